Source: an optimization exercise on an open RTL-to-GDS flow (aim: small area). Production flows keep margins and buffers that such runs may drop. At most, simulation tests tie the RTL to the original design; equivalence was not proved. Runs are listed by start time; runs that overlapped did not see each other's results, and the first one shown may already differ from the original design. Some runs may be left out. An edit can pass the tests and still lose a function that they never use. No functional check of the RTL was part of runs 4 and 5. No driver is modelled on the clock port, so clocking that relies on it looks cheaper here than on a real chip.

==> flow/design.v <==
`timescale 1ns/100ps
module alu (clk, rst_f, alu_en, rsa, rsb, imm, alu_op, alu_result, stat, stat_en);
  input   clk;
  input   rst_f;
  input   alu_en;
  input   [31:0] rsa;
  input   [31:0] rsb;
  input   [15:0] imm;
  input   [1:0]  alu_op;
  output  [31:0] alu_result;
  output  [3:0]  stat;
  output         stat_en;
  wire [3:0]  stat;
  reg  [32:0] add_out;
  reg  [31:0] log_out;
  reg  [31:0] shf_out;
  reg  [31:0] alu_out;
  reg  [63:0] reg_rot;
  reg  [31:0] imm_ext;
  reg  [31:0] alu_result;
  wire [3:0]  funct;
  wire        stat_en, fsb;
  parameter add = 1, sub = 2, lnot = 4, lor = 5, land = 6, lxor = 7;
  parameter shf_r = 10, shf_l = 11, rot_r = 8, rot_l = 9;
  assign funct = imm[3:0];
  always @ (imm)
  begin
    if (imm[15] == 1'b0)
      imm_ext[31:16] = 16'h0000;
    else
      imm_ext[31:16] = 16'hFFFF;
    imm_ext[15:0] = imm;
  end
  always @ (rsa, rsb, funct, imm_ext, alu_op)
    if (alu_op[0] == 1'b0)
      if (funct == sub)
        add_out = rsa - rsb;
      else
        add_out = rsa + rsb;
    else
      add_out = rsa + imm_ext;  
  always @ (rsa, rsb, funct)
    case (funct[1:0])
      2'b00:    log_out = ~rsa;
      2'b01:    log_out = rsa | rsb;
      2'b10:    log_out = rsa & rsb;
      2'b11:    log_out = rsa ^ rsb;
    endcase
  always @ (rsa, rsb, funct)
  begin
    reg_rot = 64'h0;
    case (funct[1:0])
      2'b10: begin                    
        shf_out = rsa >> rsb;
      end
      2'b11: begin                    
        shf_out = rsa << rsb;
      end
      2'b00: begin                    
        reg_rot = {rsa, rsa} >> rsb[4:0];
        shf_out = reg_rot[31:0];
      end
      default: begin                  
        reg_rot = {rsa, rsa} << rsb[4:0];
        shf_out = reg_rot[63:32];
      end
    endcase
  end
  always @ (add_out, log_out, shf_out, funct, alu_op)
  begin
    if (alu_op[0] == 1'b1)
      alu_out = add_out[31:0];
    else
    begin
      case (funct[3:2])
        2'b00: alu_out = add_out[31:0];
        2'b01: alu_out = log_out;
        2'b10: alu_out = shf_out;
        2'b11: alu_out = 32'H00000000;
      endcase
    end
  end
  always @(posedge clk or negedge rst_f)
    if (!rst_f)
      alu_result <= 32'H00000000;
    else if (alu_en == 1'b1)
      alu_result <= alu_out;
  assign fsb = (funct == sub) ? 1'b1 : 1'b0;
  assign stat[3] = add_out[32];
  assign stat[2] = (~(fsb ^ rsa[31] ^ rsb[31])) & (fsb ^ rsb[31] ^ add_out[31]);
  assign stat[1] = alu_out[31];
  assign stat[0] = ~|alu_out[31:0];
  assign stat_en = ((funct == add) || (funct == sub)) && (alu_op[1] == 1'b0) ? 1'b1 : 1'b0;
endmodule
`timescale 1ns/100ps
module rf (clk, read_rega, read_regb, rd_en, write_reg, write_data, rf_we, rsa, rsb);
  input  clk;
  input  [3:0]  read_rega;
  input  [3:0]  read_regb;
  input  rd_en;
  input  [3:0]  write_reg;
  input  [31:0] write_data;
  input  rf_we;
  output [31:0] rsa;
  output [31:0] rsb;
  reg    [31:0] ram_array [15:0];
  reg    [31:0] rsa;
  reg    [31:0] rsb;
  always @(posedge clk)
  begin
    if (rd_en == 1'b1)
    begin
      if (read_rega == 4'H0)
        rsa <= 32'H00000000;
      else
        rsa <= ram_array[read_rega];
    end
  end
  always @(posedge clk)
  begin
    if (rd_en == 1'b1)
    begin
      if (read_regb == 4'H0)
        rsb <= 32'H00000000;
      else
        rsb <= ram_array[read_regb];
    end
  end
  always @(posedge clk)
  begin
    if (rf_we == 1'b1)
      ram_array[write_reg] <= write_data;
  end
endmodule
`timescale 1ns/100ps
module statreg (clk, rst_f, in, enable, out);
  input        clk;
  input        rst_f;
  input  [3:0] in;
  input        enable;
  output [3:0] out;
  reg   [3:0] outreg;
  always @ (posedge clk or negedge rst_f)
    if (!rst_f)
      outreg <= 4'b0000;
    else if (enable == 1'b1)
      outreg <= in;
  assign out = outreg;
endmodule
`timescale 1ns/100ps
module ir (clk, rst_f, ir_load, read_data, instr);
  input         clk;
  input         rst_f;
  input         ir_load;
  input  [31:0] read_data;
  output [31:0] instr;
  wire          clk;
  wire          ir_load;
  wire   [31:0] read_data;
  reg    [31:0] instr;
  always @(posedge clk or negedge rst_f)
    if (!rst_f)
      instr <= 32'h00000000;
    else if (ir_load == 1'b1)
      instr <= read_data;
endmodule
`timescale 1ns/100ps
module pc (clk, br_addr, pc_sel, pc_write, pc_rst, pc_out, pc_inc);
  input         clk;
  input  [15:0] br_addr;
  input         pc_sel;
  input         pc_write;
  input         pc_rst;
  output [15:0] pc_out;
  output [15:0] pc_inc;
  reg    [15:0] pc_in;
  reg    [15:0] pc_out;
  wire   [15:0] pc_inc;
  always @(posedge clk or posedge pc_rst)
  begin
    if (pc_rst == 1'b1)
      pc_out <= 16'h0000;
    else
      if (pc_write == 1'b1)
        pc_out <= pc_in;
  end
  always @(br_addr, pc_inc, pc_sel)
  begin
    if (pc_sel == 1'b0)
      pc_in = pc_inc;
    else
      pc_in = br_addr;
  end
  assign pc_inc = pc_out + 1;
endmodule
`timescale 1ns/100ps
module br (pc_inc, imm, br_sel, br_addr);
  input  [15:0] pc_inc;
  input  [15:0] imm;
  input         br_sel;
  output [15:0] br_addr;
  reg   [15:0] br_in;
  always @ (pc_inc, br_sel)
  begin
    if (br_sel == 1'b1)
      br_in = 16'h0000;
    else
      br_in = pc_inc;
  end
  assign br_addr = br_in + imm;
endmodule
`timescale 1ns/100ps
module mux4 (in_a, in_b, in_swap, sel, out);
  input  [3:0] in_a;
  input  [3:0] in_b;
  input  [3:0] in_swap;
  input  [1:0] sel;
  output [3:0] out;
  reg   [3:0] out;
  always @ (in_a, in_b, in_swap, sel)
  begin
    if (sel == 0)
      out = in_a;
    else if(sel == 1)
      out = in_b;
    else
      out = in_swap;
  end
endmodule
`timescale 1ns/100ps
module mux16 (in_a, in_b, sel, out);
  input  [15:0] in_a;
  input  [15:0] in_b;
  input         sel;
  output [15:0] out;
  reg   [15:0] out;
  always @ (in_a, in_b, sel)
  begin
    if (sel == 1'b0)
      out = in_a;
    else
      out = in_b;
  end
endmodule 
`timescale 1ns/100ps
module mux32 (in_a, in_b, sel, out);
  input  [31:0] in_a;
  input  [31:0] in_b;
  input         sel;
  output [31:0] out;
  reg   [31:0] outreg;
  always @ (in_a, in_b, sel)
  begin
    if (sel == 1'b0)
      outreg = in_a;
    else
      outreg = in_b;
  end
  assign out = outreg;
endmodule
`timescale 1ns/100ps
module register_swap(in_a, in_b, sel, data_out);
input [3:0] in_a;
input [3:0] in_b;
input sel;
output [3:0] data_out;
reg [3:0] data_out;
always @ (in_a, in_b, sel)
begin
	if(sel == 1'b1)
		data_out = in_a;
	else
		data_out = in_b;
end
endmodule
`timescale 1ns/100ps
module ctrl (clk, rst_f, opcode, mm, stat, rf_we, alu_op, wb_sel, rd_sel, br_sel, pc_rst, pc_write, pc_sel,
             mm_sel, dm_we, ir_load, rd_en, stat_we, reg_swap, data_swap, mux_swap, halted);
  input clk, rst_f;
  input [3:0] stat, opcode, mm;
  output reg rf_we, wb_sel, mm_sel, dm_we, ir_load, rd_en, stat_we;
  output reg br_sel, pc_write, pc_sel;
  output pc_rst;
  output reg [1:0] alu_op;
  output reg [1:0] rd_sel;
  output reg reg_swap, data_swap, mux_swap;
  output halted;
  parameter start0 = 0, start1 = 1, fetch = 2, decode = 3, execute = 4, mem = 5, writeback = 6, halt = 7;
  parameter NOOP = 0, LOD = 1, STR = 2, SWAP = 3, ALU_OP = 8, BRA = 4, BRR = 5, BNE = 6, HLT = 15;
  parameter am_imm = 8;
  reg [2:0]  present_state, next_state;
  reg        taken;
  assign pc_rst = ~rst_f;
  assign halted = (present_state == halt);
  always @(posedge clk or negedge rst_f)
  begin
    if (!rst_f)
      present_state <= start0;
    else
      present_state <= next_state;
  end
  always @(opcode, mm, stat)
  begin
    case (opcode)
      BRA, BRR: taken = ((mm & stat) != 4'b0000);
      BNE:      taken = ((mm & stat) == 4'b0000);
      default:  taken = 1'b0;
    endcase
  end
  always @(present_state, opcode, taken)
  begin
    case (present_state)
      start0:    next_state = start1;
      start1:    next_state = fetch;
      fetch:     next_state = decode;
      decode:    next_state = (opcode == HLT) ? halt : execute;
      execute:   next_state = taken ? fetch : mem;
      mem:       next_state = writeback;
      writeback: next_state = fetch;
      default:   next_state = halt;
    endcase
  end
  always @(present_state, opcode, mm, taken)
  begin
    rf_we     = 1'b0;
    wb_sel    = 1'b0;
    dm_we     = 1'b0;
    ir_load   = 1'b0;
    rd_en     = 1'b0;
    stat_we   = 1'b0;
    pc_write  = 1'b0;
    pc_sel    = 1'b0;
    rd_sel    = 2'b00;
    reg_swap  = 1'b0;
    data_swap = 1'b0;
    mux_swap  = 1'b0;
    if (opcode == ALU_OP)
      alu_op = (mm == am_imm) ? 2'b01 : 2'b00;
    else if ((opcode == LOD) || (opcode == STR))
      alu_op = 2'b11;
    else
      alu_op = 2'b10;
    mm_sel = (mm == am_imm);
    br_sel = (opcode != BRR);
    case (present_state)
      fetch:   ir_load = 1'b1;
      decode:  rd_en = 1'b1;
      execute:
        begin
          stat_we  = 1'b1;
          pc_write = 1'b1;
          pc_sel   = taken;
        end
      mem:
        begin
          if (opcode == STR)
            dm_we = 1'b1;
          if (opcode == SWAP)
            begin
              rf_we     = 1'b1;
              rd_sel    = 2'b10;
              reg_swap  = 1'b0;
              data_swap = 1'b0;
              mux_swap  = 1'b1;
            end
        end
      writeback:
        begin
          if (opcode == ALU_OP)
            begin
              rf_we  = 1'b1;
              rd_sel = (mm == am_imm) ? 2'b01 : 2'b00;
            end
          if (opcode == LOD)
            begin
              rf_we  = 1'b1;
              rd_sel = 2'b01;
              wb_sel = 1'b1;
            end
          if (opcode == SWAP)
            begin
              rf_we     = 1'b1;
              rd_sel    = 2'b10;
              reg_swap  = 1'b1;
              data_swap = 1'b1;
              mux_swap  = 1'b1;
            end
        end
      default: ;
    endcase
  end
endmodule
`timescale 1ns/100ps
module sisc (clk, rst_f, imem_addr, imem_rdata, dmem_addr, dmem_wdata, dmem_we, dmem_rdata, halted);
  input         clk, rst_f;
  output [15:0] imem_addr;
  input  [31:0] imem_rdata;
  output [15:0] dmem_addr;
  output [31:0] dmem_wdata;
  output        dmem_we;
  input  [31:0] dmem_rdata;
  output        halted;
  wire [3:0] mux4_result;
  wire [31:0] wb_data;
  wire [31:0] rsa;
  wire [31:0] rsb;
  wire rf_we;
  wire rd_en;
  wire cc_en;
  wire stat_we;
  wire [3:0] cc;
  wire [31:0] alu_result;
  wire wb_sel;
  wire [1:0] alu_op;
  wire [3:0] stat_out;
  wire [1:0] rd_sel;
  wire [15:0] pc_out;
  wire [15:0] pc_inc;
  wire [15:0] branch_address;
  wire [31:0] IR;
  wire pc_write;
  wire pc_sel;
  wire pc_rst;
  wire br_sel;
  wire ir_load;
  wire [15:0] mux16_result;
  wire mm_sel;
  wire dm_we;
  wire [31:0] data_swapped;
  wire [31:0] swap_mux_data;
  wire [3:0] swap_reg;
  wire swapmux;
  wire swap_data_sel;
  wire swap_reg_sel;
  assign imem_addr  = pc_out;
  assign dmem_addr  = mux16_result;
  assign dmem_wdata = rsb;
  assign dmem_we    = dm_we;
  mux32 swapmuxer (.in_a (wb_data),
                   .in_b (data_swapped),
                   .sel  (swapmux),
                   .out  (swap_mux_data));
  mux32 sd (.in_a (rsa),
            .in_b (rsb),
            .sel  (swap_data_sel),
            .out  (data_swapped));
  register_swap sr (.in_a     (IR[23:20]),
                    .in_b     (IR[19:16]),
                    .sel      (swap_reg_sel),
                    .data_out (swap_reg));
  mux16 amux16 (.in_a (alu_result[15:0]),
                .in_b (IR[15:0]),
                .sel  (mm_sel),
                .out  (mux16_result));
  mux4 amux4 (.in_a    (IR[15:12]),
              .in_b    (IR[19:16]),
              .in_swap (swap_reg),
              .sel     (rd_sel),
              .out     (mux4_result));
  rf my_rf (.clk        (clk),
            .read_rega  (IR[23:20]),
            .read_regb  (IR[19:16]),
            .rd_en      (rd_en),
            .write_reg  (mux4_result[3:0]),
            .write_data (swap_mux_data[31:0]),
            .rf_we      (rf_we),
            .rsa        (rsa),
            .rsb        (rsb));
  alu my_alu (.clk        (clk),
              .rst_f      (rst_f),
              .alu_en     (stat_we),
              .rsa        (rsa[31:0]),
              .rsb        (rsb[31:0]),
              .imm        (IR[15:0]),
              .alu_op     (alu_op[1:0]),
              .alu_result (alu_result),
              .stat       (cc),
              .stat_en    (cc_en));
  mux32 amux32 (.in_a (alu_result[31:0]),
                .in_b (dmem_rdata[31:0]),
                .sel  (wb_sel),
                .out  (wb_data));
  statreg my_s (.clk    (clk),
                .rst_f  (rst_f),
                .in     (cc[3:0]),
                .enable (cc_en & stat_we),
                .out    (stat_out));
  ctrl my_ctrl (.clk       (clk),
                .rst_f     (rst_f),
                .opcode    (IR[31:28]),
                .mm        (IR[27:24]),
                .stat      (stat_out),
                .rf_we     (rf_we),
                .alu_op    (alu_op),
                .wb_sel    (wb_sel),
                .rd_sel    (rd_sel),
                .br_sel    (br_sel),
                .pc_rst    (pc_rst),
                .pc_write  (pc_write),
                .pc_sel    (pc_sel),
                .mm_sel    (mm_sel),
                .dm_we     (dm_we),
                .ir_load   (ir_load),
                .rd_en     (rd_en),
                .stat_we   (stat_we),
                .reg_swap  (swap_reg_sel),
                .data_swap (swap_data_sel),
                .mux_swap  (swapmux),
                .halted    (halted));
  pc progcounter (.clk      (clk),
                  .br_addr  (branch_address[15:0]),
                  .pc_sel   (pc_sel),
                  .pc_write (pc_write),
                  .pc_rst   (pc_rst),
                  .pc_out   (pc_out[15:0]),
                  .pc_inc   (pc_inc[15:0]));
  ir instr_reg (.clk       (clk),
                .rst_f     (rst_f),
                .ir_load   (ir_load),
                .read_data (imem_rdata),
                .instr     (IR));
  br branch (.pc_inc  (pc_inc[15:0]),
             .imm     (IR[15:0]),
             .br_sel  (br_sel),
             .br_addr (branch_address));
endmodule
==> flow/run.sh <==
#!/bin/bash
# synth_recipe.tcl (not shown) runs the flow's synth.tcl, then flattens the netlist and writes it again
# the make line also repeats each setting of config.mk as NAME=value (left out here)
make -C /OpenROAD-flow-scripts/flow DESIGN_CONFIG=/design/flow/config.mk WORK_HOME=/design/flow/orfs CLKGATE_MAP_FILE= SYNTH_SCRIPT=/design/flow/synth_recipe.tcl finish
==> flow/config.mk <==
export PLATFORM = sky130hd
export DESIGN_NAME = sisc
export DESIGN_NICKNAME = sisc
export VERILOG_FILES = /design/flow/design.v
export SDC_FILE = /design/flow/constraint.sdc
export NUM_CORES = 4
export LEC_CHECK = 0
export CAP_MARGIN = 20
export CORE_MARGIN = 2
export CORE_UTILIZATION = 40
export SLEW_MARGIN = 20
==> flow/constraint.sdc <==
create_clock -name core_clock -period 10.0 [get_ports {clk}]
set_input_delay 2.0000 -clock core_clock [delete_from_list [all_inputs] [get_ports {clk}]]
set_output_delay 2.0000 -clock core_clock [all_outputs]
set_load 0.01 [all_outputs]
==> impl_metrics.yaml, run 1 <==
global_route:
  grt_pass1_vias: 31000
  grtUsageTotal_pct: 27.8
  grt_max_degree: 74
  antenna_found_initial: 8
  grt_overflow: 0
  grt_pass1_wl_mm: 224
floorplan:
  dieArea_sq_um: 110000
  pin_count: 132
  die_width_um: 332
  initial_utilization_pct: 40.2
  die_h_um: 332
  num_rows: 120
  core-area_sq_um: 107000
synthesis:
  syn_inst: 3298
  ys.warnings.count: 11
  synth_area_sq_um: 43000
  postSynth.asyncResetShare_pct: 13.1
  synth-seq-cells: 663
  yosysTopAreaCellShare_pct: 40.2
  synth_commonest_cells: "edfxtp_1, mux4_2, nand2_1"
  yosysMostFrequentCell: "edfxtp_1"
  yosys_most_used_dff: "edfxtp_1"
  netlist-cell-type-count: 92
  synth_edf_count: 576
  syn_avg_cell_area_sq_um: 13.0
  synth.largest_area_cell: "edfxtp_1"
  yosys-top-cells-area: "edfxtp_1, mux4_2, dfrtp_1"
  ys_seq_area_share_pct: 45.3
setup_path:
  crit_start: "my_rf.rsb[1]"
  reg2reg_depth: 24
  crit_type: "reg -> reg"
  critPathCaptureType: "flip-flop"
  crit_path_end: "my_s.outreg[1]"
  cp.arrival_ns: 8.08
  reg2reg_slack_ns: 2.42
  reg2reg_from: "my_rf.rsb[1]"
  reg2reg_to: "my_s.outreg[1]"
  crit_path_start_kind: "flip-flop"
  cp_data_required_time_ns: 10.50
  critPathMaxFanout: 12
clocking:
  clockBufferDepth: 3
  htree_num_levels: 3
  path_clk_slew_ns: 0.07
  cts.sinks: 663
  cts_tree: "built"
  clock_latency_ns: 0.65
  cts-root-buf: "clkbuf_16"
  cts_resized: 0
  cts_hold_buf: 0
  numCtsBuffers: 70
  postCtsSetupBuffers: 0
route:
  vias: 31600
  dr.pass1.iters: 6
  routed_via_density: 6.56
  wire_per_inst_um: 32.2
  drc_errors: 0
  routed_wl_mm: 155
  drt_first_iter_violations: 4163
  drtAntennaViolNets: 0
cells_and_area:
  final_cells: 4818
  synthToLayoutAreaGrowth_pct: 12.7
  regArea_sq_um: 19500
  largest_register_ffs: 512
  fillers: 9521
  regMostFlops: "my_rf.ram_array"
  drive_gt1_share_pct: 23.9
  multi_input_comb_area_sq_um: 22200
  post-route-cell-area_sq_um: 48500
  num-nets-final: 3544
timing:
  slew_headroom_pct: 13.4
  worst_pin_slew_ns: 1.27
  finalCriticalPeriod_ns: 7.58
  worst_slack_ns: 2.42
  fmax_mhz: 132
  drv_slew: 0
  fin_crit_sh_pct: 75.8
  final-setup-viol-count: 0
  fin_worst_skew_ns: 0.0340
  hold_violations: 0
  rsz0062_at_grt: "no"
  setup_tns_ns: 0
run_status:
  status: "no timing/DRC/antenna violations"
placement:
  portBuffers: 131
  place.gp.congestion: 1.02
  dp_slack_ns: 2.62
  dp_hpwl_mm: 104
  dpl_cell_area_sq_um: 46100
  dp_cells: 4689
flow_run:
  max-cap-violations: 0
hold_path:
  hold_class: "reg -> reg"
placed cells by master (no fill, tap or decap), types with 84 or more instances in the layout:
master	instances
buf_4	122
nand2_1	266
nor2_1	181
inv_1	114
edfxtp_1	576
mux4_2	426
ha_1	118
o21ai_0	142
clkdlybuf4s50_1	130
xnor2_1	84
a21oi_1	143
nor2b_1	84
through the flow:
step | hold slack (ns) | util, %
after detailed placement | 0.475 | 43.2
final | 0.488 | 45.3
after CTS | 0.489 | 45.3
after global routing | 0.524 | 45.3
after global placement | 0.459 | 43.2
after floorplan | 0.445 | -
worst max-delay path: stages (launching register included):
cell	delay, ns
edfxtp_1	0.75
clkinv_1	0.44
ha_1	0.37
nor2b_1	0.24
nor3_1	0.22
o21ai_0	0.12
o2bb2ai_1	0.21
o2111ai_1	0.34
nor4_2	0.58
nand2_1	0.13
xnor2_1	0.18
a21oi_1	0.12
ha_1	0.44
nand2_1	0.08
nor4_1	0.59
o2111ai_1	0.44
a21oi_1	0.33
nor4_1	0.10
or2_2	0.32
o21ai_0	0.41
a21oi_1	0.14
o21ba_2	0.22
xor2_1	0.20
a21oi_1	0.15
mux2_2	0.32
routing by layer:
metal	up-vias	share of wire [%]	GRT usage, %
met2	1773	46	43.1
met4	8	4.8	12.4
met1	16300	39	38.3
met3	338	9.9	5.30
li1	13200	-	-
met5	-	0.034	0
final cells by class:
cell class | count | share of cell area (%)
multi-input cells | 2252 | 45.9
well taps | 1403 | 3.62
diodes | 1 | 0.00516
repair buffers | 253 | 4.62
clock inverters | 40 | 0.790
inverters | 118 | 0.914
clock buffers | 88 | 3.95
flip-flops and latches | 663 | 40.2
how the worst min path moves through the flow:
stage	end	from	depth (start not counted)	slack, ns
after floorplan	my_alu.alu_result[20]	my_alu.alu_result[20]	2	0.45
after global placement	my_alu.alu_result[18]	my_alu.alu_result[18]	2	0.46
after CTS	my_alu.alu_result[18]	my_alu.alu_result[18]	2	0.49
after global routing	my_alu.alu_result[18]	my_alu.alu_result[18]	2	0.52
after detailed placement	my_alu.alu_result[18]	my_alu.alu_result[18]	2	0.48
final	my_alu.alu_result[29]	my_alu.alu_result[29]	2	0.49
cell families after synthesis:
family / Yosys count / share of synthesized area, %
mux: 602 / 27.1
simple gates: 839 / 9.40
compound gates: 585 / 8.97
fa+ha+maj: 120 / 3.53
buf+inv: 383 / 3.58
xor+xnor: 106 / 2.16
flops: 663 / 45.3
Power of run 1 is not shown: the default activity estimate is doubtful for this run.
==> inputs of run 2 (changes only) <==
==> flow/design.v (replaced) <==
`timescale 1ns/100ps
module sisc (clk, rst_f, imem_addr, imem_rdata, dmem_addr, dmem_wdata, dmem_we, dmem_rdata, halted);
  input         clk, rst_f;
  output [15:0] imem_addr;
  input  [31:0] imem_rdata;
  output [15:0] dmem_addr;
  output [31:0] dmem_wdata;
  output        dmem_we;
  input  [31:0] dmem_rdata;
  output        halted;
  reg  [4:0]  ph;         
  reg         rot;        
  reg         hlt;
  reg  [15:0] pc;
  reg  [3:0]  st;         
  reg         c;          
  reg         acc;        
  reg  [4:0]  k;          
  reg  [15:0] a;          
  reg  [31:0] t;          
  reg  [31:0] r1, r2, r3, r4, r5, r6, r7, r8, r9, r10, r11, r12, r13, r14, r15;
  wire [3:0] op = imem_rdata[31:28];
  wire [3:0] mm = imem_rdata[27:24];
  wire [3:0] rs = imem_rdata[23:20];
  wire [3:0] rt = imem_rdata[19:16];
  wire [3:0] rd = imem_rdata[15:12];
  wire [3:0] fn = imem_rdata[3:0];
  wire act   = ~hlt;
  wire mm8   = (mm == 4'd8);
  wire isalu = (op == 4'd8);
  wire immf  = isalu & mm8;
  wire regf  = isalu & ~mm8;
  wire islod = (op == 4'd1);
  wire isstr = (op == 4'd2);
  wire isls  = islod | isstr;
  wire isswp = (op == 4'd3);
  wire ishlt = (op == 4'd15);
  wire isbr  = (op == 4'd4) | (op == 4'd5) | (op == 4'd6);
  wire issh  = regf & (fn[3:2] == 2'b10);
  wire two   = isalu | isls | isswp;
  wire last  = two ? rot : 1'b1;
  wire pcp   = act & ~ishlt & last & ph[4];      
  wire r0    = ~rot;
  wire anys  = |(mm & st);
  wire tk    = isbr & ((op == 4'd6) ? ~anys : anys);
  wire rel   = ~(tk & ((op == 4'd4) | (op == 4'd6)));
  reg pa, pb;
  always @* begin
    case (rs)
      4'd1: pa = r1[0];   4'd2: pa = r2[0];   4'd3: pa = r3[0];   4'd4: pa = r4[0];
      4'd5: pa = r5[0];   4'd6: pa = r6[0];   4'd7: pa = r7[0];   4'd8: pa = r8[0];
      4'd9: pa = r9[0];   4'd10: pa = r10[0]; 4'd11: pa = r11[0]; 4'd12: pa = r12[0];
      4'd13: pa = r13[0]; 4'd14: pa = r14[0]; 4'd15: pa = r15[0];
      default: pa = 1'b0;
    endcase
    case (rt)
      4'd1: pb = r1[0];   4'd2: pb = r2[0];   4'd3: pb = r3[0];   4'd4: pb = r4[0];
      4'd5: pb = r5[0];   4'd6: pb = r6[0];   4'd7: pb = r7[0];   4'd8: pb = r8[0];
      4'd9: pb = r9[0];   4'd10: pb = r10[0]; 4'd11: pb = r11[0]; 4'd12: pb = r12[0];
      4'd13: pb = r13[0]; 4'd14: pb = r14[0]; 4'd15: pb = r15[0];
      default: pb = 1'b0;
    endcase
  end
  wire [3:0] iidx  = (ph[4] & ~pcp) ? 4'd15 : ph[3:0];
  wire       ibit  = imem_rdata[iidx];
  wire       pcbit = pc[ph[3:0]];
  wire       dbit  = dmem_rdata[ph];
  wire inv   = issh ? fn[0] : (fn == 4'd2);
  wire first = (ph[3:0] == 4'd0) & (ph[4] == pcp);
  wire xb    = pcp ? (rel & pcbit) : ((immf | (regf & ~issh) | (isls & ~mm8)) & pa);
  wire yb    = pcp ? (tk & ibit) : ((immf | isls) ? ibit : (regf & (pb ^ inv)));
  wire cin   = pcp ? rel : (regf & inv);
  wire ci    = first ? cin : c;
  wire sum   = xb ^ yb ^ ci;
  wire co    = (xb & yb) | (xb & ci) | (yb & ci);
  reg lg;
  always @* begin
    case (fn[1:0])
      2'b00: lg = ~pa;
      2'b01: lg = pa | pb;
      2'b10: lg = pa & pb;
      default: lg = pa ^ pb;
    endcase
  end
  wire res = (regf & fn[3]) ? 1'b0 : ((regf & fn[2]) ? lg : sum);
  wire [4:0] kn   = ~k;
  wire       tap  = t[kn];
  wire [5:0] pk   = {1'b0, ph} + {1'b0, k};
  wire       msk  = fn[1] & (acc | (fn[0] ? ((k != 5'd0) & ~pk[5]) : pk[5]));
  reg       we;
  reg [3:0] wa;
  reg       wb;
  always @* begin
    we = 1'b0;
    wa = rt;
    wb = res;
    if (act) begin
      if (r0) begin
        if (isalu & ~issh) begin we = 1'b1; wa = regf ? rd : rt; wb = res; end
        if (isswp)         begin we = 1'b1; wa = rt; wb = pa; end
        if (islod & ph[4]) begin we = 1'b1; wa = rt; wb = dbit; end
      end else begin
        if (issh)           begin we = 1'b1; wa = rd; wb = tap & ~msk; end
        if (isswp)          begin we = 1'b1; wa = rs; wb = tap; end
        if (islod & ~ph[4]) begin we = 1'b1; wa = rt; wb = dbit; end
      end
    end
  end
  wire [15:0] wsel = we ? (16'd1 << wa) : 16'd0;
  always @(posedge clk) begin
    r1  <= {wsel[1]  ? wb : r1[0],  r1[31:1]};
    r2  <= {wsel[2]  ? wb : r2[0],  r2[31:1]};
    r3  <= {wsel[3]  ? wb : r3[0],  r3[31:1]};
    r4  <= {wsel[4]  ? wb : r4[0],  r4[31:1]};
    r5  <= {wsel[5]  ? wb : r5[0],  r5[31:1]};
    r6  <= {wsel[6]  ? wb : r6[0],  r6[31:1]};
    r7  <= {wsel[7]  ? wb : r7[0],  r7[31:1]};
    r8  <= {wsel[8]  ? wb : r8[0],  r8[31:1]};
    r9  <= {wsel[9]  ? wb : r9[0],  r9[31:1]};
    r10 <= {wsel[10] ? wb : r10[0], r10[31:1]};
    r11 <= {wsel[11] ? wb : r11[0], r11[31:1]};
    r12 <= {wsel[12] ? wb : r12[0], r12[31:1]};
    r13 <= {wsel[13] ? wb : r13[0], r13[31:1]};
    r14 <= {wsel[14] ? wb : r14[0], r14[31:1]};
    r15 <= {wsel[15] ? wb : r15[0], r15[31:1]};
  end
  wire aen = pcp | (act & r0 & isls & ~ph[4]);
  always @(posedge clk) begin
    c <= co;
    t <= {t[30:0], issh ? pa : pb};
    if (r0) acc <= ((ph == 5'd0) ? 1'b0 : acc) | (issh ? (pb & (ph >= 5'd5)) : sum);
    if (r0 & (ph < 5'd5)) k <= {sum, k[4:1]};
    if (aen) a <= {sum, a[15:1]};
  end
  wire stwe = act & r0 & (ph == 5'd31) & isalu & ((fn == 4'd1) | (fn == 4'd2));
  wire fsb  = (fn == 4'd2);
  always @(posedge clk or negedge rst_f) begin
    if (!rst_f) begin
      ph  <= 5'd0;
      rot <= 1'b0;
      hlt <= 1'b0;
      pc  <= 16'd0;
      st  <= 4'd0;
    end else begin
      ph  <= ph + 5'd1;
      hlt <= hlt | ishlt;
      if (ph == 5'd31) rot <= two & r0 & act;
      if (pcp & (ph == 5'd31)) pc <= {sum, a[15:1]};
      if (stwe) st <= {co ^ (regf & fsb),
                       ~(fsb ^ pa ^ pb) & (fsb ^ pb ^ sum),
                       sum,
                       ~(acc | sum)};
    end
  end
  assign imem_addr  = pc;
  assign dmem_addr  = a;
  assign dmem_we    = act & isstr & rot & (ph == 5'd0);
  assign dmem_wdata = {t[0], t[1], t[2], t[3], t[4], t[5], t[6], t[7],
                       t[8], t[9], t[10], t[11], t[12], t[13], t[14], t[15],
                       t[16], t[17], t[18], t[19], t[20], t[21], t[22], t[23],
                       t[24], t[25], t[26], t[27], t[28], t[29], t[30], t[31]};
  assign halted = hlt;
endmodule
--- a/flow/config.mk
+++ b/flow/config.mk
@@ -6,4 +6,5 @@
 export NUM_CORES = 4
 export LEC_CHECK = 0
+export ABC_AREA = 1
 export CAP_MARGIN = 20
 export CORE_MARGIN = 2
==> run 2 against run 1 <==
Still clean. Critical path depth down 18. First-iteration DRC count fell by 92%. Die area fell by 65%. Clock skew decreased by 0.023 ns. Sequential share of layout area rose by 23 points. Synthesized cell count down 63%. Design area is 62% lower. Fmax grew 24%. Critical path type is now in -> out. Largest cell class is now registers.
==> impl_metrics.yaml, run 2 <==
clocking:
  cts.sinks: 562
  htree_num_levels: 2
  clock_latency_ns: 0.55
  cts_hold_buf: 0
  cts-root-buf: "clkbuf_16"
  clockBufferDepth: 3
  path_clk_slew_ns: 0.06
  postCtsSetupBuffers: 0
  numCtsBuffers: 50
  cts_resized: 0
  cts_tree: "built"
global_route:
  grt_overflow: 0
  grt_use_met1_pct: 18.9
  grtUsageTotal_pct: 13.5
  grt_pass1_vias: 8097
  antenna_found_initial: 0
  busiest_layer: "met2"
  groute.layer.met3.usage_pct: 3.47
  grt_max_degree: 37
  use_met2_pct: 20.7
  grt_pass1_wl_mm: 42.0
cells_and_area:
  diodes: 0
  synthToLayoutAreaGrowth_pct: 22.8
  drive_gt1_share_pct: 10.1
  final_common_cell: "dfxtp_1"
  fillers: 3240
  num-nets-final: 1458
  final_cell_mix: "dfxtp_1, nand2_1, clkdlybuf4s50_1, nand3_1"
route:
  routed_via_density: 4.46
  drtAntennaViolNets: 0
  dr.pass1.iters: 5
  drc_errors: 0
  wire_per_inst_um: 13.7
  vias: 8413
  drt_first_iter_violations: 317
  routed_wl_mm: 25.9
synthesis:
  yosys_most_used_dff: "dfxtp_1"
  synth-seq-cells: 562
  synth.largest_area_cell: "dfxtp_1"
  yosysTopAreaCellShare_pct: 68.9
  postSynth.asyncResetShare_pct: 4.80
  syn_avg_cell_area_sq_um: 12.3
  synth_edf_count: 22
  netlist-cell-type-count: 48
  syn_inst: 1217
  ys.warnings.count: 1
  yosys-top-cells-area: "dfxtp_1, nand2_1, dfrtp_1"
  synth_commonest_cells: "dfxtp_1, nand2_1, nand3_1"
  yosysMostFrequentCell: "dfxtp_1"
  synth_area_sq_um: 14900
  ys_seq_area_share_pct: 77.8
setup_path:
  reg2reg_from: "ph[0]"
  crit_path_start_kind: "input pin"
  reg2reg_slack_ns: 5.52
  reg2reg_depth: 19
  cp_data_required_time_ns: 8.00
  critPathMaxFanout: 8
  max_stage_delay_ns: 0.67
  reg2reg_to: "r12[31]"
  critPathCaptureType: "output port"
  crit_type: "in -> out"
  path_delay_family: "buffers and inverters"
  crit_chain: "clkdlybuf4s50_1 > inv_1 > nor3_1 > nand2_1 > nor2_1 > clkdlybuf4s50_1"
  critPathSlowestCell: "clkdlybuf4s50_1"
  cp_common_cell: "clkdlybuf4s50_1"
  cp.arrival_ns: 4.11
  path_buf_inv: 3
timing:
  finalCriticalPeriod_ns: 6.11
  worst_pin_slew_ns: 1.04
  fmax_mhz: 164
  drv_slew: 0
  setup_tns_ns: 0
  hold_violations: 0
  fin_crit_sh_pct: 61.1
  fin_worst_skew_ns: 0.0107
  slew_headroom_pct: 30.7
  rsz0062_at_grt: "no"
  final-setup-viol-count: 0
hold_path:
  hold_class: "reg -> reg"
  min_to: "r4[3]"
  holdPathStages: 0
  worstHoldStart: "r4[4]"
placement:
  dp_hpwl_mm: 17.2
  portBuffers: 131
  place.gp.congestion: 0.831
floorplan:
  die_h_um: 197
  pin_count: 132
  core-area_sq_um: 36700
  dieArea_sq_um: 38800
  num_rows: 70
  die_width_um: 197
  initial_utilization_pct: 40.6
run_status:
  status: "no timing/DRC/antenna violations"
flow_run:
  max-cap-violations: 0
[run 2: layer usage]
| metal | up-vias | part of all wire, % | wire (um) |
|---|---|---|---|
| met5 | - | 0 | 0 |
| met1 | 3917 | 49 | 12800 |
| li1 | 4240 | - | - |
| met2 | 212 | 42 | 10900 |
| met3 | 44 | 6.3 | 1620 |
| met4 | 0 | 2.0 | 515 |
[run 2: cell families (layout without fill, tap and decap cells)]
| group | after synthesis | in the layout | synth area share [%] |
|---|---|---|---|
| AO/OA/AOI/OAI | 84 | 84 | 3.28 |
| adder cells (fa/ha/maj) | 11 | 11 | 0.973 |
| multiplexers | 15 | 15 | 1.13 |
| AND/OR/NAND/NOR | 431 | 431 | 13.4 |
| buffers and inverters | 110 | 311 | 3.18 |
| flip-flops | 562 | 562 | 77.8 |
| XOR/XNOR | 4 | 4 | 0.235 |
[run 2: layout make-up]
type	count	area [sq um]	share of cell area, %
sequential	562	11600	63.4
tap	468	586	3.20
clock inverter	15	126	0.690
timing repair buffer	133	1330	7.25
multi-input combinational	545	2840	15.5
inverter	89	342	1.87
clock buffer	74	1480	8.11
[run 2: how the worst max path moves through the flow]
stage	slack (ns)	endpoint	startpoint	cells after the start
global route	3.77	dmem_we	imem_rdata[29]	6
CTS	3.99	dmem_we	imem_rdata[29]	6
global placement	4.03	dmem_we	imem_rdata[29]	6
floorplan	5.26	r8[31]	imem_rdata[29]	28
detailed placement	3.91	r11[31]	imem_rdata[29]	25
finish	3.89	dmem_we	imem_rdata[29]	6
[run 2: per-stage QoR]
step	setup WS (ns)	hold slack [ns]	utilization [%]	instances	cell area [sq um]
6_report	3.89	0.316	49.9	1886	18300
5_1_grt	3.77	0.324	49.9	1886	18300
4_1_cts	3.99	0.317	49.9	1886	18300
3_5_place_dp	3.91	0.312	45.5	1797	16700
3_3_place_gp	4.03	0.310	45.5	1797	16700
2_1_floorplan	5.26	0.310	-	1217	14900
Power of run 2 is not shown: the default activity estimate is doubtful for this run.
==> inputs of run 3 (changes only) <==
==> flow/flow/run.sh (new file) <==
#!/bin/bash
# Standard ORFS layout (standard synthesis unchanged) with smaller port buffers
# and a clock tree with larger sink clusters and no dummy loads.
set -euo pipefail
export BUFFER_PORTS_ARGS="-buffer_cell sky130_fd_sc_hd__buf_1"
export CTS_ARGS="-sink_clustering_enable -repair_clock_nets -dont_use_dummy_load -sink_clustering_size 30 -sink_clustering_max_diameter 100"
bash standard.sh finish > flow_make.log 2>&1
==> flow/standard.sh (new file) <==
#!/bin/bash
# synth_recipe.tcl (not shown) runs the flow's synth.tcl, then flattens the netlist and writes it again
# the make line also repeats each setting of config.mk as NAME=value (left out here)
make -C /OpenROAD-flow-scripts/flow DESIGN_CONFIG=/design/flow/config.mk WORK_HOME=/design/flow/orfs CLKGATE_MAP_FILE= SYNTH_SCRIPT=/design/flow/synth_recipe.tcl "${@:-finish}"
--- a/flow/config.mk
+++ b/flow/config.mk
@@ -9,4 +9,5 @@
 export CAP_MARGIN = 20
 export CORE_MARGIN = 2
-export CORE_UTILIZATION = 40
+export CORE_UTILIZATION = 70
+export PLACE_DENSITY = 0.8
 export SLEW_MARGIN = 20
removed: flow/run.sh
==> run 3 against run 2 <==
Flip-flop and latch count stayed put. Utilization up 27 points. First-iteration DRC count up 82%. Worst hold slack lost 0.011 ns. Critical endpoint is now r12[31]. Highest routed layer is now met5. Design area decreased by 12%. Via count rose by 1.7%. Routed wire length rose by 6.4%. Critical path type is now in -> reg. Still clean. Synthesized cell count unchanged. Sequential share of layout area increased by 8.2 points. Global-route usage increased by 11 points. Final cell count fell by 14%.
==> impl_metrics.yaml, run 3 <==
timing:
  hold_violations: 0
  rsz0062_at_grt: "no"
  finalCriticalPeriod_ns: 5.31
  drv_slew: 0
  fin_crit_sh_pct: 53.1
  worst_pin_slew_ns: 0.680
  slew_headroom_pct: 54.6
  worst_slack_ns: 4.69
  setup_tns_ns: 0
  fmax_mhz: 188
  fin_worst_skew_ns: 0.0496
  final-setup-viol-count: 0
clocking:
  cts-root-buf: "clkbuf_16"
  htree_num_levels: 1
  clock_latency_ns: 0.55
  postCtsSetupBuffers: 0
  cts_hold_buf: 0
  cts.sinks: 562
  numCtsBuffers: 22
  cts_tree: "built"
  path_clk_slew_ns: 0.11
  clockBufferDepth: 3
  cts_resized: 0
route:
  drt-met1-wl_mm: 11.7
  drc_errors: 0
  drt_first_iter_violations: 578
  routed-wl-met3_mm: 2.12
  routed_via_density: 5.25
  routed_wl_mm: 27.5
  met2_length_mm: 13.1
  vias: 8553
  top_layer: "met5"
  wire_per_inst_um: 16.9
  drtAntennaViolNets: 0
  dr.pass1.iters: 5
synthesis:
  yosysTopAreaCellShare_pct: 68.9
  synth_commonest_cells: "dfxtp_1, nand2_1, nand3_1"
  synth-seq-cells: 562
  synthMuxAreaShare_pct: 1.13
  synth_top_family_by_area: "simple AND/OR/NAND/NOR gates"
  synthXorXnorAreaFrac_pct: 0.235
  yosysMostFrequentCell: "dfxtp_1"
  synth_simple_gate_area_share_pct: 13.4
  ys_seq_area_share_pct: 77.8
  netlist-cell-type-count: 48
  syn_avg_cell_area_sq_um: 12.3
  synth_area_sq_um: 14900
  ys.warnings.count: 1
  synth-compound-area-share_pct: 3.28
  yosys.area_share.adder_pct: 0.973
  syn_inst: 1217
  postSynth.asyncResetShare_pct: 4.80
  synth.largest_area_cell: "dfxtp_1"
  synth_edf_count: 22
  yosys_most_used_dff: "dfxtp_1"
  yosys-top-cells-area: "dfxtp_1, nand2_1, dfrtp_1"
setup_path:
  cp_common_cell: "nand2_1"
  cp.arrival_ns: 5.77
  critPathSlowestCell: "fa_1"
  path_buf_inv: 4
  crit_path_start_kind: "input pin"
  critPathCaptureType: "flip-flop"
  path_delay_family: "simple AND/OR/NAND/NOR gates"
  cp_data_required_time_ns: 10.46
  crit_type: "in -> reg"
  critPathMaxFanout: 15
  max_stage_delay_ns: 0.64
global_route:
  grt_overflow: 0
  grt_pass1_vias: 8138
  antenna_found_initial: 2
  grt_max_degree: 37
  grtUsageTotal_pct: 24.4
  grt_pass1_wl_mm: 42.7
placement:
  place.gp.congestion: 0.969
  dp_slack_ns: 4.37
  dpl_cell_area_sq_um: 15600
  dp_hpwl_mm: 17.9
  portBuffers: 131
cells_and_area:
  regArea_sq_um: 11600
  drive_gt1_share_pct: 6.65
  diodes: 0
  final_common_cell: "dfxtp_1"
  multi_input_comb_area_sq_um: 2840
  fillers: 1271
  final_cell_mix: "dfxtp_1, nand2_1, buf_1, nand3_1"
  post-route-cell-area_sq_um: 16200
  num-nets-final: 1432
  synthToLayoutAreaGrowth_pct: 8.64
floorplan:
  die_h_um: 150
  dieArea_sq_um: 22500
  core-area_sq_um: 21000
  pin_count: 132
  die_width_um: 150
  initial_utilization_pct: 71.2
  num_rows: 53
run_status:
  status: "no timing/DRC/antenna violations"
flow_run:
  max-cap-violations: 0
hold_path:
  hold_class: "reg -> reg"
[run 3: area by class of cell]
cell class	count	area share [%]
well taps	275	2.12
flip-flops and latches	562	71.6
multi-input cells	545	17.5
clock buffers	22	3.40
repair buffers	135	3.22
inverters	89	2.11
[run 3: path summary, 6_finish.rpt]
| kind | start | to | slack (ns) | depth (start not counted) |
|---|---|---|---|---|
| setup / recovery | imem_rdata[29] | r12[31] | 4.69 | 25 |
| hold / removal | r8[5] | r8[4] | 0.31 | 0 |
| setup reg to reg | rot | r12[31] | 6.04 | 22 |
| hold reg to reg | r8[5] | r8[4] | 0.31 | 0 |
| max in group asynchronous | rst_f | st[3] | 8.25 | 2 |
| min in group asynchronous | rst_f | ph[2] | 1.43 | 2 |
[run 3: logic make-up after synthesis]
group                      Yosys count
DFF                                562
and+or+nand+nor                    431
buffers and inverters              110
AOI/OAI and AO/OA                   84
muxes                               15
adders and majority gates           11
xor gates and xnor gates             4
[run 3: through the flow]
step / cells / util (%) / hold slack [ns]
after floorplan: 1217 / - / 0.310
after global placement: 1606 / 74.7 / 0.310
after detailed placement: 1606 / 74.7 / 0.312
after CTS: 1628 / 77.3 / 0.299
after global routing: 1628 / 77.3 / 0.304
final: 1628 / 77.3 / 0.305
[run 3: layer usage]
metal | up-vias | track usage [%]
li1 | 4143 | -
met1 | 3988 | 33.2
met2 | 359 | 41.5
met3 | 59 | 3.87
met4 | 4 | 5.85
met5 | - | 0
Power of run 3 is not shown: the default activity estimate is doubtful for this run.
==> inputs of run 4 (changes only) <==
--- a/flow/design.v
+++ b/flow/design.v
@@ -62,10 +62,9 @@
     endcase
   end
-  wire [3:0] iidx  = (ph[4] & ~pcp) ? 4'd15 : ph[3:0];
-  wire       ibit  = imem_rdata[iidx];
+  wire       ph0   = (ph[3:0] == 4'd0);
+  wire       ibit  = (ph[4] & ~pcp) ? imem_rdata[15] : (ph0 ? imem_rdata[0] : a[0]);
   wire       pcbit = pc[ph[3:0]];
-  wire       dbit  = dmem_rdata[ph];
   wire inv   = issh ? fn[0] : (fn == 4'd2);
-  wire first = (ph[3:0] == 4'd0) & (ph[4] == pcp);
+  wire first = ph0 & (ph[4] == pcp);
   wire xb    = pcp ? (rel & pcbit) : ((immf | (regf & ~issh) | (isls & ~mm8)) & pa);
   wire yb    = pcp ? (tk & ibit) : ((immf | isls) ? ibit : (regf & (pb ^ inv)));
@@ -87,5 +86,5 @@
   wire       tap  = t[kn];
   wire [5:0] pk   = {1'b0, ph} + {1'b0, k};
-  wire       msk  = fn[1] & (acc | (fn[0] ? ((k != 5'd0) & ~pk[5]) : pk[5]));
+  wire       msk  = issh & fn[1] & (acc | (fn[0] ? ((k != 5'd0) & ~pk[5]) : pk[5]));
   reg       we;
   reg [3:0] wa;
@@ -99,9 +98,9 @@
         if (isalu & ~issh) begin we = 1'b1; wa = regf ? rd : rt; wb = res; end
         if (isswp)         begin we = 1'b1; wa = rt; wb = pa; end
-        if (islod & ph[4]) begin we = 1'b1; wa = rt; wb = dbit; end
+        if (islod & ph[4] & ~ph0) begin we = 1'b1; wa = rt; wb = tap; end
       end else begin
         if (issh)           begin we = 1'b1; wa = rd; wb = tap & ~msk; end
         if (isswp)          begin we = 1'b1; wa = rs; wb = tap; end
-        if (islod & ~ph[4]) begin we = 1'b1; wa = rt; wb = dbit; end
+        if (islod & (~ph[4] | ph0)) begin we = 1'b1; wa = rt; wb = tap; end
       end
     end
@@ -125,11 +124,19 @@
     r15 <= {wsel[15] ? wb : r15[0], r15[31:1]};
   end
-  wire aen = pcp | (act & r0 & isls & ~ph[4]);
+  wire [31:0] dw = {dmem_rdata[16:0], dmem_rdata[31:17]};
+  wire [31:0] dwr;
+  assign dwr = {dw[0], dw[1], dw[2], dw[3], dw[4], dw[5], dw[6], dw[7],
+                dw[8], dw[9], dw[10], dw[11], dw[12], dw[13], dw[14], dw[15],
+                dw[16], dw[17], dw[18], dw[19], dw[20], dw[21], dw[22], dw[23],
+                dw[24], dw[25], dw[26], dw[27], dw[28], dw[29], dw[30], dw[31]};
+  wire tld = islod & r0 & (ph == 5'd16);
   always @(posedge clk) begin
     c <= co;
-    t <= {t[30:0], issh ? pa : pb};
+    if (tld) t <= dwr;
+    else     t <= {t[30:0], issh ? pa : pb};
     if (r0) acc <= ((ph == 5'd0) ? 1'b0 : acc) | (issh ? (pb & (ph >= 5'd5)) : sum);
-    if (r0 & (ph < 5'd5)) k <= {sum, k[4:1]};
-    if (aen) a <= {sum, a[15:1]};
+    if (r0 & (ph < 5'd5)) k <= {issh & sum, k[4:1]};
+    if (ph0) a <= {sum, imem_rdata[15:1]};
+    else     a <= {sum, a[15:1]};
   end
   wire stwe = act & r0 & (ph == 5'd31) & isalu & ((fn == 4'd1) | (fn == 4'd2));
@@ -155,9 +162,9 @@
   assign imem_addr  = pc;
   assign dmem_addr  = a;
-  assign dmem_we    = act & isstr & rot & (ph == 5'd0);
-  assign dmem_wdata = {t[0], t[1], t[2], t[3], t[4], t[5], t[6], t[7],
-                       t[8], t[9], t[10], t[11], t[12], t[13], t[14], t[15],
-                       t[16], t[17], t[18], t[19], t[20], t[21], t[22], t[23],
-                       t[24], t[25], t[26], t[27], t[28], t[29], t[30], t[31]};
+  assign dmem_we    = act & isstr & rot & (ph == 5'd16);
+  assign dmem_wdata = {t[16], t[17], t[18], t[19], t[20], t[21], t[22], t[23],
+                       t[24], t[25], t[26], t[27], t[28], t[29], t[30], t[31],
+                       t[0], t[1], t[2], t[3], t[4], t[5], t[6], t[7],
+                       t[8], t[9], t[10], t[11], t[12], t[13], t[14], t[15]};
   assign halted = hlt;
 endmodule
==> flow/flow/run.sh (replaced) <==
#!/bin/bash
# Standard ORFS layout (standard synthesis unchanged) with small port buffers
# and a clock tree with larger sink clusters and no dummy loads.
set -euo pipefail
export BUFFER_PORTS_ARGS="-buffer_cell sky130_fd_sc_hd__buf_1"
export CTS_ARGS="-sink_clustering_enable -repair_clock_nets -dont_use_dummy_load -sink_clustering_size 40 -sink_clustering_max_diameter 100"
bash standard.sh finish > flow_make.log 2>&1
--- a/flow/config.mk
+++ b/flow/config.mk
@@ -6,8 +6,7 @@
 export NUM_CORES = 4
 export LEC_CHECK = 0
-export ABC_AREA = 1
 export CAP_MARGIN = 20
 export CORE_MARGIN = 2
-export CORE_UTILIZATION = 70
-export PLACE_DENSITY = 0.8
+export CORE_UTILIZATION = 80
+export PLACE_DENSITY = 0.85
 export SLEW_MARGIN = 20
==> run 4 against run 3 <==
The flow now stops in 3_5_place_dp. Synthesized cell count is 23% lower. Area after synthesis down 2.4%.
==> impl_metrics.yaml, run 4 <==
synthesis:
  synthMuxAreaShare_pct: 9.38
  yosys_most_used_dff: "dfxtp_1"
  yosysTopAreaCellShare_pct: 72.8
  synth_commonest_cells: "dfxtp_1, nand2_1, mux2_2"
  synth-compound-area-share_pct: 3.78
  synth_top_family_by_area: "multiplexers"
  netlist-cell-type-count: 73
  yosys.area_share.adder_pct: 0.998
  synth.largest_area_cell: "dfxtp_1"
  synth-seq-cells: 562
  yosysMostFrequentCell: "dfxtp_1"
  synthXorXnorAreaFrac_pct: 0.421
  syn_avg_cell_area_sq_um: 15.5
  postSynth.asyncResetShare_pct: 4.80
  ys_seq_area_share_pct: 78.7
  synth_simple_gate_area_share_pct: 5.70
  syn_inst: 937
  ys.warnings.count: 1
  synth_area_sq_um: 14600
  synth_edf_count: 6
  yosys-top-cells-area: "dfxtp_1, dfrtp_1, mux2_2"
floorplan:
  num_rows: 49
  die_h_um: 139
  initial_utilization_pct: 81.3
  pin_count: 132
  die_width_um: 139
run_status:
  lastStage: "3_5_place_dp"
  firstError: "[ERROR DPL-0033] detailed placement checks failed during check placement."
  status: "stopped before the end"
placement:
  dp_hpwl_mm: 20.5
  place.gp.congestion: 0.971
  portBuffers: 131
[run 4: cells by family after synthesis]
family          Yosys count
buf+inv                  37
flops                   562
xor+xnor                  7
mux                     102
simple gates            147
compound gates           71
fa+ha+maj                11
[run 4: how the worst min path moves through the flow]
stage               to  depth (start not counted)    start
2_1_floorplan   r10[0]                          0   r10[1]
3_3_place_gp   r11[27]                          0  r11[28]
[run 4: per-stage QoR]
step,setup WS [ns],hold WS [ns]
3_3_place_gp,3.59,0.310
2_1_floorplan,4.08,0.310
==> inputs of run 5 (changes only) <==
==> flow/flow/run.sh (replaced) <==
#!/bin/bash
# Standard ORFS layout (standard synthesis unchanged) with small port buffers
# and a clock tree with larger sink clusters and no dummy loads.
set -euo pipefail
export BUFFER_PORTS_ARGS="-buffer_cell sky130_fd_sc_hd__buf_1"
export CTS_ARGS="-sink_clustering_enable -repair_clock_nets -dont_use_dummy_load -sink_clustering_size 30 -sink_clustering_max_diameter 100"
bash standard.sh finish > flow_make.log 2>&1
--- a/flow/config.mk
+++ b/flow/config.mk
@@ -8,5 +8,5 @@
 export CAP_MARGIN = 20
 export CORE_MARGIN = 2
-export CORE_UTILIZATION = 80
-export PLACE_DENSITY = 0.85
+export CORE_UTILIZATION = 70
+export PLACE_DENSITY = 0.8
 export SLEW_MARGIN = 20
==> run 5 against run 4 <==
The run now finishes clean. Area after synthesis stayed put. Synthesized cell count stayed put.
==> impl_metrics.yaml, run 5 <==
synthesis:
  synth_edf_count: 6
  syn_avg_cell_area_sq_um: 15.5
  ys.warnings.count: 1
  yosysTopAreaCellShare_pct: 72.8
  yosys_most_used_dff: "dfxtp_1"
  synth_area_sq_um: 14600
  synth_commonest_cells: "dfxtp_1, nand2_1, mux2_2"
  netlist-cell-type-count: 73
  synth.largest_area_cell: "dfxtp_1"
  synth-seq-cells: 562
  ys_seq_area_share_pct: 78.7
  yosysMostFrequentCell: "dfxtp_1"
  syn_inst: 937
  yosys-top-cells-area: "dfxtp_1, dfrtp_1, mux2_2"
  postSynth.asyncResetShare_pct: 4.80
setup_path:
  crit_start: "imem_rdata[16]"
  crit_type: "in -> reg"
  cp.arrival_ns: 6.52
  critPathCaptureType: "flip-flop"
  cp_data_required_time_ns: 10.45
  reg2reg_slack_ns: 4.90
  reg2reg_from: "ph[0]"
  critPathMaxFanout: 15
  crit_path_start_kind: "input pin"
global_route:
  grt_overflow: 0
  antenna_found_initial: 2
  grt_pass1_vias: 7512
  grt_max_degree: 34
  grt_pass1_wl_mm: 42.7
  grtUsageTotal_pct: 25.4
hold_path:
  worstHoldStart: "r2[29]"
  hold_class: "reg -> reg"
placement:
  place.gp.congestion: 0.883
  portBuffers: 131
  dp_hpwl_mm: 16.5
timing:
  finalCriticalPeriod_ns: 6.07
  fin_worst_skew_ns: 0.0740
  holdWs_ns: 0.280
  fin_crit_sh_pct: 60.7
  setup_tns_ns: 0
  hold_violations: 0
  fmax_mhz: 165
  final-setup-viol-count: 0
  drv_slew: 0
  slew_headroom_pct: 46.2
  worst_pin_slew_ns: 0.806
  rsz0062_at_grt: "no"
clocking:
  cts_tree: "built"
  clockBufferDepth: 3
  cts_hold_buf: 0
  cts.sinks: 562
  htree_num_levels: 1
  clock_latency_ns: 0.57
  postCtsSetupBuffers: 0
  cts_resized: 0
  cts-root-buf: "clkbuf_16"
  path_clk_slew_ns: 0.11
  numCtsBuffers: 22
cells_and_area:
  synthToLayoutAreaGrowth_pct: 8.86
  fillers: 1124
  num-nets-final: 1142
  drive_gt1_share_pct: 10.8
  final_common_cell: "dfxtp_1"
  diodes: 0
  final_cell_mix: "dfxtp_1, buf_1, nand2_1, mux2_2, dfrtp_1"
floorplan:
  core-area_sq_um: 20300
  die_width_um: 148
  initial_utilization_pct: 71.7
  num_rows: 52
  dieArea_sq_um: 22000
  pin_count: 132
  die_h_um: 148
route:
  drc_errors: 0
  drtAntennaViolNets: 0
  routed_wl_mm: 27.5
  drt_first_iter_violations: 363
  dr.pass1.iters: 4
  routed_via_density: 5.40
  wire_per_inst_um: 20.6
  vias: 7201
flow_run:
  max-cap-violations: 0
run_status:
  status: "no timing/DRC/antenna violations"
==> run 5: cell counts after synthesis <==
No cell type changed its count.
==> run 5: cell type report <==
| class | count | area [sq um] | share of cell area [%] |
|---|---|---|---|
| clock buffer | 22 | 551 | 3.48 |
| inverter | 8 | 30.0 | 0.190 |
| multi-input combinational | 338 | 2970 | 18.7 |
| sequential | 562 | 11400 | 72.3 |
| tap | 270 | 338 | 2.13 |
| timing repair buffer | 133 | 507 | 3.20 |
==> run 5: layer usage <==
metal	part of all wire (%)	GRT usage [%]	up-vias
li1	-	-	3396
met1	42	34.4	3508
met2	49	43.0	237
met3	5.6	4.02	60
met4	3.3	7.48	0
met5	0	0	-
==> run 5: logic make-up (layout without fill, tap and decap cells) <==
kind of cell,Yosys count,in the layout,synth area share (%)
flops,562,562,78.7
simple gates,147,147,5.70
mux,102,102,9.38
compound gates,71,71,3.78
buf+inv,37,163,1.05
fa+ha+maj,11,11,0.998
xor+xnor,7,7,0.421
==> run 5: critical path, stage by stage <==
cell      delay [ns]
buf_1           0.33
mux4_2          0.57
mux4_2          0.60
xor2_1          0.20
o32ai_1         0.09
o21a_1          0.22
fa_1            0.70
a31oi_1         0.08
a2111o_1        0.42
o211ai_1        0.29
a21oi_1         0.17
a211oi_4        0.60
mux2_1          0.24
==> run 5: path summary, 6_finish.rpt <==
| check | end | cells past startpoint |
|---|---|---|
| max in group asynchronous | st[1] | 2 |
| min in group asynchronous | ph[2] | 2 |
| worst max-delay path | r1[31] | 13 |
| worst min register to register | r2[28] | 0 |
| worst min-delay path | r2[28] | 0 |
| worst max register to register | r1[31] | 15 |
==> run 5: metrics by stage <==
stage                     std cells  cell area (sq um)  utilization (%)  setup slack (ns)
after floorplan                 937              14600                -              4.08
after global placement         1311              15300             75.2              3.54
after detailed placement       1311              15300             75.2              3.41
after CTS                      1333              15800             78.0              3.71
after global routing           1333              15800             78.0              3.62
final                          1333              15800             78.0              3.93
Power of run 5 is not shown: the default activity estimate is doubtful for this run.
==> inputs of run 6 (changes only) <==
--- a/flow/design.v
+++ b/flow/design.v
@@ -67,5 +67,5 @@
   wire inv   = issh ? fn[0] : (fn == 4'd2);
   wire first = ph0 & (ph[4] == pcp);
-  wire xb    = pcp ? (rel & pcbit) : ((immf | (regf & ~issh) | (isls & ~mm8)) & pa);
+  wire xb    = pcp ? (rel & pcbit) : ((immf | (regf & ~issh) | (isls & ~mm8) | isswp) & pa);
   wire yb    = pcp ? (tk & ibit) : ((immf | isls) ? ibit : (regf & (pb ^ inv)));
   wire cin   = pcp ? rel : (regf & inv);
@@ -85,6 +85,7 @@
   wire [4:0] kn   = ~k;
   wire       tap  = t[kn];
-  wire [5:0] pk   = {1'b0, ph} + {1'b0, k};
-  wire       msk  = issh & fn[1] & (acc | (fn[0] ? ((k != 5'd0) & ~pk[5]) : pk[5]));
+  wire       lsh  = issh & fn[1];
+  wire       shv  = (lsh & fn[0] & (k == 5'd0)) ? pa : tap;
+  wire       tin  = issh ? (pa & ~(lsh & (fn[0] ^ rot))) : pb;
   reg       we;
   reg [3:0] wa;
@@ -97,8 +98,8 @@
       if (r0) begin
         if (isalu & ~issh) begin we = 1'b1; wa = regf ? rd : rt; wb = res; end
-        if (isswp)         begin we = 1'b1; wa = rt; wb = pa; end
+        if (isswp)         begin we = 1'b1; wa = rt; wb = res; end
         if (islod & ph[4] & ~ph0) begin we = 1'b1; wa = rt; wb = tap; end
       end else begin
-        if (issh)           begin we = 1'b1; wa = rd; wb = tap & ~msk; end
+        if (issh)           begin we = 1'b1; wa = rd; wb = shv & ~(lsh & acc); end
         if (isswp)          begin we = 1'b1; wa = rs; wb = tap; end
         if (islod & (~ph[4] | ph0)) begin we = 1'b1; wa = rt; wb = tap; end
@@ -134,5 +135,5 @@
     c <= co;
     if (tld) t <= dwr;
-    else     t <= {t[30:0], issh ? pa : pb};
+    else     t <= {t[30:0], tin};
     if (r0) acc <= ((ph == 5'd0) ? 1'b0 : acc) | (issh ? (pb & (ph >= 5'd5)) : sum);
     if (r0 & (ph < 5'd5)) k <= {issh & sum, k[4:1]};
--- a/flow/flow/run.sh
+++ b/flow/flow/run.sh
@@ -1,4 +1,4 @@
 #!/bin/bash
-# Standard ORFS layout (standard synthesis unchanged) with small port buffers
+# Standard ORFS layout (standard synthesis unchanged) with smaller port buffers
 # and a clock tree with larger sink clusters and no dummy loads.
 set -euo pipefail
==> run 6 against run 5 <==
Sequential share of layout area rose by 0.40 points. Utilization is 0.18 points lower. Synthesized cell count up 2.5%. Non-clock buffer count grew 2. Register-to-register slack better by 0.46 ns. Clock skew shrank 0.039 ns. First-iteration DRC count rose by 55%. Critical path type unchanged.
==> impl_metrics.yaml, run 6 <==
run_status:
  status: "no timing/DRC/antenna violations"
floorplan:
  die_width_um: 148
  dieArea_sq_um: 21800
  pin_count: 132
  initial_utilization_pct: 71.5
  core-area_sq_um: 20200
  num_rows: 52
  die_h_um: 148
synthesis:
  ys_seq_area_share_pct: 79.1
  synth-seq-cells: 562
  yosysTopAreaCellShare_pct: 73.2
  syn_inst: 960
  synth_edf_count: 6
  yosys_most_used_dff: "dfxtp_1"
  synth_commonest_cells: "dfxtp_1, nand2_1, mux2_2"
  synth_area_sq_um: 14500
  netlist-cell-type-count: 69
  syn_avg_cell_area_sq_um: 15.1
  synth.largest_area_cell: "dfxtp_1"
  postSynth.asyncResetShare_pct: 4.80
  yosys-top-cells-area: "dfxtp_1, mux2_2, dfrtp_1"
  yosysMostFrequentCell: "dfxtp_1"
  ys.warnings.count: 1
flow_run:
  max-cap-violations: 0
setup_path:
  critPathSlowestCell: "fa_1"
  reg2reg_to: "r14[31]"
  cp.arrival_ns: 6.36
  path_buf_inv: 1
  critPathCaptureType: "flip-flop"
  crit_type: "in -> reg"
  cp_data_required_time_ns: 10.46
  crit_path_end: "r14[31]"
  crit_path_start_kind: "input pin"
  reg2reg_depth: 15
  crit_chain: "buf_1 > or3b_2 > o21ai_0 > a221oi_1 > nor2b_1 > mux2_2 > a32oi_1 > o21ai_0 > fa_1 > a31oi_1 > a21o_1 > o21ai_0 > o211ai_1 > a22oi_2 > mux2_2"
  path_delay_family: "compound AO/OA/AOI/OAI gates"
  cp.depth: 15
  reg2reg_slack_ns: 5.36
  max_stage_delay_ns: 0.73
  cp_common_cell: "o21ai_0"
  crit_start: "imem_rdata[29]"
  reg2reg_from: "ph[0]"
  critPathMaxFanout: 16
global_route:
  grt_max_degree: 34
  grt_pass1_wl_mm: 42.3
  antenna_found_initial: 2
  grt_pass1_vias: 7527
  grt_overflow: 0
  grtUsageTotal_pct: 25.2
clocking:
  htree_num_levels: 1
  cts_tree: "built"
  path_clk_slew_ns: 0.10
  cts.sinks: 562
  cts_hold_buf: 0
  clockBufferDepth: 3
  clock_latency_ns: 0.55
  numCtsBuffers: 22
  cts_resized: 0
  cts-root-buf: "clkbuf_16"
  postCtsSetupBuffers: 0
route:
  routed-wl-met3_mm: 1.73
  dr.pass1.iters: 5
  wire_per_inst_um: 20.1
  met2_length_mm: 13.0
  drc_errors: 0
  drt_first_iter_violations: 562
  routed_via_density: 5.41
  vias: 7327
  top_layer: "met4"
  drtAntennaViolNets: 0
  routed_wl_mm: 27.2
  drt-met1-wl_mm: 11.7
timing:
  rsz0062_at_grt: "no"
  finalCriticalPeriod_ns: 5.90
  fin_worst_skew_ns: 0.0348
  fin_crit_sh_pct: 59.0
  final-setup-viol-count: 0
  drv_slew: 0
  slew_headroom_pct: 44.5
  worst_pin_slew_ns: 0.832
  fmax_mhz: 169
  hold_violations: 0
  setup_tns_ns: 0
cells_and_area:
  num-nets-final: 1157
  final_common_cell: "dfxtp_1"
  final_cell_mix: "dfxtp_1, buf_1, nand2_1, mux2_2, dfrtp_1"
  synthToLayoutAreaGrowth_pct: 8.90
  drive_gt1_share_pct: 11.6
hold_path:
  hold_class: "reg -> reg"
placement:
  portBuffers: 131
  place.gp.congestion: 0.870
  dp_hpwl_mm: 16.3
run 6: cell types whose count changed after synthesis, sizes merged, moves of 5 or more:
cell    delta
nand2      +7
mux2i      -5
clkbuf    +10
nor3       +9
o31ai      -5
a21oi      +5
run 6: worst min-delay path by stage:
stage / slack (ns) / depth (start not counted) / to / from
after floorplan: 0.31 / 0 / r10[0] / r10[1]
after global placement: 0.31 / 0 / r8[11] / r8[12]
after detailed placement: 0.31 / 0 / r10[12] / r10[13]
after CTS: 0.32 / 0 / r4[12] / r4[13]
after global routing: 0.31 / 0 / r14[21] / r14[22]
final: 0.31 / 0 / r14[21] / r14[22]
run 6: layout make-up:
class	count	area (sq um)
inverters	10	37.5
clock buffers	22	551
repair buffers	135	522
flip-flops and latches	562	11400
multi-input cells	353	2850
fillers	1074	4480
diodes	2	5.00
well taps	270	338
run 6: cells by family (layout without fill, tap and decap cells):
logic type      Yosys count  in the layout  synth area share, %
flops                   562            562                 79.1
fa+ha+maj                 8              8                0.727
mux                      96             96                 8.70
simple gates            171            171                 6.39
compound gates           70             70                 3.36
xor+xnor                  8              8                0.484
other cells               0              2                    0
buf+inv                  45            167                 1.21
run 6: metal layers:
layer  global-route usage, %  vias to the layer above
li1                        -                     3464
met5                       0                        -
met3                    4.10                       54
met1                    35.1                     3519
met2                    41.0                      290
met4                    8.17                        0
run 6: per-stage QoR:
stage | hold WS [ns] | instance area, sq um | setup WS, ns | utilization [%] | cells
2_1_floorplan | 0.310 | 14500 | 4.37 | - | 960
3_3_place_gp | 0.310 | 15200 | 3.57 | 75.1 | 1330
3_5_place_dp | 0.312 | 15200 | 3.32 | 75.1 | 1330
4_1_cts | 0.317 | 15700 | 3.74 | 77.8 | 1352
5_1_grt | 0.314 | 15800 | 3.66 | 77.9 | 1354
6_report | 0.313 | 15800 | 4.10 | 77.9 | 1354
Power of run 6 is not shown: the default activity estimate is doubtful for this run.
==> inputs of run 7 (changes only) <==
==> flow/flow/run.sh (replaced) <==
#!/bin/bash
# Standard ORFS layout (standard synthesis unchanged) with small port buffers
# and a clock tree with larger sink clusters and no dummy loads.
set -euo pipefail
export BUFFER_PORTS_ARGS="-buffer_cell sky130_fd_sc_hd__buf_1"
export CTS_ARGS="-sink_clustering_enable -repair_clock_nets -dont_use_dummy_load -sink_clustering_size 34 -sink_clustering_max_diameter 50"
bash standard.sh finish > flow_make.log 2>&1
==> run 7 against run 6 <==
Synthesized cell count is the same. Utilization is 1.5 points higher. Register-to-register slack improved by 0.08 ns. Count of clock-buffer cells in the layout up 12. Sequential share of layout area down 1.4 points. Die area unchanged. Global-route usage rose by 1.5 points. Flip-flop and latch count unchanged. Critical path type unchanged.
==> impl_metrics.yaml, run 7 <==
run_status:
  status: "no timing/DRC/antenna violations"
cells_and_area:
  synthToLayoutAreaGrowth_pct: 11.0
  final_cells: 1367
  drive_gt1_share_pct: 12.6
  final_common_cell: "dfxtp_1"
  final_cell_mix: "dfxtp_1, buf_1, nand2_1, mux2_2, clkbuf_16"
  num-nets-final: 1171
clocking:
  cts_resized: 0
  clock_latency_ns: 0.54
  cts.sinks: 562
  numCtsBuffers: 34
  cts_tree: "built"
  htree_num_levels: 2
  clockBufferDepth: 3
  postCtsSetupBuffers: 0
  cts-root-buf: "clkbuf_16"
  cts_hold_buf: 0
  path_clk_slew_ns: 0.11
setup_path:
  cp_common_cell: "o21ai_0"
  max_stage_delay_ns: 0.63
  crit_type: "in -> reg"
  crit_chain: "buf_1 > or3b_2 > o21ai_0 > a221oi_1 > nor2b_1 > mux2_2 > a32oi_1 > o21ai_0 > fa_1 > o22ai_1 > o2111ai_1 > o211ai_1 > a22oi_1 > clkbuf_4 > clkbuf_2 > mux2_1"
  reg2reg_depth: 16
  path_delay_family: "compound AO/OA/AOI/OAI gates"
  path_buf_inv: 3
  critPathCaptureType: "flip-flop"
  cp_data_required_time_ns: 10.33
  cp.depth: 16
  critPathSlowestCell: "buf_1"
  critPathMaxFanout: 16
  cp.arrival_ns: 6.25
  crit_path_start_kind: "input pin"
floorplan:
  die_width_um: 148
  die_h_um: 148
  dieArea_sq_um: 21800
  initial_utilization_pct: 71.5
  core-area_sq_um: 20200
  pin_count: 132
  num_rows: 52
global_route:
  grt_max_degree: 34
  grtUsageTotal_pct: 26.7
  grt_pass1_wl_mm: 44.4
  antenna_found_initial: 2
  grt_pass1_vias: 7763
  grt_overflow: 0
timing:
  hold_violations: 0
  worst_pin_slew_ns: 0.862
  setup_tns_ns: 0
  finalCriticalPeriod_ns: 5.92
  fin_crit_sh_pct: 59.2
  slew_headroom_pct: 42.5
  drv_slew: 0
  rsz0062_at_grt: "no"
  fmax_mhz: 169
  final-setup-viol-count: 0
  fin_worst_skew_ns: 0.0758
  holdWs_ns: 0.292
synthesis:
  synth_commonest_cells: "dfxtp_1, nand2_1, mux2_2"
  yosys_most_used_dff: "dfxtp_1"
  syn_inst: 960
  syn_avg_cell_area_sq_um: 15.1
  synthMuxAreaShare_pct: 8.70
  yosys.area_share.adder_pct: 0.727
  synth_simple_gate_area_share_pct: 6.39
  synth.largest_area_cell: "dfxtp_1"
  ys.warnings.count: 1
  netlist-cell-type-count: 69
  yosysMostFrequentCell: "dfxtp_1"
  yosysTopAreaCellShare_pct: 73.2
  synthXorXnorAreaFrac_pct: 0.484
  synth-seq-cells: 562
  ys_seq_area_share_pct: 79.1
  synth_top_family_by_area: "multiplexers"
  synth-compound-area-share_pct: 3.36
  synth_area_sq_um: 14500
  yosys-top-cells-area: "dfxtp_1, mux2_2, dfrtp_1"
  postSynth.asyncResetShare_pct: 4.80
  synth_edf_count: 6
route:
  routed_wl_mm: 28.7
  drt_first_iter_violations: 624
  vias: 7556
  drc_errors: 0
  dr.pass1.iters: 5
  routed_via_density: 5.53
  wire_per_inst_um: 21.0
  drtAntennaViolNets: 0
placement:
  dp_cells: 1330
  place.gp.congestion: 0.870
  portBuffers: 131
  dp_hpwl_mm: 16.3
hold_path:
  holdPathStages: 0
  hold_class: "reg -> reg"
flow_run:
  max-cap-violations: 0
[run 7: cell counts after synthesis]
Identical to the previous run, type by type.
[run 7: worst paths after layout]
kind                                 to  slack (ns)            from
worst max-delay path             r4[31]        4.08  imem_rdata[29]
worst min-delay path            r14[22]        0.29         r14[23]
worst max register to register   r4[31]        5.44           ph[0]
worst min register to register  r14[22]        0.29         r14[23]
max in group asynchronous         pc[0]        8.22           rst_f
min in group asynchronous           rot        1.50           rst_f
[run 7: cell families (layout without fill, tap and decap cells)]
| kind of cell | count (synthesis) | in the layout |
|---|---|---|
| fa+ha+maj | 8 | 8 |
| mux | 96 | 96 |
| flops | 562 | 562 |
| buf+inv | 45 | 181 |
| other cells | 0 | 1 |
| simple gates | 171 | 171 |
| compound gates | 70 | 70 |
| xor+xnor | 8 | 8 |
[run 7: through the flow]
step	utilization [%]	instance area, sq um	worst slack (ns)
after floorplan	-	14500	4.37
after global placement	75.1	15200	3.57
after detailed placement	75.1	15200	3.32
after CTS	79.3	16000	3.71
after global routing	79.4	16100	3.73
final	79.4	16100	4.08
[run 7: worst reg2reg max path, stage by stage, from the launching register on]
cell	delay, ns
dfrtp_1	0.52
inv_1	0.14
ha_1	0.17
or3b_2	0.71
nand2_1	0.15
nand2_1	0.07
mux2_2	0.27
a32oi_1	0.19
o21ai_0	0.13
fa_1	0.63
o22ai_1	0.21
o2111ai_1	0.16
o211ai_1	0.21
a22oi_1	0.11
clkbuf_4	0.21
clkbuf_2	0.18
mux2_1	0.33
[run 7: cell type report]
class / count / area (sq um)
repair buffers: 137 / 534
inverters: 10 / 37.5
diodes: 1 / 2.50
fillers: 1027 / 4180
well taps: 270 / 338
multi-input cells: 353 / 2850
clock buffers: 34 / 851
flip-flops and latches: 562 / 11400
[run 7: per-layer routing]
layer  share of wire [%]  routed length, um  GRT usage [%]
met5                   0                  0              0
met4                 3.3                949           8.56
met3                 7.3               2090           4.75
met2                  48              13700           44.1
met1                  42              12000           36.4
Power of run 7 is not shown: the default activity estimate is doubtful for this run.
==> inputs of run 8 (changes only) <==
==> flow/flow/run.sh (replaced) <==
#!/bin/bash
# Standard ORFS layout (standard synthesis unchanged) with small port buffers
# and a clock tree with larger sink clusters and no dummy loads.
set -euo pipefail
export BUFFER_PORTS_ARGS="-buffer_cell sky130_fd_sc_hd__buf_1"
export CTS_ARGS="-sink_clustering_enable -repair_clock_nets -dont_use_dummy_load -sink_clustering_size 32 -sink_clustering_max_diameter 70"
bash standard.sh finish > flow_make.log 2>&1
--- a/flow/config.mk
+++ b/flow/config.mk
@@ -8,5 +8,5 @@
 export CAP_MARGIN = 20
 export CORE_MARGIN = 2
-export CORE_UTILIZATION = 70
-export PLACE_DENSITY = 0.8
+export CORE_UTILIZATION = 72
+export PLACE_DENSITY = 0.85
 export SLEW_MARGIN = 20
==> run 8 against run 7 <==
Still clean. Non-clock buffer count is 2 lower. Worst setup slack gained 0.045 ns. Routed wire length grew 0.14%. Synthesized cell count is the same. Critical path depth shrank 1. Global-route usage rose by 0.69 points. Largest cell class unchanged. Highest routed layer is now met5.
==> impl_metrics.yaml, run 8 <==
run_status:
  status: "no timing/DRC/antenna violations"
setup_path:
  critPathCaptureType: "flip-flop"
  crit_type: "in -> reg"
  cp_data_required_time_ns: 10.47
  crit_path_start_kind: "input pin"
  cp.arrival_ns: 6.35
  critPathMaxFanout: 16
clocking:
  clockBufferDepth: 3
  cts_tree: "built"
  path_clk_slew_ns: 0.11
  cts_resized: 0
  postCtsSetupBuffers: 0
  cts.sinks: 562
  cts_hold_buf: 0
  clock_latency_ns: 0.56
  numCtsBuffers: 22
  cts-root-buf: "clkbuf_16"
  htree_num_levels: 1
cells_and_area:
  drive_gt1_share_pct: 11.6
  final_cell_mix: "dfxtp_1, buf_1, nand2_1, mux2_2, dfrtp_1"
  num-nets-final: 1157
  fillers: 966
  final_common_cell: "dfxtp_1"
  synthToLayoutAreaGrowth_pct: 8.86
route:
  drtAntennaViolNets: 0
  vias: 7634
  dr.pass1.iters: 7
  drt_first_iter_violations: 789
  routed_via_density: 5.66
  drc_errors: 0
  wire_per_inst_um: 21.3
  routed_wl_mm: 28.7
synthesis:
  ys_seq_area_share_pct: 79.1
  yosysMostFrequentCell: "dfxtp_1"
  yosys_most_used_dff: "dfxtp_1"
  ys.warnings.count: 1
  syn_inst: 960
  yosysTopAreaCellShare_pct: 73.2
  synth-seq-cells: 562
  synth_edf_count: 6
  synth_area_sq_um: 14500
  synth.largest_area_cell: "dfxtp_1"
  synth_commonest_cells: "dfxtp_1, nand2_1, mux2_2"
  yosys-top-cells-area: "dfxtp_1, mux2_2, dfrtp_1"
  postSynth.asyncResetShare_pct: 4.80
  syn_avg_cell_area_sq_um: 15.1
  netlist-cell-type-count: 69
global_route:
  grt_overflow: 0
  grt_pass1_vias: 7802
  grt_max_degree: 34
  antenna_found_initial: 2
  grtUsageTotal_pct: 27.4
  grt_pass1_wl_mm: 44.9
timing:
  fmax_mhz: 170
  worst_pin_slew_ns: 0.794
  setup_tns_ns: 0
  drv_slew: 0
  final-setup-viol-count: 0
  slew_headroom_pct: 47.1
  fin_crit_sh_pct: 58.8
  finalCriticalPeriod_ns: 5.88
  hold_violations: 0
  rsz0062_at_grt: "no"
  worst_slack_ns: 4.12
  fin_worst_skew_ns: 0.0736
placement:
  dp_slack_ns: 3.33
  portBuffers: 131
  place.gp.congestion: 0.882
  dp_hpwl_mm: 17.0
floorplan:
  initial_utilization_pct: 73.8
  die_h_um: 146
  die_width_um: 146
  pin_count: 132
  num_rows: 51
  dieArea_sq_um: 21200
  core-area_sq_um: 19600
hold_path:
  hold_class: "reg -> reg"
flow_run:
  max-cap-violations: 0
## run 8: changes by cell type in the layout (fill, tap and decap cells not counted)
cell,change
diode_2,+1
clkbuf_16,-12
a22oi_1,-1
clkbuf_2,-1
clkbuf_4,-1
a22oi_2,+1
## run 8: stage by stage
| step | utilization [%] | instance area (sq um) | instances | hold WS (ns) |
|---|---|---|---|---|
| floorplan | - | 14500 | 960 | 0.310 |
| global placement | 77.5 | 15200 | 1325 | 0.311 |
| detailed placement | 77.5 | 15200 | 1325 | 0.312 |
| CTS | 80.3 | 15700 | 1347 | 0.288 |
| global route | 80.4 | 15700 | 1348 | 0.301 |
| finish | 80.4 | 15700 | 1349 | 0.293 |
## run 8: area by class of cell
cell class	count	area, sq um	share of cell area (%)
Antenna cell	2	5.00	0.0318
Multi-Input combinational cell	353	2850	18.1
Inverter	10	37.5	0.238
Tap cell	265	332	2.11
Sequential cell	562	11400	72.7
Timing Repair Buffer	135	522	3.31
Clock buffer	22	551	3.50
## run 8: worst paths after layout
check	from	end	slack, ns	cells past startpoint
worst max-delay path	imem_rdata[29]	r13[31]	4.12	15
worst min-delay path	r8[7]	r8[6]	0.29	0
worst max register to register	ph[0]	r13[31]	5.42	15
worst min register to register	r8[7]	r8[6]	0.29	0
max in group asynchronous	rst_f	st[3]	8.21	2
min in group asynchronous	rst_f	pc[10]	1.44	2
## run 8: logic make-up (layout without fill, tap and decap cells)
group / count (synthesis) / after routing / share of synthesized area (%)
adder cells (fa/ha/maj): 8 / 8 / 0.727
AO/OA/AOI/OAI: 70 / 70 / 3.36
XOR/XNOR: 8 / 8 / 0.484
buffers and inverters: 45 / 167 / 1.21
flip-flops: 562 / 562 / 79.1
other: 0 / 2 / 0
AND/OR/NAND/NOR: 171 / 171 / 6.39
multiplexers: 96 / 96 / 8.70
## run 8: worst max-delay path: stages
cell	delay (ns)
buf_1	0.56
or3b_2	0.27
o21ai_0	0.09
a221oi_1	0.50
nor2b_1	0.10
mux2_2	0.30
a32oi_1	0.18
o21ai_0	0.13
fa_1	0.73
a31oi_1	0.07
a21o_1	0.19
o21ai_0	0.08
o211ai_1	0.14
a22oi_2	0.69
mux2_2	0.31
## run 8: per-layer routing
| metal | track usage [%] | wire [um] |
|---|---|---|
| met1 | 37.5 | 11700 |
| met2 | 45.4 | 13900 |
| met3 | 4.08 | 2000 |
| met4 | 9.51 | 1200 |
| met5 | 0 | 14 |
Power of run 8 is not shown: the default activity estimate is doubtful for this run.
==> inputs of run 9 (changes only) <==
--- a/flow/design.v
+++ b/flow/design.v
@@ -84,8 +84,8 @@
   wire res = (regf & fn[3]) ? 1'b0 : ((regf & fn[2]) ? lg : sum);
   wire [4:0] kn   = ~k;
-  wire       tap  = t[kn];
+  wire       tap  = t[31];
   wire       lsh  = issh & fn[1];
   wire       shv  = (lsh & fn[0] & (k == 5'd0)) ? pa : tap;
-  wire       tin  = issh ? (pa & ~(lsh & (fn[0] ^ rot))) : pb;
+  wire       tin  = issh ? (pa & ~(lsh & (fn[0] ^ rot))) : (islod ? t[31] : pb);
   reg       we;
   reg [3:0] wa;
@@ -99,9 +99,8 @@
         if (isalu & ~issh) begin we = 1'b1; wa = regf ? rd : rt; wb = res; end
         if (isswp)         begin we = 1'b1; wa = rt; wb = res; end
-        if (islod & ph[4] & ~ph0) begin we = 1'b1; wa = rt; wb = tap; end
       end else begin
-        if (issh)           begin we = 1'b1; wa = rd; wb = shv & ~(lsh & acc); end
-        if (isswp)          begin we = 1'b1; wa = rs; wb = tap; end
-        if (islod & (~ph[4] | ph0)) begin we = 1'b1; wa = rt; wb = tap; end
+        if (issh)          begin we = 1'b1; wa = rd; wb = shv & ~(lsh & acc); end
+        if (isswp)         begin we = 1'b1; wa = rs; wb = tap; end
+        if (islod)         begin we = 1'b1; wa = rt; wb = tap; end
       end
     end
@@ -132,8 +131,13 @@
                 dw[24], dw[25], dw[26], dw[27], dw[28], dw[29], dw[30], dw[31]};
   wire tld = islod & r0 & (ph == 5'd16);
+  wire m16 = kn[4] ? t[15] : tin;
+  wire m8  = kn[3] ? t[23] : m16;
+  wire m4  = kn[2] ? t[27] : m8;
+  wire m2  = kn[1] ? t[29] : m4;
+  wire m1  = kn[0] ? t[30] : m2;
   always @(posedge clk) begin
     c <= co;
     if (tld) t <= dwr;
-    else     t <= {t[30:0], tin};
+    else     t <= {m1, m2, t[28], m4, t[26:24], m8, t[22:16], m16, t[14:0], tin};
     if (r0) acc <= ((ph == 5'd0) ? 1'b0 : acc) | (issh ? (pb & (ph >= 5'd5)) : sum);
     if (r0 & (ph < 5'd5)) k <= {issh & sum, k[4:1]};
==> flow/flow/run.sh (replaced) <==
#!/bin/bash
# Standard ORFS layout (standard synthesis unchanged) with smaller port buffers
# and a clock tree with larger sink clusters and no dummy loads.
set -euo pipefail
export BUFFER_PORTS_ARGS="-buffer_cell sky130_fd_sc_hd__buf_1"
export CTS_ARGS="-sink_clustering_enable -repair_clock_nets -dont_use_dummy_load -sink_clustering_size 30 -sink_clustering_max_diameter 100"
bash standard.sh finish > flow_make.log 2>&1
--- a/flow/config.mk
+++ b/flow/config.mk
@@ -8,5 +8,5 @@
 export CAP_MARGIN = 20
 export CORE_MARGIN = 2
-export CORE_UTILIZATION = 72
-export PLACE_DENSITY = 0.85
+export CORE_UTILIZATION = 70
+export PLACE_DENSITY = 0.8
 export SLEW_MARGIN = 20
==> run 9 against run 8 <==
Die area up 0.70%. Still clean. Routed wire length down 6.8%. Flip-flop and latch count unchanged. Design area down 1.9%. Non-clock buffer count up 1. Area after synthesis down 2.1%. Worst setup slack better by 0.45 ns. Register-to-register slack better by 0.12 ns. Count of clock-buffer cells in the layout unchanged. Final cell count up 0.22%. Via count down 7.6%.
==> impl_metrics.yaml, run 9 <==
floorplan:
  die_width_um: 146
  dieArea_sq_um: 21400
  num_rows: 52
  initial_utilization_pct: 70.7
  core-area_sq_um: 20000
  die_h_um: 146
  pin_count: 132
clocking:
  cts_tree: "built"
  htree_num_levels: 1
  cts-root-buf: "clkbuf_16"
  postCtsSetupBuffers: 0
  cts_hold_buf: 0
  cts.sinks: 562
  clockBufferDepth: 3
  clock_latency_ns: 0.55
  path_clk_slew_ns: 0.11
  cts_resized: 0
  numCtsBuffers: 22
setup_path:
  cp.arrival_ns: 5.86
  cp_data_required_time_ns: 10.43
  crit_path_start_kind: "input pin"
  critPathMaxFanout: 15
  crit_type: "in -> reg"
  critPathCaptureType: "flip-flop"
route:
  vias: 7053
  dr.pass1.iters: 5
  wire_per_inst_um: 19.8
  drtAntennaViolNets: 0
  routed_wl_mm: 26.8
  drt_first_iter_violations: 467
  routed_via_density: 5.22
  drc_errors: 0
cells_and_area:
  final_common_cell: "dfxtp_1"
  diodes: 0
  final_cell_mix: "dfxtp_1, buf_1, nand2_1, mux2_2, nor2_1"
  synthToLayoutAreaGrowth_pct: 9.02
  drive_gt1_share_pct: 9.43
  num-nets-final: 1157
timing:
  fin_worst_skew_ns: 0.0516
  fin_crit_sh_pct: 54.3
  setup_tns_ns: 0
  finalCriticalPeriod_ns: 5.43
  slew_headroom_pct: 34.2
  final-setup-viol-count: 0
  fmax_mhz: 184
  rsz0062_at_grt: "no"
  hold_violations: 0
  worst_pin_slew_ns: 0.988
  drv_slew: 0
synthesis:
  synth_commonest_cells: "dfxtp_1, nand2_1, mux2_2"
  netlist-cell-type-count: 65
  synth_area_sq_um: 14200
  yosysMostFrequentCell: "dfxtp_1"
  yosys_most_used_dff: "dfxtp_1"
  syn_avg_cell_area_sq_um: 14.9
  syn_inst: 953
  yosysTopAreaCellShare_pct: 74.8
  ys_seq_area_share_pct: 80.8
  synth.largest_area_cell: "dfxtp_1"
  synth_edf_count: 6
  yosys-top-cells-area: "dfxtp_1, dfrtp_1, mux2_2"
  ys.warnings.count: 1
  postSynth.asyncResetShare_pct: 4.80
  synth-seq-cells: 562
global_route:
  grt_max_degree: 32
  grt_overflow: 0
  grt_pass1_wl_mm: 41.6
  grtUsageTotal_pct: 25.2
  grt_pass1_vias: 7205
  antenna_found_initial: 0
run_status:
  status: "no timing/DRC/antenna violations"
flow_run:
  max-cap-violations: 0
placement:
  place.gp.congestion: 0.883
  portBuffers: 131
  dp_hpwl_mm: 15.9
hold_path:
  hold_class: "reg -> reg"
==> run 9: final timing paths <==
kind | from | end | slack, ns | cells past startpoint
max in group asynchronous | rst_f | pc[7] | 8.25 | 2
max | imem_rdata[21] | r12[31] | 4.57 | 13
min reg2reg | r3[7] | r3[6] | 0.31 | 0
max reg2reg | ph[0] | r12[31] | 5.54 | 15
min | r3[7] | r3[6] | 0.31 | 0
min in group asynchronous | rst_f | hlt | 1.43 | 2
==> run 9: cell type report <==
class | count | area, sq um
flip-flops and latches | 562 | 11400
inverters | 9 | 33.8
fillers | 1096 | 4600
well taps | 270 | 338
repair buffers | 136 | 529
clock buffers | 22 | 551
multi-input cells | 353 | 2540
==> run 9: cells by family after synthesis <==
logic type	share of synthesized area (%)
compound gates	3.28
xor+xnor	0.495
fa+ha+maj	0.671
buf+inv	1.30
flops	80.8
mux	6.62
simple gates	6.84
==> run 9: layer usage <==
metal,wire (um),track usage [%],vias up
met3,1490,3.75,28
met5,0,0,-
li1,-,-,3395
met4,469,5.29,0
met2,13100,42.7,244
met1,11700,35.3,3386
==> run 9: critical path: stages <==
cell      delay (ns)
buf_1           0.38
mux2_2          0.40
a221oi_1        0.36
nor3_1          0.12
a21oi_2         0.36
nor4_1          0.12
a31o_2          0.25
fa_1            0.63
a21oi_1         0.17
a221oi_1        0.08
nand3_1         0.13
nand4_2         0.38
mux2_1          0.47
==> run 9: metrics by stage <==
stage	setup slack (ns)	cell area, sq um	util [%]	hold WS [ns]	std cells
5_1_grt	4.31	15400	77.1	0.306	1352
6_report	4.57	15400	77.1	0.310	1352
2_1_floorplan	4.80	14200	-	0.310	953
4_1_cts	4.55	15400	77.1	0.304	1352
3_3_place_gp	4.26	14900	74.3	0.311	1330
3_5_place_dp	4.08	14900	74.3	0.312	1330
Power of run 9 is not shown: the default activity estimate is doubtful for this run.
==> inputs of run 10 (changes only) <==
==> flow/flow/run.sh (replaced) <==
#!/bin/bash
set -euo pipefail
export BUFFER_PORTS_ARGS="-buffer_cell sky130_fd_sc_hd__buf_1"
export CTS_ARGS="-sink_clustering_enable -repair_clock_nets -dont_use_dummy_load -sink_clustering_size 30 -sink_clustering_max_diameter 100 -root_buf sky130_fd_sc_hd__clkbuf_4 -tree_buf sky130_fd_sc_hd__clkbuf_8"
bash standard.sh finish > flow_make.log 2>&1
==> run 10 against run 9 <==
Still clean. Fmax increased by 2.7%. Via count down 0.37%. Flip-flop and latch count did not move. Clock skew is 0.062 ns higher. Utilization down 0.24 points. Register-to-register slack got worse by 0.02 ns. Critical path type is now in -> out. Largest cell class unchanged. Highest routed layer unchanged.
==> impl_metrics.yaml, run 10 <==
setup_path:
  critPathMaxFanout: 12
  max_stage_delay_ns: 0.39
  cp_data_required_time_ns: 8.00
  cp_common_cell: "buf_1"
  critPathCaptureType: "output port"
  crit_chain: "buf_1 > nand2b_1 > or3_1 > nor3_1 > buf_1"
  reg2reg_to: "r1[31]"
  reg2reg_depth: 15
  cp.arrival_ns: 3.28
  critPathSlowestCell: "buf_1"
  crit_type: "in -> out"
  reg2reg_from: "ph[0]"
  crit_path_start_kind: "input pin"
  reg2reg_slack_ns: 5.52
synthesis:
  ys_seq_area_share_pct: 80.8
  synth_area_sq_um: 14200
  netlist-cell-type-count: 65
  synth_commonest_cells: "dfxtp_1, nand2_1, mux2_2"
  yosysMostFrequentCell: "dfxtp_1"
  yosys_most_used_dff: "dfxtp_1"
  synth.largest_area_cell: "dfxtp_1"
  syn_inst: 953
  ys.warnings.count: 1
  yosysTopAreaCellShare_pct: 74.8
  synth-seq-cells: 562
  syn_avg_cell_area_sq_um: 14.9
  yosys-top-cells-area: "dfxtp_1, dfrtp_1, mux2_2"
  postSynth.asyncResetShare_pct: 4.80
  synth_edf_count: 6
hold_path:
  hold_class: "reg -> reg"
  min_to: "r3[6]"
  holdPathStages: 0
  worstHoldStart: "r3[7]"
timing:
  worst_pin_slew_ns: 1.00
  fin_crit_sh_pct: 52.8
  slew_headroom_pct: 33.2
  final-setup-viol-count: 0
  fin_worst_skew_ns: 0.114
  finalCriticalPeriod_ns: 5.28
  setup_tns_ns: 0
  drv_slew: 0
  rsz0062_at_grt: "no"
  fmax_mhz: 189
  hold_violations: 0
  worst_slack_ns: 4.72
  holdWs_ns: 0.245
floorplan:
  core-area_sq_um: 20000
  dieArea_sq_um: 21400
  num_rows: 52
  pin_count: 132
  initial_utilization_pct: 70.7
  die_width_um: 146
  die_h_um: 146
clocking:
  cts_resized: 0
  htree_num_levels: 1
  postCtsSetupBuffers: 0
  cts_hold_buf: 0
  path_clk_slew_ns: 0.11
  cts-root-buf: "clkbuf_4"
  numCtsBuffers: 22
  cts_tree: "built"
  cts.sinks: 562
  clock_latency_ns: 0.79
  clockBufferDepth: 3
flow_run:
  max-cap-violations: 0
route:
  wire_per_inst_um: 18.5
  dr.pass1.iters: 5
  drt_first_iter_violations: 451
  routed_wl_mm: 25.0
  drc_errors: 0
  drtAntennaViolNets: 0
  vias: 7027
  routed_via_density: 5.19
global_route:
  grt_pass1_vias: 7145
  grt_pass1_wl_mm: 39.8
  grtUsageTotal_pct: 23.9
  antenna_found_initial: 2
  grt_max_degree: 32
  grt_overflow: 0
placement:
  dp_slack_ns: 4.08
  place.gp.congestion: 0.883
  portBuffers: 131
  dp_hpwl_mm: 15.9
cells_and_area:
  synthToLayoutAreaGrowth_pct: 8.68
  num-nets-final: 1157
  final_common_cell: "dfxtp_1"
  drive_gt1_share_pct: 9.43
  final_cell_mix: "dfxtp_1, buf_1, nand2_1, mux2_2, nor2_1"
  fillers: 1101
run_status:
  status: "no timing/DRC/antenna violations"
run 10: cell count changes in the layout (fill, tap and decap cells not counted), sizes merged:
| cell | change |
|---|---|
| diode | +2 |
run 10: final cells by class:
type                            count  area, sq um  share of cell area [%]
Antenna cell                        2         5.00                  0.0325
Clock buffer                       22          498                    3.23
Inverter                            9         33.8                   0.219
Multi-Input combinational cell    353         2540                    16.5
Sequential cell                   562        11400                    74.3
Tap cell                          270          338                    2.19
Timing Repair Buffer              136          529                    3.44
run 10: cell families (layout without fill, tap and decap cells):
family,count (synthesis),after routing,share of synthesized area (%)
adder cells (fa/ha/maj),7,7,0.671
flip-flops,562,562,80.8
AND/OR/NAND/NOR,202,202,6.84
AO/OA/AOI/OAI,64,64,3.28
XOR/XNOR,8,8,0.495
buffers and inverters,38,167,1.30
multiplexers,72,72,6.62
other,0,2,0
run 10: worst max path at each step:
stage / start / end / slack [ns] / cells past startpoint
2_1_floorplan: imem_rdata[17] / r10[31] / 4.80 / 13
3_3_place_gp: imem_rdata[17] / r15[31] / 4.26 / 12
3_5_place_dp: imem_rdata[21] / r13[31] / 4.08 / 13
4_1_cts: imem_rdata[29] / dmem_we / 4.74 / 5
5_1_grt: imem_rdata[21] / r2[31] / 4.50 / 13
6_report: imem_rdata[29] / dmem_we / 4.72 / 5
run 10: per-layer routing:
metal / wire length, um / vias up / GRT usage (%)
li1: - / 3401 / -
met1: 11200 / 3350 / 34.4
met2: 12000 / 246 / 39.4
met3: 1440 / 30 / 3.47
met4: 377 / 0 / 5.15
met5: 0 / - / 0
run 10: critical path, delay by kind of cell:
kind / cells / cell delay [ns]
buffers and inverters: 2 / 0.58
and+or+nand+nor: 3 / 0.72
run 10: per-stage QoR:
stage | instance area (sq um) | std cells | util, %
4_1_cts | 15400 | 1352 | 76.8
6_report | 15400 | 1354 | 76.8
3_5_place_dp | 14900 | 1330 | 74.3
2_1_floorplan | 14200 | 953 | -
3_3_place_gp | 14900 | 1330 | 74.3
5_1_grt | 15400 | 1353 | 76.8
Power of run 10 is not shown: the default activity estimate is doubtful for this run.
==> inputs of run 11 (changes only) <==
==> flow/flow/run.sh (replaced) <==
#!/bin/bash
set -euo pipefail
export BUFFER_PORTS_ARGS="-buffer_cell sky130_fd_sc_hd__buf_1"
export CTS_ARGS="-sink_clustering_enable -repair_clock_nets -dont_use_dummy_load -sink_clustering_size 30 -sink_clustering_max_diameter 100 -root_buf sky130_fd_sc_hd__clkbuf_8 -buf_list 'sky130_fd_sc_hd__clkbuf_8 sky130_fd_sc_hd__clkbuf_16'"
bash standard.sh finish > flow_make.log 2>&1
==> run 11 against run 10 <==
The flow now stops in 4_1_cts. Synthesized cell count did not move. Area after synthesis did not move.
==> impl_metrics.yaml, run 11 <==
synthesis:
  syn_avg_cell_area_sq_um: 14.9
  yosysTopAreaCellShare_pct: 74.8
  syn_inst: 953
  synth_commonest_cells: "dfxtp_1, nand2_1, mux2_2"
  postSynth.asyncResetShare_pct: 4.80
  ys_seq_area_share_pct: 80.8
  synth-seq-cells: 562
  yosysMostFrequentCell: "dfxtp_1"
  yosys_most_used_dff: "dfxtp_1"
  synth_edf_count: 6
  synth_area_sq_um: 14200
  netlist-cell-type-count: 65
  ys.warnings.count: 1
  synth.largest_area_cell: "dfxtp_1"
  yosys-top-cells-area: "dfxtp_1, dfrtp_1, mux2_2"
floorplan:
  die_h_um: 146
  initial_utilization_pct: 70.7
  pin_count: 132
  num_rows: 52
  die_width_um: 146
placement:
  dp_hpwl_mm: 15.9
  portBuffers: 131
  place.gp.congestion: 0.883
  dpl_cell_area_sq_um: 14900
run_status:
  firstError: "[ERROR STA-0564] clock_tree_synthesis positional arguments not supported."
  status: "stopped before the end"
  lastStage: "4_1_cts"
-- run 11: cell counts after synthesis --
No cell type changed its count.
-- run 11: worst max-delay path by stage --
stage	start	endpoint	slack, ns	cells past startpoint
after detailed placement	imem_rdata[21]	r13[31]	4.08	13
after global placement	imem_rdata[17]	r15[31]	4.26	12
after floorplan	imem_rdata[17]	r10[31]	4.80	13
-- run 11: cells by family after synthesis --
group	count (synthesis)	synth area share, %
DFF	562	80.8
and+or+nand+nor	202	6.84
xor gates and xnor gates	8	0.495
AOI/OAI and AO/OA	64	3.28
buffers and inverters	38	1.30
muxes	72	6.62
adders and majority gates	7	0.671
-- run 11: per-stage QoR --
stage	std cells	worst slack, ns	hold WS, ns	utilization [%]
after floorplan	953	4.80	0.310	-
after global placement	1330	4.26	0.311	74.3
after detailed placement	1330	4.08	0.312	74.3
==> inputs of run 12 (changes only) <==
==> flow/flow/run.sh (replaced) <==
#!/bin/bash
set -euo pipefail
export BUFFER_PORTS_ARGS="-buffer_cell sky130_fd_sc_hd__buf_1"
export CTS_ARGS="-sink_clustering_enable -repair_clock_nets -dont_use_dummy_load -sink_clustering_size 32 -sink_clustering_max_diameter 120 -root_buf sky130_fd_sc_hd__clkbuf_4 -tree_buf sky130_fd_sc_hd__clkbuf_4"
bash standard.sh finish > flow_make.log 2>&1
==> run 12 against run 11 <==
The run now finishes clean. Area after synthesis unchanged. Synthesized cell count unchanged.
==> impl_metrics.yaml, run 12 <==
run_status:
  status: "no timing/DRC/antenna violations"
setup_path:
  cp_data_required_time_ns: 10.59
  reg2reg_from: "ph[0]"
  critPathMaxFanout: 15
  crit_path_end: "r10[31]"
  cp.arrival_ns: 5.92
  crit_type: "in -> reg"
  crit_start: "imem_rdata[21]"
  crit_path_start_kind: "input pin"
  reg2reg_slack_ns: 5.52
  critPathCaptureType: "flip-flop"
  reg2reg_to: "r10[31]"
  reg2reg_depth: 15
floorplan:
  pin_count: 132
  die_h_um: 146
  core-area_sq_um: 20000
  dieArea_sq_um: 21400
  initial_utilization_pct: 70.7
  num_rows: 52
  die_width_um: 146
cells_and_area:
  fillers: 1115
  regArea_sq_um: 11400
  num-nets-final: 1156
  final_common_cell: "dfxtp_1"
  synthToLayoutAreaGrowth_pct: 8.49
  drive_gt1_share_pct: 9.34
  final_util_pct: 76.7
  final_cell_mix: "dfxtp_1, buf_1, nand2_1, mux2_2, nor2_1"
  multi_input_comb_area_sq_um: 2540
route:
  drtAntennaViolNets: 0
  routed_via_density: 5.19
  vias: 7014
  routed_wl_mm: 25.8
  dr.pass1.iters: 8
  drt_first_iter_violations: 393
  drc_errors: 0
  wire_per_inst_um: 19.1
clocking:
  cts-root-buf: "clkbuf_4"
  postCtsSetupBuffers: 0
  cts_hold_buf: 0
  clockBufferDepth: 3
  cts_tree: "built"
  htree_num_levels: 1
  cts_resized: 0
  cts.sinks: 562
  path_clk_slew_ns: 0.12
  clock_latency_ns: 0.77
  numCtsBuffers: 21
synthesis:
  synth_top_family_by_area: "simple AND/OR/NAND/NOR gates"
  synth_area_sq_um: 14200
  synth_simple_gate_area_share_pct: 6.84
  yosysTopAreaCellShare_pct: 74.8
  synth-compound-area-share_pct: 3.28
  synthXorXnorAreaFrac_pct: 0.495
  yosys-top-cells-area: "dfxtp_1, dfrtp_1, mux2_2"
  synthMuxAreaShare_pct: 6.62
  synth-seq-cells: 562
  netlist-cell-type-count: 65
  synth.largest_area_cell: "dfxtp_1"
  ys.warnings.count: 1
  ys_seq_area_share_pct: 80.8
  postSynth.asyncResetShare_pct: 4.80
  yosys.area_share.adder_pct: 0.671
  yosysMostFrequentCell: "dfxtp_1"
  yosys_most_used_dff: "dfxtp_1"
  syn_inst: 953
  synth_edf_count: 6
  synth_commonest_cells: "dfxtp_1, nand2_1, mux2_2"
  syn_avg_cell_area_sq_um: 14.9
placement:
  dp_slack_ns: 4.08
  portBuffers: 131
  dp_hpwl_mm: 15.9
  place.gp.congestion: 0.883
timing:
  finalCriticalPeriod_ns: 5.32
  fmax_mhz: 188
  fin_worst_skew_ns: 0.0726
  hold_violations: 0
  worst_pin_slew_ns: 1.01
  rsz0062_at_grt: "no"
  fin_crit_sh_pct: 53.2
  setup_tns_ns: 0
  slew_headroom_pct: 32.9
  worst_slack_ns: 4.68
  final-setup-viol-count: 0
  drv_slew: 0
global_route:
  grt_overflow: 0
  grt_use_met1_pct: 34.6
  grtUsageTotal_pct: 24.3
  groute.layer.met3.usage_pct: 3.13
  busiest_layer: "met2"
  grt_pass1_wl_mm: 40.2
  antenna_found_initial: 1
  use_met2_pct: 40.5
  grt_max_degree: 33
  grt_pass1_vias: 7077
hold_path:
  hold_class: "reg -> reg"
flow_run:
  max-cap-violations: 0
==> run 12: cell counts after synthesis <==
Identical to the previous run, type by type.
==> run 12: how the worst min path moves through the flow <==
stage | from | end | slack (ns) | cells past startpoint
detailed placement | r10[11] | r10[10] | 0.31 | 0
floorplan | r10[1] | r10[0] | 0.31 | 0
global route | r1[29] | r1[28] | 0.28 | 0
global placement | r14[1] | r14[0] | 0.31 | 0
finish | r10[26] | r10[25] | 0.27 | 0
CTS | r10[26] | r10[25] | 0.27 | 0
==> run 12: area by class of cell <==
| cell class | count | area share, % |
|---|---|---|
| clock buffers | 21 | 3.08 |
| diodes | 1 | 0.0163 |
| flip-flops and latches | 562 | 74.5 |
| inverters | 9 | 0.220 |
| repair buffers | 136 | 3.44 |
| well taps | 270 | 2.20 |
| multi-input cells | 353 | 16.6 |
==> run 12: critical path, stage by stage <==
cell and delay [ns]:
buf_1 0.43, mux2_2 0.41, a221oi_1 0.35, nor3_1 0.12
a21oi_2 0.36, nor4_1 0.12, a31o_2 0.24, fa_1 0.62
a21oi_1 0.17, a221oi_1 0.08, nand3_1 0.13, nand4_2 0.41
mux2_2 0.46
==> run 12: kinds of logic (layout without fill, tap and decap cells) <==
family	count (synthesis)	count (layout)
multiplexers	72	72
XOR/XNOR	8	8
buffers and inverters	38	166
other	0	1
AND/OR/NAND/NOR	202	202
flip-flops	562	562
adder cells (fa/ha/maj)	7	7
AO/OA/AOI/OAI	64	64
==> run 12: through the flow <==
| stage | hold WS [ns] | area [sq um] | std cells |
|---|---|---|---|
| 6_report | 0.268 | 15400 | 1352 |
| 5_1_grt | 0.280 | 15400 | 1352 |
| 4_1_cts | 0.274 | 15400 | 1351 |
| 3_5_place_dp | 0.312 | 14900 | 1330 |
| 3_3_place_gp | 0.311 | 14900 | 1330 |
| 2_1_floorplan | 0.310 | 14200 | 953 |
==> run 12: layer usage <==
metal  part of all wire (%)  vias to the layer above
met2                     48                      234
li1                       -                     3391
met4                    2.3                        0
met1                     44                     3345
met3                    5.0                       44
met5                      0                        -
Power of run 12 is not shown: the default activity estimate is doubtful for this run.
==> inputs of run 13 (changes only) <==
==> flow/flow/run.sh (replaced) <==
#!/bin/bash
# Standard ORFS layout (standard synthesis unchanged). Changes from the standard flow's own
# layout: port buffers are buf_1; the clock tree uses sink clusters of up to 30
# flip-flops (clkbuf_16 each), no dummy loads, and clkbuf_4 root/tree buffers.
# ORFS writes each step's log under orfs/logs; make's output goes to flow_make.log.
set -euo pipefail
export BUFFER_PORTS_ARGS="-buffer_cell sky130_fd_sc_hd__buf_1"
export CTS_ARGS="-sink_clustering_enable -repair_clock_nets -dont_use_dummy_load -sink_clustering_size 30 -sink_clustering_max_diameter 100 -root_buf sky130_fd_sc_hd__clkbuf_4 -tree_buf sky130_fd_sc_hd__clkbuf_8"
bash standard.sh finish > flow_make.log 2>&1
==> run 13 against run 12 <==
Still clean. Utilization increased by 0.14 points. Die area stayed put. Fmax increased by 0.76%. Routed wire length decreased by 3.1%. Worst setup slack improved by 0.040 ns. Critical path depth fell by 8. Critical endpoint is now dmem_we. Largest cell class unchanged. Highest routed layer unchanged.
==> impl_metrics.yaml, run 13 <==
run_status:
  status: "no timing/DRC/antenna violations"
floorplan:
  pin_count: 132
  die_h_um: 146
  num_rows: 52
  die_width_um: 146
  initial_utilization_pct: 70.7
  dieArea_sq_um: 21400
  core-area_sq_um: 20000
synthesis:
  synth_area_sq_um: 14200
  synth-seq-cells: 562
  synth.largest_area_cell: "dfxtp_1"
  syn_inst: 953
  ys_seq_area_share_pct: 80.8
  postSynth.asyncResetShare_pct: 4.80
  yosysMostFrequentCell: "dfxtp_1"
  yosys_most_used_dff: "dfxtp_1"
  syn_avg_cell_area_sq_um: 14.9
  yosysTopAreaCellShare_pct: 74.8
  yosys-top-cells-area: "dfxtp_1, dfrtp_1, mux2_2"
  synth_commonest_cells: "dfxtp_1, nand2_1, mux2_2"
  netlist-cell-type-count: 65
  ys.warnings.count: 1
  synth_edf_count: 6
clocking:
  cts.sinks: 562
  htree_num_levels: 1
  clockBufferDepth: 3
  cts_resized: 0
  cts_hold_buf: 0
  numCtsBuffers: 22
  postCtsSetupBuffers: 0
  clock_latency_ns: 0.79
  cts-root-buf: "clkbuf_4"
  path_clk_slew_ns: 0.11
  cts_tree: "built"
timing:
  drv_slew: 0
  final-setup-viol-count: 0
  slew_headroom_pct: 33.2
  fin_crit_sh_pct: 52.8
  rsz0062_at_grt: "no"
  setup_tns_ns: 0
  fmax_mhz: 189
  fin_worst_skew_ns: 0.114
  hold_violations: 0
  worst_pin_slew_ns: 1.00
  finalCriticalPeriod_ns: 5.28
global_route:
  grt_pass1_wl_mm: 39.8
  grtUsageTotal_pct: 23.9
  grt_max_degree: 32
  grt_pass1_vias: 7145
  grt_overflow: 0
  antenna_found_initial: 2
route:
  wire_per_inst_um: 18.5
  routed_via_density: 5.19
  drtAntennaViolNets: 0
  routed_wl_mm: 25.0
  drt_first_iter_violations: 451
  dr.pass1.iters: 5
  vias: 7027
  drc_errors: 0
setup_path:
  crit_path_start_kind: "input pin"
  crit_type: "in -> out"
  cp_data_required_time_ns: 8.00
  critPathCaptureType: "output port"
  cp.arrival_ns: 3.28
  critPathMaxFanout: 12
placement:
  place.gp.congestion: 0.883
  portBuffers: 131
  dp_hpwl_mm: 15.9
  dp_cells: 1330
hold_path:
  hold_class: "reg -> reg"
cells_and_area:
  final_util_pct: 76.8
  final_cell_mix: "dfxtp_1, buf_1, nand2_1, mux2_2, nor2_1"
  final_common_cell: "dfxtp_1"
  fillers: 1101
  drive_gt1_share_pct: 9.43
  synthToLayoutAreaGrowth_pct: 8.68
  final_cells: 1354
  num-nets-final: 1157
flow_run:
  max-cap-violations: 0
==> run 13: cell types whose count changed in the layout (fill, tap and decap cells not counted), sizes merged <==
cell / delta
diode: +1
clkbuf: +1
==> run 13: path summary, 6_finish.rpt <==
check	from	slack [ns]	cells after the start	to
setup / recovery	imem_rdata[29]	4.72	5	dmem_we
hold / removal	r3[7]	0.25	0	r3[6]
setup reg to reg	ph[0]	5.52	15	r1[31]
hold reg to reg	r3[7]	0.25	0	r3[6]
max in group asynchronous	rst_f	8.45	2	pc[7]
min in group asynchronous	rst_f	1.18	2	hlt
==> run 13: layout make-up <==
class	count	area [sq um]	share of cell area, %
sequential	562	11400	74.3
multi-input combinational	353	2540	16.5
timing repair buffer	136	529	3.44
clock buffer	22	498	3.23
tap	270	338	2.19
inverter	9	33.8	0.219
antenna	2	5.00	0.0325
==> run 13: kinds of logic (layout without fill, tap and decap cells) <==
kind of cell	after synthesis	count (layout)	synth area share, %
XOR/XNOR	8	8	0.495
adder cells (fa/ha/maj)	7	7	0.671
other	0	2	0
buffers and inverters	38	167	1.30
AO/OA/AOI/OAI	64	64	3.28
AND/OR/NAND/NOR	202	202	6.84
flip-flops	562	562	80.8
multiplexers	72	72	6.62
==> run 13: metrics by stage <==
stage	setup slack (ns)	area (sq um)	hold WS [ns]
final	4.72	15400	0.245
after global routing	4.50	15400	0.254
after CTS	4.74	15400	0.240
after detailed placement	4.08	14900	0.312
after global placement	4.26	14900	0.311
after floorplan	4.80	14200	0.310
==> run 13: critical path: stages <==
cell      delay [ns]
buf_1           0.39
nand2b_1        0.13
or3_1           0.37
nor3_1          0.22
buf_1           0.19
==> run 13: routing by layer <==
layer  GRT usage [%]  vias to the layer above  part of all wire, %
li1                -                     3401                    -
met1            34.4                     3350                   45
met2            39.4                      246                   48
met3            3.47                       30                  5.8
met4            5.15                        0                  1.5
met5               0                        -                    0
Power of run 13 is not shown: the default activity estimate is doubtful for this run.
==> inputs of run 14 (changes only) <==
==> flow/flow/run.sh (replaced) <==
#!/bin/bash
set -euo pipefail
export BUFFER_PORTS_ARGS="-buffer_cell sky130_fd_sc_hd__buf_1"
export CTS_ARGS="-sink_clustering_enable -repair_clock_nets -dont_use_dummy_load -sink_clustering_size 32 -sink_clustering_max_diameter 120 -root_buf sky130_fd_sc_hd__clkbuf_4 -tree_buf sky130_fd_sc_hd__clkbuf_4"
export RECOVER_POWER=100; export REMOVE_ABC_BUFFERS=1
bash standard.sh finish > flow_make.log 2>&1
==> run 14 against run 13 <==
Still clean on timing, DRC and antenna. Fmax is 9.7% lower. Final cell count is 0.15% lower. Critical path type is now in -> reg. Critical path depth is 9 higher. Design area is 0.50% lower. First-iteration DRC count is 4.2% lower. Worst hold slack better by 0.052 ns. Highest routed layer unchanged. Clock skew is 0.076 ns lower. Synthesized cell count stayed put. Count of clock-buffer cells in the layout is 1 lower. Largest cell class unchanged. Die area stayed put. Sequential share of layout area is 0.37 points higher.
==> impl_metrics.yaml, run 14 <==
cells_and_area:
  final_cell_mix: "dfxtp_1, buf_1, nand2_1, mux2_2, nor2_1"
  synthToLayoutAreaGrowth_pct: 8.14
  drive_gt1_share_pct: 8.23
  final_common_cell: "dfxtp_1"
  final_cells: 1352
  post-route-cell-area_sq_um: 15300
  num-nets-final: 1156
synthesis:
  ys.warnings.count: 1
  synth_area_sq_um: 14200
  yosys_most_used_dff: "dfxtp_1"
  synth_commonest_cells: "dfxtp_1, nand2_1, mux2_2"
  synth_edf_count: 6
  netlist-cell-type-count: 65
  synth-seq-cells: 562
  syn_avg_cell_area_sq_um: 14.9
  yosysTopAreaCellShare_pct: 74.8
  synth.largest_area_cell: "dfxtp_1"
  postSynth.asyncResetShare_pct: 4.80
  yosysMostFrequentCell: "dfxtp_1"
  ys_seq_area_share_pct: 80.8
  yosys-top-cells-area: "dfxtp_1, dfrtp_1, mux2_2"
  syn_inst: 953
global_route:
  antenna_found_initial: 1
  grt_pass1_vias: 6959
  grt_pass1_wl_mm: 37.6
  grtUsageTotal_pct: 22.3
  grt_max_degree: 33
  grt_overflow: 0
clocking:
  clockBufferDepth: 3
  cts_resized: 0
  cts-root-buf: "clkbuf_4"
  path_clk_slew_ns: 0.11
  cts_hold_buf: 0
  clock_latency_ns: 0.77
  numCtsBuffers: 21
  cts.sinks: 562
  htree_num_levels: 1
  postCtsSetupBuffers: 0
  cts_tree: "built"
route:
  wire_per_inst_um: 17.4
  routed_wl_mm: 23.5
  vias: 7009
  dr.pass1.iters: 6
  routed_via_density: 5.18
  drtAntennaViolNets: 0
  drt_first_iter_violations: 432
  drc_errors: 0
placement:
  dp_cells: 1330
  dpl_cell_area_sq_um: 14900
  dp_hpwl_mm: 15.2
  dp_slack_ns: 4.19
  place.gp.congestion: 0.906
  portBuffers: 131
timing:
  final-setup-viol-count: 0
  slew_headroom_pct: 4.09
  finalCriticalPeriod_ns: 5.85
  drv_slew: 0
  fin_crit_sh_pct: 58.5
  setup_tns_ns: 0
  worst_pin_slew_ns: 1.44
  worst_slack_ns: 4.15
  fmax_mhz: 171
  rsz0062_at_grt: "no"
  fin_worst_skew_ns: 0.0381
  hold_violations: 0
setup_path:
  critPathCaptureType: "flip-flop"
  crit_start: "imem_rdata[31]"
  crit_path_end: "r1[31]"
  critPathMaxFanout: 15
  crit_path_start_kind: "input pin"
  reg2reg_to: "r1[31]"
  crit_type: "in -> reg"
  reg2reg_depth: 15
  reg2reg_from: "ph[0]"
  reg2reg_slack_ns: 4.73
  cp_data_required_time_ns: 10.63
  cp.arrival_ns: 6.48
hold_path:
  hold_class: "reg -> reg"
  worstHoldStart: "r12[19]"
run_status:
  status: "no timing/DRC/antenna violations"
floorplan:
  dieArea_sq_um: 21400
  die_width_um: 146
  initial_utilization_pct: 70.7
  num_rows: 52
  pin_count: 132
  core-area_sq_um: 20000
  die_h_um: 146
flow_run:
  max-cap-violations: 0
==> run 14: cell counts after synthesis <==
Identical to the previous run, type by type.
==> run 14: kinds of logic (layout without fill, tap and decap cells) <==
group,after synthesis,in the layout,share of synthesized area (%)
muxes,72,72,6.62
other,0,1,0
and+or+nand+nor,202,202,6.84
buffers and inverters,38,166,1.30
xor gates and xnor gates,8,8,0.495
adders and majority gates,7,7,0.671
AOI/OAI and AO/OA,64,64,3.28
DFF,562,562,80.8
==> run 14: worst min-delay path by stage <==
stage	slack, ns	end	depth (start not counted)
6_report	0.30	r12[18]	0
5_1_grt	0.28	r5[28]	0
4_1_cts	0.30	r5[28]	0
3_5_place_dp	0.31	r2[24]	0
3_3_place_gp	0.31	r15[4]	0
2_1_floorplan	0.31	r10[0]	0
==> run 14: worst max-delay path: stages <==
cell,delay (ns)
clkbuf_1,0.31
nor4b_1,1.05
nor3_1,0.20
o21a_1,0.29
o21ai_0,0.17
o31a_1,0.18
a22oi_1,0.07
o2bb2ai_1,0.21
fa_1,0.58
a21oi_1,0.18
a221oi_1,0.08
nand3_1,0.11
nand4_1,0.50
mux2_1,0.55
==> run 14: layout make-up <==
cell class	count	area, sq um
clock buffer	21	473
antenna	1	2.50
timing repair buffer	136	518
tap	270	338
sequential	562	11400
inverter	9	33.8
multi-input combinational	353	2510
fill	1206	4720
==> run 14: per-stage QoR <==
step           hold slack (ns)  util, %
2_1_floorplan            0.310        -
3_3_place_gp             0.310     74.3
3_5_place_dp             0.312     74.3
4_1_cts                  0.298     76.7
5_1_grt                  0.283     76.4
6_report                 0.297     76.4
==> run 14: per-layer routing <==
metal,GRT usage [%],part of all wire (%)
met1,32.3,46
met3,3.78,5.6
met2,36.3,47
met4,4.71,1.4
met5,0,0
Power of run 14 is not shown: the default activity estimate is doubtful for this run.
==> inputs of run 15 (changes only) <==
--- a/flow/config.mk
+++ b/flow/config.mk
@@ -6,7 +6,7 @@
 export NUM_CORES = 4
 export LEC_CHECK = 0
-export CAP_MARGIN = 20
+export CAP_MARGIN = 5
 export CORE_MARGIN = 2
 export CORE_UTILIZATION = 70
 export PLACE_DENSITY = 0.8
-export SLEW_MARGIN = 20
+export SLEW_MARGIN = 5
==> run 15 against run 14 <==
Clock skew unchanged. Synthesized cell count stayed put. Count of clock-buffer cells in the layout unchanged. Utilization unchanged. First-iteration DRC count stayed put. Area after synthesis unchanged. Critical endpoint unchanged. Design area unchanged. Final cell count unchanged. Critical path type unchanged. Worst hold slack unchanged. Die area is the same. Fmax unchanged.
==> impl_metrics.yaml, run 15 <==
global_route:
  antenna_found_initial: 1
  grt_max_degree: 33
  grt_pass1_wl_mm: 37.6
  grt_pass1_vias: 6959
  grtUsageTotal_pct: 22.3
  grt_overflow: 0
floorplan:
  pin_count: 132
  core-area_sq_um: 20000
  die_h_um: 146
  num_rows: 52
  initial_utilization_pct: 70.7
  dieArea_sq_um: 21400
  die_width_um: 146
synthesis:
  yosysMostFrequentCell: "dfxtp_1"
  yosys-top-cells-area: "dfxtp_1, dfrtp_1, mux2_2"
  synthXorXnorAreaFrac_pct: 0.495
  synth_edf_count: 6
  postSynth.asyncResetShare_pct: 4.80
  yosys.area_share.adder_pct: 0.671
  synth_commonest_cells: "dfxtp_1, nand2_1, mux2_2"
  syn_inst: 953
  synth.largest_area_cell: "dfxtp_1"
  synth_area_sq_um: 14200
  yosys_most_used_dff: "dfxtp_1"
  synth_top_family_by_area: "simple AND/OR/NAND/NOR gates"
  syn_avg_cell_area_sq_um: 14.9
  synth-seq-cells: 562
  synth-compound-area-share_pct: 3.28
  ys_seq_area_share_pct: 80.8
  netlist-cell-type-count: 65
  yosysTopAreaCellShare_pct: 74.8
  ys.warnings.count: 1
  synthMuxAreaShare_pct: 6.62
  synth_simple_gate_area_share_pct: 6.84
timing:
  finalCriticalPeriod_ns: 5.85
  rsz0062_at_grt: "no"
  setup_tns_ns: 0
  slew_headroom_pct: 4.09
  drv_slew: 0
  hold_violations: 0
  worst_pin_slew_ns: 1.44
  fin_crit_sh_pct: 58.5
  fmax_mhz: 171
  final-setup-viol-count: 0
  fin_worst_skew_ns: 0.0381
setup_path:
  max_stage_delay_ns: 1.05
  crit_chain: "clkbuf_1 > nor4b_1 > nor3_1 > o21a_1 > o21ai_0 > o31a_1 > a22oi_1 > o2bb2ai_1 > fa_1 > a21oi_1 > a221oi_1 > nand3_1 > nand4_1 > mux2_1"
  cp.arrival_ns: 6.48
  cp_data_required_time_ns: 10.63
  crit_path_start_kind: "input pin"
  reg2reg_to: "r1[31]"
  reg2reg_from: "ph[0]"
  crit_path_end: "r1[31]"
  critPathSlowestCell: "nor4b_1"
  critPathCaptureType: "flip-flop"
  critPathMaxFanout: 15
  crit_start: "imem_rdata[31]"
  crit_type: "in -> reg"
  reg2reg_slack_ns: 4.73
  reg2reg_depth: 15
clocking:
  clock_latency_ns: 0.77
  cts_tree: "built"
  path_clk_slew_ns: 0.11
  cts-root-buf: "clkbuf_4"
  clockBufferDepth: 3
  numCtsBuffers: 21
  cts.sinks: 562
  cts_hold_buf: 0
  cts_resized: 0
  htree_num_levels: 1
  postCtsSetupBuffers: 0
route:
  vias: 7009
  drt_first_iter_violations: 432
  drtAntennaViolNets: 0
  wire_per_inst_um: 17.4
  dr.pass1.iters: 6
  routed_wl_mm: 23.5
  drc_errors: 0
  routed_via_density: 5.18
cells_and_area:
  fillers: 1206
  final_common_cell: "dfxtp_1"
  num-nets-final: 1156
  final_util_pct: 76.4
  synthToLayoutAreaGrowth_pct: 8.14
  drive_gt1_share_pct: 8.23
  final_cell_mix: "dfxtp_1, buf_1, nand2_1, mux2_2, nor2_1"
run_status:
  status: "no timing/DRC/antenna violations"
flow_run:
  max-cap-violations: 0
placement:
  portBuffers: 131
  dp_hpwl_mm: 15.2
  place.gp.congestion: 0.906
hold_path:
  hold_class: "reg -> reg"
run 15: cell counts in the layout (fill, tap and decap cells not counted):
No cell type changed its count.
run 15: how the worst min path moves through the flow:
| stage | from | depth (start not counted) | slack (ns) | endpoint |
|---|---|---|---|---|
| finish | r12[19] | 0 | 0.30 | r12[18] |
| global route | r5[29] | 0 | 0.28 | r5[28] |
| CTS | r5[29] | 0 | 0.30 | r5[28] |
| detailed placement | r2[25] | 0 | 0.31 | r2[24] |
| global placement | r15[5] | 0 | 0.31 | r15[4] |
| floorplan | r10[1] | 0 | 0.31 | r10[0] |
run 15: logic make-up after synthesis:
| family | after synthesis |
|---|---|
| compound gates | 64 |
| xor+xnor | 8 |
| fa+ha+maj | 7 |
| buf+inv | 38 |
| flops | 562 |
| mux | 72 |
| simple gates | 202 |
run 15: per-stage QoR:
step                cell area (sq um)  worst slack, ns  hold WS [ns]  cells
finish                          15300             4.15         0.297   1352
global route                    15300             3.70         0.283   1352
CTS                             15400             4.74         0.298   1351
detailed placement              14900             4.19         0.312   1330
global placement                14900             4.28         0.310   1330
floorplan                       14000             4.77         0.310    924
run 15: worst max-delay path: cells and delay by family:
kind            cells  cell delay [ns]
compound gates      7             1.18
buf+inv             1             0.31
fa+ha+maj           1             0.58
mux                 1             0.55
simple gates        4             1.86
run 15: routing by layer:
layer / up-vias / part of all wire, % / track usage [%]
met4: 0 / 1.4 / 4.71
met3: 27 / 5.6 / 3.78
met1: 3380 / 46 / 32.3
met5: - / 0 / 0
li1: 3397 / - / -
met2: 205 / 47 / 36.3
run 15: cell type report:
class / count / area (sq um) / share of cell area, %
Timing Repair Buffer: 136 / 518 / 3.38
Clock buffer: 21 / 473 / 3.09
Sequential cell: 562 / 11400 / 74.7
Antenna cell: 1 / 2.50 / 0.0163
Inverter: 9 / 33.8 / 0.221
Tap cell: 270 / 338 / 2.21
Multi-Input combinational cell: 353 / 2510 / 16.4
Power of run 15 is not shown: the default activity estimate is doubtful for this run.
==> inputs of run 16 (changes only) <==
==> flow/flow/run.sh (replaced) <==
#!/bin/bash
set -euo pipefail
export BUFFER_PORTS_ARGS="-buffer_cell sky130_fd_sc_hd__buf_1"
export CTS_ARGS="-sink_clustering_enable -repair_clock_nets -dont_use_dummy_load -sink_clustering_size 32 -sink_clustering_max_diameter 120 -root_buf sky130_fd_sc_hd__clkbuf_4 -tree_buf sky130_fd_sc_hd__clkbuf_4"
export REMOVE_ABC_BUFFERS=1
bash standard.sh finish > flow_make.log 2>&1
--- a/flow/config.mk
+++ b/flow/config.mk
@@ -6,7 +6,7 @@
 export NUM_CORES = 4
 export LEC_CHECK = 0
-export CAP_MARGIN = 5
+export CAP_MARGIN = 20
 export CORE_MARGIN = 2
 export CORE_UTILIZATION = 70
 export PLACE_DENSITY = 0.8
-export SLEW_MARGIN = 5
+export SLEW_MARGIN = 20
==> run 16 against run 15 <==
Clock skew is 0.011 ns higher. Count of clock-buffer cells in the layout is the same. Synthesized cell count stayed put. Die area stayed put. Flip-flop and latch count unchanged. Global-route usage stayed put. Largest cell class unchanged. Critical endpoint is now dmem_we. Register-to-register slack better by 1.0 ns.
==> impl_metrics.yaml, run 16 <==
run_status:
  status: "no timing/DRC/antenna violations"
route:
  routed_wl_mm: 23.6
  drt_first_iter_violations: 474
  drtAntennaViolNets: 0
  routed_via_density: 5.18
  wire_per_inst_um: 17.4
  drc_errors: 0
  dr.pass1.iters: 5
  vias: 6998
placement:
  dp_slack_ns: 4.19
  dp_hpwl_mm: 15.2
  portBuffers: 131
  place.gp.congestion: 0.906
  dpl_cell_area_sq_um: 14900
cells_and_area:
  drive_gt1_share_pct: 9.34
  final_cell_mix: "dfxtp_1, buf_1, nand2_1, mux2_2, nor2_1"
  post-route-cell-area_sq_um: 15400
  synthToLayoutAreaGrowth_pct: 8.49
  num-nets-final: 1156
  final_common_cell: "dfxtp_1"
global_route:
  grt_max_degree: 33
  grt_pass1_wl_mm: 37.6
  grt_overflow: 0
  antenna_found_initial: 1
  grt_pass1_vias: 6959
  grtUsageTotal_pct: 22.3
setup_path:
  max_stage_delay_ns: 0.42
  critPathCaptureType: "output port"
  cp_common_cell: "buf_1"
  cp_data_required_time_ns: 8.00
  critPathSlowestCell: "buf_1"
  crit_chain: "buf_1 > nand2b_1 > or3_1 > nor3_1 > buf_1"
  path_delay_family: "simple AND/OR/NAND/NOR gates"
  path_buf_inv: 2
  critPathMaxFanout: 12
  cp.arrival_ns: 3.28
  crit_path_start_kind: "input pin"
  crit_type: "in -> out"
timing:
  setup_tns_ns: 0
  drv_slew: 0
  final-setup-viol-count: 0
  worst_pin_slew_ns: 0.983
  rsz0062_at_grt: "no"
  holdWs_ns: 0.294
  worst_slack_ns: 4.72
  slew_headroom_pct: 34.5
  finalCriticalPeriod_ns: 5.28
  fmax_mhz: 189
  fin_crit_sh_pct: 52.8
  fin_worst_skew_ns: 0.0490
  hold_violations: 0
clocking:
  cts_resized: 0
  cts_hold_buf: 0
  path_clk_slew_ns: 0.11
  cts_tree: "built"
  cts-root-buf: "clkbuf_4"
  htree_num_levels: 1
  postCtsSetupBuffers: 0
  cts.sinks: 562
  clock_latency_ns: 0.78
  clockBufferDepth: 3
  numCtsBuffers: 21
synthesis:
  yosysTopAreaCellShare_pct: 74.8
  synth-seq-cells: 562
  synth_area_sq_um: 14200
  yosys-top-cells-area: "dfxtp_1, dfrtp_1, mux2_2"
  synth_commonest_cells: "dfxtp_1, nand2_1, mux2_2"
  syn_avg_cell_area_sq_um: 14.9
  yosys_most_used_dff: "dfxtp_1"
  ys_seq_area_share_pct: 80.8
  postSynth.asyncResetShare_pct: 4.80
  ys.warnings.count: 1
  netlist-cell-type-count: 65
  syn_inst: 953
  synth_edf_count: 6
  yosysMostFrequentCell: "dfxtp_1"
  synth.largest_area_cell: "dfxtp_1"
flow_run:
  max-cap-violations: 0
floorplan:
  core-area_sq_um: 20000
  initial_utilization_pct: 70.7
  num_rows: 52
  pin_count: 132
  die_width_um: 146
  die_h_um: 146
  dieArea_sq_um: 21400
hold_path:
  hold_class: "reg -> reg"
[run 16: cell counts after synthesis]
Identical to the previous run, type by type.
[run 16: path summary, 6_finish.rpt]
check	from	endpoint	slack, ns	cells after the start
worst max-delay path	imem_rdata[29]	dmem_we	4.72	5
worst min-delay path	r12[19]	r12[18]	0.29	0
worst max register to register	ph[0]	r1[31]	5.74	15
worst min register to register	r12[19]	r12[18]	0.29	0
max in group asynchronous	rst_f	pc[10]	8.50	2
min in group asynchronous	rst_f	pc[1]	1.22	2
[run 16: worst reg2reg max path: stages (launching register included)]
cell and delay [ns]:
dfrtp_1 0.55, inv_1 0.14, ha_1 0.14, nor3b_2 0.49, buf_4 0.34, mux2i_1 0.23
o21ai_0 0.11, o31a_1 0.13, a22oi_1 0.14, o2bb2ai_1 0.12, fa_1 0.62, a21oi_1 0.18
a221oi_1 0.08, nand3_1 0.13, nand4_2 0.35, mux2_2 0.42
[run 16: layout make-up]
| type | instances | area, sq um |
|---|---|---|
| clock buffer | 21 | 473 |
| inverter | 9 | 33.8 |
| antenna | 1 | 2.50 |
| fill | 1193 | 4670 |
| timing repair buffer | 136 | 529 |
| tap | 270 | 338 |
| sequential | 562 | 11400 |
| multi-input combinational | 353 | 2540 |
[run 16: per-layer routing]
layer / GRT usage [%] / wire length, um / vias to the layer above
met5: 0 / 0 / -
met4: 4.71 / 367 / 0
met3: 3.78 / 1510 / 30
met2: 36.3 / 10900 / 225
met1: 32.3 / 10800 / 3349
li1: - / - / 3394
[run 16: stage by stage]
stage          std cells  utilization [%]
2_1_floorplan        924                -
3_3_place_gp        1330             74.3
3_5_place_dp        1330             74.3
4_1_cts             1351             76.7
5_1_grt             1352             76.7
6_report            1352             76.7
[run 16: logic make-up after synthesis]
kind of cell	after synthesis	share of synthesized area, %
compound gates	64	3.28
fa+ha+maj	7	0.671
buf+inv	38	1.30
flops	562	80.8
mux	72	6.62
simple gates	202	6.84
xor+xnor	8	0.495
Power of run 16 is not shown: the default activity estimate is doubtful for this run.
==> inputs of run 17 (changes only) <==
==> flow/flow/run.sh (replaced) <==
#!/bin/bash
# Standard ORFS layout (standard synthesis unchanged). Changes from the standard flow's own
# layout: port buffers are buf_1; the clock tree uses sink clusters of up to 32
# flip-flops within 120 um (clkbuf_16 each), no dummy loads, and clkbuf_4
# root/tree buffers; buffers that ABC inserted are removed at floorplan and
# non-critical gates are downsized after global routing (RECOVER_POWER).
# ORFS writes each step's log under orfs/logs; make's output goes to flow_make.log.
set -euo pipefail
export BUFFER_PORTS_ARGS="-buffer_cell sky130_fd_sc_hd__buf_1"
export CTS_ARGS="-sink_clustering_enable -repair_clock_nets -dont_use_dummy_load -sink_clustering_size 32 -sink_clustering_max_diameter 120 -root_buf sky130_fd_sc_hd__clkbuf_4 -tree_buf sky130_fd_sc_hd__clkbuf_4"
export RECOVER_POWER=100
export REMOVE_ABC_BUFFERS=1
bash standard.sh finish > flow_make.log 2>&1
==> run 17 against run 16 <==
Via count grew 0.16%. Die area is the same. Critical path depth grew 9. Area after synthesis is the same. Worst setup slack lost 0.57 ns. Non-clock buffer count is the same. Register-to-register slack lost 1.0 ns. Utilization shrank 0.24 points. Clock skew shrank 0.011 ns. First-iteration DRC count shrank 8.9%. Synthesized cell count is the same. Highest routed layer unchanged.
==> impl_metrics.yaml, run 17 <==
clocking:
  numCtsBuffers: 21
  path_clk_slew_ns: 0.11
  cts-root-buf: "clkbuf_4"
  cts_tree: "built"
  cts_resized: 0
  postCtsSetupBuffers: 0
  htree_num_levels: 1
  cts.sinks: 562
  clock_latency_ns: 0.77
  clockBufferDepth: 3
  cts_hold_buf: 0
hold_path:
  worstHoldStart: "r12[19]"
  hold_class: "reg -> reg"
setup_path:
  reg2reg_depth: 15
  cp.arrival_ns: 6.48
  crit_start: "imem_rdata[31]"
  crit_path_start_kind: "input pin"
  crit_type: "in -> reg"
  crit_path_end: "r1[31]"
  cp_data_required_time_ns: 10.63
  critPathCaptureType: "flip-flop"
  reg2reg_slack_ns: 4.73
  reg2reg_from: "ph[0]"
  reg2reg_to: "r1[31]"
  critPathMaxFanout: 15
route:
  drt_first_iter_violations: 432
  routed_wl_mm: 23.5
  drc_errors: 0
  dr.pass1.iters: 6
  vias: 7009
  wire_per_inst_um: 17.4
  drtAntennaViolNets: 0
  routed_via_density: 5.18
global_route:
  grt_pass1_vias: 6959
  grt_pass1_wl_mm: 37.6
  grtUsageTotal_pct: 22.3
  grt_overflow: 0
  antenna_found_initial: 1
  grt_max_degree: 33
synthesis:
  yosysMostFrequentCell: "dfxtp_1"
  synth_simple_gate_area_share_pct: 6.84
  synth_top_family_by_area: "simple AND/OR/NAND/NOR gates"
  syn_inst: 953
  yosys.area_share.adder_pct: 0.671
  synth-seq-cells: 562
  synth_area_sq_um: 14200
  postSynth.asyncResetShare_pct: 4.80
  ys.warnings.count: 1
  synth.largest_area_cell: "dfxtp_1"
  netlist-cell-type-count: 65
  yosysTopAreaCellShare_pct: 74.8
  synth_commonest_cells: "dfxtp_1, nand2_1, mux2_2"
  synth-compound-area-share_pct: 3.28
  synthMuxAreaShare_pct: 6.62
  yosys-top-cells-area: "dfxtp_1, dfrtp_1, mux2_2"
  yosys_most_used_dff: "dfxtp_1"
  synthXorXnorAreaFrac_pct: 0.495
  syn_avg_cell_area_sq_um: 14.9
  synth_edf_count: 6
  ys_seq_area_share_pct: 80.8
placement:
  dp_hpwl_mm: 15.2
  place.gp.congestion: 0.906
  portBuffers: 131
timing:
  finalCriticalPeriod_ns: 5.85
  worst_pin_slew_ns: 1.44
  final-setup-viol-count: 0
  setup_tns_ns: 0
  hold_violations: 0
  fin_worst_skew_ns: 0.0381
  fmax_mhz: 171
  fin_crit_sh_pct: 58.5
  slew_headroom_pct: 4.09
  drv_slew: 0
  rsz0062_at_grt: "no"
floorplan:
  die_width_um: 146
  initial_utilization_pct: 70.7
  pin_count: 132
  core-area_sq_um: 20000
  dieArea_sq_um: 21400
  num_rows: 52
  die_h_um: 146
cells_and_area:
  synthToLayoutAreaGrowth_pct: 8.14
  regArea_sq_um: 11400
  final_common_cell: "dfxtp_1"
  multi_input_comb_area_sq_um: 2510
  drive_gt1_share_pct: 8.23
  fillers: 1206
  num-nets-final: 1156
  final_cell_mix: "dfxtp_1, buf_1, nand2_1, mux2_2, nor2_1"
run_status:
  status: "no timing/DRC/antenna violations"
flow_run:
  max-cap-violations: 0
## run 17: cell count changes in the layout (fill, tap and decap cells not counted), sizes merged
cell,previous run,this run
buf,136,131
clkbuf,21,26
## run 17: worst min path at each step
stage / to / slack, ns / cells after the start
3_5_place_dp: r2[24] / 0.31 / 0
5_1_grt: r5[28] / 0.28 / 0
6_report: r12[18] / 0.30 / 0
2_1_floorplan: r10[0] / 0.31 / 0
3_3_place_gp: r15[4] / 0.31 / 0
4_1_cts: r5[28] / 0.30 / 0
## run 17: kinds of logic (layout without fill, tap and decap cells)
group                    after synthesis  after routing
buffers and inverters                 38            166
multiplexers                          72             72
XOR/XNOR                               8              8
adder cells (fa/ha/maj)                7              7
flip-flops                           562            562
other                                  0              1
AO/OA/AOI/OAI                         64             64
AND/OR/NAND/NOR                      202            202
## run 17: critical path, cell delays in order
cell	delay [ns]
clkbuf_1	0.31
nor4b_1	1.05
nor3_1	0.20
o21a_1	0.29
o21ai_0	0.17
o31a_1	0.18
a22oi_1	0.07
o2bb2ai_1	0.21
fa_1	0.58
a21oi_1	0.18
a221oi_1	0.08
nand3_1	0.11
nand4_1	0.50
mux2_1	0.55
## run 17: cell type report
| type | instances | share of cell area, % |
|---|---|---|
| Inverter | 9 | 0.221 |
| Multi-Input combinational cell | 353 | 16.4 |
| Sequential cell | 562 | 74.7 |
| Clock buffer | 21 | 3.09 |
| Antenna cell | 1 | 0.0163 |
| Timing Repair Buffer | 136 | 3.38 |
| Tap cell | 270 | 2.21 |
## run 17: per-stage QoR
step                hold WS [ns]  cell area [sq um]  instances  utilization [%]  worst slack, ns
floorplan                  0.310              14000        924                -             4.77
detailed placement         0.312              14900       1330             74.3             4.19
global route               0.283              15300       1352             76.4             3.70
finish                     0.297              15300       1352             76.4             4.15
global placement           0.310              14900       1330             74.3             4.28
CTS                        0.298              15400       1351             76.7             4.74
## run 17: layer usage
layer | routed length, um | up-vias | GRT usage (%)
met3 | 1310 | 27 | 3.78
li1 | - | 3397 | -
met4 | 340 | 0 | 4.71
met5 | 0 | - | 0
met2 | 11000 | 205 | 36.3
met1 | 10900 | 3380 | 32.3
Power of run 17 is not shown: the default activity estimate is doubtful for this run.
==> inputs of run 18 (changes only) <==
--- a/flow/config.mk
+++ b/flow/config.mk
@@ -8,5 +8,5 @@
 export CAP_MARGIN = 20
 export CORE_MARGIN = 2
-export CORE_UTILIZATION = 70
-export PLACE_DENSITY = 0.8
+export CORE_UTILIZATION = 75
+export PLACE_DENSITY = 0.85
 export SLEW_MARGIN = 20
==> run 18 against run 17 <==
Critical path type unchanged. Critical endpoint is now r3[31]. Via count grew 7.2%. Register-to-register slack gained 0.06 ns. The layout now fails its checks (max-capacitance violations, max-slew violations). Worst setup slack lost 0.32 ns. Area after synthesis is the same.
==> impl_metrics.yaml, run 18 <==
run_status:
  status: "complete, but fails checks"
  failed_checks: "max-capacitance violations, max-slew violations"
synthesis:
  synth_top_family_by_area: "simple AND/OR/NAND/NOR gates"
  syn_avg_cell_area_sq_um: 14.9
  synth-seq-cells: 562
  synthMuxAreaShare_pct: 6.62
  synth_simple_gate_area_share_pct: 6.84
  synth-compound-area-share_pct: 3.28
  yosys_most_used_dff: "dfxtp_1"
  syn_inst: 953
  yosys.area_share.adder_pct: 0.671
  yosys-top-cells-area: "dfxtp_1, dfrtp_1, mux2_2"
  netlist-cell-type-count: 65
  yosysMostFrequentCell: "dfxtp_1"
  yosysTopAreaCellShare_pct: 74.8
  synthXorXnorAreaFrac_pct: 0.495
  synth.largest_area_cell: "dfxtp_1"
  postSynth.asyncResetShare_pct: 4.80
  ys.warnings.count: 1
  ys_seq_area_share_pct: 80.8
  synth_area_sq_um: 14200
  synth_commonest_cells: "dfxtp_1, nand2_1, mux2_2"
  synth_edf_count: 6
global_route:
  antenna_found_initial: 3
  grt_pass1_vias: 7698
  grt_overflow: 0
  grt_pass1_wl_mm: 45.6
  grtUsageTotal_pct: 30.4
  grt_max_degree: 33
route:
  routed-wl-met3_mm: 2.81
  routed_via_density: 5.71
  dr.pass1.iters: 8
  vias: 7511
  wire_per_inst_um: 22.7
  drc_errors: 0
  met2_length_mm: 14.2
  drt_first_iter_violations: 735
  routed_wl_mm: 29.9
  drtAntennaViolNets: 0
  top_layer: "met5"
  drt-met1-wl_mm: 11.6
timing:
  fin_worst_skew_ns: 0.0671
  fin_crit_sh_pct: 61.7
  drv_slew: 28
  final-setup-viol-count: 0
  slew_headroom_pct: -1.62
  worst_pin_slew_ns: 1.52
  rsz0062_at_grt: "no"
  finalCriticalPeriod_ns: 6.17
  hold_violations: 0
  fmax_mhz: 162
  setup_tns_ns: 0
cells_and_area:
  fillers: 870
  final_cells: 1316
  synthToLayoutAreaGrowth_pct: 7.83
  final_common_cell: "dfxtp_1"
  drive_gt1_share_pct: 7.86
  num-nets-final: 1156
  final_cell_mix: "dfxtp_1, buf_1, nand2_1, mux2_2, nor2_1"
hold_path:
  holdPathStages: 0
  min_to: "r15[10]"
  worstHoldStart: "r15[11]"
  hold_class: "reg -> reg"
clocking:
  htree_num_levels: 1
  cts_resized: 0
  numCtsBuffers: 21
  cts_tree: "built"
  cts-root-buf: "clkbuf_4"
  postCtsSetupBuffers: 0
  clock_latency_ns: 0.79
  clockBufferDepth: 3
  path_clk_slew_ns: 0.12
  cts_hold_buf: 0
  cts.sinks: 562
setup_path:
  critPathSlowestCell: "nor4b_1"
  crit_type: "in -> reg"
  cp.arrival_ns: 6.79
  cp_data_required_time_ns: 10.62
  reg2reg_to: "r3[31]"
  crit_chain: "clkbuf_1 > nor4b_1 > nor3_1 > o21a_1 > and2_0 > nor4_1 > a31o_2 > fa_1 > a21oi_1 > a221oi_1 > nand3_1 > nand4_1 > mux2_1"
  reg2reg_depth: 15
  critPathMaxFanout: 15
  reg2reg_from: "ph[0]"
  max_stage_delay_ns: 1.20
  critPathCaptureType: "flip-flop"
  crit_path_start_kind: "input pin"
  reg2reg_slack_ns: 4.79
floorplan:
  core-area_sq_um: 18600
  die_h_um: 141
  dieArea_sq_um: 20000
  pin_count: 132
  num_rows: 50
  initial_utilization_pct: 76.0
  die_width_um: 141
placement:
  dp_hpwl_mm: 17.4
  dp_cells: 1294
  place.gp.congestion: 0.888
  portBuffers: 131
flow_run:
  max-cap-violations: 1
-- run 18: how the worst max path moves through the flow --
stage,start,end,slack [ns],depth (start not counted)
final,imem_rdata[29],r3[31],3.83,13
after global placement,imem_rdata[17],r14[31],4.29,12
after floorplan,imem_rdata[30],r12[31],4.77,13
after CTS,imem_rdata[21],r14[31],4.52,13
after detailed placement,imem_rdata[21],r13[31],3.99,13
after global routing,imem_rdata[31],r3[31],3.33,14
-- run 18: final cells by class --
class                   instances  area (sq um)  area share, %
multi-input cells             353          2510           16.4
inverters                       9          33.8          0.221
flip-flops and latches        562         11400           74.9
clock buffers                  21           473           3.10
well taps                     234           293           1.92
diodes                          1          2.50         0.0164
repair buffers                136           518           3.39
-- run 18: critical path, delay by kind of cell --
family                   cells  cell delay [ns]
buffers and inverters        1             0.22
AND/OR/NAND/NOR              6             2.65
AO/OA/AOI/OAI                4             0.75
adder cells (fa/ha/maj)      1             0.54
multiplexers                 1             0.62
-- run 18: cells by family (layout without fill, tap and decap cells) --
kind of cell             count (synthesis)  in the layout
flip-flops                             562            562
AND/OR/NAND/NOR                        202            202
multiplexers                            72             72
AO/OA/AOI/OAI                           64             64
buffers and inverters                   38            166
XOR/XNOR                                 8              8
adder cells (fa/ha/maj)                  7              7
other                                    0              1
-- run 18: through the flow --
stage          worst slack [ns]  util [%]  instance area, sq um  hold WS [ns]
6_report                   3.83      81.9                 15300         0.286
3_3_place_gp               4.29      79.6                 14800         0.311
2_1_floorplan              4.77         -                 14000         0.310
4_1_cts                    4.52      82.2                 15300         0.272
5_1_grt                    3.33      81.9                 15300         0.283
3_5_place_dp               3.99      79.6                 14800         0.312
-- run 18: layer usage --
layer,vias up,GRT usage [%]
met5,-,0
met4,2,11.4
met3,124,7.36
met2,446,50.1
met1,3561,39.8
li1,3378,-
Power of run 18 is not shown: the default activity estimate is doubtful for this run.
==> inputs of run 19 (changes only) <==
--- a/flow/config.mk
+++ b/flow/config.mk
@@ -8,5 +8,5 @@
 export CAP_MARGIN = 20
 export CORE_MARGIN = 2
-export CORE_UTILIZATION = 75
-export PLACE_DENSITY = 0.85
+export CORE_UTILIZATION = 62
+export PLACE_DENSITY = 0.75
 export SLEW_MARGIN = 20
==> run 19 against run 18 <==
Still fails the layout checks on max-capacitance violations, max-slew violations. Sequential share of layout area shrank 0.31 points. Flip-flop and latch count unchanged. Register-to-register slack barely moved. Count of clock-buffer cells in the layout stayed put. Final cell count up 3.9%. Routed wire length down 26%. Worst setup slack improved by 0.28 ns. Non-clock buffer count stayed put. Global-route usage down 12 points.
==> impl_metrics.yaml, run 19 <==
cells_and_area:
  final_cell_mix: "dfxtp_1, buf_1, nand2_1, mux2_2, nor2_1"
  num-nets-final: 1156
  drive_gt1_share_pct: 8.42
  multi_input_comb_area_sq_um: 2510
  regArea_sq_um: 11400
  final_common_cell: "dfxtp_1"
  synthToLayoutAreaGrowth_pct: 8.28
  fillers: 1592
flow_run:
  max-cap-violations: 1
synthesis:
  yosys_most_used_dff: "dfxtp_1"
  syn_avg_cell_area_sq_um: 14.9
  postSynth.asyncResetShare_pct: 4.80
  ys_seq_area_share_pct: 80.8
  syn_inst: 953
  synth_commonest_cells: "dfxtp_1, nand2_1, mux2_2"
  yosysTopAreaCellShare_pct: 74.8
  netlist-cell-type-count: 65
  yosys-top-cells-area: "dfxtp_1, dfrtp_1, mux2_2"
  synth_area_sq_um: 14200
  yosysMostFrequentCell: "dfxtp_1"
  synth.largest_area_cell: "dfxtp_1"
  synth_edf_count: 6
  synth-seq-cells: 562
  ys.warnings.count: 1
global_route:
  grt_max_degree: 33
  grtUsageTotal_pct: 18.1
  grt_overflow: 0
  grt_pass1_wl_mm: 34.6
  grt_pass1_vias: 6549
  antenna_found_initial: 1
clocking:
  cts_hold_buf: 0
  htree_num_levels: 1
  postCtsSetupBuffers: 0
  cts_resized: 0
  clock_latency_ns: 0.75
  cts.sinks: 562
  numCtsBuffers: 21
  clockBufferDepth: 3
  cts-root-buf: "clkbuf_4"
  cts_tree: "built"
  path_clk_slew_ns: 0.11
route:
  drt_first_iter_violations: 394
  drc_errors: 0
  wire_per_inst_um: 16.1
  routed_via_density: 4.96
  vias: 6778
  drtAntennaViolNets: 0
  routed_wl_mm: 22.0
  dr.pass1.iters: 4
placement:
  portBuffers: 131
  dp_hpwl_mm: 14.5
  place.gp.congestion: 0.857
setup_path:
  reg2reg_slack_ns: 4.79
  reg2reg_from: "ph[0]"
  crit_type: "in -> reg"
  crit_chain: "clkbuf_1 > nor4b_1 > nor3_1 > o21a_1 > and2_0 > nor4_1 > a31o_2 > fa_1 > a21oi_1 > a221oi_1 > nand3_1 > nand4_1 > mux2_1"
  reg2reg_depth: 15
  crit_start: "imem_rdata[31]"
  max_stage_delay_ns: 1.12
  crit_path_end: "r14[31]"
  critPathMaxFanout: 15
  critPathCaptureType: "flip-flop"
  reg2reg_to: "r14[31]"
  cp.arrival_ns: 6.48
  cp_data_required_time_ns: 10.59
  crit_path_start_kind: "input pin"
  critPathSlowestCell: "nor4b_1"
floorplan:
  num_rows: 55
  dieArea_sq_um: 24100
  die_width_um: 155
  pin_count: 132
  core-area_sq_um: 22500
  die_h_um: 155
  initial_utilization_pct: 62.9
timing:
  finalCriticalPeriod_ns: 5.89
  final-setup-viol-count: 0
  setup_tns_ns: 0
  fin_worst_skew_ns: 0.0546
  fin_crit_sh_pct: 58.9
  drv_slew: 27
  slew_headroom_pct: -0.0551
  hold_violations: 0
  fmax_mhz: 170
  worst_pin_slew_ns: 1.50
  rsz0062_at_grt: "no"
run_status:
  failed_checks: "max-capacitance violations, max-slew violations"
  status: "complete, but fails checks"
hold_path:
  hold_class: "reg -> reg"
==> run 19: cell counts after synthesis <==
Identical to the previous run, type by type.
==> run 19: cell families after synthesis <==
logic type / after synthesis / synth area share, %
flops: 562 / 80.8
mux: 72 / 6.62
simple gates: 202 / 6.84
compound gates: 64 / 3.28
xor+xnor: 8 / 0.495
fa+ha+maj: 7 / 0.671
buf+inv: 38 / 1.30
==> run 19: how the worst min path moves through the flow <==
| stage | slack (ns) | to | depth (start not counted) | startpoint |
|---|---|---|---|---|
| floorplan | 0.31 | r10[0] | 0 | r10[1] |
| global placement | 0.31 | r9[13] | 0 | r9[14] |
| finish | 0.29 | r12[19] | 0 | r12[20] |
| detailed placement | 0.31 | r12[23] | 0 | r12[24] |
| global route | 0.30 | r12[19] | 0 | r12[20] |
| CTS | 0.30 | r11[25] | 0 | r11[26] |
==> run 19: metrics by stage <==
stage / std cells / setup slack [ns] / utilization (%) / hold slack (ns) / area (sq um)
2_1_floorplan: 924 / 4.77 / - / 0.310 / 14000
3_3_place_gp: 1345 / 4.27 / 66.3 / 0.311 / 14900
3_5_place_dp: 1345 / 4.20 / 66.3 / 0.312 / 14900
4_1_cts: 1366 / 4.73 / 68.4 / 0.297 / 15400
5_1_grt: 1367 / 3.59 / 68.2 / 0.299 / 15300
6_report: 1367 / 4.11 / 68.2 / 0.295 / 15300
==> run 19: cell type report <==
type / count / share of cell area, %
multi-input cells: 353 / 16.3
diodes: 1 / 0.0163
flip-flops and latches: 562 / 74.6
repair buffers: 136 / 3.38
clock buffers: 21 / 3.08
well taps: 285 / 2.33
inverters: 9 / 0.220
==> run 19: routing by layer <==
metal	GRT usage [%]	vias to the layer above	routed length [um]
met1	26.8	3186	10800
li1	-	3384	-
met5	0	-	0
met2	28.7	178	9660
met4	3.97	0	317
met3	2.79	30	1190
==> run 19: worst max-delay path: cells and delay by family <==
family / cells / cell delay [ns]
mux: 1 / 0.52
fa+ha+maj: 1 / 0.52
buf+inv: 1 / 0.29
simple gates: 6 / 2.43
compound gates: 4 / 0.71
Power of run 19 is not shown: the default activity estimate is doubtful for this run.
==> inputs of run 20 (changes only) <==
--- a/flow/flow/run.sh
+++ b/flow/flow/run.sh
@@ -11,3 +11,4 @@
 export RECOVER_POWER=100
 export REMOVE_ABC_BUFFERS=1
+export POST_GLOBAL_ROUTE_TCL="$PWD/flow/post_grt.tcl"
 bash standard.sh finish > flow_make.log 2>&1
==> flow/flow/post_grt.tcl (new file) <==
# After the power-recovery downsizing, fix any slew or capacitance it broke.
global_route -start_incremental
repair_design -slew_margin 20 -cap_margin 20
global_route -end_incremental
--- a/flow/config.mk
+++ b/flow/config.mk
@@ -8,5 +8,5 @@
 export CAP_MARGIN = 20
 export CORE_MARGIN = 2
-export CORE_UTILIZATION = 62
-export PLACE_DENSITY = 0.75
+export CORE_UTILIZATION = 75
+export PLACE_DENSITY = 0.85
 export SLEW_MARGIN = 20
==> run 20 against run 19 <==
Now clean on timing, DRC and antenna. Final cell count shrank 3.7%. Fmax is 0.97% lower. Routed wire length grew 36%. Count of clock-buffer cells in the layout did not move. Sequential share of layout area is 0.26 points higher. Highest routed layer is now met5. Clock skew is 0.017 ns higher. Critical endpoint is now r3[31]. Largest cell class unchanged. Critical path depth did not move. Design area fell by 0.34%.
==> impl_metrics.yaml, run 20 <==
timing:
  fin_worst_skew_ns: 0.0719
  final-setup-viol-count: 0
  fin_crit_sh_pct: 59.5
  setup_tns_ns: 0
  worst_pin_slew_ns: 0.976
  fmax_mhz: 168
  drv_slew: 0
  hold_violations: 0
  slew_headroom_pct: 34.9
  finalCriticalPeriod_ns: 5.95
clocking:
  cts-root-buf: "clkbuf_4"
  htree_num_levels: 1
  cts_hold_buf: 0
  clockBufferDepth: 3
  cts_resized: 0
  cts_tree: "built"
  path_clk_slew_ns: 0.12
  numCtsBuffers: 21
  clock_latency_ns: 0.79
  cts.sinks: 562
  postCtsSetupBuffers: 0
route:
  routed_wl_mm: 29.9
  vias: 7602
  drt_first_iter_violations: 774
  dr.pass1.iters: 6
  drc_errors: 0
  routed_via_density: 5.77
  wire_per_inst_um: 22.7
  drtAntennaViolNets: 0
setup_path:
  critPathSlowestCell: "fa_1"
  critPathCaptureType: "flip-flop"
  crit_chain: "buf_1 > nor4b_1 > a31oi_1 > o311a_1 > a21oi_2 > nor4_1 > a31o_2 > fa_1 > a21oi_1 > a221oi_1 > nand3_1 > nand4_1 > mux2_1"
  reg2reg_depth: 15
  reg2reg_to: "r3[31]"
  critPathMaxFanout: 15
  cp.arrival_ns: 6.56
  crit_path_start_kind: "input pin"
  reg2reg_slack_ns: 5.19
  reg2reg_from: "ph[0]"
  max_stage_delay_ns: 0.64
  crit_type: "in -> reg"
  cp_data_required_time_ns: 10.61
global_route:
  grt_overflow: 0
  busiest_layer: "met2"
  grt_use_met1_pct: 39.8
  grt_pass1_wl_mm: 45.6
  grt_max_degree: 33
  groute.layer.met3.usage_pct: 7.36
  use_met2_pct: 50.1
  antenna_found_initial: 3
  grtUsageTotal_pct: 30.4
  grt_pass1_vias: 7698
placement:
  dp_hpwl_mm: 17.4
  place.gp.congestion: 0.888
  portBuffers: 131
floorplan:
  core-area_sq_um: 18600
  die_h_um: 141
  pin_count: 132
  dieArea_sq_um: 20000
  die_width_um: 141
  initial_utilization_pct: 76.0
  num_rows: 50
synthesis:
  synthXorXnorAreaFrac_pct: 0.495
  postSynth.asyncResetShare_pct: 4.80
  synth_area_sq_um: 14200
  synthMuxAreaShare_pct: 6.62
  synth_commonest_cells: "dfxtp_1, nand2_1, mux2_2"
  ys_seq_area_share_pct: 80.8
  synth.largest_area_cell: "dfxtp_1"
  synth_simple_gate_area_share_pct: 6.84
  netlist-cell-type-count: 65
  ys.warnings.count: 1
  synth_edf_count: 6
  yosys_most_used_dff: "dfxtp_1"
  yosys-top-cells-area: "dfxtp_1, dfrtp_1, mux2_2"
  synth-compound-area-share_pct: 3.28
  syn_avg_cell_area_sq_um: 14.9
  yosysTopAreaCellShare_pct: 74.8
  yosys.area_share.adder_pct: 0.671
  synth_top_family_by_area: "simple AND/OR/NAND/NOR gates"
  yosysMostFrequentCell: "dfxtp_1"
  syn_inst: 953
  synth-seq-cells: 562
hold_path:
  min_to: "r15[10]"
  hold_class: "reg -> reg"
  worstHoldStart: "r15[11]"
  holdPathStages: 0
cells_and_area:
  synthToLayoutAreaGrowth_pct: 7.91
  final_cell_mix: "dfxtp_1, buf_1, nand2_1, mux2_2, nor2_1"
  num-nets-final: 1156
  final_common_cell: "dfxtp_1"
  drive_gt1_share_pct: 8.14
flow_run:
  max-cap-violations: 0
run_status:
  status: "no timing/DRC/antenna violations"
-- run 20: cell types whose count changed in the layout (fill, tap and decap cells not counted), sizes merged --
cell	delta
diode	+1
-- run 20: how the worst max path moves through the flow --
stage | slack [ns] | from | endpoint
global placement | 4.29 | imem_rdata[17] | r14[31]
CTS | 4.52 | imem_rdata[21] | r14[31]
finish | 4.05 | imem_rdata[22] | r3[31]
detailed placement | 3.99 | imem_rdata[21] | r13[31]
floorplan | 4.77 | imem_rdata[30] | r12[31]
-- run 20: cell type report --
type                    instances  area (sq um)
flip-flops and latches        562         11400
repair buffers                136           520
inverters                       9          33.8
clock buffers                  21           473
multi-input cells             353          2510
diodes                          2          5.00
fillers                       871          3360
well taps                     234           293
-- run 20: through the flow --
stage / instances / hold slack (ns) / worst slack (ns) / area [sq um] / util, %
floorplan: 924 / 0.310 / 4.77 / 14000 / -
global placement: 1294 / 0.311 / 4.29 / 14800 / 79.6
detailed placement: 1294 / 0.312 / 3.99 / 14800 / 79.6
CTS: 1315 / 0.272 / 4.52 / 15300 / 82.2
finish: 1317 / 0.280 / 4.05 / 15300 / 82.0
-- run 20: kinds of logic (layout without fill, tap and decap cells) --
family                   Yosys count  count (layout)
AO/OA/AOI/OAI                     64              64
adder cells (fa/ha/maj)            7               7
multiplexers                      72              72
AND/OR/NAND/NOR                  202             202
flip-flops                       562             562
XOR/XNOR                           8               8
other                              0               2
buffers and inverters             38             166
-- run 20: routing by layer --
layer  wire length (um)  vias up  part of all wire (%)
met5                  7        -                 0.023
met1              11600     3614                    39
met4               1310        2                   4.4
met3               2800      129                   9.4
li1                   -     3384                     -
met2              14200      473                    47
-- run 20: critical path, delay by kind of cell --
family | cells | cell delay (ns)
buffers and inverters | 1 | 0.43
muxes | 1 | 0.63
adders and majority gates | 1 | 0.64
AOI/OAI and AO/OA | 6 | 1.40
and+or+nand+nor | 4 | 1.44
Power of run 20 is not shown: the default activity estimate is doubtful for this run.
==> inputs of run 21 (changes only) <==
--- a/flow/config.mk
+++ b/flow/config.mk
@@ -8,5 +8,5 @@
 export CAP_MARGIN = 20
 export CORE_MARGIN = 2
-export CORE_UTILIZATION = 75
-export PLACE_DENSITY = 0.85
+export CORE_UTILIZATION = 70
+export PLACE_DENSITY = 0.8
 export SLEW_MARGIN = 20
==> run 21 against run 20 <==
First-iteration DRC count shrank 44%. Non-clock buffer count is the same. Clock skew shrank 0.032 ns. Worst hold slack gained 0.017 ns. Flip-flop and latch count is the same. Global-route usage shrank 8.1 points. Final cell count grew 2.7%. Critical path type is now reg -> out. Critical endpoint is now dmem_we.
==> impl_metrics.yaml, run 21 <==
run_status:
  status: "no timing/DRC/antenna violations"
clocking:
  clockBufferDepth: 3
  cts-root-buf: "clkbuf_4"
  cts_resized: 0
  cts_hold_buf: 0
  cts_tree: "built"
  htree_num_levels: 1
  clock_latency_ns: 0.77
  numCtsBuffers: 21
  path_clk_slew_ns: 0.12
  cts.sinks: 562
  postCtsSetupBuffers: 0
floorplan:
  initial_utilization_pct: 70.7
  dieArea_sq_um: 21400
  die_width_um: 146
  pin_count: 132
  core-area_sq_um: 20000
  num_rows: 52
  die_h_um: 146
route:
  wire_per_inst_um: 17.4
  dr.pass1.iters: 5
  drt_first_iter_violations: 430
  drc_errors: 0
  routed_wl_mm: 23.5
  drtAntennaViolNets: 0
  vias: 7031
  routed_via_density: 5.20
synthesis:
  syn_avg_cell_area_sq_um: 14.9
  synth-seq-cells: 562
  synth.largest_area_cell: "dfxtp_1"
  yosysTopAreaCellShare_pct: 74.8
  netlist-cell-type-count: 65
  yosysMostFrequentCell: "dfxtp_1"
  synth_commonest_cells: "dfxtp_1, nand2_1, mux2_2"
  syn_inst: 953
  ys.warnings.count: 1
  yosys_most_used_dff: "dfxtp_1"
  postSynth.asyncResetShare_pct: 4.80
  synth_edf_count: 6
  synth_area_sq_um: 14200
  ys_seq_area_share_pct: 80.8
  yosys-top-cells-area: "dfxtp_1, dfrtp_1, mux2_2"
global_route:
  grtUsageTotal_pct: 22.3
  grt_pass1_wl_mm: 37.6
  antenna_found_initial: 1
  grt_overflow: 0
  grt_pass1_vias: 6959
  grt_max_degree: 33
setup_path:
  cp_data_required_time_ns: 8.00
  cp.arrival_ns: 3.76
  crit_type: "reg -> out"
  critPathCaptureType: "output port"
  critPathMaxFanout: 14
  crit_path_start_kind: "flip-flop"
timing:
  fmax_mhz: 174
  fin_worst_skew_ns: 0.0398
  finalCriticalPeriod_ns: 5.76
  fin_crit_sh_pct: 57.6
  hold_violations: 0
  worst_pin_slew_ns: 1.03
  setup_tns_ns: 0
  drv_slew: 0
  final-setup-viol-count: 0
  slew_headroom_pct: 31.1
cells_and_area:
  final_cell_mix: "dfxtp_1, buf_1, nand2_1, mux2_2, nor2_1"
  synthToLayoutAreaGrowth_pct: 8.20
  fillers: 1206
  final_cells: 1352
  drive_gt1_share_pct: 8.42
  num-nets-final: 1156
  final_common_cell: "dfxtp_1"
placement:
  portBuffers: 131
  place.gp.congestion: 0.906
  dp_cells: 1330
  dp_hpwl_mm: 15.2
flow_run:
  max-cap-violations: 0
hold_path:
  hold_class: "reg -> reg"
## run 21: area by class of cell
type                            count  area, sq um  share of cell area, %
Timing Repair Buffer              136          519                   3.39
Clock buffer                       21          473                   3.09
Tap cell                          270          338                   2.20
Inverter                            9         33.8                  0.220
Antenna cell                        1         2.50                 0.0163
Sequential cell                   562        11400                   74.7
Multi-Input combinational cell    353         2510                   16.4
## run 21: kinds of logic (layout without fill, tap and decap cells)
| logic type | after synthesis | count (layout) | synth area share (%) |
|---|---|---|---|
| mux | 72 | 72 | 6.62 |
| xor+xnor | 8 | 8 | 0.495 |
| compound gates | 64 | 64 | 3.28 |
| buf+inv | 38 | 166 | 1.30 |
| other cells | 0 | 1 | 0 |
| fa+ha+maj | 7 | 7 | 0.671 |
| flops | 562 | 562 | 80.8 |
| simple gates | 202 | 202 | 6.84 |
## run 21: through the flow
stage               util [%]  instance area (sq um)  hold WS (ns)  worst slack [ns]
finish                  76.5                  15300         0.297              4.24
CTS                     76.7                  15400         0.298              4.74
detailed placement      74.3                  14900         0.312              4.19
global placement        74.3                  14900         0.310              4.28
floorplan                  -                  14000         0.310              4.77
## run 21: worst paths after layout
kind / start / cells after the start / slack (ns) / endpoint
max: ph[0] / 7 / 4.24 / dmem_we
min: r12[19] / 0 / 0.30 / r12[18]
max reg2reg: ph[0] / 15 / 4.74 / r1[31]
min reg2reg: r12[19] / 0 / 0.30 / r12[18]
max in group asynchronous: rst_f / 2 / 8.22 / pc[10]
min in group asynchronous: rst_f / 2 / 1.34 / pc[1]
## run 21: critical path: stages (launching register included)
cell and delay [ns]:
dfrtp_1 0.55, inv_1 0.14, ha_1 0.14, nor3b_1 0.82
clkbuf_1 0.69, nand2_1 0.26, nor3_1 0.25, buf_1 0.17
## run 21: per-layer routing
metal,up-vias,wire length (um),track usage (%)
li1,3395,-,-
met4,0,340,4.71
met2,223,11000,36.3
met5,-,0,0
met1,3386,10800,32.3
met3,27,1420,3.78
Power of run 21 is not shown: the default activity estimate is doubtful for this run.
==> inputs of run 22 (changes only) <==
--- a/flow/flow/run.sh
+++ b/flow/flow/run.sh
@@ -4,5 +4,6 @@
 # flip-flops within 120 um (clkbuf_16 each), no dummy loads, and clkbuf_4
 # root/tree buffers; buffers that ABC inserted are removed at floorplan and
-# non-critical gates are downsized after global routing (RECOVER_POWER).
+# non-critical gates are downsized after global routing (RECOVER_POWER), then
+# repair_design runs again (flow/post_grt.tcl) to fix any slew this causes.
 # ORFS writes each step's log under orfs/logs; make's output goes to flow_make.log.
 set -euo pipefail
==> run 22 against run 21 <==
Still clean. Utilization is the same. Register-to-register slack about the same. Area after synthesis did not move. Routed wire length unchanged. Sequential share of layout area did not move. Count of clock-buffer cells in the layout stayed put. Global-route usage is the same. Flip-flop and latch count stayed put. Worst hold slack unchanged. Non-clock buffer count unchanged. Critical endpoint unchanged.
==> impl_metrics.yaml, run 22 <==
clocking:
  cts_resized: 0
  numCtsBuffers: 21
  cts_hold_buf: 0
  path_clk_slew_ns: 0.12
  clockBufferDepth: 3
  cts-root-buf: "clkbuf_4"
  clock_latency_ns: 0.77
  cts_tree: "built"
  postCtsSetupBuffers: 0
  cts.sinks: 562
  htree_num_levels: 1
placement:
  portBuffers: 131
  dp_hpwl_mm: 15.2
  dp_cells: 1330
  place.gp.congestion: 0.906
flow_run:
  max-cap-violations: 0
setup_path:
  reg2reg_slack_ns: 4.74
  cp_data_required_time_ns: 8.00
  cp.arrival_ns: 3.76
  crit_path_start_kind: "flip-flop"
  reg2reg_to: "r1[31]"
  critPathMaxFanout: 14
  critPathCaptureType: "output port"
  reg2reg_depth: 15
  crit_type: "reg -> out"
  reg2reg_from: "ph[0]"
floorplan:
  num_rows: 52
  pin_count: 132
  core-area_sq_um: 20000
  die_width_um: 146
  dieArea_sq_um: 21400
  die_h_um: 146
  initial_utilization_pct: 70.7
synthesis:
  synth_edf_count: 6
  netlist-cell-type-count: 65
  yosysTopAreaCellShare_pct: 74.8
  synth_area_sq_um: 14200
  ys_seq_area_share_pct: 80.8
  ys.warnings.count: 1
  synth-seq-cells: 562
  syn_avg_cell_area_sq_um: 14.9
  synth.largest_area_cell: "dfxtp_1"
  postSynth.asyncResetShare_pct: 4.80
  yosysMostFrequentCell: "dfxtp_1"
  syn_inst: 953
  yosys-top-cells-area: "dfxtp_1, dfrtp_1, mux2_2"
  yosys_most_used_dff: "dfxtp_1"
  synth_commonest_cells: "dfxtp_1, nand2_1, mux2_2"
timing:
  fmax_mhz: 174
  finalCriticalPeriod_ns: 5.76
  fin_crit_sh_pct: 57.6
  fin_worst_skew_ns: 0.0398
  setup_tns_ns: 0
  drv_slew: 0
  worst_pin_slew_ns: 1.03
  slew_headroom_pct: 31.1
  hold_violations: 0
  final-setup-viol-count: 0
cells_and_area:
  fillers: 1206
  final_cells: 1352
  num-nets-final: 1156
  final_common_cell: "dfxtp_1"
  drive_gt1_share_pct: 8.42
  synthToLayoutAreaGrowth_pct: 8.20
  final_cell_mix: "dfxtp_1, buf_1, nand2_1, mux2_2, nor2_1"
run_status:
  status: "no timing/DRC/antenna violations"
global_route:
  grt_pass1_vias: 6959
  grt_pass1_wl_mm: 37.6
  antenna_found_initial: 1
  grtUsageTotal_pct: 22.3
  grt_overflow: 0
  grt_max_degree: 33
hold_path:
  holdPathStages: 0
  worstHoldStart: "r12[19]"
  hold_class: "reg -> reg"
  min_to: "r12[18]"
route:
  routed_wl_mm: 23.5
  drtAntennaViolNets: 0
  drc_errors: 0
  routed_via_density: 5.20
  drt_first_iter_violations: 430
  dr.pass1.iters: 5
  vias: 7031
  wire_per_inst_um: 17.4
-- run 22: layout make-up --
cell class / count / area [sq um] / area share [%]
Tap cell: 270 / 338 / 2.20
Antenna cell: 1 / 2.50 / 0.0163
Sequential cell: 562 / 11400 / 74.7
Inverter: 9 / 33.8 / 0.220
Multi-Input combinational cell: 353 / 2510 / 16.4
Timing Repair Buffer: 136 / 519 / 3.39
Clock buffer: 21 / 473 / 3.09
-- run 22: logic make-up (layout without fill, tap and decap cells) --
kind of cell | Yosys count | in the layout | share of synthesized area, %
xor+xnor | 8 | 8 | 0.495
other cells | 0 | 1 | 0
fa+ha+maj | 7 | 7 | 0.671
flops | 562 | 562 | 80.8
mux | 72 | 72 | 6.62
buf+inv | 38 | 166 | 1.30
simple gates | 202 | 202 | 6.84
compound gates | 64 | 64 | 3.28
-- run 22: metal layers --
metal / routed length [um] / GRT usage, % / share of wire, %
met1: 10800 / 32.3 / 46
met3: 1420 / 3.78 / 6.1
met5: 0 / 0 / 0
met2: 11000 / 36.3 / 47
met4: 340 / 4.71 / 1.4
-- run 22: worst max path at each step --
stage | start | endpoint | cells past startpoint
after floorplan | imem_rdata[30] | r12[31] | 13
after global placement | imem_rdata[17] | r14[31] | 12
after detailed placement | imem_rdata[17] | r12[31] | 12
after CTS | imem_rdata[29] | dmem_we | 5
final | ph[0] | dmem_we | 7
-- run 22: worst max-delay path, cell delays in order (launching register included) --
cell and delay [ns]:
dfrtp_1 0.55, inv_1 0.14, ha_1 0.14, nor3b_1 0.82
clkbuf_1 0.69, nand2_1 0.26, nor3_1 0.25, buf_1 0.17
-- run 22: stage by stage --
step	util [%]	hold WS (ns)	cell area (sq um)	setup WS [ns]
2_1_floorplan	-	0.310	14000	4.77
4_1_cts	76.7	0.298	15400	4.74
3_3_place_gp	74.3	0.310	14900	4.28
3_5_place_dp	74.3	0.312	14900	4.19
6_report	76.5	0.297	15300	4.24
Power of run 22 is not shown: the default activity estimate is doubtful for this run.

==> afterwards: timing with drivers on the ports <==
No port has a modelled driver above. Below, the same layouts with a new extraction and two added sets of constraints. Step 1, drivers: a clkbuf_16 drives clk and a buf_2 each remaining input, both assumed. Step 2 moves the port delays by t, midway between the first and last clock arrival at a register: inputs arrive t later, outputs are due t later. That takes back most of the time a late clock gives input paths. Three values: ideal, step 1, step 2; two values: the first two.
| run | t (ns) | setup WS [ns] | worst data-port slew with drivers (ns) | pins driven straight from the clock port |
|---|---|---|---|---|
| run 1 | 0.700 | 2.423 / 2.423 / 2.423 | 0.09 | 1 |
| run 2 | 0.595 | 3.892 / 3.845 / 3.832 | 0.06 | 1 |
| run 3 | 0.569 | 4.686 / 4.696 / 4.135 | 0.07 | 1 |
| run 5 | 0.578 | 3.932 / 3.909 / 3.331 | 0.07 | 1 |
| run 6 | 0.567 | 4.095 / 4.112 / 3.546 | 0.08 | 1 |
| run 7 | 0.546 | 4.079 / 4.097 / 3.551 | 0.07 | 1 |
| run 8 | 0.573 | 4.125 / 4.149 / 3.576 | 0.07 | 1 |
| run 9 | 0.571 | 4.572 / 4.564 / 3.993 | 0.06 | 1 |
| run 10 | 0.780 | 4.716 / 4.684 / 3.942 | 0.06 | 1 |
| run 12 | 0.778 | 4.676 / 4.662 / 3.884 | 0.06 | 1 |
| run 13 | 0.780 | 4.716 / 4.684 / 3.942 | 0.06 | 1 |
| run 14 | 0.790 | 4.151 / 4.165 / 3.374 | 0.06 | 1 |
| run 15 | 0.790 | 4.151 / 4.165 / 3.374 | 0.06 | 1 |
| run 16 | 0.793 | 4.718 / 4.693 / 4.094 | 0.07 | 1 |
| run 17 | 0.790 | 4.151 / 4.165 / 3.374 | 0.06 | 1 |
| run 18 | 0.799 | 3.829 / 3.850 / 3.050 | 0.07 | 1 |
| run 19 | 0.763 | 4.112 / 4.128 / 3.365 | 0.07 | 1 |
| run 20 | 0.799 | 4.054 / 4.065 / 3.266 | 0.07 | 1 |
| run 21 | 0.789 | 4.237 / 4.194 / 3.826 | 0.06 | 1 |
| run 22 | 0.789 | 4.237 / 4.194 / 3.826 | 0.06 | 1 |
The setup slack of run 12, which loses most, moves by -0.014 ns with the drivers and by -0.792 ns with both steps.
